Context: an optimization exercise on an open-source flow, tuned for small area, a short achievable clock period and few clock cycles. The choices shown serve that exercise and are no tape-out recipe.
Function was checked by simulation only, so behaviour that the tests miss may differ from the original.
The runs stand in the order in which they began. Some may have run side by side, so a run need not build on the results above it, and the first need not be the original design.
Not every run is shown, and edits may drop behaviour that the tests do not exercise.
No activity file was given, so power comes from the tool's default toggle rates.

$ cat config.mk
export PLATFORM = sky130hd
export DESIGN_NAME = WorkingFinal
export DESIGN_NICKNAME = WorkingFinal
export VERILOG_FILES = /design/flow/design.v
export SDC_FILE = /design/flow/constraint.sdc
export NUM_CORES = 4
export LEC_CHECK = 0
export CAP_MARGIN = 20
export CORE_MARGIN = 2
export CORE_UTILIZATION = 40
export SLEW_MARGIN = 20
$ cat constraint.sdc
create_clock -name core_clock -period 30.0 [get_ports {clk}]
set_input_delay 6.0000 -clock core_clock [delete_from_list [all_inputs] [get_ports {clk}]]
set_output_delay 6.0000 -clock core_clock [all_outputs]
set_load 0.01 [all_outputs]
$ cat design.v
module DFF( input D ,input D1 ,output reg Q, input Write,input Write1, input Clk);
	always@(posedge Clk) 
	begin
	if(Write)
		begin
		Q<=D;
		end
	else if(Write1)
		begin
		Q<=D1;
		end
	else
		Q<=Q;
	end
endmodule
module Register(input[15:0] in_Reg,input[15:0] in_Reg1, output [15:0] out_Reg, input reg_Write,input reg_Write1, input Clk);
	DFF D0(in_Reg[0],in_Reg1[0],out_Reg[0],reg_Write,reg_Write1,Clk);
	DFF D1(in_Reg[1],in_Reg1[1],out_Reg[1],reg_Write,reg_Write1,Clk);
	DFF D2(in_Reg[2],in_Reg1[2],out_Reg[2],reg_Write,reg_Write1,Clk);
	DFF D3(in_Reg[3],in_Reg1[3],out_Reg[3],reg_Write,reg_Write1,Clk);
	DFF D4(in_Reg[4],in_Reg1[4],out_Reg[4],reg_Write,reg_Write1,Clk);
	DFF D5(in_Reg[5],in_Reg1[5],out_Reg[5],reg_Write,reg_Write1,Clk);
	DFF D6(in_Reg[6],in_Reg1[6],out_Reg[6],reg_Write,reg_Write1,Clk);
	DFF D7(in_Reg[7],in_Reg1[7],out_Reg[7],reg_Write,reg_Write1,Clk);
	DFF D8(in_Reg[8],in_Reg1[8],out_Reg[8],reg_Write,reg_Write1,Clk);
	DFF D9(in_Reg[9],in_Reg1[9],out_Reg[9],reg_Write,reg_Write1,Clk);
	DFF D10(in_Reg[10],in_Reg1[10],out_Reg[10],reg_Write,reg_Write1,Clk);
	DFF D11(in_Reg[11],in_Reg1[11],out_Reg[11],reg_Write,reg_Write1,Clk);
	DFF D12(in_Reg[12],in_Reg1[12],out_Reg[12],reg_Write,reg_Write1,Clk);
	DFF D13(in_Reg[13],in_Reg1[13],out_Reg[13],reg_Write,reg_Write1,Clk);
	DFF D14(in_Reg[14],in_Reg1[14],out_Reg[14],reg_Write,reg_Write1,Clk);
	DFF D15(in_Reg[15],in_Reg1[15],out_Reg[15],reg_Write,reg_Write1,Clk);
endmodule
module IRlt(input Clk, input [15:0] in_IR, input IR_Write, output [15:0] out_IR);
	Register IR(in_IR,16'd0,out_IR,IR_Write,1'b0,Clk);
endmodule
module Decoder3to8(DestReg, DecOut);
	input [2:0] DestReg;
	output reg [7:0] DecOut;
	always@(DestReg)
	casex(DestReg)
		3'b000: DecOut=8'b00000001;
		3'b001: DecOut=8'b00000010;
		3'b010: DecOut=8'b00000100;
		3'b011: DecOut=8'b00001000;
		3'b100: DecOut=8'b00010000;
		3'b101: DecOut=8'b00100000;
		3'b110: DecOut=8'b01000000;
		3'b111: DecOut=8'b10000000;
	endcase
endmodule
module Mux8to1(reg_Out1,reg_Out2,reg_Out3,reg_Out4,reg_Out5,reg_Out6,reg_Out7,reg_Out8,Bus,Src);
	input[15:0]reg_Out1,reg_Out2,reg_Out3,reg_Out4,reg_Out5,reg_Out6,reg_Out7,reg_Out8;
	input[2:0]Src;
	output reg [15:0]Bus;
	always@(reg_Out1,reg_Out2,reg_Out3,reg_Out4,reg_Out5,reg_Out6,reg_Out7,reg_Out8 ,Src)
	begin
	case(Src)
		3'b000:Bus=reg_Out1;
		3'b001:Bus=reg_Out2;
		3'b010:Bus=reg_Out3;
		3'b011:Bus=reg_Out4;
		3'b100:Bus=reg_Out5;
		3'b101:Bus=reg_Out6;
		3'b110:Bus=reg_Out7;
		3'b111:Bus=reg_Out8;
	endcase
	end
endmodule
module RegFile(SrcA, SrcB,SrcC, DestReg, WriteData,WriteData1, OutBusA, OutBusB,OutBusC,reg_Write,reg_Write1, Clk);
	input [2:0]SrcA, SrcB,SrcC, DestReg;
	input Clk,reg_Write,reg_Write1;
	input [15:0]WriteData,WriteData1;
	output[15:0]OutBusA, OutBusB,OutBusC;
	wire [7:0]DecOut,DecOut1,Array,Array1;
	wire [15:0]out_Reg1,out_Reg2,out_Reg3,out_Reg4,out_Reg5,out_Reg6,out_Reg7,out_Reg8;
	wire [2:0]out;
		Register R1(16'd1,WriteData1,out_Reg1,1'b1,1'b0,Clk);
		Register R2(16'd3,WriteData1,out_Reg2,1'b1,1'b0,Clk);
		Register R3(16'd4,WriteData1,out_Reg3,1'b1,1'b0,Clk);
		Register R4(16'd15,WriteData1,out_Reg4,1'b1,1'b0,Clk);
		Register R5(WriteData,WriteData1,out_Reg5,Array[4],Array1[4],Clk);
		Register R6(WriteData,WriteData1,out_Reg6,Array[5],Array1[5],Clk);
		Register R7(WriteData,WriteData1,out_Reg7,Array[6],Array1[6],Clk);
		Register R8(WriteData,WriteData1,out_Reg8,Array[7],Array1[7],Clk);
		Decoder3to8 dec(DestReg,DecOut);
		Decoder3to8 dec1(SrcA,DecOut1);
		and (Array1[0],DecOut1[0],reg_Write1);
		and (Array1[1],DecOut1[1],reg_Write1);
		and (Array1[2],DecOut1[2],reg_Write1);
		and (Array1[3],DecOut1[3],reg_Write1);
		and (Array1[4],DecOut1[4],reg_Write1);
		and (Array1[5],DecOut1[5],reg_Write1);
		and (Array1[6],DecOut1[6],reg_Write1);
		and (Array1[7],DecOut1[7],reg_Write1);
		and (Array[0],DecOut[0],reg_Write);
		and (Array[1],DecOut[1],reg_Write);
		and (Array[2],DecOut[2],reg_Write);
		and (Array[3],DecOut[3],reg_Write);
		and (Array[4],DecOut[4],reg_Write);
		and (Array[5],DecOut[5],reg_Write);
		and (Array[6],DecOut[6],reg_Write);
		and (Array[7],DecOut[7],reg_Write);
		Mux8to1 m(out_Reg1,out_Reg2,out_Reg3,out_Reg4,out_Reg5,out_Reg6,out_Reg7,out_Reg8,OutBusA,SrcA);
		Mux8to1 m1(out_Reg1,out_Reg2,out_Reg3,out_Reg4,out_Reg5,out_Reg6,out_Reg7,out_Reg8,OutBusB,SrcB);
		Mux8to1 m2(out_Reg1,out_Reg2,out_Reg3,out_Reg4,out_Reg5,out_Reg6,out_Reg7,out_Reg8,OutBusC,SrcC);
endmodule
module Mux2to1(input control, input[15:0] in0, input[15:0] in1, output reg[15:0] out);
always @ (in0 or in1 or control) begin
	case(control)
		1'b0: out=in0;
		1'b1: out=in1;
	endcase
end
endmodule
module Mux4to1(input[1:0] control, input[15:0] in0, input[15:0] in1, input[15:0] in2, input[15:0] in3, output reg[15:0] out);
always @ (control or in0 or in1 or in2 or in3) begin
	case(control)
		2'b00: out=in0;
		2'b01: out=in1;
		2'b10: out=in2;
		2'b11: out=in3;
	endcase
end
endmodule
module Mux4to1_3bit(input [2:0]Src1,input [2:0]Src2, input [1:0]index,output reg [2:0]out);
	always@(Src1,Src2,index)
	begin
	case(index)
		2'b00:out=Src1;
		2'b10:out=Src2;
		2'b01:out=Src1;
		2'b11:out=Src1;
endcase
end
endmodule
module Mux5to1(input[2:0] control, input[15:0] in0, input[15:0] in1, input[15:0] in2, input[15:0] in3, input[15:0] in4, output reg[15:0] out);
always @ (control or in0 or in1 or in2 or in3 or in4) begin
	case(control)
		3'b000: out=in0;
		3'b001: out=in1;
		3'b010: out=in2;
		3'b011: out=in3;
		3'b100: out=in4;
		default: out=0;
	endcase
end
endmodule
module Sext6b(input[5:0] in, output reg[15:0] out);
	always @ (in)
		out = {in[5],in[5],in[5],in[5],in[5],in[5],in[5],in[5],in[5],in[5],in[5],in};
endmodule
module Sext3b(input[2:0] in, output reg[15:0] out);
	always @ (in)
		out = {in[2],in[2],in[2],in[2],in[2],in[2],in[2],in[2],in[2],in[2],in[2],in[2],in[2],in};
endmodule
module Zext6b(input[5:0] in, output reg[15:0] out);
	always @ (in)
		out = {1'b0,1'b0,1'b0,1'b0,1'b0,1'b0,1'b0,1'b0,1'b0,1'b0,in};
endmodule
module shiftconcat (input[15:0] in1, input[11:0] in2, output reg[15:0] out);
reg[11:0] temp;
always @ (in1,in2) begin
	out = {in1[15:13],in2,1'b0};
end
endmodule 
module shift1 (input[15:0] in, output[15:0]  out);
	assign out=in<<1;
endmodule
module ALU(input[3:0] aluop, input[15:0] A, input[15:0] B, input[15:0] C, output reg [15:0] LO, output reg[15:0] HI, output reg NZ);
	wire[15:0] out1; wire[15:0] out2;
	always @ (aluop,A,B,C) begin
		HI=0;
		LO=0;
		NZ=0;
		case(aluop)
			4'b0000: LO=A+B+C;
			4'b0001: LO=A-B-C;
			4'b0010: LO=A+B-C;
			4'b0011: begin
						if (C==16'd0) begin
							LO=16'hffff;
							HI=B;
						end
						else begin
							LO=B/C; 
							HI=B%C;
						end
					 end
			4'b0100: LO=A+B+C;
			4'b0101: LO=A<<C;
			4'b0110: LO=A>>C;
			4'b0111: LO=$signed(A)>>>C;
			4'b1000: LO=C+A;
			4'b1001: LO=C+A;
			4'b1010: begin
						if (A!=B)
							NZ=1;
						end
			4'b1011: LO = A|C;
			4'b1100: LO = A+C; 
			4'b1101: LO = B+C;  
			4'b1111: LO = A+B;
			default: ;
		endcase
	end
endmodule
module ctrlckt(input clk,
input reset,
input [3:0] opcode,
output reg w1,
output reg w2,
output reg pcwritecond,
output reg pcwrite,
output reg iord,
output reg memread,
output reg memwrite,
output reg [1:0] memtoreg,
output reg irwrite,
output reg A,
output reg B,
output reg [2:0] C,
output reg [1:0] pcsource,
output reg [3:0] aluop,
output reg ccpcinit,
output reg [3:0]opcodereg,
output reg [2:0]curstate);
always@(posedge clk)
	begin
	if(reset) begin
		curstate<=3'b000;
		w1<=1'b0;
		w2<=1'b0;
		pcwritecond<=1'b0;
		pcwrite<=1'b0;
		iord<=1'b0;
		memread<=1'b0;
		memwrite<=1'b0;
		memtoreg<=2'b00;
		irwrite<=1'b0;
		A<=1'b0;
		B<=1'b0;
		C<=3'b000;
		pcsource<=2'b00;
		aluop<=4'b0000;
		ccpcinit<=1;
	end
	else begin
		ccpcinit<=0;
		if(curstate==3'b000)
			begin
			curstate<=3'b001;
			w1<=1'b0;
			w2<=1'b0;
			pcwritecond<=1'b0;
			pcwrite<=1'b1;
			iord<=1'b0;
			memread<=1'b1;
			memwrite<=1'b0;
			memtoreg<=2'b00;
			irwrite<=1'b1;
			A<=1'b0;
			B<=1'b0;
			C<=3'b000;
			pcsource<=2'b00;
			aluop<=4'b1111;  
		end
		else if(curstate==3'b001)
			begin
			opcodereg<=opcode;
			curstate<=3'b010;
			w1<=1'b0;
			w2<=1'b0;
			pcwritecond<=1'b0;
			pcwrite<=1'b0;
			iord<=1'b0;
			memread<=1'b0;
			memwrite<=1'b0;
			memtoreg<=2'b00;
			irwrite<=1'b0;
			A<=1'b0;
			B<=1'b0;
			C<=3'b001;
			pcsource<=2'b00;
			aluop<=4'b1100;  
		end
		else if(curstate==3'b010)
			begin
				if(opcode==4'b0000)
				begin
					curstate<=3'b011;
					w1<=1'b0;
					w2<=1'b0;
					pcwritecond<=1'b0;
					pcwrite<=1'b0;
					iord<=1'b0;
					memread<=1'b0;
					memwrite<=1'b0;
					memtoreg<=2'b00;
					irwrite<=1'b0;
					A<=1'b1;
					B<=1'b1;
					C<=3'b000;
					pcsource<=2'b00;
					aluop<=4'b0000;
				end
				else if(opcode==4'b0001)
				begin
					curstate<=3'b011;
					w1<=1'b0;
					w2<=1'b0;
					pcwritecond<=1'b0;
					pcwrite<=1'b0;
					iord<=1'b0;
					memread<=1'b0;
					memwrite<=1'b0;
					memtoreg<=2'b00;
					irwrite<=1'b0;
					A<=1'b1;
					B<=1'b1;
					C<=3'b000;
					pcsource<=2'b00;
					aluop<=4'b0001;
				end
				else if (opcode==4'b0010)
				begin
					curstate<=3'b011;
					w1<=1'b0;
					w2<=1'b0;
					pcwritecond<=1'b0;
					pcwrite<=1'b0;
					iord<=1'b0;
					memread<=1'b0;
					memwrite<=1'b0;
					memtoreg<=2'b00;
					irwrite<=1'b0;
					A<=1'b1;
					B<=1'b1;
					C<=3'b000;
					pcsource<=2'b00;
					aluop<=4'b0010;
				end
				else if (opcode==4'b0011)
				begin
					curstate<=3'b011;
					w1<=1'b0;
					w2<=1'b0;
					pcwritecond<=1'b0;
					pcwrite<=1'b0;
					iord<=1'b0;
					memread<=1'b0;
					memwrite<=1'b0;
					memtoreg<=2'b00;
					irwrite<=1'b0;
					A<=1'b1;
					B<=1'b1;
					C<=3'b000;
					pcsource<=2'b00;
					aluop<=4'b0011;
				end
				else if(opcode == 4'b0100)
				begin
					curstate<=3'b011;
					w1<=1'b0;
					w2<=1'b0;
					pcwritecond<=1'b0;
					pcwrite<=1'b0;
					iord<=1'b0;
					memread<=1'b0;
					memwrite<=1'b0;
					memtoreg<=2'b00;
					irwrite<=1'b0;
					A<=1'b1;
					B<=1'b1;
					C<=3'b011;
					pcsource<=2'b00;
					aluop<=4'b0100;
				end
				else if(opcode==4'b0101)
				begin
					curstate<=3'b011;
					w1<=1'b0;
					w2<=1'b0;
					pcwritecond<=1'b0;
					pcwrite<=1'b0;
					iord<=1'b0;
					memread<=1'b0;
					memwrite<=1'b0;
					memtoreg<=2'b00;
					irwrite<=1'b0;
					A<=1'b1;
					B<=1'b1;
					C<=3'b011;
					pcsource<=2'b00;
					aluop<=4'b0101;
				end
				else if (opcode==4'b0110)
				begin
					curstate<=3'b011;
					w1<=1'b0;
					w2<=1'b0;
					pcwritecond<=1'b0;
					pcwrite<=1'b0;
					iord<=1'b0;
					memread<=1'b0;
					memwrite<=1'b0;
					memtoreg<=2'b00;
					irwrite<=1'b0;
					A<=1'b1;
					B<=1'b1;
					C<=3'b011;
					pcsource<=2'b00;
					aluop<=4'b0110;
				end
				else if (opcode == 4'b0111)
				begin
					curstate<=3'b011;
					w1<=1'b0;
					w2<=1'b0;
					pcwritecond<=1'b0;
					pcwrite<=1'b0;
					iord<=1'b0;
					memread<=1'b0;
					memwrite<=1'b0;
					memtoreg<=2'b00;
					irwrite<=1'b0;
					A<=1'b1;
					B<=1'b1;
					C<=3'b011;
					pcsource<=2'b00;
					aluop<=4'b0111;
				end
				else if (opcode==4'b1000)
				begin
					curstate<=3'b011;
					w1<=1'b0;
					w2<=1'b0;
					pcwritecond<=1'b0;
					pcwrite<=1'b0;
					iord<=1'b0;
					memread<=1'b0;
					memwrite<=1'b0;
					memtoreg<=2'b00;
					irwrite<=1'b0;
					A<=1'b1;
					B<=1'b0;
					C<=3'b010;
					pcsource<=2'b00;
					aluop<=4'b1000;
				end
				else if(opcode==4'b1001)
				begin
					curstate<=3'b011;
					w1<=1'b0;
					w2<=1'b0;
					pcwritecond<=1'b0;
					pcwrite<=1'b0;
					iord<=1'b0;
					memread<=1'b0;
					memwrite<=1'b0;
					memtoreg<=2'b00;
					irwrite<=1'b0;
					A<=1'b1;
					B<=1'b0;
					C<=3'b010;
					pcsource<=2'b00;
					aluop<=4'b1001;
				end
				else if (opcode==4'b1010)
				begin
					curstate<=3'b000;
					w1<=1'b0;
					w2<=1'b0;
					pcwritecond<=1'b1;
					pcwrite<=1'b0;
					iord<=1'b0;
					memread<=1'b0;
					memwrite<=1'b0;
					memtoreg<=2'b00;
					irwrite<=1'b0;
					A<=1'b1;
					B<=1'b1;
					C<=3'b010;
					pcsource<=2'b10;
					aluop<=4'b1010;
				end
				else if(opcode==4'b1011)
				begin
					curstate<=3'b011;
					w1<=1'b0;
					w2<=1'b0;
					pcwritecond<=1'b0;
					pcwrite<=1'b0;
					iord<=1'b0;
					memread<=1'b0;
					memwrite<=1'b0;
					memtoreg<=2'b00;
					irwrite<=1'b0;
					A<=1'b1;
					B<=1'b0;
					C<=3'b100;
					pcsource<=2'b00;
					aluop<=4'b1011;
				end
				else if(opcode==4'b1100)
				begin
					curstate<=3'b000;
					w1<=1'b0;
					w2<=1'b0;
					pcwritecond<=1'b0;
					pcwrite<=1'b1;
					iord<=1'b0;
					memread<=1'b0;
					memwrite<=1'b0;
					memtoreg<=2'b00;
					irwrite<=1'b0;
					A<=1'b1;
					B<=1'b0;
					C<=3'b010;
					pcsource<=2'b01;
					aluop<=4'b1100;
				end
				else if(opcode == 4'b1101)
				begin
					curstate<=3'b000;
					w1<=1'b1;
					w2<=1'b0;
					pcwritecond<=1'b0;
					pcwrite<=1'b1;
					iord<=1'b0;
					memread<=1'b0;
					memwrite<=1'b0;
					memtoreg<=2'b10;
					irwrite<=1'b0;
					A<=1'b1;
					B<=1'b0;
					C<=3'b010;
					pcsource<=2'b00;
					aluop<=4'b1100;
				end		
			end
		else if (curstate==3'b011)	
			begin
				if(opcode==4'b0000)
				begin
					curstate<=3'b000;
					w1<=1'b1;
					w2<=1'b0;
					pcwritecond<=1'b0;
					pcwrite<=1'b0;
					iord<=1'b0;
					memread<=1'b0;
					memwrite<=1'b0;
					memtoreg<=2'b01;
					irwrite<=1'b0;
					A<=1'b0;
					B<=1'b0;
					C<=3'b000;
					pcsource<=2'b00;
					aluop<=4'b1110;
				end	
				else if (opcode==4'b0001)
				begin
					curstate<=3'b000;
					w1<=1'b1;
					w2<=1'b0;
					pcwritecond<=1'b0;
					pcwrite<=1'b0;
					iord<=1'b0;
					memread<=1'b0;
					memwrite<=1'b0;
					memtoreg<=2'b01;
					irwrite<=1'b0;
					A<=1'b0;
					B<=1'b0;
					C<=3'b000;
					pcsource<=2'b00;
					aluop<=4'b1110;
				end
				else if(opcode == 4'b0010)
				begin
					curstate<=3'b000;
					w1<=1'b1;
					w2<=1'b0;
					pcwritecond<=1'b0;
					pcwrite<=1'b0;
					iord<=1'b0;
					memread<=1'b0;
					memwrite<=1'b0;
					memtoreg<=2'b01;
					irwrite<=1'b0;
					A<=1'b0;
					B<=1'b0;
					C<=3'b000;
					pcsource<=2'b00;
					aluop<=4'b1110;
				end
				else if(opcode==4'b0011)
				begin
					curstate<=3'b000;
					w1<=1'b1;
					w2<=1'b1;
					pcwritecond<=1'b0;
					pcwrite<=1'b0;
					iord<=1'b0;
					memread<=1'b0;
					memwrite<=1'b0;
					memtoreg<=2'b01;
					irwrite<=1'b0;
					A<=1'b0;
					B<=1'b0;
					C<=3'b000;
					pcsource<=2'b00;
					aluop<=4'b1110;
				end
				else if(opcode==4'b0100)
				begin
					curstate<=3'b000;
					w1<=1'b1;
					w2<=1'b0;
					pcwritecond<=1'b0;
					pcwrite<=1'b0;
					iord<=1'b0;
					memread<=1'b0;
					memwrite<=1'b0;
					memtoreg<=2'b01;
					irwrite<=1'b0;
					A<=1'b1;
					B<=1'b0;
					C<=3'b100;
					pcsource<=2'b00;
					aluop<=4'b1110;
				end
				else if(opcode==4'b0101)
				begin
					curstate<=3'b000;
					w1<=1'b1;
					w2<=1'b0;
					pcwritecond<=1'b0;
					pcwrite<=1'b0;
					iord<=1'b0;
					memread<=1'b0;
					memwrite<=1'b0;
					memtoreg<=2'b01;
					irwrite<=1'b0;
					A<=1'b1;
					B<=1'b0;
					C<=3'b100;
					pcsource<=2'b00;
					aluop<=4'b1110;
				end
				else if(opcode==4'b0110)
				begin
					curstate<=3'b000;
					w1<=1'b1;
					w2<=1'b0;
					pcwritecond<=1'b0;
					pcwrite<=1'b0;
					iord<=1'b0;
					memread<=1'b0;
					memwrite<=1'b0;
					memtoreg<=2'b01;
					irwrite<=1'b0;
					A<=1'b1;
					B<=1'b0;
					C<=3'b100;
					pcsource<=2'b00;
					aluop<=4'b1110;
				end
				else if(opcode==4'b0111)
				begin
					curstate<=3'b000;
					w1<=1'b1;
					w2<=1'b0;
					pcwritecond<=1'b0;
					pcwrite<=1'b0;
					iord<=1'b0;
					memread<=1'b0;
					memwrite<=1'b0;
					memtoreg<=2'b01;
					irwrite<=1'b0;
					A<=1'b1;
					B<=1'b0;
					C<=3'b100;
					pcsource<=2'b00;
					aluop<=4'b1110;
				end
				else if(opcode==4'b1000)
				begin
					curstate<=3'b100;
					w1<=1'b0;
					w2<=1'b0;
					pcwritecond<=1'b0;
					pcwrite<=1'b0;
					iord<=1'b1;
					memread<=1'b1;
					memwrite<=1'b0;
					memtoreg<=2'b00;
					irwrite<=1'b0;
					A<=1'b0;
					B<=1'b0;
					C<=3'b100;
					pcsource<=2'b00;
					aluop<=4'b1110;
				end
				else if(opcode==4'b1001)
				begin
					curstate<=3'b000;
					w1<=1'b0;
					w2<=1'b0;
					pcwritecond<=1'b0;
					pcwrite<=1'b0;
					iord<=1'b1;
					memread<=1'b0;
					memwrite<=1'b1;
					memtoreg<=2'b00;
					irwrite<=1'b0;
					A<=1'b1;
					B<=1'b0;
					C<=3'b100;
					pcsource<=2'b00;
					aluop<=4'b1110;
					opcodereg<=opcode;
				end
				else if(opcode==4'b1011)
				begin
					curstate<=3'b000;
					w1<=1'b1;
					w2<=1'b0;
					pcwritecond<=1'b0;
					pcwrite<=1'b0;
					iord<=1'b0;
					memread<=1'b0;
					memwrite<=1'b0;
					memtoreg<=2'b01;
					irwrite<=1'b0;
					A<=1'b0;
					B<=1'b0;
					C<=3'b000;
					pcsource<=2'b00;
					aluop<=4'b1110;
				end
			end
		else if (curstate==3'b100) begin
			if(opcode==4'b1000)
			begin
				curstate<=3'b000;
				w1<=1'b1;
				w2<=1'b0;
				pcwritecond<=1'b0;
				pcwrite<=1'b0;
				iord<=1'b0;
				memread<=1'b0;
				memwrite<=1'b0;
				memtoreg<=2'b00;
				irwrite<=1'b0;
				A<=1'b0;
				B<=1'b0;
				C<=3'b000;
				pcsource<=2'b00;
				aluop<=4'b1110;
			end	
		end
	end	
end
endmodule
module WorkingFinal(input clk, input reset, input wire[15:0] mem_rdata, output wire[15:0] mem_addr, output wire[15:0] mem_wdata, output wire mem_we, output wire halt);
	wire[15:0] MemOut, IRout, AluOutLo, AluOutHi, ALUInA, ALUInB, ALUInC, PCin, PCout, MemAddr, OutBusB, DMRout, RegWD1;
	wire ccpcwrite, ccirwrite, ccA, ccB, ccw1;
	wire[2:0] ccC, RFinB, curstate;
	wire[3:0] opcodereg, ccaluop;
	wire[15:0] LOout,Bout, RegWD2,OutBusA,OutBusC,Aout,Cout,PCSrcIn1,AluSrcCIn1,AluSrcCIn2,AluSrcCIn3,AluSrcCIn4;
	wire wNZ, wire1, PCwrite1,ccw2,ccpcwritecond,cciord,ccmemread,ccmemwrite,ccpcinit;
	wire[1:0] ccpcsource,ccmemtoreg;
	ctrlckt  cc (clk,reset,IRout[15:12],ccw1,ccw2,ccpcwritecond,ccpcwrite,cciord,ccmemread,ccmemwrite,ccmemtoreg,ccirwrite,ccA,ccB,ccC,ccpcsource,ccaluop,ccpcinit,opcodereg,curstate);
	and(wire1,ccpcwritecond,wNZ);
	or(PCwrite1,wire1,ccpcwrite);
	Register PC (PCin,16'd0,PCout,PCwrite1,ccpcinit,clk);
	Mux2to1 IorD (cciord,PCout,LOout,MemAddr);
	assign mem_addr = MemAddr;
	assign mem_wdata = Bout;
	assign mem_we = ccmemwrite;
	assign MemOut = mem_rdata;
	assign halt = (curstate == 3'b010) && (IRout[15:13] == 3'b111);
	IRlt ir1(clk,MemOut,ccirwrite,IRout);
	Register DMR(MemOut,16'd0,DMRout,1'b1,1'b0,clk);
	Mux4to1 MemToReg(ccmemtoreg,DMRout,LOout,PCout,16'd1,RegWD1);
	Mux4to1_3bit m4to13bit (IRout[5:3],IRout[11:9],IRout[15:14],RFinB);
	RegFile rfile1 (IRout[8:6],RFinB,IRout[2:0],IRout[11:9],RegWD1,RegWD2,OutBusA,OutBusB,OutBusC,ccw1,ccw2,clk);
	Register RegAluSrcA(OutBusA,16'd0,Aout,1'b1,1'b0,clk);
	Register RegAluSrcB(OutBusB,16'd0,Bout,1'b1,1'b0,clk);
	Register RegAluSrcC(OutBusC,16'd0,Cout,1'b1,1'b0,clk);
	shiftconcat conc (PCout,IRout[11:0],PCSrcIn1);
	Sext6b s6b (IRout[5:0], AluSrcCIn2);
	shift1 sh1 (AluSrcCIn2,AluSrcCIn1);
	Sext3b s3b (IRout[2:0], AluSrcCIn3);
	Zext6b z6b (IRout[5:0],AluSrcCIn4);
	Mux2to1 AluSrcA(ccA, PCout, Aout, ALUInA);
	Mux2to1 AluSrcB(ccB, 16'd2, Bout,ALUInB);
	Mux5to1 AluSrcC(ccC, Cout, AluSrcCIn1, AluSrcCIn2, AluSrcCIn3, AluSrcCIn4, ALUInC);
	ALU alu (ccaluop, ALUInA,ALUInB,ALUInC, AluOutLo,AluOutHi,wNZ);
	Register HI(AluOutHi,16'd0,RegWD2,1'b1,ccpcinit,clk);
	Register LO(AluOutLo,16'd0,LOout,1'b1,ccpcinit,clk);
	Mux4to1 PCSrc (ccpcsource,AluOutLo,PCSrcIn1,LOout,16'd1,PCin);
endmodule
$ cat run.sh
#!/bin/bash
# synth_recipe.tcl (not shown) runs the flow's synth.tcl, then flattens the netlist and writes it again
# the make line also repeats each setting of config.mk as NAME=value (left out here)
make -C /OpenROAD-flow-scripts/flow DESIGN_CONFIG=/design/flow/config.mk WORK_HOME=/design/flow/orfs CLKGATE_MAP_FILE= SYNTH_SCRIPT=/design/flow/synth_recipe.tcl finish
==> out/metrics.csv, run 1 <==
metric,value,unit
outcome,timing/DRC/antenna clean,
Starting Density,40.32,%
vias,24233,
first-pass GRT wire length,147600,um
Core ar.,58800,um^2
ANT nets after route,0,
H-tree levels,1,
Final Net Count,3245,
Final Skew,0.01442,ns
ys async rst share,0,%
endpoint class of the critical path,flop,
yosys warns,13,
wire per inst,26.54,um
CP max FO,20,
"flops & latches, synth",223,
largest net degree at the start of global routing,41,
post-synthesis cell area,23710,um^2
Routed WL,100800,um
TritonCTS clock tree,done,
Die X,247.4,um
"Setup violations, final",0,
PortBufs,51,
GP Congestion,1.039,
maximum clock path buffer count,3,
row cnt,89,
Hold Crit Start,cc.irwrite$_SDFFE_PP0P_,
"Hold-fix buffers, CTS",0,
syn avg cell area,8.066,um^2
required time of the critical path,30.27,ns
crit share post-route,95.88,%
synthesized instance count,2939,
DR pass1 iterations,6,
I/O pin count,52,
die area,61230,um^2
vias per std cell,6.380,
Fin. Hold Viols,0,
initial antenna violation count,0,
dpl ws,-1.096,ns
"Seq/Total Area, Yosys",22.89,%
Synth Flop Type,dfxtp_1,
R2R Path Start,cc.C[0]$_SDFFE_PP0P_,
Clock Tree Root,clkbuf_16,
Remaining DRCs,0,
total CTS buffers,20,
worst hold path type,flop to flop,
Peak Freq,34.77,MHz
Area Growth Syn to Fin,13.49,%
crit path from,cc.C[0]$_SDFFE_PP0P_,
filler instances,5813,
MaxCap Viol Count,0,
"CTS clk-pin slew, worst paths",0.07,ns
GRT Resource Usage Total,31.95,%
CP arrival,29.04,ns
post-synth cell types,102,
Crit Path Category,flop to flop,
"slowest stage delay, CP",0.56,ns
Slew Limit Fails,0,
syn nets,3174,
Clock Sinks,223,
"EDFF count, synth",96,
share of cells above drive strength 1,14.19,%
dpl hpwl,77160,um
grt ovf,0,
worst setup margin,1.236,ns
worst skew pair latency,0.52,ns
"slowest stage cell, crit path",or4b_1,
Slew HR,21.66,%
CP Launch Type,flop,
Worst Tran Pin Value,1.145,ns
Final min period,28.76,ns
Die Ht,247.4,um
initial DRC count,2625,
number of global-route vias before repair,23242,
most numerous cell on the critical path,ha_1,
==> flip-flops by register name (all words and copies together), names as in the netlist, 2 cells and up <==
register,flops
cc.memtoreg,2
cc.C,3
cc.pcsource,2
rfile1.DecOut1,4
rfile1.DecOut,4
cc.aluop,4
cc.curstate,3
==> repair_timing <==
item / in CTS / in global routing
endpoints found under the setup margin: 18 / 19
endpoints found under the hold margin: 0 / 0
gates cloned: 0 / 1
gates resized for setup: 17 / 74
setup buffers: 3 / 24
pin swaps: 1 / 29
==> per-layer routing <==
metal	wire length [um]	GRT usage (%)	vias to the layer above
li1	-	-	11071
met4	5951	16.29	0
met1	41710	41.69	11658
met2	45390	51.97	1241
met5	0	0	-
met3	7735	3.860	263
==> Yosys cell counts (15+ instances only) <==
library cell,instances,area (um^2)
xor2_1,55,481.7
a22oi_1,21,157.7
inv_1,118,442.9
edfxtp_1,96,2883
o21bai_1,22,165.2
nor2_1,230,863.3
buf_4,18,135.1
a211oi_1,53,397.9
or3_1,20,125.1
o22ai_1,16,100.1
nand4_1,31,193.9
clkbuf_1,125,469.2
a21o_1,69,518.0
fa_1,19,380.4
o21ai_0,242,1211
nor4_1,15,93.84
and3_1,16,100.1
and2_1,44,275.3
o21a_1,49,367.9
nor3_1,96,480.5
mux2i_1,75,750.7
mux4_2,38,855.8
mux2_2,50,563.0
nand2b_1,33,206.5
nor2b_1,40,250.2
xnor2_1,89,779.5
nand3_1,49,245.2
dfxtp_1,127,2542
a31oi_1,32,200.2
o31ai_1,17,127.6
o211ai_1,37,277.8
ha_1,198,2477
or2_2,17,106.4
a21oi_1,239,1196
nand2_1,297,1115
==> kinds of logic (layout without fill, tap and decap cells) <==
logic type               after synthesis  in the layout  synth area share (%)
buffers and inverters                291            375                 5.051
XOR/XNOR                             144            144                 5.320
AO/OA/AOI/OAI                        972            973                 26.79
flip-flops                           223            223                 22.89
multiplexers                         166            166                 9.311
adder cells (fa/ha/maj)              217            217                 12.06
AND/OR/NAND/NOR                      926            926                 18.58
other                                  0              1                     0
==> cell type report <==
cell class              instances  area [um^2]  share of cell area [%]
diodes                          1        2.502                0.009302
clock buffers                  26        554.3                   2.060
clock inverters                10        101.3                  0.3767
inverters                     123        461.7                   1.716
multi-input cells            2426        17580                   65.33
flip-flops and latches        223         5430                   20.19
well taps                     773        967.2                   3.595
repair buffers                216         1809                   6.725
==> worst max-delay path: cells and delay by family, from the launching register on <==
family | cells | cell delay (ns)
AOI/OAI and AO/OA | 64 | 14.03
adders and majority gates | 15 | 4.75
buffers and inverters | 13 | 2.23
DFF | 1 | 0.38
and+or+nand+nor | 35 | 7.12
==> path summary, 6_finish.rpt <==
kind	endpoint	slack, ns	cells past startpoint
setup / recovery	PC.D0.Q$_SDFFCE_PN0P_	1.24	127
setup reg to reg	PC.D0.Q$_SDFFCE_PN0P_	1.24	127
hold / removal	ir1.IR.D4.Q$_DFFE_PP_	0.46	0
hold reg to reg	ir1.IR.D4.Q$_DFFE_PP_	0.46	0
==> placed cells by master, fill, tap and decap left out, types with 31 or more instances in the layout <==
cell and instances:
a21o_1 69, o21a_1 48, mux4_2 38, a211oi_1 46
mux2i_1 71, buf_4 160, ha_1 194, xor2_1 55
a31oi_1 31, o211ai_1 37, edfxtp_1 96, nand2_1 288
nand4_1 31, a21oi_1 228, o21ai_0 232, inv_1 118
nor2b_1 40, dfxtp_1 125, mux2_2 50, nor3_1 88
xnor2_1 89, clkdlybuf4s50_1 51, nand2b_1 33, nor2_1 227
and2_1 42, nand3_1 49
==> per-stage QoR <==
| step | area [um^2] | setup TNS [ns] | hold WS, ns | cells | util (%) |
|---|---|---|---|---|---|
| final | 26900 | 0 | 0.4642 | 3798 | 45.75 |
| after global routing | 26900 | -0.4986 | 0.4822 | 3797 | 45.75 |
| after CTS | 26330 | 0 | 0.4671 | 3771 | 44.78 |
| after detailed placement | 25580 | -13.80 | 0.4469 | 3732 | 43.50 |
| after global placement | 25550 | -4.693 | 0.4446 | 3731 | 43.45 |
| after floorplan | 23740 | 0 | 0.4693 | 2939 | - |
Testbench counts, summed over its fixed seeds: cycles 35,663.
Power of run 1 is left out: the tool's default activity adds up to more than one toggle a clock period on the data nets, which glitch-free logic cannot reach.
==> run 2, diff against run 1 <==
==> design.v (replaced) <==
module WorkingFinal(input clk, input reset, input wire [15:0] mem_rdata,
                    output wire [15:0] mem_addr, output wire [15:0] mem_wdata,
                    output wire mem_we, output wire halt);
	reg [15:0] mar;       
	reg [15:0] pc;        
	reg [15:0] ir;        
	reg        iv;        
	reg [15:0] wdr;       
	reg [15:0] rem;       
	reg [15:0] r4, r5, r6, r7;
	reg        we;        
	reg        dcyc;      
	reg        ldw;       
	reg [2:0]  ldrd;      
	reg        halted;
	reg [1:0]  dst;       
	reg [3:0]  cnt;       
	assign mem_addr  = mar;
	assign mem_wdata = wdr;
	assign mem_we    = we;
	assign halt      = halted;
	wire [3:0] op = ir[15:12];
	wire [2:0] rd = ir[11:9];
	wire [2:0] rs = ir[8:6];
	wire [2:0] rt = ir[5:3];
	wire [2:0] rc = ir[2:0];
	wire [15:0] sext6 = {{10{ir[5]}}, ir[5:0]};
	wire [15:0] sext3 = {{13{ir[2]}}, ir[2:0]};
	wire isDIV  = (op == 4'b0011);
	wire isLW   = (op == 4'b1000);
	wire isSW   = (op == 4'b1001);
	wire isBNE  = (op == 4'b1010);
	wire isJ    = (op == 4'b1100);
	wire isJALR = (op == 4'b1101);
	wire isSH   = (op[3:2] == 2'b01) && (op[1:0] != 2'b00);
	wire isORI  = (op == 4'b1011);
	wire wrRd   = (op[3] == 1'b0 && op != 4'b0011) || isORI || isJALR;
	wire fc = !dcyc && !halted;    
	wire ev = iv && fc;            
	function [15:0] rdreg(input [2:0] i, input [15:0] a4, input [15:0] a5,
	                      input [15:0] a6, input [15:0] a7);
		case (i)
			3'd0: rdreg = 16'd1;
			3'd1: rdreg = 16'd3;
			3'd2: rdreg = 16'd4;
			3'd3: rdreg = 16'd15;
			3'd4: rdreg = a4;
			3'd5: rdreg = a5;
			3'd6: rdreg = a6;
			default: rdreg = a7;
		endcase
	endfunction
	wire [2:0] bidx = (isBNE || isSW) ? rd : rt;
	wire [15:0] A = rdreg(rs, r4, r5, r6, r7);
	wire [15:0] B = rdreg(bidx, r4, r5, r6, r7);
	wire [15:0] C = rdreg(rc, r4, r5, r6, r7);
	reg [15:0] x, y;
	reg cin1, cin2;
	always @(*) begin
		x = B; y = C; cin1 = 1'b0; cin2 = 1'b0;
		case (op)
			4'b0001: begin x = ~B; y = ~C; cin1 = 1'b1; cin2 = 1'b1; end
			4'b0010: begin y = ~C; cin2 = 1'b1; end
			4'b0100: y = sext3;
			4'b1000, 4'b1001, 4'b1101: begin x = 16'd0; y = sext6; end
			default: ;
		endcase
	end
	wire [15:0] cs = A ^ x ^ y;
	wire [15:0] cc = (A & x) | (A & y) | (x & y);
	wire [16:0] addw = {cs, 1'b1} + {cc[14:0], cin1, cin2};
	wire [15:0] sum = addw[16:1];
	wire big = ir[2];    
	wire [1:0] sa = ir[1:0];
	wire [15:0] sll = big ? 16'd0 : (A << sa);
	wire [15:0] srl = big ? 16'd0 : (A >> sa);
	wire signed [15:0] As = A;
	wire [15:0] sra0 = As >>> sa;
	wire [15:0] sra = big ? {16{A[15]}} : sra0;
	reg [15:0] res;
	always @(*) begin
		case (op)
			4'b0101: res = sll;
			4'b0110: res = srl;
			4'b0111: res = sra;
			4'b1011: res = A | {10'd0, ir[5:0]};
			default: res = sum;
		endcase
	end
	wire [15:0] marp2 = mar + 16'd2;
	wire ne = (A != B);
	wire [15:0] btgt = mar + {sext6[14:0], 1'b0};
	wire [15:0] jtgt_e = {mar[15:13], ir[11:0], 1'b0};
	wire [15:0] jtgt_f = {marp2[15:13], mem_rdata[11:0], 1'b0};
	wire e_redir = ev && ((isBNE && ne) || isJALR || isJ);
	wire e_mem   = ev && (isLW || isSW);
	wire e_stall = ev && isDIV && (dst != 2'd2);
	wire fa      = fc && !e_redir && !e_stall;            
	wire fj_ok   = fa && !e_mem;                          
	wire f_isJ   = (mem_rdata[15:12] == 4'b1100);
	wire f_isH   = (mem_rdata[15:13] == 3'b111);
	wire div_start = ev && isDIV && (dst == 2'd0);
	wire div_iter  = (dst == 2'd1);
	wire div_last  = div_iter && (cnt == 4'd0);
	wire div_qw    = ev && (dst == 2'd2);
	wire [16:0] dt = {rem, wdr[15]} - {1'b0, C};
	wire dq = !dt[16];
	wire [15:0] rnext = dq ? dt[15:0] : {rem[14:0], wdr[15]};
	wire dz = (C == 16'd0);
	wire [1:0] lzn = dz ? 2'd0 :
	                 (B[15:12] != 4'd0) ? 2'd0 :
	                 (B[11:8]  != 4'd0) ? 2'd1 :
	                 (B[7:4]   != 4'd0) ? 2'd2 : 2'd3;
	reg [15:0] bsh;
	always @(*) begin
		case (lzn)
			2'd0: bsh = B;
			2'd1: bsh = {B[11:0], 4'd0};
			2'd2: bsh = {B[7:0], 8'd0};
			default: bsh = {B[3:0], 12'd0};
		endcase
	end
	reg        wen;
	reg [1:0]  widx;
	reg [15:0] wdat;
	always @(*) begin
		wen = 1'b0; widx = rd[1:0]; wdat = res;
		if (dcyc) begin
			wen = ldw && ldrd[2]; widx = ldrd[1:0]; wdat = mem_rdata;
		end else if (div_last) begin
			wen = rs[2]; widx = rs[1:0]; wdat = rnext;
		end else if (div_qw) begin
			wen = rd[2]; widx = rd[1:0]; wdat = wdr;
		end else if (ev && wrRd) begin
			wen = rd[2]; widx = rd[1:0]; wdat = isJALR ? mar : res;
		end
	end
	always @(posedge clk) begin
		if (wen && widx == 2'd0) r4 <= wdat;
		if (wen && widx == 2'd1) r5 <= wdat;
		if (wen && widx == 2'd2) r6 <= wdat;
		if (wen && widx == 2'd3) r7 <= wdat;
	end
	always @(posedge clk) begin
		pc <= marp2;
		if (reset) begin
			mar <= 16'd0;
			iv <= 1'b0;
			we <= 1'b0;
			dcyc <= 1'b0;
			halted <= 1'b0;
			dst <= 2'd0;
		end else begin
			we <= 1'b0;
			dcyc <= 1'b0;
			if (dcyc) begin
				mar <= pc;
			end else if (!halted) begin
				if (fa) begin
					ir <= mem_rdata;
					iv <= !(fj_ok && f_isJ);
					if (f_isH) halted <= 1'b1;
				end else if (e_redir) begin
					iv <= 1'b0;
				end
				if (e_redir)
					mar <= isBNE ? btgt : (isJ ? jtgt_e : sum);
				else if (e_mem)
					mar <= sum;
				else if (e_stall)
					mar <= mar;
				else if (f_isJ)
					mar <= jtgt_f;
				else
					mar <= marp2;
				if (e_mem) begin
					dcyc <= 1'b1;
					we <= isSW;
					ldw <= isLW;
					ldrd <= rd;
					wdr <= B;
				end
				if (div_start) begin
					wdr <= bsh;
					rem <= 16'd0;
					cnt <= {~lzn, 2'b11};
					dst <= 2'd1;
				end
				if (div_qw)
					dst <= 2'd0;
			end
			if (div_iter) begin
				wdr <= {wdr[14:0], dq};
				rem <= rnext;
				cnt <= cnt - 4'd1;
				if (cnt == 4'd0) dst <= 2'd2;
			end
		end
	end
endmodule
==> out/metrics.csv, run 2 <==
metric,value,unit
post-synthesis cell area,13830,um^2
largest net degree at the start of global routing,57,
ANT nets after route,0,
R2R Setup Slk,22.07,ns
first-pass GRT wire length,89580,um
reg-to-reg endpoint,r7[11]$_DFFE_PP_,
Core ar.,34290,um^2
Remaining DRCs,0,
H-tree levels,4,
"slowest stage cell, crit path",o21ai_0,
Compound-Gate Fraction of Synth Area,26.42,%
post-synth cell types,84,
Worst Tran Pin Value,1.107,ns
CP arrival,8.04,ns
mux cell area share after synthesis,7.176,%
row cnt,68,
maximum clock path buffer count,2,
Fin Setup TNS,0,ns
WP depth,19,
Leakage,5.743,nW
Routed WL,60380,um
largest area contributor in the netlist,edfxtp_1,
wire per inst,28.40,um
ys async rst share,0,%
Clock Sinks,158,
MaxCap Viol Count,0,
most numerous cell on the critical path,o21ai_0,
pwr dens,64.93,nW/um^2
Flop pwr share,29.1,%
"CTS clk-pin slew, worst paths",0.07,ns
grt ovf,0,
syn avg cell area,8.375,um^2
simple logic cell fraction of the synthesized area,18.67,%
outcome,timing/DRC/antenna clean,
worst skew pair latency,0.45,ns
clock share of power,22.0,%
DR pass1 iterations,8,
Synth Area in XOR/XNOR,4.135,%
"Seq/Total Area, Yosys",31.56,%
switching share of power,44.86,%
required time of the critical path,30.11,ns
"CP delay by family, top",compound AO/OA/AOI/OAI gates,
internal power,0.5520,mW
"slowest stage delay, CP",0.78,ns
"Setup violations, final",0,
initial DRC count,1893,
TritonCTS clock tree,done,
buffers plus inverters on the worst setup path,1,
vias per std cell,6.697,
die area,36070,um^2
synthesized instance count,1651,
crit path capture,r7[11]$_DFFE_PP_,
Final Hold Slack,0.4244,ns
top-area cell type share of the netlist area,26.06,%
Die X,189.9,um
CP Launch Type,flop,
CP max FO,14,
# Post-CTS Setup Buffers,0,
synth cell count leaders,"180 x nor2_1, 159 x nand2_1, 135 x a21oi_1",
Final Skew,0.01312,ns
crit path from,ir[15]$_DFFE_PP_,
RSZ-0062 raised after global routing,no,
Slew Limit Fails,0,
PortBufs,51,
I/O pin count,52,
worst hold path type,flop to flop,
Peak Freq,126.0,MHz
Slew HR,26.09,%
dpl hpwl,45680,um
number of global-route vias before repair,13533,
"commonest non-fill, non-tap cell in the layout",nor2_1,
"commonest non-fill, non-tap cells in the layout","177 x nor2_1, 159 x nand2_1, 135 x a21oi_1, 120 x edfxtp_1, 116 x o21ai_0",
R2R depth,19,
GP Congestion,1.010,
Final min period,7.935,ns
"critical path, cell by cell",nor2b_1 > buf_4 > nand2_2 > a31oi_2 > nor2_1 > a311oi_2 > o21ai_0 > fa_1 > fa_1 > nor2b_1 > o31ai_1 > a221oi_1 > a211o_1 > a21oi_1 > xnor2_1 > a221oi_1 > o21ai_0 > o21ai_0 > o21ai_0,
Starting Density,40.33,%
"flops & latches, synth",158,
"EDFF count, synth",120,
Fin. Hold Viols,0,
Clock Tree Root,clkbuf_16,
Gate power share,48.9,%
Hold Crit Depth,0,
Final Net Count,1740,
total CTS buffers,17,
share of cells above drive strength 1,7.545,%
Crit Path Category,flop to flop,
synth top area cells,"edfxtp_1 26%, dfxtp_1 5.5%, a21oi_1 4.9%, nor2_1 4.9%, nand2_1 4.3%",
most frequent cell after synthesis,nor2_1,
endpoint class of the critical path,flop,
initial antenna violation count,1,
"Hold-fix buffers, CTS",0,
CTS resizes,0,
switching power,0.4491,mW
Area Growth Syn to Fin,11.51,%
syn nets,1734,
Synth Flop Type,edfxtp_1,
crit share post-route,26.45,%
Die Ht,189.9,um
post-synthesis adder-cell area fraction,6.859,%
GRT Resource Usage Total,33.60,%
largest family of logic cells by synthesized area,compound AO/OA/AOI/OAI gates,
vias,14237,
R2R Path Start,ir[15]$_DFFE_PP_,
maximum VDD drop,0.04847,mV
yosys warns,1,
[run 2: cell count changes after synthesis, sizes merged, moves of 47 or more]
cell | before | now
ha | 198 | 47
nand2 | 298 | 160
nor3 | 98 | 37
inv | 120 | 71
nor2 | 231 | 180
a21oi | 239 | 135
dfxtp | 127 | 38
clkbuf | 125 | 78
o21ai | 252 | 121
[run 2: worst reg2reg max path, stage by stage (launching register included)]
cell	delay (ns)
edfxtp_1	0.64
nor2b_1	0.61
buf_4	0.36
nand2_2	0.16
a31oi_2	0.53
nor2_1	0.11
a311oi_2	0.77
o21ai_0	0.25
fa_1	0.55
fa_1	0.47
nor2b_1	0.19
o31ai_1	0.13
a221oi_1	0.56
a211o_1	0.24
a21oi_1	0.08
xnor2_1	0.40
a221oi_1	0.18
o21ai_0	0.47
o21ai_0	0.12
o21ai_0	0.78
[run 2: per-stage QoR]
stage          area, um^2  utilization, %  cells  total power, mW  setup WS [ns]
2_1_floorplan       13830               -   1651           0.5801          22.32
3_3_place_gp        14840           43.29   2093           0.7624          21.74
3_5_place_dp        14850           43.30   2093           0.7652          21.69
4_1_cts             15410           44.94   2125           0.9833          22.16
5_1_grt             15420           44.96   2125            1.039          21.76
6_report            15420           44.97   2126            1.001          22.07
[run 2: kinds of logic after synthesis]
family	count (synthesis)
AND/OR/NAND/NOR	557
buffers and inverters	180
AO/OA/AOI/OAI	550
adder cells (fa/ha/maj)	65
multiplexers	80
XOR/XNOR	61
flip-flops	158
[run 2: worst min path at each step]
stage,from,endpoint,slack (ns)
2_1_floorplan,mar[0]$_SDFFE_PP0P_,pc[0]$_DFF_P_,0.36
3_3_place_gp,mar[0]$_SDFFE_PP0P_,pc[0]$_DFF_P_,0.41
3_5_place_dp,mar[0]$_SDFFE_PP0P_,pc[0]$_DFF_P_,0.41
4_1_cts,mar[0]$_SDFFE_PP0P_,pc[0]$_DFF_P_,0.42
5_1_grt,mar[0]$_SDFFE_PP0P_,pc[0]$_DFF_P_,0.44
6_report,mar[0]$_SDFFE_PP0P_,pc[0]$_DFF_P_,0.42
[run 2: area by class of cell]
cell class	count	area [um^2]
Sequential cell	158	4365
Timing Repair Buffer	96	848.3
Multi-Input combinational cell	1313	8803
Inverter	71	266.5
Clock buffer	17	425.4
Clock inverter	15	137.6
Antenna cell	1	2.502
Fill cell	3426	18870
Tap cell	455	569.3
[run 2: power groups by stage]
stage          clock [mW]  combinational (mW)  sequential [mW]
3_5_place_dp            0               0.470            0.295
6_report            0.220               0.490            0.291
2_1_floorplan           0               0.292            0.288
3_3_place_gp            0               0.467            0.295
5_1_grt             0.229               0.518            0.292
4_1_cts             0.220               0.472            0.291
[run 2: routing by layer]
layer / part of all wire (%) / GRT usage, %
met1: 40 / 45.98
met2: 43 / 50.94
met3: 11 / 6.217
met4: 5.9 / 16.64
met5: 0 / 0
Testbench counts for the RTL of run 2, summed over its fixed seeds: cycles 17,385.
==> run 3, diff against run 2 <==
--- a/design.v
+++ b/design.v
@@ -2,7 +2,6 @@
                     output wire [15:0] mem_addr, output wire [15:0] mem_wdata,
                     output wire mem_we, output wire halt);
 	reg [15:0] mar;       
-	reg [15:0] pc;        
 	reg [15:0] ir;        
 	reg        iv;        
 	reg [15:0] wdr;       
@@ -14,7 +13,7 @@
 	reg [2:0]  ldrd;      
 	reg        halted;
 	reg [1:0]  dst;       
-	reg [3:0]  cnt;       
+	reg [2:0]  cnt;       
 	assign mem_addr  = mar;
 	assign mem_wdata = wdr;
 	assign mem_we    = we;
@@ -26,11 +25,11 @@
 	wire [2:0] rc = ir[2:0];
 	wire [15:0] sext6 = {{10{ir[5]}}, ir[5:0]};
 	wire [15:0] sext3 = {{13{ir[2]}}, ir[2:0]};
+	wire [15:0] soff = {sext6[14:0], 1'b0};
 	wire isDIV  = (op == 4'b0011);
 	wire isLW   = (op == 4'b1000);
 	wire isSW   = (op == 4'b1001);
 	wire isBNE  = (op == 4'b1010);
-	wire isJ    = (op == 4'b1100);
 	wire isJALR = (op == 4'b1101);
 	wire isSH   = (op[3:2] == 2'b01) && (op[1:0] != 2'b00);
 	wire isORI  = (op == 4'b1011);
@@ -62,12 +61,14 @@
 			4'b0001: begin x = ~B; y = ~C; cin1 = 1'b1; cin2 = 1'b1; end
 			4'b0010: begin y = ~C; cin2 = 1'b1; end
 			4'b0100: y = sext3;
+			4'b1010: begin x = mar; y = soff; end
 			4'b1000, 4'b1001, 4'b1101: begin x = 16'd0; y = sext6; end
 			default: ;
 		endcase
 	end
-	wire [15:0] cs = A ^ x ^ y;
-	wire [15:0] cc = (A & x) | (A & y) | (x & y);
+	wire [15:0] a = isBNE ? 16'd0 : A;
+	wire [15:0] cs = a ^ x ^ y;
+	wire [15:0] cc = (a & x) | (a & y) | (x & y);
 	wire [16:0] addw = {cs, 1'b1} + {cc[14:0], cin1, cin2};
 	wire [15:0] sum = addw[16:1];
 	wire big = ir[2];    
@@ -89,23 +90,24 @@
 	end
 	wire [15:0] marp2 = mar + 16'd2;
 	wire ne = (A != B);
-	wire [15:0] btgt = mar + {sext6[14:0], 1'b0};
-	wire [15:0] jtgt_e = {mar[15:13], ir[11:0], 1'b0};
 	wire [15:0] jtgt_f = {marp2[15:13], mem_rdata[11:0], 1'b0};
-	wire e_redir = ev && ((isBNE && ne) || isJALR || isJ);
+	wire e_redir = ev && ((isBNE && ne) || isJALR);
 	wire e_mem   = ev && (isLW || isSW);
 	wire e_stall = ev && isDIV && (dst != 2'd2);
 	wire fa      = fc && !e_redir && !e_stall;            
-	wire fj_ok   = fa && !e_mem;                          
 	wire f_isJ   = (mem_rdata[15:12] == 4'b1100);
 	wire f_isH   = (mem_rdata[15:13] == 3'b111);
+	wire [15:0] nseq = f_isJ ? jtgt_f : marp2;
 	wire div_start = ev && isDIV && (dst == 2'd0);
 	wire div_iter  = (dst == 2'd1);
-	wire div_last  = div_iter && (cnt == 4'd0);
+	wire div_last  = div_iter && (cnt == 3'd0);
 	wire div_qw    = ev && (dst == 2'd2);
-	wire [16:0] dt = {rem, wdr[15]} - {1'b0, C};
-	wire dq = !dt[16];
-	wire [15:0] rnext = dq ? dt[15:0] : {rem[14:0], wdr[15]};
+	wire [16:0] dt1 = {rem, wdr[15]} - {1'b0, C};
+	wire dq1 = !dt1[16];
+	wire [15:0] r1 = dq1 ? dt1[15:0] : {rem[14:0], wdr[15]};
+	wire [16:0] dt2 = {r1, wdr[14]} - {1'b0, C};
+	wire dq2 = !dt2[16];
+	wire [15:0] rnext = dq2 ? dt2[15:0] : {r1[14:0], wdr[14]};
 	wire dz = (C == 16'd0);
 	wire [1:0] lzn = dz ? 2'd0 :
 	                 (B[15:12] != 4'd0) ? 2'd0 :
@@ -142,7 +144,6 @@
 		if (wen && widx == 2'd3) r7 <= wdat;
 	end
 	always @(posedge clk) begin
-		pc <= marp2;
 		if (reset) begin
 			mar <= 16'd0;
 			iv <= 1'b0;
@@ -151,50 +152,54 @@
 			halted <= 1'b0;
 			dst <= 2'd0;
 		end else begin
-			we <= 1'b0;
-			dcyc <= 1'b0;
-			if (dcyc) begin
-				mar <= pc;
-			end else if (!halted) begin
-				if (fa) begin
-					ir <= mem_rdata;
-					iv <= !(fj_ok && f_isJ);
-					if (f_isH) halted <= 1'b1;
-				end else if (e_redir) begin
-					iv <= 1'b0;
-				end
-				if (e_redir)
-					mar <= isBNE ? btgt : (isJ ? jtgt_e : sum);
-				else if (e_mem)
-					mar <= sum;
-				else if (e_stall)
-					mar <= mar;
-				else if (f_isJ)
-					mar <= jtgt_f;
-				else
-					mar <= marp2;
-				if (e_mem) begin
-					dcyc <= 1'b1;
-					we <= isSW;
-					ldw <= isLW;
-					ldrd <= rd;
-					wdr <= B;
-				end
-				if (div_start) begin
-					wdr <= bsh;
-					rem <= 16'd0;
-					cnt <= {~lzn, 2'b11};
-					dst <= 2'd1;
-				end
-				if (div_qw)
-					dst <= 2'd0;
-			end
-			if (div_iter) begin
-				wdr <= {wdr[14:0], dq};
-				rem <= rnext;
-				cnt <= cnt - 4'd1;
-				if (cnt == 4'd0) dst <= 2'd2;
-			end
+			we <= e_mem && isSW;
+			dcyc <= e_mem;
+			if (dcyc)
+				mar <= rem;
+			else if (halted)
+				mar <= mar;
+			else if (e_redir)
+				mar <= sum;
+			else if (e_mem)
+				mar <= sum;
+			else if (e_stall)
+				mar <= mar;
+			else
+				mar <= nseq;
+			if (fa)
+				iv <= !f_isJ;
+			else if (e_redir)
+				iv <= 1'b0;
+			if (fa && f_isH)
+				halted <= 1'b1;
+			if (div_start)
+				dst <= 2'd1;
+			else if (div_last)
+				dst <= 2'd2;
+			else if (div_qw)
+				dst <= 2'd0;
 		end
 	end
+	always @(posedge clk) begin
+		if (fa)
+			ir <= mem_rdata;
+		ldw <= isLW;
+		ldrd <= rd;
+		if (div_iter)
+			wdr <= {wdr[13:0], dq1, dq2};
+		else if (div_start)
+			wdr <= bsh;
+		else
+			wdr <= B;
+		if (div_iter)
+			cnt <= cnt - 3'd1;
+		else
+			cnt <= {~lzn, 1'b1};
+		if (div_iter)
+			rem <= rnext;
+		else if (div_start)
+			rem <= 16'd0;
+		else
+			rem <= nseq;
+	end
 endmodule
==> flow/run.sh (new file) <==
#!/bin/bash
# The standard layout (standard.sh: ORFS synthesis to finish, unchanged
# scripts and constraints), with timing repair asked to keep a setup margin,
# so that the repair works on the achieved period and not just on the 30 ns
# clock. The make output goes to standard.log; ORFS keeps each step's log
# under orfs/logs.
set -euo pipefail
bash standard.sh SETUP_SLACK_MARGIN=23 finish > standard.log 2>&1
==> standard.sh (new file) <==
#!/bin/bash
# synth_recipe.tcl (not shown) runs the flow's synth.tcl, then flattens the netlist and writes it again
# the make line also repeats each setting of config.mk as NAME=value (left out here)
make -C /OpenROAD-flow-scripts/flow DESIGN_CONFIG=/design/flow/config.mk WORK_HOME=/design/flow/orfs CLKGATE_MAP_FILE= SYNTH_SCRIPT=/design/flow/synth_recipe.tcl "${@:-finish}"
--- a/config.mk
+++ b/config.mk
@@ -5,7 +5,8 @@
 export SDC_FILE = /design/flow/constraint.sdc
 export NUM_CORES = 4
 export LEC_CHECK = 0
+export ABC_AREA = 1
 export CAP_MARGIN = 20
 export CORE_MARGIN = 2
-export CORE_UTILIZATION = 40
+export CORE_UTILIZATION = 45
 export SLEW_MARGIN = 20
removed: run.sh
==> out/metrics.csv, run 3 <==
metric,value,unit
Fin Setup TNS,0,ns
total CTS buffers,17,
Clock Sinks,141,
CP Launch Type,flop,
Final Net Count,2176,
endpoint class of the critical path,output pin,
syn avg cell area,6.482,um^2
R2R depth,30,
Starting Density,45.49,%
"flops & latches, synth",141,
Slew Limit Fails,0,
Gate power share,71.3,%
Fin. Hold Viols,0,
"Setup violations, final",0,
row cnt,62,
Area Growth Syn to Fin,15.26,%
switching share of power,57.17,%
outcome,timing/DRC/antenna clean,
switching power,1.028,mW
post-synth cell types,60,
die area,30320,um^2
vias,15063,
clock share of power,11.8,%
CP max FO,2,
synth cell count leaders,"637 x nand2_1, 252 x inv_1, 174 x o21ai_0",
Leakage,7.131,nW
first-pass GRT wire length,88030,um
"CP delay by family, top",flip-flops,
"slowest stage cell, crit path",dfxtp_4,
maximum clock path buffer count,2,
yosys warns,1,
MaxCap Viol Count,0,
synthesized instance count,2009,
CP arrival,0.97,ns
pwr dens,119.8,nW/um^2
wire per inst,24.34,um
I/O pin count,52,
"slowest stage delay, CP",0.37,ns
initial DRC count,2229,
"Seq/Total Area, Yosys",27.82,%
synth top area cells,"edfxtp_1 18%, nand2_1 18%, dfxtp_1 9.4%, inv_1 7.3%, o21ai_0 6.7%",
most frequent cell after synthesis,nand2_1,
Routed WL,60530,um
R2R Setup Slk,23.39,ns
"commonest non-fill, non-tap cells in the layout","631 x nand2_1, 244 x inv_1, 152 x o21ai_0, 131 x nor2_1, 131 x nand3_1",
number of global-route vias before repair,13928,
Flop pwr share,16.9,%
top-area cell type share of the netlist area,18.45,%
Core ar.,28630,um^2
required time of the critical path,24.00,ns
Die Ht,174.1,um
cell count after placement,2405,
Die X,174.1,um
final cell count without fillers,2487,
Worst Tran Pin Value,1.151,ns
"Core Util, Final",52.43,%
Remaining DRCs,0,
maximum VDD drop,0.2190,mV
Synth Flop Type,edfxtp_1,
RSZ-0062 raised after global routing,yes,
vias per std cell,6.057,
TritonCTS clock tree,done,
Crit Path Category,flop to output pin,
largest net degree at the start of global routing,36,
buffers plus inverters on the worst setup path,1,
R2R Path Start,ir[12]$_DFFE_PP_,
H-tree levels,4,
WP depth,1,
post-synthesis cell area,13020,um^2
reg-to-reg endpoint,r7[13]$_DFFE_PP_,
Clock Tree Root,clkbuf_16,
worst skew pair latency,0.47,ns
GRT Resource Usage Total,39.71,%
Peak Freq,143.4,MHz
Slew HR,23.20,%
ys async rst share,0,%
share of cells above drive strength 1,12.36,%
Final min period,6.972,ns
crit path from,mar[3]$_SDFFE_PP0P_,
DR pass1 iterations,5,
internal power,0.7704,mW
"critical path, cell by cell",buf_2,
"CTS clk-pin slew, worst paths",0.08,ns
GP Congestion,1.020,
crit share post-route,23.24,%
Final Skew,0.01869,ns
largest area contributor in the netlist,edfxtp_1,
initial antenna violation count,2,
grt ovf,0,
"EDFF count, synth",80,
"commonest non-fill, non-tap cell in the layout",nand2_1,
syn nets,2095,
crit path capture,mem_addr[3],
dpl hpwl,47160,um
ANT cells,0,
worst hold path type,flop to flop,
PortBufs,51,
ANT nets after route,0,
## run 3: cell count changes after synthesis, sizes merged, moves of 32 or more
| cell | previous run | this run |
|---|---|---|
| edfxtp | 120 | 80 |
| nand2 | 160 | 657 |
| o21ai | 121 | 179 |
| inv | 71 | 255 |
| nand3 | 33 | 140 |
| clkbuf | 78 | 44 |
| nor2 | 180 | 148 |
| mux2i | 56 | 3 |
| a21oi | 135 | 102 |
## run 3: repair_timing
item	4_1_cts	5_1_grt
endpoints found under the setup margin	129	95
hold endpoints to repair	0	0
pin swaps	1	8
gates cloned	0	2
gates resized for setup	226	44
buffers inserted	32	16
hold buffers	0	0
## run 3: how the worst min path moves through the flow
| stage | from | endpoint | slack, ns | cells past startpoint |
|---|---|---|---|---|
| finish | cnt[0]$_SDFF_PN1_ | cnt[0]$_SDFF_PN1_ | 0.39 | 1 |
| floorplan | cnt[0]$_SDFF_PN1_ | cnt[0]$_SDFF_PN1_ | 0.37 | 1 |
| global placement | cnt[0]$_SDFF_PN1_ | cnt[0]$_SDFF_PN1_ | 0.38 | 1 |
| global route | cnt[0]$_SDFF_PN1_ | cnt[0]$_SDFF_PN1_ | 0.43 | 1 |
| detailed placement | cnt[0]$_SDFF_PN1_ | cnt[0]$_SDFF_PN1_ | 0.38 | 1 |
| CTS | cnt[0]$_SDFF_PN1_ | cnt[0]$_SDFF_PN1_ | 0.39 | 1 |
## run 3: routing by layer
layer	track usage [%]	up-vias	share of wire [%]
met5	0	-	0.026
met4	24.96	2	7.7
met3	6.977	222	10
met2	60.24	953	42
met1	52.45	7023	40
li1	-	6863	-
## run 3: layout make-up
class,count,area (um^2)
sequential,141,3719
clock inverter,15,136.4
clock buffer,17,425.4
timing repair buffer,125,909.6
tap,384,480.5
inverter,261,1011
multi-input combinational,1544,8328
fill,2888,13620
## run 3: metrics by stage
step / instance area (um^2) / hold WS, ns / power [mW] / setup WS [ns]
6_report: 15010 / 0.3886 / 1.799 / 23.03
5_1_grt: 15010 / 0.4279 / 1.911 / 22.95
4_1_cts: 14770 / 0.3933 / 1.726 / 23.01
3_5_place_dp: 13980 / 0.3769 / 1.497 / 21.61
3_3_place_gp: 13980 / 0.3773 / 1.493 / 21.64
2_1_floorplan: 13100 / 0.3663 / 1.082 / 22.71
## run 3: power by group through the flow
stage | combinational (mW) | clock [mW] | sequential, mW
final | 1.28 | 0.212 | 0.305
after global routing | 1.38 | 0.221 | 0.306
after CTS | 1.21 | 0.212 | 0.303
after detailed placement | 1.18 | 0 | 0.314
after global placement | 1.18 | 0 | 0.314
after floorplan | 0.785 | 0 | 0.297
## run 3: cell families (layout without fill, tap and decap cells)
family,after synthesis,after routing,synth area share [%]
DFF,141,141,27.82
xor gates and xnor gates,48,48,3.228
adders and majority gates,68,68,7.571
AOI/OAI and AO/OA,423,423,18.73
muxes,3,3,0.2306
and+or+nand+nor,1001,1002,32.62
buffers and inverters,325,418,9.800
Testbench counts for the RTL of run 3, summed over its fixed seeds: cycles 15,817.
==> run 4, diff against run 3 <==
--- a/design.v
+++ b/design.v
@@ -13,7 +13,7 @@
 	reg [2:0]  ldrd;      
 	reg        halted;
 	reg [1:0]  dst;       
-	reg [2:0]  cnt;       
+	reg [3:0]  cnt;       
 	assign mem_addr  = mar;
 	assign mem_wdata = wdr;
 	assign mem_we    = we;
@@ -60,17 +60,19 @@
 		case (op)
 			4'b0001: begin x = ~B; y = ~C; cin1 = 1'b1; cin2 = 1'b1; end
 			4'b0010: begin y = ~C; cin2 = 1'b1; end
+			4'b0011: begin x = {rem[14:0], wdr[15]}; y = ~C; cin2 = 1'b1; end
 			4'b0100: y = sext3;
 			4'b1010: begin x = mar; y = soff; end
 			4'b1000, 4'b1001, 4'b1101: begin x = 16'd0; y = sext6; end
 			default: ;
 		endcase
 	end
-	wire [15:0] a = isBNE ? 16'd0 : A;
+	wire [15:0] a = (isBNE || isDIV) ? 16'd0 : A;
 	wire [15:0] cs = a ^ x ^ y;
 	wire [15:0] cc = (a & x) | (a & y) | (x & y);
-	wire [16:0] addw = {cs, 1'b1} + {cc[14:0], cin1, cin2};
+	wire [17:0] addw = {1'b0, cs, 1'b1} + {1'b0, cc[14:0], cin1, cin2};
 	wire [15:0] sum = addw[16:1];
+	wire cout = addw[17] | cc[15];    
 	wire big = ir[2];    
 	wire [1:0] sa = ir[1:0];
 	wire [15:0] sll = big ? 16'd0 : (A << sa);
@@ -100,14 +102,10 @@
 	wire [15:0] nseq = f_isJ ? jtgt_f : marp2;
 	wire div_start = ev && isDIV && (dst == 2'd0);
 	wire div_iter  = (dst == 2'd1);
-	wire div_last  = div_iter && (cnt == 3'd0);
+	wire div_last  = div_iter && (cnt == 4'd0);
 	wire div_qw    = ev && (dst == 2'd2);
-	wire [16:0] dt1 = {rem, wdr[15]} - {1'b0, C};
-	wire dq1 = !dt1[16];
-	wire [15:0] r1 = dq1 ? dt1[15:0] : {rem[14:0], wdr[15]};
-	wire [16:0] dt2 = {r1, wdr[14]} - {1'b0, C};
-	wire dq2 = !dt2[16];
-	wire [15:0] rnext = dq2 ? dt2[15:0] : {r1[14:0], wdr[14]};
+	wire dq = rem[15] | cout;
+	wire [15:0] rnext = dq ? sum : {rem[14:0], wdr[15]};
 	wire dz = (C == 16'd0);
 	wire [1:0] lzn = dz ? 2'd0 :
 	                 (B[15:12] != 4'd0) ? 2'd0 :
@@ -122,6 +120,9 @@
 			default: bsh = {B[3:0], 12'd0};
 		endcase
 	end
+	wire dhz = (C[15:2] == 14'd0);
+	wire s1q = dz || (dhz && C[1:0] == 2'd1 && bsh[15]);
+	wire s1r = bsh[15] && !(dhz && C[1:0] == 2'd1);
 	reg        wen;
 	reg [1:0]  widx;
 	reg [15:0] wdat;
@@ -186,19 +187,19 @@
 		ldw <= isLW;
 		ldrd <= rd;
 		if (div_iter)
-			wdr <= {wdr[13:0], dq1, dq2};
+			wdr <= {wdr[14:0], dq};
 		else if (div_start)
-			wdr <= bsh;
+			wdr <= {bsh[14:0], s1q};
 		else
 			wdr <= B;
 		if (div_iter)
-			cnt <= cnt - 3'd1;
+			cnt <= cnt - 4'd1;
 		else
-			cnt <= {~lzn, 1'b1};
+			cnt <= {~lzn, 2'b10};
 		if (div_iter)
 			rem <= rnext;
 		else if (div_start)
-			rem <= 16'd0;
+			rem <= {15'd0, s1r};
 		else
 			rem <= nseq;
 	end
==> out/metrics.csv, run 4 <==
metric,value,unit
Slew Limit Fails,0,
maximum clock path buffer count,2,
Clock Tree Root,clkbuf_16,
Fin. Hold Viols,0,
dpl ws,21.81,ns
GP Congestion,1.041,
Area after DPL,12820,um^2
worst hold path type,flop to flop,
syn nets,1870,
Remaining DRCs,0,
H-tree levels,4,
RSZ-0062 raised after global routing,no,
worst skew pair latency,0.44,ns
maximum VDD drop,0.08820,mV
CP max FO,4,
Final Net Count,1928,
most frequent cell after synthesis,nand2_1,
TritonCTS clock tree,done,
die area,27800,um^2
post-synth cell types,55,
initial antenna violation count,2,
ANT nets after route,0,
top-area cell type share of the netlist area,20.16,%
Synth Flop Type,edfxtp_1,
Crit Path Category,primary input to flop,
DR pass1 iterations,6,
Worst Tran Pin Value,1.119,ns
Fin Setup TNS,0,ns
total power,1.419,mW
endpoint class of the critical path,flop,
ANT cells,0,
vias per std cell,6.171,
Clock Sinks,142,
largest net degree at the start of global routing,43,
"CTS clk-pin slew, worst paths",0.07,ns
"commonest non-fill, non-tap cell in the layout",nand2_1,
worst setup margin,22.97,ns
Area Growth Syn to Fin,14.72,%
CP Launch Type,primary input,
syn avg cell area,6.561,um^2
filler instances,2734,
post-synthesis cell area,11920,um^2
PortBufs,51,
Leakage,6.452,nW
Starting Density,45.72,%
MaxCap Viol Count,0,
grt ovf,0,
initial DRC count,2217,
"Seq/Total Area, Yosys",30.58,%
ys async rst share,0,%
crit share post-route,23.44,%
required time of the critical path,30.14,ns
design area,13670,um^2
yosys warns,1,
share of cells above drive strength 1,12.45,%
dpl hpwl,41690,um
total CTS buffers,17,
synth cell count leaders,"474 x nand2_1, 271 x inv_1, 185 x nor2_1",
outcome,timing/DRC/antenna clean,
synth top area cells,"edfxtp_1 20%, nand2_1 15%, dfxtp_1 10%, inv_1 8.5%, nor2_1 5.8%",
"EDFF count, synth",80,
Final min period,7.031,ns
synthesized instance count,1816,
largest area contributor in the netlist,edfxtp_1,
Die X,166.7,um
Final Skew,0.01830,ns
pwr dens,103.8,nW/um^2
Core ar.,26060,um^2
wire per inst,24.72,um
GRT Resource Usage Total,38.59,%
vias,13711,
CP arrival,7.17,ns
Die Ht,166.7,um
"commonest non-fill, non-tap cells in the layout","469 x nand2_1, 268 x inv_1, 181 x nor2_1, 134 x nand3_1, 125 x o21ai_0",
number of global-route vias before repair,12335,
row cnt,59,
first-pass GRT wire length,80330,um
I/O pin count,52,
Routed WL,54940,um
Peak Freq,142.2,MHz
Slew HR,25.31,%
"Setup violations, final",0,
"flops & latches, synth",142,
==> run 4: cell count changes in the layout (fill, tap and decap cells not counted), sizes merged, moves of 26 or more <==
| cell | change |
|---|---|
| o22ai | +30 |
| inv | +26 |
| nor2 | +50 |
| a21oi | -65 |
| o21ai | -37 |
| buf | -26 |
| nand2 | -168 |
| ha | -31 |
==> run 4: kinds of logic after synthesis <==
kind of cell,count (synthesis),synth area share (%)
compound gates,367,18.90
buf+inv,354,11.62
xor+xnor,21,1.544
flops,142,30.58
fa+ha+maj,36,4.851
simple gates,895,32.42
mux,1,0.08401
==> run 4: final cells by class <==
type | instances | area (um^2) | area share [%]
timing repair buffer | 104 | 777.0 | 5.684
tap | 335 | 419.2 | 3.066
inverter | 285 | 1099 | 8.037
sequential | 142 | 3724 | 27.24
clock inverter | 15 | 131.4 | 0.9611
timing repair inverter | 2 | 17.52 | 0.1281
multi-input combinational | 1322 | 7077 | 51.77
clock buffer | 17 | 425.4 | 3.112
==> run 4: final timing paths <==
| kind | endpoint | slack, ns | startpoint | cells past startpoint |
|---|---|---|---|---|
| worst min register to register | cnt[0]$_SDFF_PN0_ | 0.42 | cnt[0]$_SDFF_PN0_ | 1 |
| worst max-delay path | r5[7]$_DFFE_PP_ | 22.97 | mem_rdata[7] | 3 |
| worst min-delay path | cnt[0]$_SDFF_PN0_ | 0.42 | cnt[0]$_SDFF_PN0_ | 1 |
| worst max register to register | r5[10]$_DFFE_PP_ | 23.28 | ir[13]$_DFFE_PP_ | 27 |
==> run 4: layer usage <==
metal,global-route usage (%),up-vias,wire [um]
met5,0,-,27
met4,15.44,4,2409
met3,10.27,154,7428
met2,55.59,1011,22470
met1,54.81,6300,22600
li1,-,6242,-
==> run 4: critical path, cell delays in order <==
cell and delay (ns):
clkdlybuf4s50_1 0.47, inv_1 0.14, o21ai_0 0.55
==> run 4: per-stage QoR <==
step	utilization, %	hold slack (ns)	std cells
after global routing	52.46	0.4331	2222
after global placement	49.21	0.3991	2154
after floorplan	-	0.3703	1816
after CTS	52.42	0.4238	2218
final	52.46	0.4157	2222
after detailed placement	49.21	0.4138	2154
==> run 4: power breakdown <==
part           switching [mW]  total (mW)  leakage, nW  internal [mW]
clock                   0.102       0.210        0.260          0.109
combinational           0.648       0.902         4.92          0.254
sequential             0.0225       0.307         1.27          0.285
total                   0.772        1.42         6.45          0.647
==> run 4: repair_timing <==
item	in CTS	in global routing
endpoints found under the setup margin	108	85
resized for setup	196	34
gates cloned	2	2
buffers inserted	30	2
hold buffers	0	0
pin swaps	1	5
Testbench counts for the RTL of run 4, summed over its fixed seeds: cycles 16,919.
==> run 5, diff against run 4 <==
--- a/config.mk
+++ b/config.mk
@@ -9,4 +9,5 @@
 export CAP_MARGIN = 20
 export CORE_MARGIN = 2
 export CORE_UTILIZATION = 45
+export CTS_BUF_LIST = sky130_fd_sc_hd__clkbuf_8
 export SLEW_MARGIN = 20
==> out/metrics.csv, run 5 <==
metric,value,unit
Final Hold Slack,0.4215,ns
Peak Freq,143.2,MHz
Final Net Count,1928,
Clock Sinks,142,
wire per inst,24.76,um
syn avg cell area,6.561,um^2
H-tree levels,4,
"Setup violations, final",0,
top-area cell type share of the netlist area,20.16,%
Fin. Hold Viols,0,
Core ar.,26060,um^2
post-synthesis cell area,11920,um^2
total CTS buffers,17,
Slew Limit Fails,0,
WP depth,1,
Area after DPL,12820,um^2
crit share post-route,23.28,%
share of cells above drive strength 1,12.40,%
Crit Path Category,flop to output pin,
outcome,timing/DRC/antenna clean,
Hold Crit Depth,1,
"CTS clk-pin slew, worst paths",0.11,ns
endpoint class of the critical path,output pin,
synth cell count leaders,"474 x nand2_1, 271 x inv_1, 185 x nor2_1",
synth top area cells,"edfxtp_1 20%, nand2_1 15%, dfxtp_1 10%, inv_1 8.5%, nor2_1 5.8%",
yosys warns,1,
vias per std cell,6.153,
TritonCTS clock tree,done,
Final Skew,0.03032,ns
most frequent cell after synthesis,nand2_1,
Routed WL,55020,um
CP max FO,2,
ANT nets after route,0,
grt ovf,0,
post-synth cell types,55,
Clock Tree Root,clkbuf_8,
syn nets,1870,
first-pass GRT wire length,80010,um
area of the multi-input gates,7074,um^2
Area Growth Syn to Fin,12.80,%
met3 wire length,7459,um
WL met2,22560,um
initial DRC count,2137,
maximum clock path buffer count,2,
PortBufs,51,
number of global-route vias before repair,12369,
largest net degree at the start of global routing,43,
worst setup margin,23.02,ns
"critical path, cell by cell",buf_6,
synthesized instance count,1816,
DR pass1 iterations,6,
"Core Util, Final",51.58,%
maximum VDD drop,0.09111,mV
die area,27800,um^2
Worst Tran Pin Value,1.124,ns
"commonest non-fill, non-tap cells in the layout","469 x nand2_1, 268 x inv_1, 181 x nor2_1, 134 x nand3_1, 128 x o21ai_0",
Fin Setup TNS,0,ns
worst skew pair latency,0.48,ns
"CP delay by family, top",flip-flops,
ANT cells,0,
"slowest stage cell, crit path",dfxtp_4,
Synth Flop Type,edfxtp_1,
Final min period,6.985,ns
vias,13673,
CP Launch Type,flop,
Leakage,6.369,nW
dpl hpwl,41690,um
"slowest stage delay, CP",0.40,ns
GRT Resource Usage Total,38.46,%
RSZ-0062 raised after global routing,yes,
met1 wire length,22630,um
pwr dens,101.6,nW/um^2
R2R depth,27,
total power,1.366,mW
Die Ht,166.7,um
dpl ws,21.81,ns
I/O pin count,52,
Remaining DRCs,0,
highest metal used,met5,
design area,13440,um^2
largest area contributor in the netlist,edfxtp_1,
Slew HR,24.97,%
register area,3725,um^2
"Seq/Total Area, Yosys",30.58,%
buffers plus inverters on the worst setup path,1,
row cnt,59,
"flops & latches, synth",142,
cell count after placement,2154,
MaxCap Viol Count,0,
"EDFF count, synth",80,
"commonest non-fill, non-tap cell in the layout",nand2_1,
GP Congestion,1.041,
ys async rst share,0,%
worst hold path type,flop to flop,
final cell count without fillers,2222,
required time of the critical path,24.00,ns
filler instances,2748,
CP arrival,0.98,ns
initial antenna violation count,2,
Die X,166.7,um
Starting Density,45.72,%
==> run 5: cell counts after synthesis <==
No cell type changed its count.
==> run 5: kinds of logic after synthesis <==
kind of cell,share of synthesized area (%)
buffers and inverters,11.62
muxes,0.08401
DFF,30.58
and+or+nand+nor,32.42
adders and majority gates,4.851
xor gates and xnor gates,1.544
AOI/OAI and AO/OA,18.90
==> run 5: path summary, 6_finish.rpt <==
path / startpoint / end / slack (ns)
max: mar[8]$_SDFFE_PP0P_ / mem_addr[8] / 23.02
min: cnt[0]$_SDFF_PN0_ / cnt[0]$_SDFF_PN0_ / 0.42
max reg2reg: ir[13]$_DFFE_PP_ / r5[10]$_DFFE_PP_ / 23.27
min reg2reg: cnt[0]$_SDFF_PN0_ / cnt[0]$_SDFF_PN0_ / 0.42
==> run 5: repair_timing <==
item / CTS / global route
endpoints found under the hold margin: 0 / 0
cloned: 0 / 3
hold buffers: 0 / 0
gates resized for setup: 208 / 20
setup endpoints to repair: 107 / 75
pin swaps: 1 / 3
buffers inserted: 32 / 1
==> run 5: area by class of cell <==
type,count,share of cell area (%)
Clock buffer,17,1.741
Clock inverter,15,0.9775
Inverter,285,8.173
Multi-Input combinational cell,1322,52.63
Sequential cell,142,27.71
Tap cell,335,3.119
Timing Repair Buffer,105,5.576
Timing Repair inverter,1,0.06516
==> run 5: power by group <==
part / internal, mW / switching [mW]
combinational: 0.254 / 0.652
sequential: 0.284 / 0.0225
clock: 0.0598 / 0.0937
==> run 5: routing by layer <==
layer	global-route usage, %	up-vias
met1	54.52	6345
met2	54.98	963
met3	11.00	137
li1	-	6224
met4	15.37	4
met5	0	-
==> run 6, diff against run 5 <==
==> flow/run.sh (replaced) <==
#!/bin/bash
# The standard layout (standard.sh: ORFS from synthesis to finish, with
# the standard flow's constraints), with two changes:
#  - synthesis is the standard flow's synthesis script, except that ABC maps the logic
#    with flow/abc_map_a.script (area-oriented mapping); flip-flop mapping and
#    every other synthesis step are unchanged, so the registers are the same;
#  - timing repair keeps a setup margin, so that it works on the achieved
#    period and not only on the 30 ns clock.
# Make's output goes to standard.log; ORFS keeps each step's log under orfs/logs.
set -euo pipefail
here=$(pwd)
{
  echo "proc abc {args} { set i [lsearch \$args -script]; if {\$i >= 0} { lset args [expr {\$i + 1}] $here/flow/abc_map_a.script }; yosys abc {*}\$args }"
  cat synth_recipe.tcl
} > synth_recipe_own.tcl
sed "s#SYNTH_SCRIPT=$here/synth_recipe.tcl#SYNTH_SCRIPT=$here/synth_recipe_own.tcl#" standard.sh > standard_own.sh
grep -q synth_recipe_own.tcl standard_own.sh
bash standard_own.sh SETUP_SLACK_MARGIN=23 finish > standard.log 2>&1
==> flow/abc_map_a.script (new file) <==
strash
dch -f
map -a
topo
stime -c
==> out/metrics.csv, run 6 <==
metric,value,unit
outcome,timing/DRC/antenna clean,
Peak Freq,142.7,MHz
post-synth cell types,43,
area of the multi-input gates,6158,um^2
"flops & latches, synth",142,
CP arrival,7.22,ns
PortBufs,51,
total CTS buffers,17,
switching power,0.5954,mW
Remaining DRCs,0,
synth top area cells,"edfxtp_1 23%, dfxtp_1 12%, o21ai_0 9.7%, nand2_1 8.0%, clkinv_1 7.9%",
most frequent cell after synthesis,nand2_1,
"commonest non-fill, non-tap cell in the layout",nand2_1,
Clock Tree Root,clkbuf_8,
R2R Setup Slk,23.32,ns
number of global-route vias before repair,10824,
Clock Sinks,142,
"EDFF count, synth",80,
Gate power share,59.5,%
post-synthesis cell area,10430,um^2
Compound-Gate Fraction of Synth Area,30.44,%
endpoint class of the critical path,flop,
Synth Flop Type,edfxtp_1,
"CTS clk-pin slew, worst paths",0.10,ns
maximum VDD drop,0.04688,mV
R2R depth,28,
Starting Density,45.92,%
internal power,0.5983,mW
Worst Hold End,ldrd[1]$_DFF_P_,
maximum clock path buffer count,2,
worst hold path type,flop to flop,
grt ovf,0,
simple logic cell fraction of the synthesized area,17.15,%
die area,24410,um^2
H-tree levels,4,
largest family of logic cells by synthesized area,compound AO/OA/AOI/OAI gates,
register area,3720,um^2
vias per std cell,6.371,
dpl ws,21.92,ns
"Hold-fix buffers, CTS",0,
worst setup margin,22.99,ns
Final Net Count,1600,
"commonest non-fill, non-tap cells in the layout","217 x nand2_1, 202 x clkinv_1, 173 x o21ai_0, 134 x nor2_1, 125 x a21oi_1",
first-pass GRT wire length,66860,um
Die X,156.2,um
switching share of power,49.88,%
Hold Crit Start,ir[10]$_DFFE_PP_,
MaxCap Viol Count,0,
ANT cells,0,
Flop pwr share,25.0,%
Slew HR,26.75,%
I/O pin count,52,
pwr dens,96.09,nW/um^2
Fin. Hold Viols,0,
Leakage,4.567,nW
share of cells above drive strength 1,15.78,%
syn avg cell area,7.406,um^2
Slew Limit Fails,0,
initial antenna violation count,0,
initial DRC count,1566,
largest net degree at the start of global routing,55,
synth cell count leaders,"221 x nand2_1, 219 x clkinv_1, 202 x o21ai_0",
final cell count without fillers,1844,
GRT Resource Usage Total,36.86,%
wire per inst,24.23,um
"Seq/Total Area, Yosys",34.94,%
Hold Crit Depth,0,
Core ar.,22710,um^2
"slowest stage delay, CP",0.54,ns
"slowest stage cell, crit path",o21ai_1,
TritonCTS clock tree,done,
Area Growth Syn to Fin,19.13,%
dpl hpwl,33310,um
required time of the critical path,30.22,ns
"Setup violations, final",0,
Synth Area in XOR/XNOR,3.276,%
Crit Path Category,primary input to flop,
GP Congestion,1.052,
crit share post-route,23.36,%
Final min period,7.008,ns
yosys warns,1,
CP max FO,4,
clock share of power,15.6,%
ys async rst share,0,%
largest area contributor in the netlist,edfxtp_1,
reg-to-reg endpoint,r6[13]$_DFFE_PP_,
cell count after placement,1771,
CP Launch Type,primary input,
ANT nets after route,0,
Routed WL,44680,um
post-synthesis adder-cell area fraction,5.544,%
Worst Tran Pin Value,1.096,ns
mux cell area share after synthesis,0.7679,%
Die Ht,156.2,um
syn nets,1462,
Final Skew,0.01947,ns
R2R Path Start,ir[6]$_DFFE_PP_,
RSZ-0062 raised after global routing,yes,
DR pass1 iterations,6,
row cnt,55,
vias,11748,
synthesized instance count,1408,
Fin Setup TNS,0,ns
top-area cell type share of the netlist area,23.04,%
filler instances,2242,
"critical path, cell by cell",clkdlybuf4s50_1 > clkinv_1 > o21ai_1,
worst skew pair latency,0.50,ns
run 6: worst max-delay path, delay by kind of cell:
kind	cells	cell delay, ns
buffers and inverters	2	0.69
AOI/OAI and AO/OA	1	0.54
run 6: final cells by class:
cell class                 count  area share [%]
sequential                   142           29.95
tap                          285           2.871
inverter                     219           7.000
multi-input combinational   1047           49.58
clock inverter                15           1.773
timing repair buffer         119           6.950
clock buffer                  17           1.884
run 6: worst max-delay path by stage:
| stage | depth (start not counted) | end | slack [ns] | start |
|---|---|---|---|---|
| 5_1_grt | 33 | r5[10]$_DFFE_PP_ | 22.95 | ir[15]$_DFFE_PP_ |
| 3_3_place_gp | 11 | mar[12]$_SDFFE_PP0P_ | 21.94 | mem_rdata[12] |
| 4_1_cts | 3 | r4[6]$_DFFE_PP_ | 22.99 | mem_rdata[6] |
| 6_report | 3 | r6[4]$_DFFE_PP_ | 22.99 | mem_rdata[4] |
| 2_1_floorplan | 10 | mar[5]$_SDFFE_PP0P_ | 22.79 | mem_rdata[12] |
| 3_5_place_dp | 11 | mar[5]$_SDFFE_PP0P_ | 21.92 | mem_rdata[12] |
run 6: kinds of logic (layout without fill, tap and decap cells):
| family | after synthesis | after routing |
|---|---|---|
| AO/OA/AOI/OAI | 523 | 523 |
| AND/OR/NAND/NOR | 441 | 441 |
| buffers and inverters | 219 | 370 |
| flip-flops | 142 | 142 |
| XOR/XNOR | 39 | 39 |
| adder cells (fa/ha/maj) | 36 | 36 |
| multiplexers | 8 | 8 |
run 6: what timing repair did:
item / 4_1_cts / 5_1_grt
pin swaps: 1 / 7
endpoints found under the setup margin: 128 / 75
setup buffers: 32 / 9
gates resized for setup: 216 / 55
run 6: power by group through the flow:
| stage | clock network [mW] | logic [mW] | registers, mW |
|---|---|---|---|
| floorplan | 0 | 0.425 | 0.303 |
| global placement | 0 | 0.657 | 0.308 |
| detailed placement | 0 | 0.655 | 0.308 |
| CTS | 0.186 | 0.673 | 0.298 |
| global route | 0.193 | 0.770 | 0.301 |
| finish | 0.186 | 0.710 | 0.298 |
run 6: per-stage QoR:
step	util [%]	hold WS [ns]	cell area, um^2	total power [mW]
2_1_floorplan	-	0.3559	10480	0.7279
3_3_place_gp	51.03	0.3624	11590	0.9651
3_5_place_dp	51.03	0.3654	11590	0.9631
4_1_cts	53.94	0.3865	12250	1.158
5_1_grt	54.70	0.4188	12420	1.264
6_report	54.70	0.3848	12420	1.194
run 6: metal layers:
layer  GRT usage, %  up-vias  share of wire (%)
met4          17.56        0                5.3
met1          50.43     5497                 40
met3          8.917      133                 12
met5              0        -                  0
li1               -     5368                  -
met2          54.83      750                 43
==> run 7, diff against run 6 <==
--- a/design.v
+++ b/design.v
@@ -14,6 +14,7 @@
 	reg        halted;
 	reg [1:0]  dst;       
 	reg [3:0]  cnt;       
+	reg        dsm;       
 	assign mem_addr  = mar;
 	assign mem_wdata = wdr;
 	assign mem_we    = we;
@@ -60,7 +61,7 @@
 		case (op)
 			4'b0001: begin x = ~B; y = ~C; cin1 = 1'b1; cin2 = 1'b1; end
 			4'b0010: begin y = ~C; cin2 = 1'b1; end
-			4'b0011: begin x = {rem[14:0], wdr[15]}; y = ~C; cin2 = 1'b1; end
+			4'b0011: begin x = (dst == 2'd1) ? {rem[14:0], wdr[15]} : B; y = ~C; cin2 = 1'b1; end
 			4'b0100: y = sext3;
 			4'b1010: begin x = mar; y = soff; end
 			4'b1000, 4'b1001, 4'b1101: begin x = 16'd0; y = sext6; end
@@ -101,7 +102,8 @@
 	wire f_isH   = (mem_rdata[15:13] == 3'b111);
 	wire [15:0] nseq = f_isJ ? jtgt_f : marp2;
 	wire div_start = ev && isDIV && (dst == 2'd0);
-	wire div_iter  = (dst == 2'd1);
+	wire div_small = (dst == 2'd1) && dsm;
+	wire div_iter  = (dst == 2'd1) && !dsm;
 	wire div_last  = div_iter && (cnt == 4'd0);
 	wire div_qw    = ev && (dst == 2'd2);
 	wire dq = rem[15] | cout;
@@ -132,6 +134,8 @@
 			wen = ldw && ldrd[2]; widx = ldrd[1:0]; wdat = mem_rdata;
 		end else if (div_last) begin
 			wen = rs[2]; widx = rs[1:0]; wdat = rnext;
+		end else if (div_small) begin
+			wen = rs[2]; widx = rs[1:0]; wdat = B;
 		end else if (div_qw) begin
 			wen = rd[2]; widx = rd[1:0]; wdat = wdr;
 		end else if (ev && wrRd) begin
@@ -175,7 +179,7 @@
 				halted <= 1'b1;
 			if (div_start)
 				dst <= 2'd1;
-			else if (div_last)
+			else if (div_last || div_small)
 				dst <= 2'd2;
 			else if (div_qw)
 				dst <= 2'd0;
@@ -186,7 +190,10 @@
 			ir <= mem_rdata;
 		ldw <= isLW;
 		ldrd <= rd;
-		if (div_iter)
+		dsm <= div_start && !cout;
+		if (div_small)
+			wdr <= 16'd0;
+		else if (div_iter)
 			wdr <= {wdr[14:0], dq};
 		else if (div_start)
 			wdr <= {bsh[14:0], s1q};
==> out/metrics.csv, run 7 <==
metric,value,unit
die area,24790,um^2
maximum VDD drop,0.05825,mV
"Core Util, Final",55.65,%
ys async rst share,0,%
MaxCap Viol Count,0,
Worst Tran Pin Value,1.068,ns
GP Congestion,1.007,
top-area cell type share of the netlist area,22.67,%
Synth Flop Type,edfxtp_1,
number of global-route vias before repair,11593,
RSZ-0062 raised after global routing,yes,
Slew HR,28.61,%
worst hold path type,flop to flop,
Leakage,4.803,nW
maximum clock path buffer count,2,
Final Hold Slack,0.4194,ns
final cell count without fillers,1928,
vias,12426,
wire per inst,24.99,um
Area Growth Syn to Fin,22.19,%
initial antenna violation count,0,
vias per std cell,6.445,
endpoint class of the critical path,flop,
GRT Resource Usage Total,39.31,%
pwr dens,93.33,nW/um^2
initial DRC count,1637,
"commonest non-fill, non-tap cells in the layout","219 x nand2_1, 200 x clkinv_1, 169 x a21oi_1, 137 x nor2_1, 112 x o21ai_0",
required time of the critical path,30.21,ns
Die Ht,157.4,um
post-synthesis cell area,10600,um^2
PortBufs,51,
syn avg cell area,7.399,um^2
"critical path, cell by cell",clkdlybuf4s50_1 > clkinv_1 > o21ai_1,
Final Net Count,1650,
"CP delay by family, top",buffers and inverters,
cell count after placement,1837,
CP arrival,7.20,ns
syn nets,1486,
Routed WL,48180,um
Clock Sinks,143,
R2R Path Start,ir[12]$_DFFE_PP_,
Remaining DRCs,0,
Slew Limit Fails,0,
Clock Tree Root,clkbuf_8,
ANT nets after route,0,
"Seq/Total Area, Yosys",34.58,%
yosys warns,1,
Fin. Hold Viols,0,
Starting Density,45.55,%
first-pass GRT wire length,71760,um
"slowest stage delay, CP",0.53,ns
DR pass1 iterations,7,
"Hold-fix buffers, CTS",0,
Core ar.,23260,um^2
largest net degree at the start of global routing,38,
buffers plus inverters on the worst setup path,2,
crit share post-route,23.31,%
worst skew pair latency,0.49,ns
Crit Path Category,primary input to flop,
Final Skew,0.01833,ns
Fin Setup TNS,0,ns
synthesized instance count,1432,
Final min period,6.992,ns
"slowest stage cell, crit path",clkdlybuf4s50_1,
"flops & latches, synth",143,
"EDFF count, synth",80,
H-tree levels,4,
CP Launch Type,primary input,
"CTS clk-pin slew, worst paths",0.10,ns
outcome,timing/DRC/antenna clean,
most frequent cell after synthesis,nand2_1,
largest area contributor in the netlist,edfxtp_1,
TritonCTS clock tree,done,
"commonest non-fill, non-tap cell in the layout",nand2_1,
synth top area cells,"edfxtp_1 23%, dfxtp_1 12%, a21oi_1 8.1%, nand2_1 7.8%, clkinv_1 7.5%",
ANT cells,0,
crit path from,mem_rdata[9],
Peak Freq,143.0,MHz
synth cell count leaders,"220 x nand2_1, 212 x clkinv_1, 172 x a21oi_1",
share of cells above drive strength 1,15.97,%
total power,1.208,mW
I/O pin count,52,
post-synth cell types,38,
Die X,157.4,um
row cnt,56,
"Setup violations, final",0,
Hold Crit Start,ir[10]$_DFFE_PP_,
total CTS buffers,17,
grt ovf,0,
CP max FO,4,
dpl hpwl,34740,um
[run 7: repair_timing]
item                       in CTS  in global routing
gates resized for setup       238                 54
pin swaps                       3                 10
cloned                          1                  0
setup buffers                  35                 22
setup endpoints to repair     133                106
[run 7: routing by layer]
metal | global-route usage [%] | part of all wire [%]
met1 | 52.91 | 40
met2 | 59.97 | 43
met3 | 7.874 | 11
met4 | 19.91 | 6.1
met5 | 0 | 0
[run 7: worst reg2reg max path: cells and delay by family, from the launching register on]
family | cells | cell delay (ns)
AOI/OAI and AO/OA | 15 | 2.74
adders and majority gates | 2 | 0.85
buffers and inverters | 5 | 0.85
DFF | 1 | 0.42
and+or+nand+nor | 13 | 1.66
[run 7: final cells by class]
cell class / count / area [um^2]
clock buffers: 17 / 234.0
fillers: 2330 / 10320
multi-input cells: 1077 / 6352
well taps: 319 / 399.1
clock inverters: 15 / 181.4
repair buffers: 145 / 1202
flip-flops and latches: 143 / 3749
inverters: 212 / 828.3
[run 7: power by group]
| group | switching, mW | leakage, nW | internal, mW |
|---|---|---|---|
| Clock | 0.101 | 0.209 | 0.0644 |
| Combinational | 0.502 | 3.31 | 0.247 |
| Sequential | 0.0190 | 1.28 | 0.275 |
| Total | 0.622 | 4.80 | 0.586 |
[run 7: worst paths after layout]
check | end | slack (ns) | cells past startpoint
worst min register to register | ldrd[1]$_DFF_P_ | 0.42 | 0
worst max register to register | r7[13]$_DFFE_PP_ | 23.26 | 35
worst max-delay path | r4[9]$_DFFE_PP_ | 23.01 | 3
worst min-delay path | ldrd[1]$_DFF_P_ | 0.42 | 0
[run 7: cell families (layout without fill, tap and decap cells)]
| logic type | after synthesis | in the layout | share of synthesized area (%) |
|---|---|---|---|
| AO/OA/AOI/OAI | 553 | 553 | 32.00 |
| AND/OR/NAND/NOR | 447 | 447 | 17.04 |
| buffers and inverters | 212 | 389 | 7.511 |
| flip-flops | 143 | 143 | 34.58 |
| XOR/XNOR | 39 | 39 | 3.224 |
| adder cells (fa/ha/maj) | 36 | 36 | 5.456 |
| multiplexers | 2 | 2 | 0.1890 |
[run 7: metrics by stage]
| step | area [um^2] | setup slack [ns] |
|---|---|---|
| floorplan | 10650 | 22.88 |
| global placement | 11830 | 21.73 |
| detailed placement | 11830 | 21.40 |
| CTS | 12590 | 22.99 |
| global route | 12950 | 22.84 |
| finish | 12950 | 23.01 |
Testbench counts for the RTL of run 7, summed over its fixed seeds: cycles 16,429.
==> run 8, diff against run 7 <==
--- a/design.v
+++ b/design.v
@@ -14,7 +14,6 @@
 	reg        halted;
 	reg [1:0]  dst;       
 	reg [3:0]  cnt;       
-	reg        dsm;       
 	assign mem_addr  = mar;
 	assign mem_wdata = wdr;
 	assign mem_we    = we;
@@ -54,6 +53,13 @@
 	wire [15:0] A = rdreg(rs, r4, r5, r6, r7);
 	wire [15:0] B = rdreg(bidx, r4, r5, r6, r7);
 	wire [15:0] C = rdreg(rc, r4, r5, r6, r7);
+	wire big = ir[2];
+	wire [1:0] sa = ir[1:0];
+	wire left = (op == 4'b0101);
+	wire fill = (op == 4'b0111) && A[15];
+	wire [15:0] s1 = sa[0] ? (left ? {A[14:0], 1'b0} : {fill, A[15:1]}) : A;
+	wire [15:0] s2 = sa[1] ? (left ? {s1[13:0], 2'b0} : {{2{fill}}, s1[15:2]}) : s1;
+	wire [15:0] shv = big ? {16{fill}} : s2;
 	reg [15:0] x, y;
 	reg cin1, cin2;
 	always @(*) begin
@@ -61,36 +67,22 @@
 		case (op)
 			4'b0001: begin x = ~B; y = ~C; cin1 = 1'b1; cin2 = 1'b1; end
 			4'b0010: begin y = ~C; cin2 = 1'b1; end
-			4'b0011: begin x = (dst == 2'd1) ? {rem[14:0], wdr[15]} : B; y = ~C; cin2 = 1'b1; end
+			4'b0011: begin x = {rem[14:0], wdr[15]}; y = ~C; cin2 = 1'b1; end
 			4'b0100: y = sext3;
 			4'b1010: begin x = mar; y = soff; end
+			4'b0101, 4'b0110, 4'b0111: begin x = shv; y = 16'd0; end
+			4'b1011: begin x = 16'd0; y = {10'd0, ir[5:0] & ~A[5:0]}; end
 			4'b1000, 4'b1001, 4'b1101: begin x = 16'd0; y = sext6; end
 			default: ;
 		endcase
 	end
-	wire [15:0] a = (isBNE || isDIV) ? 16'd0 : A;
+	wire [15:0] a = (isBNE || isDIV || isSH) ? 16'd0 : A;
 	wire [15:0] cs = a ^ x ^ y;
 	wire [15:0] cc = (a & x) | (a & y) | (x & y);
 	wire [17:0] addw = {1'b0, cs, 1'b1} + {1'b0, cc[14:0], cin1, cin2};
 	wire [15:0] sum = addw[16:1];
 	wire cout = addw[17] | cc[15];    
-	wire big = ir[2];    
-	wire [1:0] sa = ir[1:0];
-	wire [15:0] sll = big ? 16'd0 : (A << sa);
-	wire [15:0] srl = big ? 16'd0 : (A >> sa);
-	wire signed [15:0] As = A;
-	wire [15:0] sra0 = As >>> sa;
-	wire [15:0] sra = big ? {16{A[15]}} : sra0;
-	reg [15:0] res;
-	always @(*) begin
-		case (op)
-			4'b0101: res = sll;
-			4'b0110: res = srl;
-			4'b0111: res = sra;
-			4'b1011: res = A | {10'd0, ir[5:0]};
-			default: res = sum;
-		endcase
-	end
+	wire [15:0] res = sum;
 	wire [15:0] marp2 = mar + 16'd2;
 	wire ne = (A != B);
 	wire [15:0] jtgt_f = {marp2[15:13], mem_rdata[11:0], 1'b0};
@@ -102,8 +94,7 @@
 	wire f_isH   = (mem_rdata[15:13] == 3'b111);
 	wire [15:0] nseq = f_isJ ? jtgt_f : marp2;
 	wire div_start = ev && isDIV && (dst == 2'd0);
-	wire div_small = (dst == 2'd1) && dsm;
-	wire div_iter  = (dst == 2'd1) && !dsm;
+	wire div_iter  = (dst == 2'd1);
 	wire div_last  = div_iter && (cnt == 4'd0);
 	wire div_qw    = ev && (dst == 2'd2);
 	wire dq = rem[15] | cout;
@@ -134,8 +125,6 @@
 			wen = ldw && ldrd[2]; widx = ldrd[1:0]; wdat = mem_rdata;
 		end else if (div_last) begin
 			wen = rs[2]; widx = rs[1:0]; wdat = rnext;
-		end else if (div_small) begin
-			wen = rs[2]; widx = rs[1:0]; wdat = B;
 		end else if (div_qw) begin
 			wen = rd[2]; widx = rd[1:0]; wdat = wdr;
 		end else if (ev && wrRd) begin
@@ -179,7 +168,7 @@
 				halted <= 1'b1;
 			if (div_start)
 				dst <= 2'd1;
-			else if (div_last || div_small)
+			else if (div_last)
 				dst <= 2'd2;
 			else if (div_qw)
 				dst <= 2'd0;
@@ -190,10 +179,7 @@
 			ir <= mem_rdata;
 		ldw <= isLW;
 		ldrd <= rd;
-		dsm <= div_start && !cout;
-		if (div_small)
-			wdr <= 16'd0;
-		else if (div_iter)
+		if (div_iter)
 			wdr <= {wdr[14:0], dq};
 		else if (div_start)
 			wdr <= {bsh[14:0], s1q};
==> out/metrics.csv, run 8 <==
metric,value,unit
outcome,timing/DRC/antenna clean,
GRT Resource Usage Total,39.84,%
largest area contributor in the netlist,edfxtp_1,
maximum VDD drop,0.03803,mV
required time of the critical path,30.36,ns
"Setup violations, final",0,
share of cells above drive strength 1,19.04,%
WL met2,20090,um
CP arrival,7.41,ns
pwr dens,102.5,nW/um^2
"commonest non-fill, non-tap cells in the layout","228 x nand2_1, 185 x clkinv_1, 130 x nor2_1, 117 x o21ai_0, 112 x a21oi_1",
post-synth cell types,38,
RSZ-0062 raised after global routing,yes,
top-area cell type share of the netlist area,23.52,%
worst setup margin,22.96,ns
I/O pin count,52,
initial DRC count,1660,
Final Skew,0.01626,ns
Fin Setup TNS,0,ns
Area Growth Syn to Fin,23.50,%
synth cell count leaders,"237 x nand2_1, 205 x clkinv_1, 150 x o21ai_0",
syn nets,1417,
Fin. Hold Viols,0,
GP Congestion,1.033,
Die X,154.7,um
most frequent cell after synthesis,nand2_1,
Leakage,4.651,nW
vias,11926,
Peak Freq,142.0,MHz
Starting Density,45.53,%
first-pass GRT wire length,70280,um
vias per std cell,6.538,
ANT cells,0,
worst hold path type,flop to flop,
"slowest stage delay, CP",0.27,ns
"Hold-fix buffers, CTS",0,
total CTS buffers,17,
Routed WL,47860,um
synth top area cells,"edfxtp_1 24%, dfxtp_1 12%, nand2_1 8.7%, clkinv_1 7.5%, o21ai_0 7.4%",
Die Ht,154.7,um
Slew Limit Fails,0,
Synth Flop Type,edfxtp_1,
Slew HR,24.11,%
endpoint class of the critical path,flop,
met3 wire length,5609,um
ys async rst share,0,%
Final Net Count,1580,
worst skew pair latency,0.48,ns
dpl hpwl,35260,um
crit share post-route,23.48,%
synthesized instance count,1363,
syn avg cell area,7.493,um^2
"slowest stage cell, crit path",clkdlybuf4s15_2,
CP Launch Type,primary input,
MaxCap Viol Count,0,
"CTS clk-pin slew, worst paths",0.11,ns
Core ar.,22430,um^2
DR pass1 iterations,6,
"flops & latches, synth",142,
grt ovf,0,
ANT nets after route,0,
"critical path, cell by cell",clkdlybuf4s15_2 > nand2_8 > nor3_4 > buf_6 > clkbuf_4 > a21oi_1 > a21oi_1 > nand2_1 > o21ai_0 > a31oi_1,
number of global-route vias before repair,10872,
highest metal used,met4,
yosys warns,1,
Remaining DRCs,0,
row cnt,55,
"Core Util, Final",56.22,%
post-synthesis cell area,10210,um^2
Worst Tran Pin Value,1.137,ns
largest net degree at the start of global routing,42,
"EDFF count, synth",80,
die area,23920,um^2
CP max FO,7,
"commonest non-fill, non-tap cell in the layout",nand2_1,
Clock Sinks,142,
PortBufs,51,
Final min period,7.045,ns
most numerous cell on the critical path,a21oi_1,
initial antenna violation count,0,
maximum clock path buffer count,2,
dpl ws,21.45,ns
Crit Path Category,primary input to flop,
cell count after placement,1732,
"Seq/Total Area, Yosys",35.67,%
met1 wire length,19400,um
H-tree levels,4,
final cell count without fillers,1824,
wire per inst,26.24,um
TritonCTS clock tree,done,
Clock Tree Root,clkbuf_8,
[run 8: final timing paths]
path | slack [ns] | from | cells past startpoint | to
max reg2reg | 23.28 | ir[8]$_DFFE_PP_ | 27 | r7[9]$_DFFE_PP_
min reg2reg | 0.39 | ir[10]$_DFFE_PP_ | 0 | ldrd[1]$_DFF_P_
max | 22.96 | mem_rdata[15] | 10 | mar[8]$_SDFFE_PP0P_
min | 0.39 | ir[10]$_DFFE_PP_ | 0 | ldrd[1]$_DFF_P_
[run 8: final cells by class]
cell class / count / area, um^2
clock buffer: 17 / 234.0
clock inverter: 15 / 188.9
fill: 2233 / 9821
inverter: 205 / 824.5
multi-input combinational: 1016 / 6132
sequential: 142 / 3734
tap: 285 / 356.6
timing repair buffer: 144 / 1144
[run 8: power by group]
group          total [mW]  switching, mW  internal (mW)  leakage [nW]
sequential          0.322         0.0241          0.298          1.27
combinational       0.803          0.545          0.258          3.17
clock               0.168          0.103         0.0644         0.209
total                1.29          0.672          0.620          4.65
[run 8: critical path, delay by kind of cell]
family	cells	cell delay [ns]
buffers and inverters	3	0.69
AND/OR/NAND/NOR	3	0.24
AO/OA/AOI/OAI	4	0.46
[run 8: per-layer routing]
metal	vias up	track usage, %
met2	857	58.93
met3	163	7.229
li1	5274	-
met1	5632	56.06
met4	0	19.75
met5	-	0
[run 8: stage by stage]
step                power (mW)  instance area [um^2]  hold WS (ns)
floorplan               0.7669                 10250        0.3559
global placement         1.040                 11400        0.3610
detailed placement       1.041                 11400        0.3709
CTS                      1.226                 12100        0.3969
global route             1.360                 12610        0.4218
finish                   1.293                 12610        0.3944
[run 8: cell families after synthesis]
kind of cell	synth area share [%]
AOI/OAI and AO/OA	30.37
DFF	35.67
and+or+nand+nor	17.53
xor gates and xnor gates	2.744
adders and majority gates	5.660
muxes	0.4900
buffers and inverters	7.534
[run 8: timing repair]
item,4_1_cts,5_1_grt
cloned,1,0
pin swaps,1,5
setup buffers,28,31
resized for setup,252,77
endpoints found under the setup margin,135,83
Testbench counts for the RTL of run 8, summed over its fixed seeds: cycles 16,919.
==> run 9, diff against run 8 <==
--- a/design.v
+++ b/design.v
@@ -14,6 +14,7 @@
 	reg        halted;
 	reg [1:0]  dst;       
 	reg [3:0]  cnt;       
+	reg        dsm;       
 	assign mem_addr  = mar;
 	assign mem_wdata = wdr;
 	assign mem_we    = we;
@@ -67,7 +68,7 @@
 		case (op)
 			4'b0001: begin x = ~B; y = ~C; cin1 = 1'b1; cin2 = 1'b1; end
 			4'b0010: begin y = ~C; cin2 = 1'b1; end
-			4'b0011: begin x = {rem[14:0], wdr[15]}; y = ~C; cin2 = 1'b1; end
+			4'b0011: begin x = (dst == 2'd1) ? {rem[14:0], wdr[15]} : B; y = ~C; cin2 = 1'b1; end
 			4'b0100: y = sext3;
 			4'b1010: begin x = mar; y = soff; end
 			4'b0101, 4'b0110, 4'b0111: begin x = shv; y = 16'd0; end
@@ -94,7 +95,8 @@
 	wire f_isH   = (mem_rdata[15:13] == 3'b111);
 	wire [15:0] nseq = f_isJ ? jtgt_f : marp2;
 	wire div_start = ev && isDIV && (dst == 2'd0);
-	wire div_iter  = (dst == 2'd1);
+	wire div_small = (dst == 2'd1) && dsm;
+	wire div_iter  = (dst == 2'd1) && !dsm;
 	wire div_last  = div_iter && (cnt == 4'd0);
 	wire div_qw    = ev && (dst == 2'd2);
 	wire dq = rem[15] | cout;
@@ -125,6 +127,8 @@
 			wen = ldw && ldrd[2]; widx = ldrd[1:0]; wdat = mem_rdata;
 		end else if (div_last) begin
 			wen = rs[2]; widx = rs[1:0]; wdat = rnext;
+		end else if (div_small) begin
+			wen = rs[2]; widx = rs[1:0]; wdat = B;
 		end else if (div_qw) begin
 			wen = rd[2]; widx = rd[1:0]; wdat = wdr;
 		end else if (ev && wrRd) begin
@@ -168,7 +172,7 @@
 				halted <= 1'b1;
 			if (div_start)
 				dst <= 2'd1;
-			else if (div_last)
+			else if (div_last || div_small)
 				dst <= 2'd2;
 			else if (div_qw)
 				dst <= 2'd0;
@@ -179,7 +183,10 @@
 			ir <= mem_rdata;
 		ldw <= isLW;
 		ldrd <= rd;
-		if (div_iter)
+		dsm <= div_start && !cout;
+		if (div_small)
+			wdr <= 16'd0;
+		else if (div_iter)
 			wdr <= {wdr[14:0], dq};
 		else if (div_start)
 			wdr <= {bsh[14:0], s1q};
==> out/metrics.csv, run 9 <==
metric,value,unit
"Hold-fix buffers, CTS",0,
required time of the critical path,24.00,ns
CP Launch Type,flop,
TritonCTS clock tree,done,
MaxCap Viol Count,0,
total CTS buffers,17,
"flops & latches, synth",143,
worst setup margin,23.00,ns
"Seq/Total Area, Yosys",35.22,%
first-pass GRT wire length,71770,um
Hold Crit Start,ir[11]$_DFFE_PP_,
syn avg cell area,7.515,um^2
share of cells above drive strength 1,18.67,%
"commonest non-fill, non-tap cells in the layout","226 x nand2_1, 177 x clkinv_1, 134 x nor2_1, 134 x a21oi_1, 109 x o21ai_0",
most frequent cell after synthesis,nand2_1,
crit share post-route,23.32,%
synthesized instance count,1384,
DR pass1 iterations,6,
largest area contributor in the netlist,edfxtp_1,
"CTS clk-pin slew, worst paths",0.10,ns
CP arrival,1.00,ns
dpl hpwl,35830,um
worst skew pair latency,0.49,ns
Final Net Count,1610,
Die X,156.0,um
initial antenna violation count,1,
post-synthesis cell area,10400,um^2
yosys warns,1,
Routed WL,48990,um
Clock Tree Root,clkbuf_8,
endpoint class of the critical path,output pin,
"Setup violations, final",0,
Clock Sinks,143,
post-synth cell types,39,
maximum VDD drop,0.06784,mV
initial DRC count,1794,
Starting Density,45.94,%
"slowest stage delay, CP",0.37,ns
Peak Freq,142.9,MHz
Final Hold Slack,0.3944,ns
ys async rst share,0,%
Worst Tran Pin Value,0.8760,ns
"critical path, cell by cell",buf_2,
top-area cell type share of the netlist area,23.10,%
grt ovf,0,
Crit Path Category,flop to output pin,
pwr dens,110.3,nW/um^2
Slew HR,41.24,%
PortBufs,51,
Remaining DRCs,0,
Fin Setup TNS,0,ns
synth top area cells,"edfxtp_1 23%, dfxtp_1 12%, nand2_1 8.3%, clkinv_1 7.0%, a21oi_1 6.7%",
Hold Crit Depth,0,
"Core Util, Final",56.88,%
R2R depth,38,
RSZ-0062 raised after global routing,yes,
Leakage,4.736,nW
CP max FO,2,
largest net degree at the start of global routing,34,
Area after DPL,11670,um^2
"slowest stage cell, crit path",dfxtp_2,
Slew Limit Fails,0,
outcome,timing/DRC/antenna clean,
Fin. Hold Viols,0,
dpl ws,21.47,ns
syn nets,1438,
number of global-route vias before repair,11486,
ANT nets after route,0,
design area,12880,um^2
synth cell count leaders,"231 x nand2_1, 195 x clkinv_1, 149 x nor2_1",
"commonest non-fill, non-tap cell in the layout",nand2_1,
H-tree levels,4,
R2R Setup Slk,23.24,ns
"CP delay by family, top",flip-flops,
reg-to-reg endpoint,r4[6]$_DFFE_PP_,
Die Ht,156.0,um
vias per std cell,6.649,
Area Growth Syn to Fin,23.81,%
wire per inst,26.43,um
vias,12328,
ANT cells,0,
"EDFF count, synth",80,
die area,24350,um^2
GRT Resource Usage Total,40.08,%
Worst Hold End,ldrd[2]$_DFF_P_,
Final min period,6.996,ns
I/O pin count,52,
worst hold path type,flop to flop,
Synth Flop Type,edfxtp_1,
Final Skew,0.01681,ns
GP Congestion,1.018,
R2R Path Start,ir[15]$_DFFE_PP_,
buffers plus inverters on the worst setup path,1,
row cnt,55,
Core ar.,22640,um^2
maximum clock path buffer count,2,
run 9: stage by stage:
stage	cells	power, mW
finish	1854	1.421
global route	1854	1.496
CTS	1836	1.336
detailed placement	1765	1.137
global placement	1765	1.138
floorplan	1384	0.8337
run 9: final cells by class:
class                      count  area, um^2
clock inverter                15       185.2
fill                        2186        9763
inverter                     195       790.8
sequential                   143        3752
timing repair buffer         152        1184
clock buffer                  17       234.0
multi-input combinational   1046        6370
tap                          285       356.6
timing repair inverter         1       5.005
run 9: repair_timing:
action | CTS | global route
pin swaps | 2 | 11
buffers inserted | 39 | 15
gates resized for setup | 242 | 82
endpoints found under the setup margin | 133 | 98
cloned | 0 | 3
run 9: worst reg2reg max path: cells and delay by family (launching register included):
| family | cells | cell delay, ns |
|---|---|---|
| DFF | 1 | 0.41 |
| and+or+nand+nor | 13 | 1.92 |
| buffers and inverters | 9 | 1.25 |
| AOI/OAI and AO/OA | 14 | 2.07 |
| adders and majority gates | 2 | 0.87 |
run 9: logic make-up (layout without fill, tap and decap cells):
logic type	after synthesis	count (layout)	share of synthesized area, %
buf+inv	195	380	7.037
flops	143	143	35.22
simple gates	449	449	17.30
compound gates	520	520	31.42
mux	1	1	0.09624
fa+ha+maj	36	36	5.558
xor+xnor	40	40	3.368
run 9: how the worst max path moves through the flow:
stage | from | end | slack [ns] | cells after the start
4_1_cts | ir[0]$_DFFE_PP_ | r4[6]$_DFFE_PP_ | 23.00 | 30
6_report | wdr[12]$_SDFF_PP0_ | mem_wdata[12] | 23.00 | 1
3_3_place_gp | ir[15]$_DFFE_PP_ | r4[5]$_DFFE_PP_ | 21.53 | 36
2_1_floorplan | mem_rdata[12] | mar[12]$_SDFFE_PP0P_ | 22.82 | 10
3_5_place_dp | ir[15]$_DFFE_PP_ | r4[5]$_DFFE_PP_ | 21.47 | 36
5_1_grt | ir[15]$_DFFE_PP_ | r4[6]$_DFFE_PP_ | 22.89 | 38
run 9: power breakdown:
| part | internal (mW) | switching, mW |
|---|---|---|
| Clock | 0.0646 | 0.103 |
| Sequential | 0.304 | 0.0242 |
| Combinational | 0.302 | 0.622 |
run 9: metal layers:
metal | vias up | part of all wire [%] | track usage [%]
li1 | 5426 | - | -
met1 | 5726 | 39 | 53.69
met2 | 965 | 41 | 57.50
met3 | 209 | 13 | 11.08
met5 | - | 0.022 | 0
met4 | 2 | 7.0 | 24.12
Testbench counts for the RTL of run 9, summed over its fixed seeds: cycles 16,429.
==> run 10, diff against run 9 <==
--- a/design.v
+++ b/design.v
@@ -116,6 +116,7 @@
 		endcase
 	end
 	wire dhz = (C[15:2] == 14'd0);
+	wire dv1 = dhz && (C[1:0] == 2'd1);    
 	wire s1q = dz || (dhz && C[1:0] == 2'd1 && bsh[15]);
 	wire s1r = bsh[15] && !(dhz && C[1:0] == 2'd1);
 	reg        wen;
@@ -128,7 +129,7 @@
 		end else if (div_last) begin
 			wen = rs[2]; widx = rs[1:0]; wdat = rnext;
 		end else if (div_small) begin
-			wen = rs[2]; widx = rs[1:0]; wdat = B;
+			wen = rs[2]; widx = rs[1:0]; wdat = dv1 ? 16'd0 : B;
 		end else if (div_qw) begin
 			wen = rd[2]; widx = rd[1:0]; wdat = wdr;
 		end else if (ev && wrRd) begin
@@ -183,9 +184,9 @@
 			ir <= mem_rdata;
 		ldw <= isLW;
 		ldrd <= rd;
-		dsm <= div_start && !cout;
+		dsm <= div_start && (!cout || dv1);
 		if (div_small)
-			wdr <= 16'd0;
+			wdr <= dv1 ? B : 16'd0;
 		else if (div_iter)
 			wdr <= {wdr[14:0], dq};
 		else if (div_start)
==> out/metrics.csv, run 10 <==
metric,value,unit
outcome,timing/DRC/antenna clean,
syn avg cell area,7.434,um^2
PortBufs,51,
vias per std cell,6.643,
Slew Limit Fails,0,
vias,12694,
Worst Tran Pin Value,1.140,ns
filler instances,2176,
top-area cell type share of the netlist area,22.90,%
"Hold-fix buffers, CTS",0,
register area,3755,um^2
maximum clock path buffer count,2,
synthesized instance count,1411,
"Setup violations, final",0,
I/O pin count,52,
Synth Flop Type,edfxtp_1,
endpoint class of the critical path,output pin,
initial DRC count,2211,
share of cells above drive strength 1,18.91,%
synth top area cells,"edfxtp_1 23%, dfxtp_1 12%, o21ai_0 8.3%, nand2_1 8.2%, clkinv_1 7.1%",
H-tree levels,4,
Clock Tree Root,clkbuf_8,
syn nets,1465,
pwr dens,117.9,nW/um^2
Flop pwr share,21.6,%
Clock Sinks,143,
GRT Resource Usage Total,41.28,%
row cnt,55,
"slowest stage delay, CP",0.41,ns
worst setup margin,22.99,ns
"commonest non-fill, non-tap cells in the layout","224 x nand2_1, 177 x clkinv_1, 139 x a21oi_1, 134 x nor2_1, 132 x o21ai_0",
ANT nets after route,0,
worst hold path type,flop to flop,
Routed WL,51280,um
"flops & latches, synth",143,
clock share of power,10.9,%
MaxCap Viol Count,0,
"Core Util, Final",57.64,%
Leakage,4.846,nW
CP Launch Type,flop,
area of the multi-input gates,6546,um^2
TritonCTS clock tree,done,
"commonest non-fill, non-tap cell in the layout",nand2_1,
Core ar.,22780,um^2
Starting Density,46.05,%
ys async rst share,0,%
initial antenna violation count,0,
yosys warns,1,
Fin. Hold Viols,0,
dpl hpwl,37250,um
number of global-route vias before repair,11509,
grt ovf,0,
largest net degree at the start of global routing,57,
switching power,0.8652,mW
post-synthesis cell area,10490,um^2
Fin Setup TNS,0,ns
crit share post-route,23.37,%
dpl ws,21.55,ns
"critical path, cell by cell",buf_6,
CP arrival,1.01,ns
largest area contributor in the netlist,edfxtp_1,
worst skew pair latency,0.50,ns
Slew HR,23.52,%
"Seq/Total Area, Yosys",34.93,%
R2R Setup Slk,23.22,ns
Crit Path Category,flop to output pin,
Final Net Count,1638,
"CTS clk-pin slew, worst paths",0.11,ns
Peak Freq,142.6,MHz
"EDFF count, synth",80,
Die Ht,156.7,um
synth cell count leaders,"229 x nand2_1, 198 x clkinv_1, 174 x o21ai_0",
die area,24550,um^2
most frequent cell after synthesis,nand2_1,
internal power,0.6832,mW
Gate power share,67.6,%
buffers plus inverters on the worst setup path,1,
Final Skew,0.03289,ns
required time of the critical path,24.00,ns
post-synth cell types,34,
maximum VDD drop,0.07186,mV
Area Growth Syn to Fin,25.17,%
Remaining DRCs,0,
switching share of power,55.88,%
total power,1.548,mW
"slowest stage cell, crit path",dfxtp_4,
RSZ-0062 raised after global routing,yes,
first-pass GRT wire length,73980,um
Final min period,7.011,ns
Final Hold Slack,0.4402,ns
DR pass1 iterations,6,
"CP delay by family, top",flip-flops,
total CTS buffers,17,
Die X,156.7,um
wire per inst,26.83,um
GP Congestion,1.069,
CP max FO,2,
-- run 10: final cells by class --
cell class	instances	share of cell area [%]
antenna	1	0.01906
timing repair buffer	150	9.235
sequential	143	28.60
inverter	198	6.014
tap	313	2.983
multi-input combinational	1073	49.86
timing repair inverter	1	0.04765
clock buffer	17	1.782
clock inverter	15	1.458
-- run 10: per-stage QoR --
stage	cells	instance area, um^2
finish	1911	13130
global route	1910	13130
CTS	1894	12740
detailed placement	1815	11790
global placement	1815	11780
floorplan	1411	10560
-- run 10: per-layer routing --
metal / global-route usage, % / part of all wire, % / vias to the layer above / wire (um)
met5: 0 / 0 / - / 0
met4: 20.80 / 6.5 / 0 / 3324
met3: 14.40 / 16 / 240 / 8007
met2: 55.88 / 39 / 1074 / 19800
met1: 57.71 / 39 / 5857 / 20140
li1: - / - / 5523 / -
-- run 10: logic make-up (layout without fill, tap and decap cells) --
family / after synthesis / count (layout) / synth area share [%]
fa+ha+maj: 36 / 36 / 5.511
xor+xnor: 39 / 39 / 3.257
simple gates: 446 / 449 / 16.90
other cells: 0 / 1 / 0
buf+inv: 198 / 381 / 7.086
compound gates: 548 / 548 / 32.22
flops: 143 / 143 / 34.93
mux: 1 / 1 / 0.09544
-- run 10: path summary, 6_finish.rpt --
check                                          from              end  depth (start not counted)
worst min register to register      ir[9]$_DFFE_PP_  ldrd[0]$_DFF_P_                          0
worst max register to register     ir[15]$_DFFE_PP_  r5[9]$_DFFE_PP_                         27
worst max-delay path            mar[7]$_SDFFE_PP0P_      mem_addr[7]                          1
worst min-delay path                ir[9]$_DFFE_PP_  ldrd[0]$_DFF_P_                          0
-- run 10: power by group through the flow --
stage               registers (mW)  logic, mW  clock network [mW]
floorplan                    0.333      0.511                   0
detailed placement           0.344      0.864                   0
global placement             0.344      0.863                   0
CTS                          0.332      0.930               0.168
finish                       0.334       1.05               0.168
global route                 0.337       1.08               0.176
-- run 10: repair_timing --
item / CTS / global route
pin swaps: 7 / 14
setup endpoints to repair: 132 / 103
setup buffers: 42 / 15
gates resized for setup: 266 / 89
gates cloned: 5 / 1
Testbench counts for the RTL of run 10, summed over its fixed seeds: cycles 16,041.
==> run 11, diff against run 10 <==
--- a/design.v
+++ b/design.v
@@ -102,8 +102,7 @@
 	wire dq = rem[15] | cout;
 	wire [15:0] rnext = dq ? sum : {rem[14:0], wdr[15]};
 	wire dz = (C == 16'd0);
-	wire [1:0] lzn = dz ? 2'd0 :
-	                 (B[15:12] != 4'd0) ? 2'd0 :
+	wire [1:0] lzn = (B[15:12] != 4'd0) ? 2'd0 :
 	                 (B[11:8]  != 4'd0) ? 2'd1 :
 	                 (B[7:4]   != 4'd0) ? 2'd2 : 2'd3;
 	reg [15:0] bsh;
@@ -117,7 +116,7 @@
 	end
 	wire dhz = (C[15:2] == 14'd0);
 	wire dv1 = dhz && (C[1:0] == 2'd1);    
-	wire s1q = dz || (dhz && C[1:0] == 2'd1 && bsh[15]);
+	wire s1q = dhz && C[1:0] == 2'd1 && bsh[15];
 	wire s1r = bsh[15] && !(dhz && C[1:0] == 2'd1);
 	reg        wen;
 	reg [1:0]  widx;
@@ -184,9 +183,9 @@
 			ir <= mem_rdata;
 		ldw <= isLW;
 		ldrd <= rd;
-		dsm <= div_start && (!cout || dv1);
+		dsm <= div_start && (!cout || dv1 || dz);
 		if (div_small)
-			wdr <= dv1 ? B : 16'd0;
+			wdr <= dz ? 16'hffff : (dv1 ? B : 16'd0);
 		else if (div_iter)
 			wdr <= {wdr[14:0], dq};
 		else if (div_start)
==> out/metrics.csv, run 11 <==
metric,value,unit
Leakage,4.922,nW
yosys warns,1,
PortBufs,51,
post-synth cell types,42,
number of global-route vias before repair,11488,
largest net degree at the start of global routing,34,
Area after DPL,11980,um^2
required time of the critical path,24.00,ns
pwr dens,110.1,nW/um^2
wire per inst,25.49,um
Final Hold Slack,0.3958,ns
DR pass1 iterations,6,
"Setup violations, final",0,
ANT cells,0,
"slowest stage delay, CP",0.40,ns
Final Net Count,1688,
Clock Tree Root,clkbuf_8,
CP Launch Type,flop,
H-tree levels,4,
Slew Limit Fails,0,
"CTS clk-pin slew, worst paths",0.10,ns
Gate power share,66.0,%
R2R Setup Slk,23.31,ns
Fin Setup TNS,0,ns
"Seq/Total Area, Yosys",34.31,%
Die X,158.0,um
Flop pwr share,22.6,%
share of cells above drive strength 1,18.70,%
vias,12819,
TritonCTS clock tree,done,
die area,24970,um^2
Worst Tran Pin Value,1.103,ns
"critical path, cell by cell",buf_6,
maximum VDD drop,0.09482,mV
GRT Resource Usage Total,40.04,%
CP arrival,1.00,ns
Final min period,6.998,ns
outcome,timing/DRC/antenna clean,
Peak Freq,142.9,MHz
worst hold path type,flop to flop,
initial DRC count,1734,
Fin. Hold Viols,0,
Area Growth Syn to Fin,24.95,%
row cnt,56,
internal power,0.7063,mW
ys async rst share,0,%
CP max FO,2,
first-pass GRT wire length,73110,um
most frequent cell after synthesis,nand2_1,
I/O pin count,52,
switching share of power,51.89,%
Core ar.,23400,um^2
Final Skew,0.02243,ns
"CP delay by family, top",flip-flops,
RSZ-0062 raised after global routing,yes,
Clock Sinks,143,
maximum clock path buffer count,2,
total CTS buffers,17,
grt ovf,0,
syn avg cell area,7.383,um^2
top-area cell type share of the netlist area,22.50,%
GP Congestion,1.030,
dpl hpwl,35910,um
clock share of power,11.4,%
"commonest non-fill, non-tap cells in the layout","247 x nand2_1, 180 x clkinv_1, 153 x nor2_1, 131 x a21oi_1, 129 x o21ai_0",
"slowest stage cell, crit path",dfxtp_4,
Crit Path Category,flop to output pin,
Routed WL,50120,um
post-synthesis cell area,10680,um^2
endpoint class of the critical path,output pin,
Slew HR,26.36,%
ANT nets after route,0,
worst skew pair latency,0.49,ns
synth top area cells,"edfxtp_1 23%, dfxtp_1 12%, nand2_1 8.9%, o21ai_0 7.0%, clkinv_1 6.9%",
"Core Util, Final",57.00,%
largest area contributor in the netlist,edfxtp_1,
synthesized instance count,1446,
"commonest non-fill, non-tap cell in the layout",nand2_1,
crit share post-route,23.33,%
buffers plus inverters on the worst setup path,1,
syn nets,1500,
switching power,0.7618,mW
Die Ht,158.0,um
Synth Flop Type,edfxtp_1,
initial antenna violation count,1,
MaxCap Viol Count,0,
vias per std cell,6.520,
design area,13340,um^2
Starting Density,45.62,%
Remaining DRCs,0,
filler instances,2302,
"EDFF count, synth",80,
synth cell count leaders,"254 x nand2_1, 195 x clkinv_1, 168 x nor2_1",
"flops & latches, synth",143,
[run 11: cell types whose count changed in the layout (fill, tap and decap cells not counted), sizes merged, moves of 7 or more]
cell	previous run	this run
a21oi	145	137
buf	135	153
o21ai	174	150
nor2	155	168
nand4	5	12
nand2	229	254
o211ai	22	36
o221ai	36	21
[run 11: per-stage QoR]
stage	power, mW	setup WS, ns	cells
after floorplan	0.8493	22.83	1446
after global placement	1.163	21.69	1861
after detailed placement	1.160	21.52	1861
after CTS	1.365	23.00	1931
after global routing	1.546	22.91	1966
final	1.468	23.00	1966
[run 11: cells by family after synthesis]
family | share of synthesized area, %
fa+ha+maj | 5.414
mux | 0.1875
buf+inv | 6.856
flops | 34.31
simple gates | 18.84
xor+xnor | 3.035
compound gates | 31.35
[run 11: path summary, 6_finish.rpt]
path | startpoint | end | cells past startpoint
setup / recovery | wdr[2]$_DFF_P_ | mem_wdata[2] | 1
hold / removal | ir[11]$_DFFE_PP_ | ldrd[2]$_DFF_P_ | 0
setup reg to reg | ir[13]$_DFFE_PP_ | r5[0]$_DFFE_PP_ | 29
hold reg to reg | ir[11]$_DFFE_PP_ | ldrd[2]$_DFF_P_ | 0
[run 11: timing repair]
action                                  4_1_cts  5_1_grt
hold buffers                                  0        0
resized for setup                           260       79
hold endpoints to repair                      0        0
pin swaps                                     8       17
buffers inserted                             36       34
endpoints found under the setup margin      132       98
cloned                                        2        1
[run 11: power groups by stage]
stage                     Clock, mW  Sequential (mW)  Combinational [mW]
final                         0.168            0.332               0.969
after global routing          0.175            0.334                1.04
after CTS                     0.166            0.331               0.868
after detailed placement          0            0.342               0.818
after global placement            0            0.342               0.821
after floorplan                   0            0.332               0.517
[run 11: per-layer routing]
metal / vias to the layer above / GRT usage, % / wire, um
li1: 5650 / - / -
met1: 6031 / 54.24 / 19780
met2: 963 / 61.78 / 21750
met3: 175 / 8.404 / 5910
met4: 0 / 17.46 / 2672
met5: - / 0 / 0
[run 11: layout make-up]
type,instances,area [um^2],area share (%)
Timing Repair inverter,2,13.76,0.1032
Tap cell,319,399.1,2.992
Inverter,195,778.2,5.834
Clock inverter,15,157.7,1.182
Timing Repair Buffer,166,1289,9.661
Sequential cell,143,3752,28.13
Multi-Input combinational cell,1109,6716,50.35
Clock buffer,17,234.0,1.754
Testbench counts for the RTL of run 11, summed over its fixed seeds: cycles 15,859.
==> run 12, diff against run 11 <==
--- a/design.v
+++ b/design.v
@@ -102,7 +102,8 @@
 	wire dq = rem[15] | cout;
 	wire [15:0] rnext = dq ? sum : {rem[14:0], wdr[15]};
 	wire dz = (C == 16'd0);
-	wire [1:0] lzn = (B[15:12] != 4'd0) ? 2'd0 :
+	wire [1:0] lzn = dz ? 2'd0 :
+	                 (B[15:12] != 4'd0) ? 2'd0 :
 	                 (B[11:8]  != 4'd0) ? 2'd1 :
 	                 (B[7:4]   != 4'd0) ? 2'd2 : 2'd3;
 	reg [15:0] bsh;
@@ -116,7 +117,7 @@
 	end
 	wire dhz = (C[15:2] == 14'd0);
 	wire dv1 = dhz && (C[1:0] == 2'd1);    
-	wire s1q = dhz && C[1:0] == 2'd1 && bsh[15];
+	wire s1q = dz || (dhz && C[1:0] == 2'd1 && bsh[15]);
 	wire s1r = bsh[15] && !(dhz && C[1:0] == 2'd1);
 	reg        wen;
 	reg [1:0]  widx;
@@ -183,9 +184,9 @@
 			ir <= mem_rdata;
 		ldw <= isLW;
 		ldrd <= rd;
-		dsm <= div_start && (!cout || dv1 || dz);
+		dsm <= div_start && (!cout || dv1);
 		if (div_small)
-			wdr <= dz ? 16'hffff : (dv1 ? B : 16'd0);
+			wdr <= dv1 ? B : 16'd0;
 		else if (div_iter)
 			wdr <= {wdr[14:0], dq};
 		else if (div_start)
==> flow/abc_map_a.script (replaced) <==
&get -n
&st
&dch -f
&nf -a -R 1000
&put
topo
stime -c
==> out/metrics.csv, run 12 <==
metric,value,unit
crit path capture,mar[12]$_SDFFE_PP0P_,
"Setup violations, final",0,
die area,23850,um^2
Fin Setup TNS,0,ns
first-pass GRT wire length,67760,um
number of global-route vias before repair,10810,
Final Net Count,1463,
most frequent cell after synthesis,nor2_1,
"Seq/Total Area, Yosys",35.97,%
"flops & latches, synth",143,
CP Launch Type,primary input,
worst skew pair latency,0.48,ns
Peak Freq,142.8,MHz
area of the multi-input gates,7101,um^2
endpoint class of the critical path,flop,
maximum VDD drop,0.06083,mV
initial antenna violation count,0,
DR pass1 iterations,6,
"EDFF count, synth",80,
Final min period,7.001,ns
Area Growth Syn to Fin,28.59,%
switching share of power,49.14,%
ys async rst share,0,%
clock share of power,10.8,%
Gate power share,66.5,%
worst hold path type,flop to flop,
reg-to-reg endpoint,r5[15]$_DFFE_PP_,
post-synthesis cell area,10180,um^2
"CTS clk-pin slew, worst paths",0.10,ns
I/O pin count,52,
syn nets,1262,
design area,13100,um^2
outcome,timing/DRC/antenna clean,
gr busiest metal,met2,
Flop pwr share,22.7,%
crit share post-route,23.34,%
TritonCTS clock tree,done,
"commonest non-fill, non-tap cells in the layout","153 x nor2_1, 140 x a21oi_1, 133 x nand2_1, 114 x buf_4, 80 x edfxtp_1",
Die Ht,154.4,um
Slew Limit Fails,0,
Crit Path Category,primary input to flop,
"Hold-fix buffers, CTS",0,
MaxCap Viol Count,0,
filler instances,2082,
Starting Density,45.39,%
Routed WL,46030,um
wire per inst,26.97,um
vias per std cell,6.975,
"commonest non-fill, non-tap cell in the layout",nor2_1,
Clock Tree Root,clkbuf_8,
internal power,0.7597,mW
total CTS buffers,17,
maximum clock path buffer count,2,
grt ovf,0,
Core ar.,22430,um^2
largest area contributor in the netlist,edfxtp_1,
register area,3751,um^2
Slew HR,24.42,%
Fin. Hold Viols,0,
Leakage,5.007,nW
share of cells above drive strength 1,22.86,%
crit path from,mem_rdata[13],
row cnt,55,
required time of the critical path,30.41,ns
Die X,154.4,um
post-synth cell types,55,
ANT cells,0,
Worst Tran Pin Value,1.134,ns
R2R depth,27,
"critical path, cell by cell",buf_4 > nor3_4 > buf_6 > buf_12 > a21oi_1 > mux2_4 > nor2_1 > a21oi_2 > a211oi_2,
initial DRC count,1886,
Synth Flop Type,edfxtp_1,
H-tree levels,4,
ANT nets after route,0,
dpl hpwl,31030,um
synthesized instance count,1208,
CP max FO,7,
Remaining DRCs,0,
met2 track demand over resource,57.40,%
"Core Util, Final",58.37,%
vias,11907,
CP arrival,7.41,ns
total power,1.494,mW
GRT Resource Usage Total,37.58,%
yosys warns,1,
pwr dens,114.1,nW/um^2
Clock Sinks,143,
synth top area cells,"edfxtp_1 24%, dfxtp_1 12%, a21oi_1 7.9%, nor2_1 6.1%, nand2_1 5.0%",
largest net degree at the start of global routing,73,
PortBufs,51,
R2R Path Start,ir[0]$_DFFE_PP_,
syn avg cell area,8.430,um^2
"slowest stage delay, CP",0.28,ns
synth cell count leaders,"165 x nor2_1, 161 x a21oi_1, 137 x nand2_1",
Area after DPL,11500,um^2
met1 Usage GRT,51.41,%
Final Skew,0.01885,ns
switching power,0.7342,mW
GP Congestion,1.000,
GR Layer Usage met3,8.126,%
top-area cell type share of the netlist area,23.59,%
RSZ-0062 raised after global routing,yes,
R2R Setup Slk,23.13,ns
"slowest stage cell, crit path",mux2_4,
-- run 12: cell count changes in the layout (fill, tap and decap cells not counted), sizes merged, moves of 15 or more --
cell	before	now
clkinv	189	15
nand2	254	138
o21ai	150	90
a211oi	8	46
a21oi	137	161
o22ai	27	51
xnor2	3	27
a22o	3	22
xor2	34	15
o211ai	36	19
a22oi	51	35
a21o	0	15
a222oi	0	15
nand3	44	29
-- run 12: area by class of cell --
class | instances | area share [%]
multi-input combinational | 1058 | 54.22
sequential | 143 | 28.65
timing repair buffer | 178 | 11.19
tap | 285 | 2.723
clock buffer | 17 | 1.787
clock inverter | 15 | 1.118
inverter | 11 | 0.3153
-- run 12: critical path, delay by kind of cell --
family | cells | cell delay [ns]
AND/OR/NAND/NOR | 2 | 0.32
buffers and inverters | 3 | 0.42
AO/OA/AOI/OAI | 3 | 0.36
multiplexers | 1 | 0.28
-- run 12: cells by family after synthesis --
family,share of synthesized area (%)
xor+xnor,3.612
mux,2.322
buf+inv,0.4055
fa+ha+maj,5.676
compound gates,34.64
flops,35.97
simple gates,17.37
-- run 12: power groups by stage --
stage / sequential [mW] / clock [mW] / combinational, mW
after CTS: 0.339 / 0.162 / 0.896
final: 0.340 / 0.161 / 0.993
after global routing: 0.342 / 0.170 / 1.05
after floorplan: 0.341 / 0 / 0.554
after detailed placement: 0.354 / 0 / 0.828
after global placement: 0.354 / 0 / 0.827
-- run 12: how the worst min path moves through the flow --
stage | from | to | slack [ns] | cells past startpoint
2_1_floorplan | ir[11]$_DFFE_PP_ | ldrd[2]$_DFF_P_ | 0.38 | 0
3_3_place_gp | ir[10]$_DFFE_PP_ | ldrd[1]$_DFF_P_ | 0.43 | 0
3_5_place_dp | ir[10]$_DFFE_PP_ | ldrd[1]$_DFF_P_ | 0.44 | 0
4_1_cts | cnt[0]$_SDFF_PN0_ | cnt[0]$_SDFF_PN0_ | 0.46 | 1
5_1_grt | cnt[0]$_SDFF_PN0_ | cnt[0]$_SDFF_PN0_ | 0.48 | 1
6_report | cnt[0]$_SDFF_PN0_ | cnt[0]$_SDFF_PN0_ | 0.46 | 1
-- run 12: repair_timing --
item                                   CTS  global route
resized for setup                      259            73
cloned                                   4             2
setup buffers                           63            25
setup endpoints to repair              137            94
endpoints found under the hold margin    0             0
pin swaps                               12            26
-- run 12: metrics by stage --
| stage | worst slack (ns) | cells | hold WS (ns) |
|---|---|---|---|
| final | 23.00 | 1707 | 0.4573 |
| after global routing | 22.90 | 1707 | 0.4792 |
| after CTS | 22.96 | 1680 | 0.4575 |
| after detailed placement | 21.41 | 1581 | 0.4359 |
| after global placement | 21.44 | 1581 | 0.4300 |
| after floorplan | 22.52 | 1208 | 0.3781 |
-- run 12: layer usage --
metal  up-vias  wire, um
met5         -         0
met4         0      2661
met3       176      5645
met2       891     19930
met1      5637     17790
li1       5203         -
Testbench counts for the RTL of run 12, summed over its fixed seeds: cycles 16,041.
==> run 13, diff against run 12 <==
--- a/design.v
+++ b/design.v
@@ -102,8 +102,7 @@
 	wire dq = rem[15] | cout;
 	wire [15:0] rnext = dq ? sum : {rem[14:0], wdr[15]};
 	wire dz = (C == 16'd0);
-	wire [1:0] lzn = dz ? 2'd0 :
-	                 (B[15:12] != 4'd0) ? 2'd0 :
+	wire [1:0] lzn = (B[15:12] != 4'd0) ? 2'd0 :
 	                 (B[11:8]  != 4'd0) ? 2'd1 :
 	                 (B[7:4]   != 4'd0) ? 2'd2 : 2'd3;
 	reg [15:0] bsh;
@@ -117,7 +116,7 @@
 	end
 	wire dhz = (C[15:2] == 14'd0);
 	wire dv1 = dhz && (C[1:0] == 2'd1);    
-	wire s1q = dz || (dhz && C[1:0] == 2'd1 && bsh[15]);
+	wire s1q = dhz && C[1:0] == 2'd1 && bsh[15];
 	wire s1r = bsh[15] && !(dhz && C[1:0] == 2'd1);
 	reg        wen;
 	reg [1:0]  widx;
@@ -184,9 +183,9 @@
 			ir <= mem_rdata;
 		ldw <= isLW;
 		ldrd <= rd;
-		dsm <= div_start && (!cout || dv1);
+		dsm <= div_start && (!cout || dv1 || dz);
 		if (div_small)
-			wdr <= dv1 ? B : 16'd0;
+			wdr <= dz ? 16'hffff : (dv1 ? B : 16'd0);
 		else if (div_iter)
 			wdr <= {wdr[14:0], dq};
 		else if (div_start)
==> flow/abc_map_a.script (replaced) <==
strash
dch -f
map -a
topo
stime -c
buffer -c
upsize -c
dnsize -c
==> out/metrics.csv, run 13 <==
metric,value,unit
Die X,161.3,um
TritonCTS clock tree,done,
Clock Sinks,143,
synth cell count leaders,"250 x nand2_1, 173 x inv_1, 158 x nor2_1",
ANT nets after route,0,
first-pass GRT wire length,73060,um
Peak Freq,143.3,MHz
Crit Path Category,flop to output pin,
"critical path, cell by cell",buf_6,
Starting Density,45.79,%
post-synthesis cell area,11140,um^2
"Seq/Total Area, Yosys",32.90,%
initial antenna violation count,3,
Hold Crit Depth,0,
Slew HR,27.18,%
R2R depth,30,
ys async rst share,0,%
"commonest non-fill, non-tap cells in the layout","244 x nand2_1, 165 x inv_1, 148 x nor2_1, 131 x a21oi_1, 99 x o21ai_0",
dpl ws,21.81,ns
worst skew pair latency,0.49,ns
initial DRC count,1920,
dpl hpwl,36430,um
GRT Resource Usage Total,37.79,%
Clock Tree Root,clkbuf_8,
Die Ht,161.3,um
post-synth cell types,62,
maximum clock path buffer count,2,
synth top area cells,"edfxtp_1 22%, dfxtp_1 11%, nand2_1 8.4%, a21oi_1 6.1%, inv_1 5.8%",
yosys warns,1,
CP max FO,2,
top-area cell type share of the netlist area,21.57,%
synthesized instance count,1515,
grt ovf,0,
Fin Setup TNS,0,ns
crit share post-route,23.27,%
GP Congestion,1.010,
Final Skew,0.01915,ns
Routed WL,49930,um
reg-to-reg endpoint,r6[10]$_DFFE_PP_,
worst setup margin,23.02,ns
required time of the critical path,24.00,ns
buffers plus inverters on the worst setup path,1,
Hold Crit Start,ir[11]$_DFFE_PP_,
Synth Flop Type,edfxtp_1,
die area,26020,um^2
Fin. Hold Viols,0,
Area Growth Syn to Fin,19.36,%
Worst Tran Pin Value,1.091,ns
Core ar.,24320,um^2
outcome,timing/DRC/antenna clean,
number of global-route vias before repair,11563,
Final Net Count,1669,
Slew Limit Fails,0,
pwr dens,112.2,nW/um^2
endpoint class of the critical path,output pin,
Final Hold Slack,0.3793,ns
syn avg cell area,7.350,um^2
MaxCap Viol Count,0,
Remaining DRCs,0,
"commonest non-fill, non-tap cell in the layout",nand2_1,
R2R Setup Slk,23.16,ns
filler instances,2389,
"CTS clk-pin slew, worst paths",0.10,ns
most frequent cell after synthesis,nand2_1,
PortBufs,51,
largest area contributor in the netlist,edfxtp_1,
largest net degree at the start of global routing,34,
H-tree levels,4,
"Setup violations, final",0,
"CP delay by family, top",flip-flops,
total CTS buffers,17,
wire per inst,25.55,um
share of cells above drive strength 1,19.53,%
"flops & latches, synth",143,
vias,12739,
"Core Util, Final",54.65,%
vias per std cell,6.519,
"slowest stage delay, CP",0.38,ns
worst hold path type,flop to flop,
RSZ-0062 raised after global routing,yes,
R2R Path Start,ir[0]$_DFFE_PP_,
maximum VDD drop,0.05460,mV
Leakage,5.354,nW
"Hold-fix buffers, CTS",0,
I/O pin count,52,
DR pass1 iterations,8,
row cnt,57,
"EDFF count, synth",80,
"slowest stage cell, crit path",dfxtp_4,
syn nets,1569,
Final min period,6.980,ns
Worst Hold End,ldrd[2]$_DFF_P_,
CP arrival,0.98,ns
CP Launch Type,flop,
## run 13: changes by cell type in the layout (fill, tap and decap cells not counted), sizes merged, moves of 24 or more
cell / change
buf: -31
inv: +186
xnor2: -24
nand2: +116
o21ai: +60
o22ai: -24
a211oi: -38
a21oi: -24
## run 13: cells by family after synthesis
logic type | after synthesis | synth area share [%]
DFF | 143 | 32.90
and+or+nand+nor | 501 | 18.88
buffers and inverters | 264 | 9.292
xor gates and xnor gates | 37 | 2.910
AOI/OAI and AO/OA | 532 | 30.65
adders and majority gates | 36 | 5.191
muxes | 2 | 0.1798
## run 13: what timing repair did
item,in CTS,in global routing
gates cloned,0,1
setup endpoints to repair,131,103
buffers inserted,39,29
pin swaps,8,28
gates resized for setup,232,94
## run 13: worst max path at each step
stage | slack (ns) | from | to | cells after the start
floorplan | 22.88 | mem_rdata[13] | mar[1]$_SDFFE_PP0P_ | 10
detailed placement | 21.81 | ir[13]$_DFFE_PP_ | r5[8]$_DFFE_PP_ | 32
finish | 23.02 | mar[4]$_SDFFE_PP0P_ | mem_addr[4] | 1
CTS | 23.00 | mar[14]$_SDFFE_PP0P_ | mem_addr[14] | 1
global route | 22.92 | ir[8]$_DFFE_PP_ | r4[15]$_DFFE_PP_ | 36
global placement | 21.81 | ir[13]$_DFFE_PP_ | r5[8]$_DFFE_PP_ | 32
## run 13: final cells by class
class	count	area, um^2	area share, %
multi-input cells	1108	6785	51.05
well taps	324	405.4	3.050
repair buffers	149	1205	9.065
clock buffers	17	234.0	1.760
clock inverters	15	130.1	0.9790
diodes	2	5.005	0.03765
flip-flops and latches	143	3760	28.29
repair inverters	1	5.005	0.03765
inverters	195	762.0	5.733
## run 13: power breakdown
group / leakage (nW) / internal, mW / total [mW] / switching [mW]
clock: 0.190 / 0.0603 / 0.159 / 0.0982
combinational: 3.88 / 0.304 / 1.00 / 0.698
sequential: 1.28 / 0.306 / 0.331 / 0.0250
total: 5.35 / 0.670 / 1.49 / 0.821
## run 13: routing by layer
metal	vias up	GRT usage (%)	part of all wire, %
li1	5584	-	-
met1	6013	53.96	41
met2	985	52.95	41
met3	153	10.71	13
met4	4	16.60	4.4
met5	-	0	0.052
## run 13: stage by stage
stage | total power, mW | cell area [um^2] | cells
6_report | 1.491 | 13290 | 1954
5_1_grt | 1.551 | 13290 | 1952
4_1_cts | 1.388 | 12720 | 1922
3_5_place_dp | 1.206 | 12030 | 1851
3_3_place_gp | 1.205 | 12030 | 1851
2_1_floorplan | 0.8636 | 11190 | 1515
Testbench counts for the RTL of run 13, summed over its fixed seeds: cycles 15,859.
==> run 14, diff against run 13 <==
--- a/design.v
+++ b/design.v
@@ -10,7 +10,7 @@
 	reg        we;        
 	reg        dcyc;      
 	reg        ldw;       
-	reg [2:0]  ldrd;      
+	reg [1:0]  ldrd;      
 	reg        halted;
 	reg [1:0]  dst;       
 	reg [3:0]  cnt;       
@@ -124,7 +124,7 @@
 	always @(*) begin
 		wen = 1'b0; widx = rd[1:0]; wdat = res;
 		if (dcyc) begin
-			wen = ldw && ldrd[2]; widx = ldrd[1:0]; wdat = mem_rdata;
+			wen = ldw; widx = ldrd; wdat = mem_rdata;
 		end else if (div_last) begin
 			wen = rs[2]; widx = rs[1:0]; wdat = rnext;
 		end else if (div_small) begin
@@ -181,8 +181,8 @@
 	always @(posedge clk) begin
 		if (fa)
 			ir <= mem_rdata;
-		ldw <= isLW;
-		ldrd <= rd;
+		ldw <= isLW && rd[2];
+		ldrd <= rd[1:0];
 		dsm <= div_start && (!cout || dv1 || dz);
 		if (div_small)
 			wdr <= dz ? 16'hffff : (dv1 ? B : 16'd0);
==> flow/abc_map_a.script (replaced) <==
strash
dch -f
map -a
topo
stime -c
==> out/metrics.csv, run 14 <==
metric,value,unit
Area Growth Syn to Fin,23.51,%
synth top area cells,"edfxtp_1 23%, dfxtp_1 12%, nand2_1 8.4%, o21ai_0 8.0%, clkinv_1 7.1%",
H-tree levels,4,
vias per std cell,6.574,
post-synthesis cell area,10600,um^2
Die X,157.5,um
Final Skew,0.01799,ns
"Setup violations, final",0,
Synth Flop Type,edfxtp_1,
Die Ht,157.5,um
"Seq/Total Area, Yosys",34.36,%
CP arrival,0.99,ns
buffers plus inverters on the worst setup path,1,
initial antenna violation count,1,
pwr dens,113.2,nW/um^2
grt ovf,0,
Final min period,6.995,ns
TritonCTS clock tree,done,
wire per inst,25.85,um
Worst Tran Pin Value,1.163,ns
"slowest stage cell, crit path",dfxtp_4,
post-synth cell types,38,
top-area cell type share of the netlist area,22.66,%
area of the multi-input gates,6563,um^2
worst skew pair latency,0.50,ns
MaxCap Viol Count,0,
"Core Util, Final",56.12,%
CP Launch Type,flop,
initial DRC count,1945,
die area,24800,um^2
"commonest non-fill, non-tap cells in the layout","229 x nand2_1, 179 x clkinv_1, 142 x nor2_1, 142 x o21ai_0, 141 x a21oi_1",
PortBufs,51,
outcome,timing/DRC/antenna clean,
worst hold path type,flop to flop,
I/O pin count,52,
"flops & latches, synth",142,
Remaining DRCs,0,
row cnt,56,
dpl hpwl,36530,um
ys async rst share,0,%
Final Net Count,1660,
"CP delay by family, top",flip-flops,
Core ar.,23330,um^2
Routed WL,50090,um
Crit Path Category,flop to output pin,
Clock Tree Root,clkbuf_8,
share of cells above drive strength 1,18.10,%
ANT cells,0,
crit share post-route,23.32,%
register area,3741,um^2
"commonest non-fill, non-tap cell in the layout",nand2_1,
filler instances,2329,
yosys warns,1,
largest area contributor in the netlist,edfxtp_1,
ANT nets after route,0,
first-pass GRT wire length,73140,um
syn nets,1492,
"CTS clk-pin slew, worst paths",0.11,ns
Peak Freq,143.0,MHz
GP Congestion,1.026,
Clock Sinks,142,
CP max FO,2,
"slowest stage delay, CP",0.38,ns
required time of the critical path,24.00,ns
Starting Density,45.44,%
Leakage,4.761,nW
vias,12741,
RSZ-0062 raised after global routing,yes,
number of global-route vias before repair,11526,
Fin Setup TNS,0,ns
maximum VDD drop,0.1016,mV
largest net degree at the start of global routing,40,
most frequent cell after synthesis,nand2_1,
maximum clock path buffer count,2,
Slew HR,21.85,%
synthesized instance count,1438,
endpoint class of the critical path,output pin,
GRT Resource Usage Total,40.35,%
"critical path, cell by cell",buf_6,
"EDFF count, synth",80,
DR pass1 iterations,6,
Fin. Hold Viols,0,
Slew Limit Fails,0,
synth cell count leaders,"236 x nand2_1, 201 x clkinv_1, 169 x o21ai_0",
R2R Setup Slk,23.36,ns
syn avg cell area,7.373,um^2
total CTS buffers,17,
## run 14: changes by cell type in the layout (fill, tap and decap cells not counted), sizes merged, moves of 10 or more
cell | previous run | this run
clkinv | 14 | 193
inv | 191 | 15
nand2 | 254 | 236
o211ai | 36 | 26
a21oi | 137 | 149
o21ai | 150 | 169
o22ai | 27 | 44
## run 14: path summary, 6_finish.rpt
kind         cells past startpoint                 start                to
max                              1  mar[14]$_SDFFE_PP0P_      mem_addr[14]
min reg2reg                      0      ir[10]$_DFFE_PP_   ldrd[1]$_DFF_P_
min                              0      ir[10]$_DFFE_PP_   ldrd[1]$_DFF_P_
max reg2reg                     30       ir[7]$_DFFE_PP_  r5[11]$_DFFE_PP_
## run 14: cell families (layout without fill, tap and decap cells)
group | after synthesis | count (layout) | share of synthesized area, %
fa+ha+maj | 36 | 36 | 5.452
flops | 142 | 142 | 34.36
simple gates | 464 | 465 | 17.51
mux | 2 | 2 | 0.1888
compound gates | 556 | 556 | 32.31
buf+inv | 201 | 381 | 7.116
xor+xnor | 37 | 37 | 3.056
## run 14: repair_timing
item	in CTS	in global routing
endpoints found under the setup margin	131	101
gates resized for setup	262	89
pin swaps	4	13
buffers inserted	36	18
cloned	1	1
hold buffers	0	0
## run 14: layer usage
metal | vias to the layer above | routed length [um] | track usage, %
li1 | 5592 | - | -
met1 | 5898 | 19580 | 54.21
met2 | 1028 | 20670 | 58.99
met3 | 221 | 6902 | 12.83
met4 | 2 | 2918 | 18.70
met5 | - | 12 | 0
## run 14: layout make-up
cell class | instances | area share [%]
clock buffers | 17 | 1.787
clock inverters | 15 | 1.395
inverters | 201 | 6.220
multi-input cells | 1096 | 50.11
flip-flops and latches | 142 | 28.57
well taps | 319 | 3.048
repair buffers | 147 | 8.800
repair inverters | 1 | 0.06688
## run 14: where the power goes
| part | total [mW] | switching, mW | internal, mW |
|---|---|---|---|
| logic | 0.983 | 0.658 | 0.326 |
| registers | 0.330 | 0.0247 | 0.305 |
| clock network | 0.169 | 0.104 | 0.0649 |
| total | 1.48 | 0.787 | 0.696 |
## run 14: per-stage QoR
stage / power (mW) / hold WS (ns) / instances / area, um^2 / setup slack, ns
floorplan: 0.8499 / 0.3781 / 1438 / 10620 / 22.78
global placement: 1.174 / 0.4134 / 1850 / 11870 / 21.86
detailed placement: 1.172 / 0.4191 / 1850 / 11870 / 21.88
CTS: 1.378 / 0.4399 / 1919 / 12630 / 23.00
global route: 1.551 / 0.4463 / 1938 / 13100 / 22.97
finish: 1.482 / 0.4463 / 1938 / 13100 / 23.01
Testbench counts for the RTL of run 14, summed over its fixed seeds: cycles 15,859.
==> run 15, diff against run 14 <==
--- a/flow/run.sh
+++ b/flow/run.sh
@@ -15,4 +15,4 @@
 } > synth_recipe_own.tcl
 sed "s#SYNTH_SCRIPT=$here/synth_recipe.tcl#SYNTH_SCRIPT=$here/synth_recipe_own.tcl#" standard.sh > standard_own.sh
 grep -q synth_recipe_own.tcl standard_own.sh
-bash standard_own.sh SETUP_SLACK_MARGIN=23 finish > standard.log 2>&1
+bash standard_own.sh SETUP_SLACK_MARGIN=23.3 TNS_END_PERCENT=5 finish > standard.log 2>&1
--- a/config.mk
+++ b/config.mk
@@ -11,3 +11,4 @@
 export CORE_UTILIZATION = 45
 export CTS_BUF_LIST = sky130_fd_sc_hd__clkbuf_8
 export SLEW_MARGIN = 20
+export TNS_END_PERCENT = 5
==> out/metrics.csv, run 15 <==
metric,value,unit
Area Growth Syn to Fin,25.21,%
Final Net Count,1670,
"critical path, cell by cell",clkdlybuf4s50_1 > o21ai_1 > o31ai_1 > a22oi_1 > a21oi_1,
Synth Flop Type,edfxtp_1,
maximum VDD drop,0.09172,mV
R2R Path Start,ir[2]$_DFFE_PP_,
total power,1.508,mW
largest net degree at the start of global routing,40,
dpl ws,21.50,ns
"CP delay by family, top",compound AO/OA/AOI/OAI gates,
crit path from,mem_rdata[8],
Area after DPL,11870,um^2
Final min period,7.051,ns
"slowest stage delay, CP",0.61,ns
crit path capture,mar[9]$_SDFFE_PP0P_,
grt ovf,0,
Die X,157.5,um
design area,13280,um^2
Die Ht,157.5,um
reg-to-reg endpoint,r4[1]$_DFFE_PP_,
"Setup violations, final",0,
TritonCTS clock tree,done,
I/O pin count,52,
syn nets,1492,
post-synth cell types,38,
WP depth,5,
MaxCap Viol Count,0,
PortBufs,51,
CP arrival,7.36,ns
Final Skew,0.02845,ns
maximum clock path buffer count,2,
die area,24800,um^2
Crit Path Category,primary input to flop,
synth top area cells,"edfxtp_1 23%, dfxtp_1 12%, nand2_1 8.4%, o21ai_0 8.0%, clkinv_1 7.1%",
buffers plus inverters on the worst setup path,1,
row cnt,56,
synthesized instance count,1438,
DR pass1 iterations,6,
worst skew pair latency,0.49,ns
endpoint class of the critical path,flop,
wire per inst,26.20,um
cell count after placement,1850,
R2R Setup Slk,23.47,ns
Fin Setup TNS,0,ns
Fin. Hold Viols,0,
"commonest non-fill, non-tap cells in the layout","228 x nand2_1, 176 x clkinv_1, 141 x nor2_1, 138 x a21oi_1, 137 x o21ai_0",
first-pass GRT wire length,73600,um
"CTS clk-pin slew, worst paths",0.09,ns
synth cell count leaders,"236 x nand2_1, 201 x clkinv_1, 169 x o21ai_0",
Starting Density,45.44,%
"commonest non-fill, non-tap cell in the layout",nand2_1,
dpl hpwl,37540,um
"flops & latches, synth",142,
final cell count without fillers,1950,
ANT nets after route,0,
Routed WL,51100,um
Slew HR,22.66,%
"EDFF count, synth",80,
number of global-route vias before repair,11609,
"slowest stage cell, crit path",clkdlybuf4s50_1,
H-tree levels,4,
most frequent cell after synthesis,nand2_1,
Worst Tran Pin Value,1.160,ns
CP Launch Type,primary input,
worst hold path type,flop to flop,
Peak Freq,141.8,MHz
initial antenna violation count,3,
syn avg cell area,7.373,um^2
Clock Tree Root,clkbuf_8,
total CTS buffers,17,
Slew Limit Fails,0,
pwr dens,113.6,nW/um^2
share of cells above drive strength 1,19.71,%
Clock Sinks,142,
vias,12844,
RSZ-0062 raised after global routing,yes,
CP max FO,3,
top-area cell type share of the netlist area,22.66,%
vias per std cell,6.587,
largest area contributor in the netlist,edfxtp_1,
outcome,timing/DRC/antenna clean,
Core ar.,23330,um^2
"Seq/Total Area, Yosys",34.36,%
worst setup margin,22.95,ns
GRT Resource Usage Total,40.95,%
GP Congestion,1.016,
R2R depth,32,
Remaining DRCs,0,
Leakage,4.778,nW
initial DRC count,2029,
ys async rst share,0,%
post-synthesis cell area,10600,um^2
required time of the critical path,30.31,ns
yosys warns,1,
crit share post-route,23.50,%
run 15: logic make-up after synthesis:
logic type | share of synthesized area (%)
AND/OR/NAND/NOR | 17.51
XOR/XNOR | 3.056
AO/OA/AOI/OAI | 32.31
adder cells (fa/ha/maj) | 5.452
flip-flops | 34.36
buffers and inverters | 7.116
multiplexers | 0.1888
run 15: routing by layer:
layer / track usage (%) / vias to the layer above / wire length, um
li1: - / 5613 / -
met1: 54.78 / 6020 / 19780
met4: 17.79 / 0 / 2821
met3: 13.02 / 182 / 7031
met2: 60.68 / 1029 / 21460
met5: 0 / - / 0
run 15: report_power, final:
| group | internal, mW | leakage, nW | switching, mW |
|---|---|---|---|
| registers | 0.305 | 1.27 | 0.0235 |
| logic | 0.339 | 3.31 | 0.672 |
| clock network | 0.0700 | 0.199 | 0.0992 |
run 15: worst min path at each step:
stage	endpoint	startpoint	cells past startpoint
finish	ldrd[1]$_DFF_P_	ir[10]$_DFFE_PP_	0
global route	ldrd[1]$_DFF_P_	ir[10]$_DFFE_PP_	0
CTS	ldrd[1]$_DFF_P_	ir[10]$_DFFE_PP_	0
detailed placement	ldrd[1]$_DFF_P_	ir[10]$_DFFE_PP_	0
global placement	cnt[0]$_SDFF_PN0_	cnt[0]$_SDFF_PN0_	1
floorplan	ldrd[0]$_DFF_P_	ir[9]$_DFFE_PP_	0
run 15: cell type report:
type                            count  area [um^2]
Clock buffer                       17        234.0
Antenna cell                        2        5.005
Clock inverter                     15        172.7
Fill cell                        2260        10060
Inverter                          201        843.3
Multi-Input combinational cell   1095         6665
Timing Repair inverter              1        8.758
Sequential cell                   142         3739
Timing Repair Buffer              158         1209
Tap cell                          319        399.1
run 15: metrics by stage:
stage	hold WS (ns)	utilization (%)
CTS	0.4548	54.25
floorplan	0.3781	-
detailed placement	0.4337	50.87
global placement	0.4312	50.87
finish	0.4512	56.90
global route	0.4588	56.87
run 15: timing repair:
item / 4_1_cts / 5_1_grt
endpoints found under the setup margin: 138 / 134
hold buffers: 0 / 0
buffers inserted: 37 / 28
pin swaps: 6 / 21
gates resized for setup: 274 / 100
gates cloned: 1 / 0
==> run 16, diff against run 15 <==
--- a/flow/run.sh
+++ b/flow/run.sh
@@ -15,4 +15,4 @@
 } > synth_recipe_own.tcl
 sed "s#SYNTH_SCRIPT=$here/synth_recipe.tcl#SYNTH_SCRIPT=$here/synth_recipe_own.tcl#" standard.sh > standard_own.sh
 grep -q synth_recipe_own.tcl standard_own.sh
-bash standard_own.sh SETUP_SLACK_MARGIN=23.3 TNS_END_PERCENT=5 finish > standard.log 2>&1
+bash standard_own.sh SETUP_SLACK_MARGIN=23 finish > standard.log 2>&1
--- a/config.mk
+++ b/config.mk
@@ -8,7 +8,6 @@
 export ABC_AREA = 1
 export CAP_MARGIN = 20
 export CORE_MARGIN = 2
-export CORE_UTILIZATION = 45
+export CORE_UTILIZATION = 52
 export CTS_BUF_LIST = sky130_fd_sc_hd__clkbuf_8
 export SLEW_MARGIN = 20
-export TNS_END_PERCENT = 5
==> out/metrics.csv, run 16 <==
metric,value,unit
DR pass1 iterations,19,
met3 wire length,8206,um
Slew HR,23.69,%
Peak Freq,142.3,MHz
first-pass GRT wire length,73980,um
Crit Path Category,primary input to flop,
synth top area cells,"edfxtp_1 23%, dfxtp_1 12%, nand2_1 8.4%, o21ai_0 8.0%, clkinv_1 7.1%",
endpoint class of the critical path,flop,
crit path from,mem_rdata[13],
PortBufs,51,
MaxCap Viol Count,0,
switching power,0.7816,mW
switching share of power,52.63,%
Slew Limit Fails,0,
WL met2,20450,um
Worst Tran Pin Value,1.140,ns
GP Congestion,1.039,
Fin. Hold Viols,0,
Final Skew,0.01475,ns
ys async rst share,0,%
"CTS clk-pin slew, worst paths",0.09,ns
ANT cells,0,
syn nets,1492,
crit path capture,mar[10]$_SDFFE_PP0P_,
initial DRC count,2256,
Core ar.,20100,um^2
Final Net Count,1673,
die area,21550,um^2
I/O pin count,52,
Die Ht,146.8,um
Flop pwr share,22.2,%
CP max FO,6,
GRT Resource Usage Total,46.08,%
RSZ-0062 raised after global routing,yes,
vias per std cell,6.924,
post-synthesis cell area,10600,um^2
ANT nets after route,0,
share of cells above drive strength 1,19.00,%
CP arrival,7.36,ns
Die X,146.8,um
Gate power share,66.5,%
design area,13150,um^2
Clock Sinks,142,
maximum VDD drop,0.06693,mV
worst skew pair latency,0.48,ns
yosys warns,1,
"Seq/Total Area, Yosys",34.36,%
"flops & latches, synth",142,
Final min period,7.026,ns
Area Growth Syn to Fin,23.98,%
clock share of power,11.3,%
wire per inst,26.63,um
Hold Crit Start,ir[10]$_DFFE_PP_,
Synth Flop Type,edfxtp_1,
total CTS buffers,17,
Starting Density,52.74,%
crit share post-route,23.42,%
"EDFF count, synth",80,
Clock Tree Root,clkbuf_8,
syn avg cell area,7.373,um^2
R2R depth,35,
initial antenna violation count,1,
filler instances,1817,
dpl hpwl,35960,um
TritonCTS clock tree,done,
most frequent cell after synthesis,nand2_1,
"Setup violations, final",0,
row cnt,52,
highest metal used,met5,
reg-to-reg endpoint,r6[8]$_DFFE_PP_,
synth cell count leaders,"236 x nand2_1, 201 x clkinv_1, 169 x o21ai_0",
largest net degree at the start of global routing,40,
Routed WL,50660,um
"commonest non-fill, non-tap cells in the layout","232 x nand2_1, 181 x clkinv_1, 146 x nor2_1, 141 x o21ai_0, 139 x a21oi_1",
Remaining DRCs,0,
H-tree levels,4,
"commonest non-fill, non-tap cell in the layout",nand2_1,
largest area contributor in the netlist,edfxtp_1,
Fin Setup TNS,0,ns
synthesized instance count,1438,
number of global-route vias before repair,11894,
Area after DPL,11810,um^2
outcome,timing/DRC/antenna clean,
grt ovf,0,
worst hold path type,flop to flop,
met1 wire length,17920,um
"Core Util, Final",65.38,%
post-synth cell types,38,
required time of the critical path,30.33,ns
top-area cell type share of the netlist area,22.66,%
maximum clock path buffer count,2,
R2R Setup Slk,23.30,ns
CP Launch Type,primary input,
"Hold-fix buffers, CTS",0,
R2R Path Start,ir[13]$_DFFE_PP_,
pwr dens,113.0,nW/um^2
vias,13170,
Leakage,4.818,nW
internal power,0.7033,mW
==> run 16: cell type report <==
cell class,count,area (um^2),share of cell area [%]
clock inverters,15,173.9,1.323
clock buffers,17,234.0,1.780
inverters,201,817.0,6.216
flip-flops and latches,142,3741,28.46
well taps,270,337.8,2.570
multi-input cells,1095,6609,50.28
repair buffers,161,1221,9.290
repair inverters,1,11.26,0.08567
==> run 16: what timing repair did <==
action | CTS | global route
hold endpoints to repair | 0 | 0
pin swaps | 7 | 17
resized for setup | 265 | 86
cloned | 1 | 0
setup buffers | 37 | 29
setup endpoints to repair | 132 | 98
==> run 16: how the worst min path moves through the flow <==
| stage | endpoint | slack (ns) | cells past startpoint |
|---|---|---|---|
| final | ldrd[1]$_DFF_P_ | 0.43 | 0 |
| after global routing | ldrd[1]$_DFF_P_ | 0.45 | 0 |
| after CTS | ldrd[1]$_DFF_P_ | 0.42 | 0 |
| after detailed placement | ldrd[1]$_DFF_P_ | 0.40 | 0 |
| after global placement | ldrd[1]$_DFF_P_ | 0.40 | 0 |
| after floorplan | ldrd[0]$_DFF_P_ | 0.38 | 0 |
==> run 16: kinds of logic after synthesis <==
family,synth area share (%)
AND/OR/NAND/NOR,17.51
XOR/XNOR,3.056
flip-flops,34.36
AO/OA/AOI/OAI,32.31
buffers and inverters,7.116
multiplexers,0.1888
adder cells (fa/ha/maj),5.452
==> run 16: metal layers <==
layer  vias up  global-route usage (%)
met5         -                   2.500
met4         6                   25.39
met3       333                   17.67
met2      1213                   66.34
met1      5987                   59.40
li1       5631                       -
==> run 16: per-stage QoR <==
stage / std cells / hold WS, ns / total power, mW / worst slack, ns
after detailed placement: 1802 / 0.4003 / 1.166 / 21.59
after floorplan: 1438 / 0.3781 / 0.8499 / 22.78
after global placement: 1802 / 0.4015 / 1.167 / 21.70
after global routing: 1902 / 0.4504 / 1.544 / 22.93
after CTS: 1872 / 0.4205 / 1.371 / 23.00
final: 1902 / 0.4265 / 1.485 / 22.97
==> run 16: power groups by stage <==
stage          clock network [mW]  logic (mW)  registers (mW)
6_report                    0.169       0.987           0.329
5_1_grt                     0.175        1.04           0.331
4_1_cts                     0.167       0.877           0.327
3_5_place_dp                    0       0.825           0.341
3_3_place_gp                    0       0.825           0.342
2_1_floorplan                   0       0.519           0.331
==> run 16: critical path, cell delays in order <==
cell and delay [ns]:
buf_4 0.13, nor2_4 0.09, and3_4 0.28, a21oi_2 0.05
a21oi_1 0.25, or2_2 0.17, o22ai_1 0.07, a22oi_1 0.21
a21oi_1 0.09
==> run 17, diff against run 16 <==
--- a/config.mk
+++ b/config.mk
@@ -8,6 +8,6 @@
 export ABC_AREA = 1
 export CAP_MARGIN = 20
 export CORE_MARGIN = 2
-export CORE_UTILIZATION = 52
+export CORE_UTILIZATION = 38
 export CTS_BUF_LIST = sky130_fd_sc_hd__clkbuf_8
 export SLEW_MARGIN = 20
==> out/metrics.csv, run 17 <==
metric,value,unit
vias per std cell,6.364,
post-synthesis cell area,10600,um^2
Synth Flop Type,edfxtp_1,
CP arrival,1.01,ns
ANT nets after route,0,
total CTS buffers,17,
"EDFF count, synth",80,
Final min period,7.011,ns
dpl hpwl,36840,um
required time of the critical path,24.00,ns
DR pass1 iterations,6,
die area,29250,um^2
"commonest non-fill, non-tap cells in the layout","228 x nand2_1, 180 x clkinv_1, 146 x o21ai_0, 144 x nor2_1, 140 x a21oi_1",
Final Net Count,1656,
grt ovf,0,
CP Launch Type,flop,
Core ar.,27630,um^2
row cnt,61,
I/O pin count,52,
Clock Tree Root,clkbuf_8,
Hold Crit Start,ir[9]$_DFFE_PP_,
final cell count without fillers,1993,
Worst Tran Pin Value,1.012,ns
TritonCTS clock tree,done,
top-area cell type share of the netlist area,22.66,%
Clock Sinks,142,
Die Ht,171.0,um
yosys warns,1,
endpoint class of the critical path,output pin,
"slowest stage cell, crit path",dfxtp_4,
buffers plus inverters on the worst setup path,1,
total power,1.547,mW
outcome,timing/DRC/antenna clean,
filler instances,2828,
Crit Path Category,flop to output pin,
Die X,171.0,um
H-tree levels,4,
initial DRC count,2318,
Slew Limit Fails,0,
synth cell count leaders,"236 x nand2_1, 201 x clkinv_1, 169 x o21ai_0",
ys async rst share,0,%
Fin Setup TNS,0,ns
Routed WL,50360,um
largest area contributor in the netlist,edfxtp_1,
"CP delay by family, top",flip-flops,
R2R Path Start,ir[2]$_DFFE_PP_,
MaxCap Viol Count,0,
Peak Freq,142.6,MHz
Starting Density,38.38,%
post-synth cell types,38,
worst hold path type,flop to flop,
synthesized instance count,1438,
Leakage,4.717,nW
maximum clock path buffer count,2,
Area Growth Syn to Fin,24.10,%
Slew HR,32.43,%
most frequent cell after synthesis,nand2_1,
crit share post-route,23.37,%
synth top area cells,"edfxtp_1 23%, dfxtp_1 12%, nand2_1 8.4%, o21ai_0 8.0%, clkinv_1 7.1%",
wire per inst,25.27,um
"CTS clk-pin slew, worst paths",0.09,ns
maximum VDD drop,0.05802,mV
initial antenna violation count,0,
cell count after placement,1906,
GP Congestion,1.069,
"Setup violations, final",0,
GRT Resource Usage Total,34.45,%
syn avg cell area,7.373,um^2
pwr dens,117.6,nW/um^2
vias,12683,
share of cells above drive strength 1,18.33,%
"flops & latches, synth",142,
"critical path, cell by cell",buf_6,
number of global-route vias before repair,11499,
first-pass GRT wire length,73800,um
largest net degree at the start of global routing,40,
crit path from,mar[10]$_SDFFE_PP0P_,
"slowest stage delay, CP",0.40,ns
syn nets,1492,
RSZ-0062 raised after global routing,yes,
Remaining DRCs,0,
ANT cells,0,
Final Skew,0.01760,ns
PortBufs,51,
"commonest non-fill, non-tap cell in the layout",nand2_1,
worst skew pair latency,0.50,ns
Fin. Hold Viols,0,
"Seq/Total Area, Yosys",34.36,%
"Core Util, Final",47.62,%
CP max FO,2,
==> run 17: power by group <==
part           internal (mW)  switching (mW)  total [mW]
Clock                 0.0801          0.0852       0.165
Sequential             0.305          0.0274       0.332
Combinational          0.319           0.730        1.05
==> run 17: area by class of cell <==
cell class / count / area [um^2] / area share (%)
Clock buffer: 19 / 261.5 / 1.987
Clock inverter: 13 / 153.9 / 1.170
Inverter: 201 / 818.3 / 6.219
Multi-Input combinational cell: 1095 / 6574 / 49.96
Sequential cell: 142 / 3735 / 28.39
Tap cell: 378 / 473.0 / 3.595
Timing Repair Buffer: 145 / 1142 / 8.682
==> run 17: cells by family after synthesis <==
group	after synthesis	synth area share, %
xor gates and xnor gates	37	3.056
adders and majority gates	36	5.452
AOI/OAI and AO/OA	556	32.31
DFF	142	34.36
buffers and inverters	201	7.116
muxes	2	0.1888
and+or+nand+nor	464	17.51
==> run 17: per-stage QoR <==
step	hold WS, ns	setup WS [ns]	cell area (um^2)
floorplan	0.3781	22.78	10620
global placement	0.4071	21.79	11920
detailed placement	0.4069	21.70	11920
CTS	0.4287	22.98	12750
global route	0.4370	22.95	13160
finish	0.4295	22.99	13160
==> run 17: final timing paths <==
path                            to  slack [ns]  cells past startpoint
setup / recovery      mem_addr[10]       22.99                      1
hold reg to reg    ldrd[0]$_DFF_P_        0.43                      0
hold / removal     ldrd[0]$_DFF_P_        0.43                      0
setup reg to reg  r6[10]$_DFFE_PP_       23.31                     25
==> run 17: repair_timing <==
item                                    4_1_cts  5_1_grt
pin swaps                                     6        9
gates cloned                                  0        0
hold buffers                                  0        0
endpoints found under the setup margin      131       94
resized for setup                           265       71
setup buffers                                39       16
==> run 17: routing by layer <==
layer	global-route usage (%)	part of all wire [%]
met4	15.25	4.6
met3	9.299	14
met1	49.06	41
met5	0	0
met2	48.47	41
==> run 18, diff against run 17 <==
--- a/design.v
+++ b/design.v
@@ -87,7 +87,7 @@
 	wire [15:0] marp2 = mar + 16'd2;
 	wire ne = (A != B);
 	wire [15:0] jtgt_f = {marp2[15:13], mem_rdata[11:0], 1'b0};
-	wire e_redir = ev && ((isBNE && ne) || isJALR);
+	wire e_redir = ev && ((isBNE && ne && ir[5:0] != 6'd0) || isJALR);
 	wire e_mem   = ev && (isLW || isSW);
 	wire e_stall = ev && isDIV && (dst != 2'd2);
 	wire fa      = fc && !e_redir && !e_stall;            
--- a/config.mk
+++ b/config.mk
@@ -8,6 +8,6 @@
 export ABC_AREA = 1
 export CAP_MARGIN = 20
 export CORE_MARGIN = 2
-export CORE_UTILIZATION = 38
+export CORE_UTILIZATION = 45
 export CTS_BUF_LIST = sky130_fd_sc_hd__clkbuf_8
 export SLEW_MARGIN = 20
==> out/metrics.csv, run 18 <==
metric,value,unit
Die Ht,157.3,um
"Hold-fix buffers, CTS",0,
"critical path, cell by cell",buf_6,
"slowest stage cell, crit path",dfxtp_4,
most frequent cell after synthesis,clkinv_1,
required time of the critical path,24.00,ns
largest net degree at the start of global routing,38,
"slowest stage delay, CP",0.38,ns
yosys warns,1,
synth cell count leaders,"199 x clkinv_1, 193 x nand2_1, 163 x nor2_1",
H-tree levels,4,
CP max FO,2,
Fin. Hold Viols,0,
R2R Path Start,ir[14]$_DFFE_PP_,
crit share post-route,23.31,%
row cnt,56,
I/O pin count,52,
highest metal used,met5,
Slew Limit Fails,0,
top-area cell type share of the netlist area,22.72,%
largest area contributor in the netlist,edfxtp_1,
"Setup violations, final",0,
"Seq/Total Area, Yosys",34.46,%
filler instances,2296,
worst hold path type,flop to flop,
Area Growth Syn to Fin,27.44,%
pwr dens,120.6,nW/um^2
Final Net Count,1658,
initial DRC count,2270,
Peak Freq,143.0,MHz
crit path capture,mem_addr[14],
"CP delay by family, top",flip-flops,
Core ar.,23260,um^2
WL met2,21430,um
"flops & latches, synth",142,
dpl hpwl,39220,um
RSZ-0062 raised after global routing,yes,
TritonCTS clock tree,done,
synth top area cells,"edfxtp_1 23%, dfxtp_1 12%, a21oi_1 7.3%, o21ai_0 7.1%, clkinv_1 7.1%",
synthesized instance count,1413,
Worst Tran Pin Value,1.144,ns
met1 wire length,20410,um
initial antenna violation count,1,
Die X,157.3,um
ANT cells,0,
CP arrival,0.99,ns
buffers plus inverters on the worst setup path,1,
outcome,timing/DRC/antenna clean,
post-synthesis cell area,10570,um^2
total power,1.626,mW
ANT nets after route,0,
Fin Setup TNS,0,ns
Starting Density,45.46,%
Leakage,4.893,nW
Clock Sinks,142,
DR pass1 iterations,10,
Clock Tree Root,clkbuf_8,
die area,24740,um^2
"commonest non-fill, non-tap cell in the layout",nand2_1,
Routed WL,53900,um
syn avg cell area,7.483,um^2
post-synth cell types,37,
number of global-route vias before repair,11743,
syn nets,1467,
"EDFF count, synth",80,
PortBufs,51,
Hold Crit Depth,1,
Crit Path Category,flop to output pin,
MaxCap Viol Count,0,
Remaining DRCs,0,
"commonest non-fill, non-tap cells in the layout","181 x nand2_1, 176 x clkinv_1, 142 x nor2_1, 139 x a21oi_1, 124 x o21ai_0",
Synth Flop Type,edfxtp_1,
GRT Resource Usage Total,43.14,%
GP Congestion,1.096,
vias per std cell,6.717,
vias,13004,
crit path from,mar[14]$_SDFFE_PP0P_,
reg-to-reg endpoint,r4[13]$_DFFE_PP_,
total CTS buffers,17,
met3 wire length,8282,um
Slew HR,23.28,%
share of cells above drive strength 1,21.65,%
endpoint class of the critical path,output pin,
grt ovf,0,
ys async rst share,0,%
WP depth,1,
wire per inst,27.84,um
maximum VDD drop,0.07856,mV
R2R Setup Slk,23.21,ns
R2R depth,36,
worst skew pair latency,0.49,ns
maximum clock path buffer count,2,
first-pass GRT wire length,76760,um
Final min period,6.993,ns
CP Launch Type,flop,
Final Skew,0.02505,ns
"CTS clk-pin slew, worst paths",0.11,ns
[run 18: cell count changes in the layout (fill, tap and decap cells not counted), sizes merged, moves of 9 or more]
cell    delta
inv       +12
nand2     -43
a22oi     +19
o211ai    +12
buf       +25
o21ai     -18
o221ai     -9
[run 18: per-layer routing]
metal / GRT usage (%) / vias up
met5: 0 / -
met4: 23.29 / 2
li1: - / 5596
met3: 16.05 / 267
met1: 57.72 / 6004
met2: 60.10 / 1135
[run 18: report_power, final]
group / internal [mW] / total, mW / switching (mW)
clock network: 0.0647 / 0.164 / 0.0991
logic: 0.352 / 1.13 / 0.779
registers: 0.305 / 0.331 / 0.0261
[run 18: what timing repair did]
| item | 4_1_cts | 5_1_grt |
|---|---|---|
| buffers inserted | 57 | 28 |
| gates resized for setup | 273 | 96 |
| endpoints found under the setup margin | 133 | 101 |
| pin swaps | 15 | 28 |
| cloned | 3 | 0 |
[run 18: metrics by stage]
step	util (%)	std cells	hold slack [ns]	setup slack, ns	instance area [um^2]
floorplan	-	1413	0.3781	22.93	10670
global placement	50.91	1816	0.4218	21.17	11840
detailed placement	50.93	1816	0.4402	21.08	11850
CTS	55.56	1908	0.4574	23.00	12920
global route	57.93	1936	0.4795	22.91	13480
finish	57.93	1936	0.4510	23.01	13480
[run 18: area by class of cell]
type	count	area (um^2)	area share, %
multi-input cells	1074	6788	50.37
flip-flops and latches	142	3737	27.73
repair buffers	169	1321	9.805
inverters	199	803.3	5.961
well taps	319	399.1	2.962
clock buffers	17	234.0	1.736
clock inverters	15	183.9	1.365
repair inverters	1	8.758	0.06500
[run 18: logic make-up after synthesis]
kind of cell | share of synthesized area [%]
adders and majority gates | 5.467
AOI/OAI and AO/OA | 33.03
and+or+nand+nor | 16.74
xor gates and xnor gates | 3.148
muxes | 0.09467
buffers and inverters | 7.064
DFF | 34.46
[run 18: how the worst min path moves through the flow]
stage	slack, ns	from	end
6_report	0.45	cnt[0]$_SDFF_PN0_	cnt[0]$_SDFF_PN0_
3_5_place_dp	0.44	cnt[0]$_SDFF_PN0_	cnt[0]$_SDFF_PN0_
2_1_floorplan	0.38	ir[9]$_DFFE_PP_	ldrd[0]$_DFF_P_
5_1_grt	0.48	ir[9]$_DFFE_PP_	ldrd[0]$_DFF_P_
4_1_cts	0.46	cnt[0]$_SDFF_PN0_	cnt[0]$_SDFF_PN0_
3_3_place_gp	0.42	ir[9]$_DFFE_PP_	ldrd[0]$_DFF_P_
Testbench counts for the RTL of run 18, summed over its fixed seeds: cycles 15,794.
==> run 19, diff against run 18 <==
--- a/design.v
+++ b/design.v
@@ -116,6 +116,7 @@
 	end
 	wire dhz = (C[15:2] == 14'd0);
 	wire dv1 = dhz && (C[1:0] == 2'd1);    
+	wire div_d01   = div_start && (dz || dv1);    
 	wire s1q = dhz && C[1:0] == 2'd1 && bsh[15];
 	wire s1r = bsh[15] && !(dhz && C[1:0] == 2'd1);
 	reg        wen;
@@ -127,7 +128,7 @@
 			wen = ldw; widx = ldrd; wdat = mem_rdata;
 		end else if (div_last) begin
 			wen = rs[2]; widx = rs[1:0]; wdat = rnext;
-		end else if (div_small) begin
+		end else if (div_small || div_d01) begin
 			wen = rs[2]; widx = rs[1:0]; wdat = dv1 ? 16'd0 : B;
 		end else if (div_qw) begin
 			wen = rd[2]; widx = rd[1:0]; wdat = wdr;
@@ -170,7 +171,9 @@
 				iv <= 1'b0;
 			if (fa && f_isH)
 				halted <= 1'b1;
-			if (div_start)
+			if (div_d01)
+				dst <= 2'd2;
+			else if (div_start)
 				dst <= 2'd1;
 			else if (div_last || div_small)
 				dst <= 2'd2;
@@ -183,8 +186,8 @@
 			ir <= mem_rdata;
 		ldw <= isLW && rd[2];
 		ldrd <= rd[1:0];
-		dsm <= div_start && (!cout || dv1 || dz);
-		if (div_small)
+		dsm <= div_start && !cout && !dz && !dv1;
+		if (div_small || div_d01)
 			wdr <= dz ? 16'hffff : (dv1 ? B : 16'd0);
 		else if (div_iter)
 			wdr <= {wdr[14:0], dq};
==> out/metrics.csv, run 19 <==
metric,value,unit
Worst Tran Pin Value,1.133,ns
crit share post-route,23.43,%
"slowest stage cell, crit path",clkdlybuf4s50_1,
dpl hpwl,36300,um
final cell count without fillers,1990,
DR pass1 iterations,10,
most frequent cell after synthesis,nand2_1,
worst skew pair latency,0.49,ns
Fin Setup TNS,0,ns
Area Growth Syn to Fin,29.50,%
GRT Resource Usage Total,42.29,%
"flops & latches, synth",142,
Clock Sinks,142,
"EDFF count, synth",80,
I/O pin count,52,
endpoint class of the critical path,flop,
H-tree levels,4,
yosys warns,1,
"commonest non-fill, non-tap cell in the layout",nand2_1,
die area,24990,um^2
Routed WL,52360,um
Fin. Hold Viols,0,
crit path capture,mar[8]$_SDFFE_PP0P_,
post-synth cell types,37,
row cnt,56,
clock share of power,10.9,%
pwr dens,112.9,nW/um^2
worst setup margin,22.97,ns
R2R depth,38,
top-area cell type share of the netlist area,22.48,%
synthesized instance count,1449,
Die Ht,158.1,um
CP max FO,3,
"commonest non-fill, non-tap cells in the layout","269 x nand2_1, 173 x clkinv_1, 132 x o21ai_0, 124 x buf_4, 123 x nor2_1",
Remaining DRCs,0,
maximum clock path buffer count,2,
cell count after placement,1857,
Flop pwr share,21.1,%
gr busiest metal,met2,
number of global-route vias before repair,12047,
grt ovf,0,
"CTS clk-pin slew, worst paths",0.10,ns
"critical path, cell by cell",clkdlybuf4s50_1 > o21ai_0 > o21ai_0 > o211ai_1 > a31oi_1,
synth top area cells,"edfxtp_1 22%, dfxtp_1 12%, nand2_1 9.7%, o21ai_0 7.3%, clkinv_1 7.0%",
Synth Flop Type,edfxtp_1,
Slew HR,23.81,%
vias,13054,
ANT nets after route,0,
Final Net Count,1711,
share of cells above drive strength 1,22.16,%
largest net degree at the start of global routing,34,
required time of the critical path,30.33,ns
syn nets,1503,
GP Congestion,1.073,
Core ar.,23400,um^2
switching power,0.8111,mW
"Hold-fix buffers, CTS",0,
"Setup violations, final",0,
Gate power share,68.0,%
Area after DPL,12000,um^2
MaxCap Viol Count,0,
R2R Setup Slk,23.10,ns
TritonCTS clock tree,done,
most numerous cell on the critical path,o21ai_0,
PortBufs,51,
dpl ws,21.30,ns
Starting Density,45.66,%
vias per std cell,6.560,
syn avg cell area,7.374,um^2
ys async rst share,0,%
Final Skew,0.02515,ns
initial DRC count,1896,
design area,13840,um^2
"slowest stage delay, CP",0.62,ns
Clock Tree Root,clkbuf_8,
Leakage,5.037,nW
R2R Path Start,ir[14]$_DFFE_PP_,
switching share of power,51.90,%
post-synthesis cell area,10690,um^2
maximum VDD drop,0.06378,mV
largest area contributor in the netlist,edfxtp_1,
internal power,0.7518,mW
CP Launch Type,primary input,
wire per inst,26.31,um
CP arrival,7.36,ns
initial antenna violation count,1,
Crit Path Category,primary input to flop,
met2 track demand over resource,60.52,%
RSZ-0062 raised after global routing,yes,
worst hold path type,flop to flop,
"Seq/Total Area, Yosys",34.10,%
first-pass GRT wire length,76870,um
synth cell count leaders,"277 x nand2_1, 198 x clkinv_1, 156 x o21ai_0",
Final min period,7.029,ns
outcome,timing/DRC/antenna clean,
Peak Freq,142.3,MHz
Final Hold Slack,0.4600,ns
reg-to-reg endpoint,r4[9]$_DFFE_PP_,
total CTS buffers,17,
GR Layer Usage met3,10.51,%
crit path from,mem_rdata[7],
met1 Usage GRT,58.36,%
Die X,158.1,um
Slew Limit Fails,0,
## run 19: layout make-up
class / instances / area, um^2
clock inverters: 15 / 170.2
clock buffers: 17 / 234.0
fillers: 2259 / 9565
inverters: 198 / 792.0
multi-input cells: 1114 / 7029
well taps: 319 / 399.1
repair buffers: 184 / 1480
diodes: 1 / 2.502
flip-flops and latches: 142 / 3730
## run 19: timing repair
| action | CTS | global route |
|---|---|---|
| gates resized for setup | 280 | 109 |
| endpoints found under the setup margin | 134 | 104 |
| gates cloned | 6 | 0 |
| pin swaps | 18 | 38 |
| buffers inserted | 58 | 36 |
## run 19: routing by layer
| metal | up-vias | wire [um] |
|---|---|---|
| li1 | 5750 | - |
| met1 | 6121 | 20660 |
| met2 | 985 | 21870 |
| met3 | 198 | 6758 |
| met4 | 0 | 3066 |
| met5 | - | 0 |
## run 19: cell families (layout without fill, tap and decap cells)
family,after synthesis,in the layout,synth area share [%]
other,0,1,0
muxes,1,1,0.09368
DFF,142,142,34.10
AOI/OAI and AO/OA,534,534,31.50
buffers and inverters,198,414,6.955
and+or+nand+nor,502,507,18.99
xor gates and xnor gates,36,36,2.951
adders and majority gates,36,36,5.410
## run 19: how the worst min path moves through the flow
stage	cells after the start	start	slack, ns	end
6_report	1	cnt[0]$_SDFF_PN0_	0.46	cnt[0]$_SDFF_PN0_
5_1_grt	1	cnt[0]$_SDFF_PN0_	0.48	cnt[0]$_SDFF_PN0_
3_3_place_gp	1	cnt[0]$_SDFF_PN0_	0.43	cnt[0]$_SDFF_PN0_
2_1_floorplan	0	ir[9]$_DFFE_PP_	0.36	ldrd[0]$_DFF_P_
4_1_cts	1	cnt[0]$_SDFF_PN0_	0.46	cnt[0]$_SDFF_PN0_
3_5_place_dp	1	cnt[0]$_SDFF_PN0_	0.44	cnt[0]$_SDFF_PN0_
## run 19: worst max-delay path: cells and delay by family
| kind | cells | cell delay, ns |
|---|---|---|
| buffers and inverters | 1 | 0.62 |
| AOI/OAI and AO/OA | 4 | 0.73 |
## run 19: through the flow
stage | total power [mW] | utilization (%)
floorplan | 0.8397 | -
global placement | 1.146 | 51.27
detailed placement | 1.147 | 51.27
CTS | 1.430 | 56.19
global route | 1.640 | 59.12
finish | 1.563 | 59.13
## run 19: power groups by stage
| stage | sequential, mW | clock (mW) | combinational [mW] |
|---|---|---|---|
| finish | 0.330 | 0.170 | 1.06 |
| global route | 0.332 | 0.176 | 1.13 |
| CTS | 0.328 | 0.170 | 0.933 |
| detailed placement | 0.338 | 0 | 0.809 |
| global placement | 0.338 | 0 | 0.807 |
| floorplan | 0.330 | 0 | 0.509 |
Testbench counts for the RTL of run 19, summed over its fixed seeds: cycles 15,730.

port drivers added, routing unchanged:
No port has a modelled driver above. Below, the same layouts with a new extraction and two added sets of constraints.
Step 1 assumes that a clkbuf_16 drives the clock port and a buf_2 every other input.
Step 2 times the ports against the registers' clock, not the clock port: input delays grow and output delays shrink by t, the midpoint of the rising clock arrivals with the driver on.
a / b / c = ideal ports / drivers / drivers and shift; a / b = the first two.
| run | t (ns) | setup slack, ns | hold slack, ns | worst setup path after step 2 | worst slew at a driven data input, ns |
|---|---|---|---|---|---|
| run 1 | 0.562 | 1.236 / 1.236 / 1.236 | 0.464 / 0.464 / 0.464 | register to register | 0.04 |
| run 2 | 0.499 | 22.065 / 22.065 / 21.664 | 0.424 / 0.424 / 0.424 | input to register | 0.04 |
| run 3 | 0.516 | 23.028 / 22.973 / 22.523 | 0.389 / 0.389 / 0.389 | input to register | 0.07 |
| run 4 | 0.485 | 22.969 / 22.961 / 22.505 | 0.416 / 0.416 / 0.416 | input to register | 0.04 |
| run 5 | 0.512 | 23.015 / 22.969 / 22.531 | 0.422 / 0.422 / 0.422 | input to register | 0.04 |
| run 6 | 0.532 | 22.992 / 22.971 / 22.482 | 0.385 / 0.385 / 0.385 | input to register | 0.03 |
| run 7 | 0.526 | 23.008 / 22.973 / 22.509 | 0.419 / 0.419 / 0.419 | input to register | 0.03 |
| run 8 | 0.516 | 22.955 / 22.971 / 22.462 | 0.394 / 0.394 / 0.394 | input to register | 0.04 |
| run 9 | 0.534 | 23.004 / 22.954 / 22.569 | 0.394 / 0.394 / 0.394 | input to register | 0.04 |
| run 10 | 0.528 | 22.989 / 22.941 / 22.537 | 0.440 / 0.440 / 0.440 | input to register | 0.03 |
| run 11 | 0.526 | 23.002 / 22.956 / 22.508 | 0.396 / 0.396 / 0.396 | input to register | 0.05 |
| run 12 | 0.518 | 22.999 / 22.984 / 22.466 | 0.457 / 0.457 / 0.457 | input to register | 0.07 |
| run 13 | 0.530 | 23.020 / 22.968 / 22.503 | 0.379 / 0.379 / 0.379 | input to register | 0.05 |
| run 14 | 0.538 | 23.005 / 22.956 / 22.508 | 0.446 / 0.446 / 0.446 | input to register | 0.05 |
| run 15 | 0.520 | 22.949 / 22.967 / 22.447 | 0.451 / 0.451 / 0.451 | input to register | 0.05 |
| run 16 | 0.516 | 22.974 / 22.967 / 22.476 | 0.427 / 0.427 / 0.427 | input to register | 0.03 |
| run 17 | 0.536 | 22.989 / 22.941 / 22.527 | 0.430 / 0.430 / 0.430 | input to register | 0.04 |
| run 18 | 0.522 | 23.007 / 22.962 / 22.545 | 0.451 / 0.451 / 0.451 | input to register | 0.04 |
| run 19 | 0.530 | 22.971 / 22.966 / 22.466 | 0.460 / 0.460 / 0.460 | input to register | 0.05 |
After both steps setup and hold are still met in every run listed. The setup slack of run 12, which loses most, moves by -0.015 ns with the drivers and by -0.533 ns with both steps.
